From an optimization exercise on the open Yosys and OpenROAD flow, aimed at small area, a short achievable clock period and few clock cycles; shortcuts taken in it are not production practice. The RTL was checked by simulation tests, not by an equivalence proof against the original design. The runs stand in the order in which they began. Some may have run side by side, so a run need not build on the results above it, and the first need not be the original design. Some runs may be left out. An edit can pass the tests and still lose a function that they never use. Power figures rest on the tool's default switching activity, not on a simulated workload.

==> design/flow/design.v <==
module a(
    input clk,
    input load,
    input[4:0] a_op,
    input[15:0] bus,
    input[15:0] in,
    output[15:0] out,
    output[2:0] flags,
    input reset
);
localparam A_INC = 1;
localparam A_DEC = 2;
localparam A_RTL = 3;
localparam A_RTR = 4;
localparam A_NOT = 5;
localparam A_COM = 6;
localparam A_ADD = 7;
localparam A_ADC = 8;
localparam A_SUB = 9;
localparam A_SBB = 10;
localparam A_MOD = 11;
localparam A_AND = 12;
localparam A_OR = 13;
localparam A_XOR = 14;
localparam A_SET = 15;
localparam A_CLR = 16;
localparam A_BSL = 17;
localparam A_CLW = 18;
localparam A_IN_LOAD = 19;
localparam FLAG_Z = 0;
localparam FLAG_C = 1;
localparam FLAG_S = 2;
reg[15:0] a;
reg[2:0] flags_q;
reg[15:0] a_op_val;
reg c_op_val;
always @(*) begin
    a_op_val = a;
    c_op_val = flags_q[FLAG_C];
    if (reset) begin
        a_op_val = 16'b0;
        c_op_val = 1'b0;
    end else if (!load) begin
        case (a_op)
            A_INC: begin
                {c_op_val, a_op_val} = {1'b0, a} + 17'd1;
            end
            A_DEC: begin
                c_op_val = (a < 16'd1);
                a_op_val = a - 16'd1;
            end
            A_RTL: begin
                c_op_val = a[15];
                a_op_val = a << 1;
            end
            A_RTR: begin
                c_op_val = a[0];
                a_op_val = a >> 1;
            end
            A_NOT: begin
                a_op_val = ~a;
            end
            A_COM: begin
                a_op_val = ~a + 16'd1;
            end
            A_ADD: begin
                {c_op_val, a_op_val} = {1'b0, a} + {1'b0, bus};
            end
            A_ADC: begin
                {c_op_val, a_op_val} = {1'b0, a} + {1'b0, bus} + {16'b0, flags_q[FLAG_C]};
            end
            A_SUB: begin
                c_op_val = (a < bus);
                a_op_val = a - bus;
            end
            A_SBB: begin
                c_op_val = (a < (bus + {15'b0, flags_q[FLAG_C]}));
                a_op_val = a - bus - {15'b0, flags_q[FLAG_C]};
            end
            A_AND: begin
                a_op_val = a & bus;
            end
            A_OR: begin
                a_op_val = a | bus;
            end
            A_XOR: begin
                a_op_val = a ^ bus;
            end
            A_SET: begin
                a_op_val[bus[3:0]] = 1'b1;
            end
            A_CLR: begin
                a_op_val[bus[3:0]] = 1'b0;
            end
            A_BSL: begin
                {c_op_val, a_op_val} = {1'b0, a} << bus[3:0];
            end
            A_CLW: begin
                a_op_val = 16'b0;
            end
            A_IN_LOAD: begin
                a_op_val = in;
            end
            default: begin
            end
        endcase
    end
end
always @(posedge clk) begin
    if (!reset && load) begin
        a <= bus;
    end else begin
        a <= a_op_val;
    end
    flags_q[FLAG_C] <= c_op_val;
    flags_q[FLAG_Z] <= (a_op_val == 16'b0);
    flags_q[FLAG_S] <= a_op_val[15];
end
assign out = a;
assign flags = flags_q;
endmodule
module controller(
    input clk,
    input rst,
    input[15:0] a_out,
    input[15:0] in,
    input[15:0] ir_out,
    input[15:0] ram_out,
    input[2:0] flags,
    output reg[4:0] a_op,
    output[20:0] out,
    output reset,
    output mem_re,
    output halted
);
localparam OP_NOARG = 4'b0000;
localparam OP_LDW   = 4'b0001;
localparam OP_STW   = 4'b0010;
localparam OP_ADD   = 4'b0011;
localparam OP_ADC   = 4'b0100;
localparam OP_SUB   = 4'b0101;
localparam OP_SBB   = 4'b0110;
localparam OP_MOD   = 4'b0111;
localparam OP_AND   = 4'b1000;
localparam OP_OR    = 4'b1001;
localparam OP_XOR   = 4'b1010;
localparam OP_JMP   = 4'b1011;
localparam OP_JPZ   = 4'b1100;
localparam OP_JPC   = 4'b1101;
localparam OP_JPS   = 4'b1110;
localparam OP_CAL   = 4'b1111;
localparam OP_NOST  = 2'b00;
localparam OP_MSW   = 2'b01;
localparam OP_POP   = 2'b10;
localparam OP_RET   = 2'b11;
localparam OP_NOBIT = 3'b000;
localparam OP_BWS   = 3'b001;
localparam OP_BWC   = 3'b010;
localparam OP_BWJ   = 3'b011;
localparam OP_BOS   = 3'b100;
localparam OP_BOC   = 3'b101;
localparam OP_BIJ   = 3'b110;
localparam OP_BSL   = 3'b111;
localparam OP_NOP   = 4'b0000;
localparam OP_INC   = 4'b0001;
localparam OP_DEC   = 4'b0010;
localparam OP_RTL   = 4'b0011;
localparam OP_RTR   = 4'b0100;
localparam OP_NOT   = 4'b0101;
localparam OP_COM   = 4'b0110;
localparam OP_LDP   = 4'b0111;
localparam OP_STP   = 4'b1000;
localparam OP_MWO   = 4'b1001;
localparam OP_MIW   = 4'b1010;
localparam OP_CLW   = 4'b1011;
localparam OP_CLO   = 4'b1100;
localparam OP_IDK   = 4'b1101;  
localparam OP_PSH   = 4'b1110;
localparam OP_RST   = 4'b1111;
localparam SIG_OUT_CLR_ALL  = 20;
localparam SIG_JUMP         = 19;
localparam SIG_MAR_A_LOAD   = 18;
localparam SIG_OUT_MWO      = 17;
localparam SIG_OUT_CLEAR    = 16;
localparam SIG_OUT_SET      = 15;
localparam SIG_MAR_INC      = 14;
localparam SIG_PC_MAR_LOAD  = 13;
localparam SIG_STACK_LOAD   = 12;
localparam SIG_MAR_STACK    = 11;
localparam SIG_SP_ADD       = 10;
localparam SIG_RAM_EN       = 9;
localparam SIG_MAR_LOAD     = 8;
localparam SIG_RAM_LOAD     = 7;
localparam SIG_A_EN         = 6;
localparam SIG_A_LOAD       = 5;
localparam SIG_MAR_EN       = 4;
localparam SIG_PC_LOAD      = 3;
localparam SIG_PC_INC       = 2;
localparam SIG_IR_EN        = 1;
localparam SIG_IR_LOAD      = 0;
localparam A_INC = 1;
localparam A_DEC = 2;
localparam A_RTL = 3;
localparam A_RTR = 4;
localparam A_NOT = 5;
localparam A_COM = 6;
localparam A_ADD = 7;
localparam A_ADC = 8;
localparam A_SUB = 9;
localparam A_SBB = 10;
localparam A_MOD = 11;
localparam A_AND = 12;
localparam A_OR = 13;
localparam A_XOR = 14;
localparam A_SET = 15;
localparam A_CLR = 16;
localparam A_BSL = 17;
localparam A_CLW = 18;
localparam A_IN_LOAD = 19;
localparam FLAG_Z = 0;
localparam FLAG_C = 1;
localparam FLAG_S = 2;
reg stage;
reg halt;
reg[20:0] ctrl_word;
reg stage_rst;
reg reset_op;
reg halt_op;
wire[3:0] ram_type_ram;
wire[1:0] ram_type_stack;
wire[2:0] ram_type_bit;
wire[3:0] ram_type_noarg;
wire[3:0] ir_type_ram;
wire[1:0] ir_type_stack;
wire[3:0] ir_type_noarg;
assign ram_type_ram = ram_out[15:12];
assign ram_type_stack = ram_out[11:10];
assign ram_type_bit = ram_out[6:4];
assign ram_type_noarg = ram_out[3:0];
assign ir_type_ram = ir_out[15:12];
assign ir_type_stack = ir_out[11:10];
assign ir_type_noarg = ir_out[3:0];
always @(posedge clk) begin
    if (rst) begin
        stage <= 0;
        halt <= 0;
    end else if (!halt) begin
        if (halt_op) begin
            halt <= 1;
        end
        if (stage_rst) begin
            stage <= 0;
        end else begin
            stage <= stage + 1;
        end
    end
end
assign halted = halt;
assign reset = rst | reset_op;
assign mem_re = !halt && ((stage == 0) || (ir_type_ram == OP_LDW) ||
    (ir_type_ram == OP_ADD) || (ir_type_ram == OP_ADC) ||
    (ir_type_ram == OP_SUB) || (ir_type_ram == OP_SBB) ||
    (ir_type_ram == OP_AND) || (ir_type_ram == OP_OR) ||
    (ir_type_ram == OP_XOR) ||
    ((ir_type_ram == OP_NOARG) && (ir_type_stack != OP_NOST)) ||
    ((ir_type_ram == OP_NOARG) && (ir_type_stack == OP_NOST) &&
        (ir_type_noarg == OP_LDP)));
always @(*) begin
    ctrl_word = 0;
    a_op = 0;
    stage_rst = 0;
    reset_op = 0;
    halt_op = 0;
    if (halt) begin
        stage_rst = 1;
    end else case (stage)
        0: begin
            ctrl_word[SIG_RAM_EN] = 1;
            ctrl_word[SIG_IR_LOAD] = 1;
            ctrl_word[SIG_PC_INC] = 1;
            ctrl_word[SIG_MAR_INC] = 1;
            case (ram_type_ram)
                OP_JMP: begin
                    ctrl_word[SIG_PC_LOAD] = 1;
                    ctrl_word[SIG_MAR_LOAD] = 1;
                    stage_rst = 1;
                end
                OP_JPZ: begin
                    if (flags[FLAG_Z]) begin
                        ctrl_word[SIG_PC_LOAD] = 1;
                        ctrl_word[SIG_MAR_LOAD] = 1;
                    end
                    stage_rst = 1;
                end
                OP_JPC: begin
                    if (flags[FLAG_C]) begin
                        ctrl_word[SIG_PC_LOAD] = 1;
                        ctrl_word[SIG_MAR_LOAD] = 1;
                    end
                    stage_rst = 1;
                end
                OP_JPS: begin
                    if (flags[FLAG_S]) begin
                        ctrl_word[SIG_PC_LOAD] = 1;
                        ctrl_word[SIG_MAR_LOAD] = 1;
                    end
                    stage_rst = 1;
                end
                OP_CAL: begin
                    ctrl_word[SIG_PC_LOAD] = 1;
                end
                OP_NOARG: begin
                    if (ram_type_stack == OP_NOST) begin
                        case (ram_type_bit)
                            OP_BWS: begin
                                a_op = A_SET;
                                stage_rst = 1;
                            end
                            OP_BWC: begin
                                a_op = A_CLR;  
                                stage_rst = 1;
                            end
                            OP_BWJ: begin
                                if (a_out[ram_type_noarg]) begin
                                    ctrl_word[SIG_JUMP] = 1;
                                end
                                stage_rst = 1;
                            end
                            OP_BOS: begin
                                ctrl_word[SIG_OUT_SET] = 1;
                                stage_rst = 1;
                            end
                            OP_BOC: begin
                                ctrl_word[SIG_OUT_CLEAR] = 1;
                                stage_rst = 1;
                            end
                            OP_BIJ: begin
                                if (in[ram_type_noarg]) begin
                                    ctrl_word[SIG_JUMP] = 1;
                                end
                                stage_rst = 1;
                            end
                            OP_BSL: begin
                                a_op = A_BSL;
                                stage_rst = 1;
                            end
                            default: begin
                                case (ram_type_noarg)
                                    OP_NOP: begin
                                        stage_rst = 1;
                                    end
                                    OP_INC: begin
                                        a_op = A_INC;
                                        stage_rst = 1;
                                    end
                                    OP_DEC: begin
                                        a_op = A_DEC;
                                        stage_rst = 1;
                                    end
                                    OP_RTL: begin
                                        a_op = A_RTL;
                                        stage_rst = 1;
                                    end
                                    OP_RTR: begin
                                        a_op = A_RTR;
                                        stage_rst = 1;
                                    end
                                    OP_NOT: begin
                                        a_op = A_NOT;
                                        stage_rst = 1;
                                    end
                                    OP_COM: begin
                                        a_op = A_COM;
                                        stage_rst = 1;
                                    end
                                    OP_LDP: begin
                                        ctrl_word[SIG_MAR_A_LOAD] = 1;
                                    end
                                    OP_STP: begin
                                        ctrl_word[SIG_MAR_A_LOAD] = 1;
                                    end
                                    OP_MWO: begin
                                        ctrl_word[SIG_OUT_MWO] = 1;
                                        stage_rst = 1;
                                    end
                                    OP_MIW: begin
                                        a_op = A_IN_LOAD;
                                        stage_rst = 1;
                                    end
                                    OP_CLW: begin
                                        a_op = A_CLW;
                                        stage_rst = 1;
                                    end
                                    OP_CLO: begin
                                        ctrl_word[SIG_OUT_CLR_ALL] = 1;
                                        stage_rst = 1;
                                    end
                                    OP_PSH: begin
                                        ctrl_word[SIG_MAR_LOAD] = 1;
                                    end
                                    OP_IDK: begin
                                        halt_op = 1;
                                        ctrl_word = 0;
                                        stage_rst = 1;
                                    end
                                    OP_RST: begin
                                        reset_op = 1;
                                    end
                                endcase
                            end
                        endcase
                    end else begin
                        ctrl_word[SIG_MAR_STACK] = 1;
                    end
                end
                default: begin
                    ctrl_word[SIG_MAR_LOAD] = 1;
                end      
            endcase
        end
        1: begin
            stage_rst = 1;
            ctrl_word[SIG_PC_MAR_LOAD] = 1;
            case (ir_type_ram)
                OP_LDW: begin
                    ctrl_word[SIG_RAM_EN] = 1;
                    ctrl_word[SIG_A_LOAD] = 1;
                end
                OP_STW: begin
                    ctrl_word[SIG_A_EN] = 1;
                    ctrl_word[SIG_RAM_LOAD] = 1;
                end
                OP_ADD: begin
                    a_op = A_ADD;
                    ctrl_word[SIG_RAM_EN] = 1;
                end
                OP_ADC: begin
                    a_op = A_ADC;
                    ctrl_word[SIG_RAM_EN] = 1;
                end
                OP_SUB: begin
                    a_op = A_SUB;
                    ctrl_word[SIG_RAM_EN] = 1;
                end
                OP_SBB: begin
                    a_op = A_SBB;
                    ctrl_word[SIG_RAM_EN] = 1;
                end
                OP_AND: begin
                    a_op = A_AND;
                    ctrl_word[SIG_RAM_EN] = 1;
                end
                OP_OR: begin
                    a_op = A_OR;
                    ctrl_word[SIG_RAM_EN] = 1;
                end
                OP_XOR: begin
                    a_op = A_XOR;
                    ctrl_word[SIG_RAM_EN] = 1;
                end
                OP_CAL: begin
                    ctrl_word[SIG_MAR_EN] = 1;
                    ctrl_word[SIG_STACK_LOAD] = 1;
                    ctrl_word[SIG_PC_MAR_LOAD] = 1;
                end
                OP_NOARG: begin
                    case (ir_type_stack)
                        OP_MSW: begin
                            ctrl_word[SIG_RAM_EN] = 1;
                            ctrl_word[SIG_A_LOAD] = 1;
                        end
                        OP_POP: begin
                            ctrl_word[SIG_RAM_EN] = 1;
                            ctrl_word[SIG_A_LOAD] = 1;
                            ctrl_word[SIG_SP_ADD] = 1;
                        end
                        OP_RET: begin
                            ctrl_word[SIG_RAM_EN] = 1;
                            ctrl_word[SIG_PC_LOAD] = 1;
                            ctrl_word[SIG_MAR_LOAD] = 1;
                            ctrl_word[SIG_SP_ADD] = 1;
                        end
                        OP_NOST: begin
                            case (ir_type_noarg)
                                OP_LDP: begin
                                    ctrl_word[SIG_RAM_EN] = 1;
                                    ctrl_word[SIG_A_LOAD] = 1;
                                end
                                OP_STP: begin
                                    ctrl_word[SIG_A_EN] = 1;
                                    ctrl_word[SIG_RAM_LOAD] = 1;
                                end
                                OP_PSH: begin
                                    ctrl_word[SIG_A_EN] = 1;
                                    ctrl_word[SIG_STACK_LOAD] = 1;
                                end
                            endcase
                        end
                    endcase
                end
            endcase
        end
    endcase
end
assign out = ctrl_word;
endmodule
module ir(
    input clk,
    input load,
    input[15:0] bus,
    output[15:0] out,
    input reset
);
reg[15:0] register;
always @(posedge clk) begin
    if (reset) begin
        register <= 16'b0;
    end else if (load) begin
        register <= bus;
    end
end
assign out = register;
endmodule
module mar(
    input clk,
    input load,
    input mar_inc,
    input jump,
    input pc_mar_load,
    input mar_a_load,
    input mar_stack,
    input[15:0] sp_out,
    input[9:0] ir_arg,
    input[11:0] a_out,
    input[11:0] pc,
    input[11:0] bus,
    output[11:0] out,
    input reset
);
reg[11:0] register;
always @(posedge clk) begin
    if (reset) begin
        register <= 12'b0;
    end else if (mar_stack) begin
        register <= sp_out[11:0] + ir_arg + 1;
    end else if (load) begin
        register <= bus;
    end else if (jump) begin
        register <= register + 2;
    end else if (pc_mar_load) begin
        register <= pc;
    end else if (mar_a_load) begin
        register <= a_out;
    end else if (mar_inc) begin
        register <= register + 1;
    end
end
assign out = register;
endmodule
module pc(
    input clk,
    input load,
    input inc,
    input jump,
    input[11:0] bus,
    output[15:0] out,
    input reset
);
reg[11:0] register;
always @(posedge clk) begin
    if (reset) begin
        register <= 12'b0;
    end else if (load) begin
        register <= bus;
    end else if (jump) begin
        register <= register + 2;
    end else if (inc) begin
        register <= register + 1;
    end
end
assign out = {4'b0000, register};
endmodule
module sp(
    input clk,
    input stack_load,
    input sp_add,
    input[9:0] ram_arg,
    output[15:0] out,
    input ir_reset
);
reg[11:0] register;
always @(posedge clk) begin
    if (ir_reset) begin
        register <= 12'b111111111111;
    end else if (stack_load) begin
        register <= register - 1;
    end else if (sp_add) begin
        register <= register + ram_arg + 1;
    end
end
assign out = {4'b0000, register};
endmodule
module out(
    input clk,
    input out_set,
    input out_clear,
    input out_clr_all,
    input out_mwo,
    input[15:0] a_out,
    input[15:0] bus,
    output[15:0] out,
    input reset
);
reg[15:0] out_reg;
always @(posedge clk) begin
    if (reset) begin
        out_reg <= 16'b0;
    end else if (out_set) begin
        out_reg[bus[3:0]] <= 1'b1;
    end else if (out_clear) begin
        out_reg[bus[3:0]] <= 1'b0;
    end else if (out_mwo) begin
        out_reg <= a_out;
    end else if (out_clr_all) begin
        out_reg <= 16'b0;
    end
end
assign out = out_reg;
endmodule
module meh16(
    input clk,
    input rst,
    input[15:0] in_port,
    output[15:0] out_port,
    output[11:0] mem_addr,
    output[15:0] mem_wdata,
    output mem_we,
    input[15:0] mem_rdata,
    output halted
);
wire[15:0] in;
assign in = in_port;
wire mem_re;
reg[15:0] ram_q;
wire[15:0] ram_out;
assign ram_out = mem_re ? mem_rdata : ram_q;
always @(posedge clk) begin
    if (mem_re) begin
        ram_q <= mem_rdata;
    end
end
reg[15:0] bus;
always @(*) begin
    if (a_en) begin
        bus = a_out;
    end else if (ram_en) begin
        bus = ram_out;
    end else if (mar_en) begin
        bus = {4'b0, mar_out};
    end else if (ir_en) begin
        bus = ir_out;
    end else begin
        bus = 16'b0;
    end
end
assign mem_we = (ram_load | stack_load) & !rst;
assign mem_addr = stack_load ? sp_out[11:0] : mar_out;
assign mem_wdata = bus;
wire ram_en;
wire ram_load;
wire stack_load;
wire mar_stack;
wire mar_load;
wire pc_mar_load;
wire mar_en;
wire mar_inc;
wire mar_a_load;
wire[11:0] mar_out;
mar mar(
    .clk(clk),
    .load(mar_load),
    .pc_mar_load(pc_mar_load),
    .mar_a_load(mar_a_load),
    .mar_inc(mar_inc),
    .mar_stack(mar_stack),
    .jump(jump),
    .ir_arg(ram_out[9:0]),
    .sp_out(sp_out),
    .a_out(a_out[11:0]),
    .pc(pc_out[11:0]),
    .bus(bus[11:0]),
    .out(mar_out),
    .reset(reset)
);
wire reset;
controller controller(
    .clk(clk),
    .rst(rst),
    .ir_out(ir_out),
    .ram_out(ram_out),
    .flags(flags),
    .a_out(a_out),
    .in(in),
    .a_op(a_op),
    .reset(reset),
    .mem_re(mem_re),
    .halted(halted),
    .out({
        out_clr_all,
        jump,
        mar_a_load,
        out_mwo,
        out_clear,
        out_set,
        mar_inc,
        pc_mar_load,
        stack_load,
        mar_stack,
        sp_add,
        ram_en,
        mar_load,
        ram_load,
        a_en,
        a_load,
        mar_en,
        pc_load,
        pc_inc,
        ir_en,
        ir_load
    })
);
wire[4:0] a_op;
wire a_en;
wire a_load;
wire[15:0] a_out;
wire[2:0] flags;
a reg_a(
    .clk(clk),
    .load(a_load),
    .a_op(a_op),
    .bus(bus),
    .in(in),
    .out(a_out),
    .flags(flags),
    .reset(reset)
);
wire ir_en;
wire ir_load;
wire[15:0] ir_out;
ir ir(
    .clk(clk),
    .load(ir_load),
    .bus(bus),
    .out(ir_out),
    .reset(reset)
);
wire jump;
wire pc_load;
wire pc_inc;
wire[15:0] pc_out;
pc pc(
    .clk(clk),
    .load(pc_load),
    .inc(pc_inc),
    .jump(jump),
    .bus(bus[11:0]),
    .out(pc_out),
    .reset(reset)
);
wire sp_add;
wire[15:0] sp_out;
sp sp(
    .clk(clk),
    .stack_load(stack_load),
    .sp_add(sp_add),
    .ram_arg(ram_q[9:0]),
    .out(sp_out),
    .ir_reset(reset)
);
wire out_set;
wire out_clear;
wire out_clr_all;
wire out_mwo;
wire[15:0] out_out;
out out(
    .clk(clk),
    .bus(bus),
    .a_out(a_out),
    .out_set(out_set),
    .out_clear(out_clear),
    .out_clr_all(out_clr_all),
    .out_mwo(out_mwo),
    .out(out_out),
    .reset(reset)
);
assign out_port = out_out;
endmodule
==> design/flow/run.sh <==
#!/bin/bash
# synth_recipe.tcl (not shown) runs the flow's synth.tcl, then flattens the netlist and writes it again
# the make line also repeats each setting of config.mk as NAME=value (left out here)
make -C /OpenROAD-flow-scripts/flow DESIGN_CONFIG=/design/flow/config.mk WORK_HOME=/design/flow/orfs CLKGATE_MAP_FILE= SYNTH_SCRIPT=/design/flow/synth_recipe.tcl finish
==> design/flow/config.mk <==
export PLATFORM = sky130hd
export DESIGN_NAME = meh16
export DESIGN_NICKNAME = meh16
export VERILOG_FILES = /design/flow/design.v
export SDC_FILE = /design/flow/constraint.sdc
export NUM_CORES = 4
export LEC_CHECK = 0
export CAP_MARGIN = 20
export CORE_MARGIN = 2
export CORE_UTILIZATION = 40
export SLEW_MARGIN = 20
==> design/flow/constraint.sdc <==
create_clock -name core_clock -period 8.5 [get_ports {clk}]
set_input_delay 1.7000 -clock core_clock [delete_from_list [all_inputs] [get_ports {clk}]]
set_output_delay 1.7000 -clock core_clock [all_outputs]
set_load 0.01 [all_outputs]
==> out/metrics.sh, run 1 <==
SYNTH_AREA_LEADERS='sky130_fd_sc_hd__dfxtp_1 13%, sky130_fd_sc_hd__ha_1 7.8%, sky130_fd_sc_hd__nor2_1 5.7%, sky130_fd_sc_hd__nand2_1 5.5%, sky130_fd_sc_hd__xnor2_1 4.6%'
CAP_VIOL_MAX_COUNT=0
POST_CTS_HOLD_BUFFER_COUNT=0
CLK_ROOT_BUFFER_CELL='sky130_fd_sc_hd__clkbuf_16'
GRT_MAX_DEGREE=58
DIE_WIDTH_UM=199
TIMING.HOLD.WS_PS=449
DRIVE_ABOVE_1_SHARE=0.0842
GROUTE.USAGE.OVERALL=0.422
SHARE_OF_YOSYS_CELL_AREA_CLAIMED_BY_THE_TOP_AREA_CELL_TYPE=0.130
WORSTSETUPPATHTYPE='in -> reg'
SYNTH_FF_TYPE='sky130_fd_sc_hd__dfxtp_1'
INSERTED_CLOCK_BUFFERS=9
VIA_COUNT_OF_THE_FIRST_GLOBAL_ROUTING_PASS=17693
CTS_TREE='built'
GRT_FIRST_PASS_WIRELENGTH_UM=122000
CLKTRANSATPATHREGS_PS=70
MAPPEDNETLISTAREA_UM2=15200
DETAIL_ROUTE.WL_PER_CELL_UM=31.1
FFS_LATCHES_SYNTH=99
CRITICAL_PATH.ENDPOINT='reg_a.flags_q[0]$_DFF_P_'
POWER_PER_CELL_AREA_nW_PER_UM2=245
FLOW.AREA_GROWTH_FROM_SYNTHESIS_PCT=11.5
TIMING.FINAL.CRIT_PERIOD_PS=7970
POST-ROUTE-DRC-COUNT=0
CLOCK_SKEW_PS=11.2
R2R-END='reg_a.flags_q[0]$_DFF_P_'
COMMONEST_CELLS_AFTER_ROUTING_FILL_AND_TAPS_ASIDE='231 x sky130_fd_sc_hd__nor2_1, 225 x sky130_fd_sc_hd__nand2_1, 138 x sky130_fd_sc_hd__a21oi_1'
SYNTH-WARNING-COUNT=8
MIN-DELAY-PATH-CLASS='reg -> reg'
FMAXACHIEVABLE_GHz=0.126
FLOORPLAN.DIE_AREA_UM2=39700
DATA_ARRIVAL_AT_THE_ENDPOINT_OF_THE_CRITICAL_PATH_PS=8240
CLOCK_SINK_COUNT=99
WORST-SLEW-PIN-TRANSITION_PS=1210
CRITPATHSLOWESTCELL='sky130_fd_sc_hd__o41ai_1'
POST_CTS_RESIZE_COUNT=0
LAYOUT_COMMONEST_CELL='sky130_fd_sc_hd__nor2_1'
ASYNC_RESET_FF_FRAC=0
PLACE_CONGESTION=1.10
ELEMENT_TYPE_AT_THE_CRITICAL_PATH_START='input pin'
SYNTH.LARGEST_AREA_CELL='sky130_fd_sc_hd__dfxtp_1'
POSTCTSSETUPBUFFERS=0
SETUP_REPAIR_AFTER_GLOBAL_ROUTING_MISSED_ITS_MARGIN='false'
RR_WORST_DEPTH=24
FINALHOLDVIOLATIONS=0
OVERFLOW=0
ANTENNA_CELLS=0
FINALSETUPVIOLCOUNT=0
CP-STARTPOINT='mem_rdata[6]'
DR_TOTAL_VIAS=19025
PATH_MAX_FANOUT=10
TIMING.CRITICAL_PATH.TO_TYPE='flop'
STATUS='complete, no violations'
STATIC-LEAKAGE-POWER_nW=6.50
SYNTH-EDFF-COUNT=0
ROUTED_WL_UM=84700
NUMBER_OF_PINS_EXCEEDING_THEIR_MAX_SLEW_LIMIT_IN_THE_FINAL_REPORT=0
PORT_BUFFERS=79
INITIAL_CORE_UTIL=0.405
IO_PINS=80
CLOCKBUFFERDEPTH=2
YOSYSSEQAREASHARE=0.130
NUMBER_OF_DISTINCT_STANDARD_CELLS_REFERENCED_BY_THE_SYNTHESIZED_NETLIST=107
PATH_CELLS='clkdlybuf4s50_1 > nor4_4 > nand4_1 > nor3_1 > o21a_1 > inv_1 > ha_1 > o21ai_0 > nor4b_1 > nor3_1 > a311oi_1 > nand2_1 > xnor2_1 > nor2_1 > nor4_1 > o211ai_1 > o41ai_1 > and4_1 > nand4_1 > nor4_1'
R2R-START='ir.register[14]$_SDFFE_PN0P_'
FF2FF_SETUP_SLACK_PS=1310
CTS_MAX_LEVEL=3
POST_SYNTHESIS_INSTANCE_TOTAL=2187
DR.FIRST_ITER.DRC_COUNT=3089
DETAIL_ROUTE.FIRST_PASS.ITERATIONS=9
FINAL.PERIOD_UTILIZATION=0.937
CLOCK_LATENCY_PS=370
POST_SYNTHESIS_AVERAGE_CELL_AREA_UM2=6.97
POSTROUTEANTENNANETS=0
SETUP_TNS_AFTER_FINAL_LAYOUT_PS=0
CP_DATA_REQUIRED_TIME_PS=8770
DRT-VIAS-PER-INSTANCE=6.99
MAX_SLEW_MARGIN=0.184
FLOORPLAN.CORE_AREA_UM2=37600
DIE_Y_UM=199
HPWL_UM=65500
HIGHEST_CELL_DELAY_ON_THE_WORST_TIMING_PATH_PS=710
SYNTH_FP_NETS=2319
PLACEMENTROWS=71
VDD_DROP_MAX_mV=0.127
GRT_ANTENNA_BEFORE_REPAIR=1
LAYOUT.NETS=2338
-- metal layers --
layer  vias up  global-route usage  part of all wire
met5         -                   0                 0
li1       8248                   -                 -
met3       295               0.121              0.13
met2      1405               0.590              0.40
met4         0               0.286             0.078
met1      9077               0.557              0.40
-- worst max-delay path: cells and delay by family --
family	cells	cell delay, ps
AO/OA/AOI/OAI	5	1700
buffers and inverters	2	760
adder cells (fa/ha/maj)	1	520
XOR/XNOR	1	160
AND/OR/NAND/NOR	11	3390
-- synth_stat cells, types with 9 or more instances --
library cell,n
sky130_fd_sc_hd__nor4_1,23
sky130_fd_sc_hd__buf_1,12
sky130_fd_sc_hd__dfxtp_1,99
sky130_fd_sc_hd__nand2b_1,19
sky130_fd_sc_hd__and3_1,18
sky130_fd_sc_hd__nand2_1,225
sky130_fd_sc_hd__nand4_1,33
sky130_fd_sc_hd__and4_1,10
sky130_fd_sc_hd__mux2_2,17
sky130_fd_sc_hd__a211o_1,12
sky130_fd_sc_hd__xnor2_1,80
sky130_fd_sc_hd__or3_1,28
sky130_fd_sc_hd__inv_1,78
sky130_fd_sc_hd__o22ai_1,13
sky130_fd_sc_hd__a21o_1,41
sky130_fd_sc_hd__o21ai_0,114
sky130_fd_sc_hd__and2_1,13
sky130_fd_sc_hd__o21bai_1,10
sky130_fd_sc_hd__o211ai_1,47
sky130_fd_sc_hd__nor3_1,66
sky130_fd_sc_hd__a21oi_1,139
sky130_fd_sc_hd__clkbuf_1,128
sky130_fd_sc_hd__nor3b_1,10
sky130_fd_sc_hd__a22oi_1,25
sky130_fd_sc_hd__xor2_1,30
sky130_fd_sc_hd__o31ai_1,13
sky130_fd_sc_hd__a32oi_1,9
sky130_fd_sc_hd__nand3_1,80
sky130_fd_sc_hd__nor2_1,232
sky130_fd_sc_hd__ha_1,95
sky130_fd_sc_hd__a221oi_1,33
sky130_fd_sc_hd__mux2i_1,65
sky130_fd_sc_hd__o2111ai_1,14
sky130_fd_sc_hd__a211oi_1,64
sky130_fd_sc_hd__buf_2,16
sky130_fd_sc_hd__o21ai_1,9
sky130_fd_sc_hd__a221o_1,9
sky130_fd_sc_hd__a31oi_1,22
sky130_fd_sc_hd__or2_2,13
sky130_fd_sc_hd__nor2b_1,15
sky130_fd_sc_hd__o21a_1,12
sky130_fd_sc_hd__a222oi_1,11
-- where the power goes --
group          internal (mW)  switching [mW]  total, mW
sequential             0.543           0.164      0.707
combinational           1.03            2.02       3.06
clock                  0.204           0.194      0.398
total                   1.78            2.38       4.16
-- how the worst min path moves through the flow --
stage	from	to	slack [ps]	cells after the start
3_5_place_dp	ram_q[11]$_DFF_P_	ram_q[11]$_DFF_P_	440	2
5_1_grt	ram_q[11]$_DFF_P_	ram_q[11]$_DFF_P_	490	2
4_1_cts	ram_q[11]$_DFF_P_	ram_q[11]$_DFF_P_	450	2
6_report	ram_q[11]$_DFF_P_	ram_q[11]$_DFF_P_	450	2
2_1_floorplan	ram_q[11]$_DFF_P_	ram_q[11]$_DFF_P_	410	2
3_3_place_gp	ram_q[11]$_DFF_P_	ram_q[11]$_DFF_P_	440	2
-- logic make-up after synthesis --
logic type / synth area share
multiplexers: 0.0567
AND/OR/NAND/NOR: 0.272
adder cells (fa/ha/maj): 0.0839
AO/OA/AOI/OAI: 0.330
XOR/XNOR: 0.0632
buffers and inverters: 0.0636
flip-flops: 0.130
-- metrics by stage --
stage	instances	power (mW)	setup WS, ps	util	cell area, um^2
2_1_floorplan	2187	2.54	1460	-	15200
3_3_place_gp	2705	3.58	284	0.445	16700
3_5_place_dp	2705	3.59	330	0.445	16700
4_1_cts	2719	4.00	710	0.452	17000
5_1_grt	2720	4.31	323	0.452	17000
6_report	2720	4.16	535	0.452	17000
-- area by class of cell --
| cell class | count | area [um^2] |
|---|---|---|
| flip-flops and latches | 99 | 1980 |
| clock inverters | 4 | 26.3 |
| multi-input cells | 1841 | 12300 |
| clock buffers | 10 | 239 |
| fillers | 3906 | 20600 |
| repair buffers | 170 | 1470 |
| inverters | 85 | 319 |
| well taps | 511 | 639 |
Testbench counts, summed over its fixed seeds: cycles 86,235.
==> run 2, diff against run 1 <==
==> design/flow/design.v (replaced) <==
module meh16(
    input clk,
    input rst,
    input[15:0] in_port,
    output[15:0] out_port,
    output[11:0] mem_addr,
    output[15:0] mem_wdata,
    output mem_we,
    input[15:0] mem_rdata,
    output halted
);
localparam S_F = 4'd0;   
localparam S_M = 4'd1;   
localparam S_W = 4'd2;   
localparam S_P = 4'd3;   
localparam S_X = 4'd4;   
localparam S_L = 4'd5;   
localparam S_R = 4'd6;   
localparam S_T = 4'd7;   
localparam S_B = 4'd8;   
localparam S_C = 4'd9;   
localparam S_Z = 4'd10;  
localparam E_NONE  = 5'd0;
localparam E_LD    = 5'd1;
localparam E_ADD   = 5'd2;
localparam E_ADC   = 5'd3;
localparam E_SUB   = 5'd4;
localparam E_SBB   = 5'd5;
localparam E_AND   = 5'd6;
localparam E_OR    = 5'd7;
localparam E_XOR   = 5'd8;
localparam E_INC   = 5'd9;
localparam E_DEC   = 5'd10;
localparam E_RTL   = 5'd11;
localparam E_RTR   = 5'd12;
localparam E_NOT   = 5'd13;
localparam E_CLW   = 5'd14;
localparam E_MIW   = 5'd15;
localparam E_BWS   = 5'd16;
localparam E_BWC   = 5'd17;
localparam E_CLRC  = 5'd18;
localparam E_INCNC = 5'd19;
localparam E_MWO   = 5'd20;
localparam E_BOS   = 5'd21;
localparam E_BOC   = 5'd22;
localparam E_CLO   = 5'd23;
reg[11:0] pc;
reg[15:0] d;
reg[15:0] a;
reg c;
reg[15:0] outr;
reg[11:0] sp;
reg halt;
reg[3:0] st;
reg[4:0] eop;
reg lr;          
reg sq;          
reg sel_pc, sel_d, sel_sp, sel_a;
reg we;
reg wsel_pc;
assign mem_addr = ({12{sel_pc}} & pc) | ({12{sel_d}} & d[11:0]) |
                  ({12{sel_sp}} & sp) | ({12{sel_a}} & a[11:0]);
assign mem_wdata = wsel_pc ? {4'b0, pc} : a;
assign mem_we = we;
assign out_port = outr;
assign halted = halt;
wire[15:0] ins = mem_rdata;
wire[3:0] op = ins[15:12];
wire grp0 = (ins[15:10] == 6'b0);
wire[2:0] bg = ins[6:4];
wire[3:0] lo = ins[3:0];
wire[11:0] pc_inc = pc + 12'd1;
wire z_a = (a == 16'b0);
wire e_a = (eop == E_ADD) || (eop == E_ADC) || (eop == E_SUB) ||
           (eop == E_SBB) || (eop == E_AND) || (eop == E_OR) ||
           (eop == E_XOR) || (eop == E_INC) || (eop == E_DEC) ||
           (eop == E_RTL) || (eop == E_RTR) || (eop == E_NOT) ||
           (eop == E_CLW) || (eop == E_MIW) || (eop == E_BWS) ||
           (eop == E_BWC) || (eop == E_INCNC);
wire e_c = (eop == E_ADD) || (eop == E_ADC) || (eop == E_SUB) ||
           (eop == E_SBB) || (eop == E_INC) || (eop == E_DEC);
wire c_f = (eop == E_RTR) ? a[0] : (eop == E_RTL) ? a[15] :
           (eop == E_CLRC) ? 1'b0 : c;
wire lr_cond = d[15] ? ((d[13:12] == 2'b00) ? z_a :
                        (d[13:12] == 2'b01) ? c : a[15])
                     : a[d[3:0]];
wire squash = sq | (lr & lr_cond);
wire[11:0] redirect = (lr & d[15]) ? d[11:0] : pc_inc;
wire go = (st == S_F) && !halt && !squash;
wire take = (op == 4'hB) || ((op == 4'hC) && z_a && !e_a) ||
            ((op == 4'hD) && c_f && !e_c) || ((op == 4'hE) && a[15] && !e_a);
wire late = (((op == 4'hC) || (op == 4'hE)) && e_a) || ((op == 4'hD) && e_c) ||
            (grp0 && (bg == 3'd3));
reg[3:0] st_n;
always @(*) begin
    st_n = S_F;
    case (st)
        S_F: if (go) begin
            if (op != 4'h0) begin
                if (op == 4'hF) st_n = S_W;
                else if (op <= 4'hA) st_n = S_M;
            end else if (ins[11:10] != 2'b00) begin
                st_n = S_X;
            end else begin
                case (bg)
                    3'd6: st_n = S_T;
                    3'd7: if (lo >= 4'd2) st_n = S_B;
                    3'd0: case (lo)
                        4'h6: st_n = S_C;
                        4'h7, 4'h8: st_n = S_P;
                        4'hE: st_n = S_W;
                        4'hF: st_n = S_Z;
                        default: ;
                    endcase
                    default: ;
                endcase
            end
        end
        S_X: st_n = (d[11:10] == 2'b11) ? S_R : S_L;
        S_B: st_n = (d[3:0] == 4'd2) ? S_F : S_B;
        default: st_n = S_F;
    endcase
end
wire we_n = go && ((op == 4'h2) || (op == 4'hF) ||
                   (grp0 && (bg == 3'd0) && ((lo == 4'h8) || (lo == 4'hE))));
reg[4:0] eop_n;
always @(*) begin
    eop_n = E_NONE;
    case (st)
        S_F: if (go && grp0) begin
            case (bg)
                3'd1: eop_n = E_BWS;
                3'd2: eop_n = E_BWC;
                3'd4: eop_n = E_BOS;
                3'd5: eop_n = E_BOC;
                3'd7: eop_n = (lo == 4'd0) ? E_CLRC : E_RTL;
                3'd0: case (lo)
                    4'h1: eop_n = E_INC;
                    4'h2: eop_n = E_DEC;
                    4'h3: eop_n = E_RTL;
                    4'h4: eop_n = E_RTR;
                    4'h5: eop_n = E_NOT;
                    4'h6: eop_n = E_NOT;
                    4'h9: eop_n = E_MWO;
                    4'hA: eop_n = E_MIW;
                    4'hB: eop_n = E_CLW;
                    4'hC: eop_n = E_CLO;
                    default: ;
                endcase
                default: ;
            endcase
        end
        S_M: case (d[15:12])
            4'h1: eop_n = E_LD;
            4'h3: eop_n = E_ADD;
            4'h4: eop_n = E_ADC;
            4'h5: eop_n = E_SUB;
            4'h6: eop_n = E_SBB;
            4'h8: eop_n = E_AND;
            4'h9: eop_n = E_OR;
            4'hA: eop_n = E_XOR;
            default: ;
        endcase
        S_P: if (d[3:0] == 4'h7) eop_n = E_LD;
        S_L: eop_n = E_LD;
        S_B: eop_n = E_RTL;
        S_C: eop_n = E_INCNC;
        default: ;
    endcase
end
wire sp_dec = (st == S_W);
wire[12:0] sp_sum2 = {sp, 1'b1} + {(sp_dec ? 12'hFFF : {2'b00, d[9:0]}), !sp_dec};
wire[11:0] sp_sum = sp_sum2[12:1];
wire[15:0] mask = 16'b1 << d[3:0];
reg[15:0] yv;
reg sub;
reg cin;
always @(*) begin
    yv = 16'b0;
    sub = 1'b0;
    cin = 1'b0;
    case (eop)
        E_ADD: yv = d;
        E_ADC: begin yv = d; cin = c; end
        E_SUB: begin yv = d; sub = 1'b1; cin = 1'b1; end
        E_SBB: begin yv = d; sub = 1'b1; cin = !c; end
        E_INC, E_INCNC: cin = 1'b1;
        E_DEC: sub = 1'b1;
        E_RTL: yv = a;
        default: ;
    endcase
end
wire[17:0] sum2 = {1'b0, a, 1'b1} + {1'b0, yv ^ {16{sub}}, cin};
wire[15:0] sum = sum2[16:1];
wire cout = sum2[17];
reg[15:0] a_e;
reg a_w;
reg c_e;
reg c_w;
always @(*) begin
    a_e = sum;
    a_w = 1'b1;
    c_e = cout;
    c_w = 1'b0;
    case (eop)
        E_LD: a_e = d;
        E_ADD, E_ADC, E_INC, E_RTL: c_w = 1'b1;
        E_SUB, E_DEC: begin c_e = !cout; c_w = 1'b1; end
        E_SBB: begin c_e = !cout && !(c && (&d)); c_w = 1'b1; end
        E_INCNC: ;
        E_AND: a_e = a & d;
        E_OR: a_e = a | d;
        E_XOR: a_e = a ^ d;
        E_RTR: begin a_e = {1'b0, a[15:1]}; c_e = a[0]; c_w = 1'b1; end
        E_NOT: a_e = ~a;
        E_CLW: a_e = 16'b0;
        E_MIW: a_e = in_port;
        E_BWS: a_e = a | mask;
        E_BWC: a_e = a & ~mask;
        E_CLRC: begin a_w = 1'b0; c_e = 1'b0; c_w = 1'b1; end
        default: a_w = 1'b0;
    endcase
end
wire clr = rst || (st == S_Z);
always @(posedge clk) begin
    if (clr) begin
        a <= 16'b0;
        c <= 1'b0;
        outr <= 16'b0;
        sp <= 12'hFFF;
    end else begin
        if (a_w) a <= a_e;
        if (c_w) c <= c_e;
        case (eop)
            E_MWO: outr <= a;
            E_BOS: outr <= outr | mask;
            E_BOC: outr <= outr & ~mask;
            E_CLO: outr <= 16'b0;
            default: ;
        endcase
        if (st == S_W) sp <= sp_sum;
        else if ((st == S_X) && (d[11:10] != 2'b01)) sp <= sp_sum;
    end
end
always @(posedge clk) begin
    if (rst) begin
        pc <= 12'b0;
    end else begin
        case (st)
            S_F: if (!halt) begin
                if (squash) pc <= redirect;
                else if (take) pc <= ins[11:0];
                else pc <= pc_inc;
            end
            S_W: if (d[15]) pc <= d[11:0];
            S_R: pc <= ins[11:0];
            S_Z: pc <= 12'b0;
            default: ;
        endcase
    end
end
always @(posedge clk) begin
    d[15:12] <= mem_rdata[15:12];
    d[11:4] <= (st == S_X) ? sp_sum[11:4] : mem_rdata[11:4];
    d[3:0] <= (st == S_X) ? sp_sum[3:0] : (st == S_B) ? (d[3:0] - 4'd1) : mem_rdata[3:0];
end
always @(posedge clk) begin
    if (rst) begin
        st <= S_F;
        eop <= E_NONE;
        lr <= 1'b0;
        sq <= 1'b0;
        halt <= 1'b0;
        we <= 1'b0;
        wsel_pc <= 1'b0;
        sel_pc <= 1'b1;
        sel_d <= 1'b0;
        sel_sp <= 1'b0;
        sel_a <= 1'b0;
    end else begin
        st <= st_n;
        eop <= eop_n;
        lr <= go && late;
        sq <= (st == S_T) && in_port[d[3:0]];
        if (go && grp0 && (bg == 3'd0) && (lo == 4'hD)) halt <= 1'b1;
        we <= we_n;
        wsel_pc <= go && (op == 4'hF);
        sel_d <= (st_n == S_M) || (st_n == S_L) || (st_n == S_R);
        sel_sp <= (st_n == S_W);
        sel_a <= (st_n == S_P);
        sel_pc <= !((st_n == S_M) || (st_n == S_L) || (st_n == S_R) ||
                    (st_n == S_W) || (st_n == S_P));
    end
end
endmodule
==> out/metrics.sh, run 2 <==
LAYOUT_COMMONEST_CELL='sky130_fd_sc_hd__nand2_1'
SETUP_TNS_AFTER_FINAL_LAYOUT_PS=0  # unchanged
CLOCKBUFFERDEPTH=2  # unchanged
DETAIL_ROUTE.WL_PER_CELL_UM=22.4  # -28%
SYNTH-EDFF-COUNT=0  # unchanged
ANTENNA_CELLS=0  # unchanged
VDD_DROP_MAX_mV=0.0890  # -30%
TIMING.CRITICAL_PATH.TO_TYPE='flop'
DIE_Y_UM=153  # -23%
CLOCK_LATENCY_PS=370  # about the same
CTS_TREE='built'
POST_CTS_HOLD_BUFFER_COUNT=0  # unchanged
SETUP_REPAIR_AFTER_GLOBAL_ROUTING_MISSED_ITS_MARGIN='false'
GRT_ANTENNA_BEFORE_REPAIR=1  # unchanged
YOSYSSEQAREASHARE=0.214  # +0.0842
CTS_MAX_LEVEL=3  # unchanged
PLACE_CONGESTION=0.950  # -14%
CAP_VIOL_MAX_COUNT=0  # unchanged
MAPPEDNETLISTAREA_UM2=8880  # -42%
CRITPATHSLOWESTCELL='sky130_fd_sc_hd__dfxtp_1'
SYNTH.MOST_COMMON_CELL='sky130_fd_sc_hd__nand2_1'
FLOW.AREA_GROWTH_FROM_SYNTHESIS_PCT=13.2
SYNTH-WARNING-COUNT=1  # -7
FLOORPLAN.DIE_AREA_UM2=23400  # -41%
IO_PINS=80  # unchanged
PATH_MAX_FANOUT=20  # +10
POST-ROUTE-DRC-COUNT=0  # unchanged
FINAL.PERIOD_UTILIZATION=0.570  # -0.368
PLACED_CELLS_INCL_TAPS=1491  # -45%
FINALSETUPVIOLCOUNT=0  # unchanged
CLOCK_SKEW_PS=11.4  # +0.180 ps
FINALHOLDVIOLATIONS=0  # unchanged
PLACEMENTROWS=54  # -24%
SYNTH_AREA_LEADERS='sky130_fd_sc_hd__dfxtp_1 21%, sky130_fd_sc_hd__o21ai_0 6.7%, sky130_fd_sc_hd__ha_1 5.9%, sky130_fd_sc_hd__nand2_1 5.4%, sky130_fd_sc_hd__a21oi_1 5.1%'
DATA_ARRIVAL_AT_THE_ENDPOINT_OF_THE_CRITICAL_PATH_PS=5090  # -3150 ps
FILLERS=2214  # -43%
TIMING.FINAL.CRIT_PERIOD_PS=4840  # -3120 ps
ASYNC_RESET_FF_FRAC=0  # unchanged
CLOCK_SINK_COUNT=95  # -4.0%
GRT_FIRST_PASS_WIRELENGTH_UM=52000  # -57%
LAYOUT.NETS=1300  # -44%
RR_WORST_DEPTH=14  # -42%
POSTCTSSETUPBUFFERS=0  # unchanged
SYNTH.LARGEST_AREA_CELL='sky130_fd_sc_hd__dfxtp_1'
VIA_COUNT_OF_THE_FIRST_GLOBAL_ROUTING_PASS=8963  # -49%
HPWL_UM=24400  # -63%
NUMBER_OF_DISTINCT_STANDARD_CELLS_REFERENCED_BY_THE_SYNTHESIZED_NETLIST=70  # -35%
POST_CTS_RESIZE_COUNT=0  # unchanged
FLOORPLAN.CORE_AREA_UM2=21800  # -42%
FFS_LATCHES_SYNTH=95  # -4.0%
INITIAL_CORE_UTIL=0.407  # +0.00132
CP_DATA_REQUIRED_TIME_PS=8750  # -20 ps
DRT-VIAS-PER-INSTANCE=6.45  # -7.7%
POST_SYNTHESIS_INSTANCE_TOTAL=1219  # -44%
SYNTH_FP_NETS=1297  # -44%
ELEMENT_TYPE_AT_THE_CRITICAL_PATH_START='flop'
SYNTH_FF_TYPE='sky130_fd_sc_hd__dfxtp_1'
DRIVE_ABOVE_1_SHARE=0.0628  # -0.0214
PATH_CELLS='nand2b_1 > or3b_2 > a21oi_2 > buf_4 > xnor2_1 > ha_1 > nand2_1 > nor2_1 > nand2_1 > a211oi_1 > o21ai_1 > a2111oi_0 > nor4_1 > or3b_1'
GRT_MAX_DEGREE=28  # -52%
SYNTH_COMMONEST_CELLS='127 x sky130_fd_sc_hd__nand2_1, 118 x sky130_fd_sc_hd__o21ai_0, 110 x sky130_fd_sc_hd__nor2_1'
CLKTRANSATPATHREGS_PS=70  # about the same
DR_TOTAL_VIAS=9727  # -49%
MAX_SLEW_MARGIN=0.188  # +0.00398
WORSTSETUPPATHTYPE='reg -> reg'
SHARE_OF_YOSYS_CELL_AREA_CLAIMED_BY_THE_TOP_AREA_CELL_TYPE=0.214  # +0.0842
OVERFLOW=0  # unchanged
GROUTE.USAGE.OVERALL=0.279  # -0.143
DPL-INSTANCE-AREA_UM2=9760  # -42%
DR.FIRST_ITER.DRC_COUNT=1348  # -56%
STATUS='complete, no violations'
HIGHEST_CELL_DELAY_ON_THE_WORST_TIMING_PATH_PS=660  # -50 ps
MIN-DELAY-PATH-CLASS='reg -> reg'
DIE_WIDTH_UM=153  # -23%
WORST-SLEW-PIN-TRANSITION_PS=1210  # +2.35 ps
FMAXACHIEVABLE_GHz=0.207  # +65%
TIMING.CRITICAL_PATH.MODE_CELL='sky130_fd_sc_hd__nand2_1'
STATIC-LEAKAGE-POWER_nW=3.76  # -42%
DETAIL_ROUTE.FIRST_PASS.ITERATIONS=8  # -1
ROUTED_WL_UM=33700  # -60%
POSTROUTEANTENNANETS=0  # unchanged
TIMING.HOLD.WORST_PATH_DEPTH=2  # unchanged
NUMBER_OF_PINS_EXCEEDING_THEIR_MAX_SLEW_LIMIT_IN_THE_FINAL_REPORT=0  # unchanged
LAYOUT.CELLS.NON_FILLER=1507  # -45%
CLK_ROOT_BUFFER_CELL='sky130_fd_sc_hd__clkbuf_16'
POWER_PER_CELL_AREA_nW_PER_UM2=131  # -47%
POST_SYNTHESIS_AVERAGE_CELL_AREA_UM2=7.28  # +4.5%
INSERTED_CLOCK_BUFFERS=9  # unchanged
FIN_AREA_UM2=10100  # -41%
COMMONEST_CELLS_AFTER_ROUTING_FILL_AND_TAPS_ASIDE='127 x sky130_fd_sc_hd__nand2_1, 118 x sky130_fd_sc_hd__o21ai_0, 108 x sky130_fd_sc_hd__nor2_1'
PORT_BUFFERS=79  # unchanged
==> run 2: changes by cell type after synthesis, sizes merged, moves of 42 or more <==
cell | previous run | this run
mux2i | 65 | 18
nand2 | 226 | 127
xnor2 | 80 | 38
a211oi | 66 | 13
a21oi | 141 | 91
nor2 | 233 | 110
nand3 | 81 | 24
inv | 82 | 26
ha | 95 | 42
==> run 2: worst paths after layout <==
check                        start               endpoint  slack [ps]
max              eop[1]$_SDFF_PP0_     a[14]$_SDFFE_PP0P_        3660
min          outr[15]$_SDFFE_PP0P_  outr[15]$_SDFFE_PP0P_         500
max reg2reg      eop[1]$_SDFF_PP0_     a[14]$_SDFFE_PP0P_        3660
min reg2reg  outr[15]$_SDFFE_PP0P_  outr[15]$_SDFFE_PP0P_         500
==> run 2: critical path, delay by kind of cell, from the launching register on <==
family,cells,cell delay [ps]
and+or+nand+nor,7,1990
AOI/OAI and AO/OA,4,1280
DFF,1,660
adders and majority gates,1,370
buffers and inverters,1,310
xor gates and xnor gates,1,120
==> run 2: where the power goes <==
| part | total [mW] | switching (mW) | leakage [nW] | internal (mW) |
|---|---|---|---|---|
| Combinational | 0.363 | 0.199 | 2.85 | 0.164 |
| Sequential | 0.538 | 0.0698 | 0.778 | 0.469 |
| Clock | 0.411 | 0.201 | 0.136 | 0.210 |
==> run 2: metrics by stage <==
step | total power, mW | worst slack [ps] | hold slack [ps] | utilization
2_1_floorplan | 0.758 | 4250 | 470 | -
3_3_place_gp | 0.898 | 3790 | 480 | 0.447
3_5_place_dp | 0.899 | 3750 | 481 | 0.447
4_1_cts | 1.31 | 3710 | 495 | 0.460
5_1_grt | 1.37 | 3020 | 536 | 0.461
6_report | 1.31 | 3660 | 496 | 0.461
==> run 2: metal layers <==
metal / GRT usage / up-vias / share of wire
li1: - / 4541 / -
met1: 0.391 / 4580 / 0.42
met2: 0.428 / 536 / 0.44
met3: 0.0570 / 68 / 0.11
met4: 0.0957 / 2 / 0.029
met5: 0 / - / 0.00039
==> run 2: area by class of cell <==
type	count	area, um^2	area share
inverters	26	97.6	0.00971
flip-flops and latches	95	1900	0.189
clock buffers	11	243	0.0242
repair buffers	97	926	0.0921
well taps	280	350	0.0349
multi-input cells	993	6490	0.646
clock inverters	5	42.5	0.00423
==> run 2: cells by family (layout without fill, tap and decap cells) <==
family,count (synthesis),after routing,synth area share
compound gates,424,424,0.314
fa+ha+maj,44,44,0.0637
simple gates,426,426,0.229
buf+inv,131,139,0.0561
xor+xnor,52,52,0.0513
mux,47,47,0.0710
flops,95,95,0.214
Testbench counts for the RTL of run 2, summed over its fixed seeds: cycles 87,416.
==> run 3, diff against run 2 <==
==> design/flow/design.v (replaced) <==
module meh16(
    input clk,
    input rst,
    input[15:0] in_port,
    output[15:0] out_port,
    output[11:0] mem_addr,
    output[15:0] mem_wdata,
    output mem_we,
    input[15:0] mem_rdata,
    output halted
);
localparam S_F = 4'd0;   
localparam S_M = 4'd1;   
localparam S_W = 4'd2;   
localparam S_P = 4'd3;   
localparam S_X = 4'd4;   
localparam S_L = 4'd5;   
localparam S_R = 4'd6;   
localparam S_T = 4'd7;   
localparam S_B = 4'd8;   
localparam S_C = 4'd9;   
localparam S_Z = 4'd10;  
localparam E_NONE  = 5'd0;
localparam E_LD    = 5'd1;
localparam E_ADD   = 5'd2;   
localparam E_SUB   = 5'd3;   
localparam E_SBB   = 5'd4;
localparam E_INCNC = 5'd5;   
localparam E_AND   = 5'd6;
localparam E_OR    = 5'd7;
localparam E_XOR   = 5'd8;
localparam E_RTR   = 5'd9;
localparam E_NOT   = 5'd10;
localparam E_CLW   = 5'd11;
localparam E_MIW   = 5'd12;
localparam E_BWS   = 5'd13;
localparam E_BWC   = 5'd14;
localparam E_CLRC  = 5'd15;
localparam E_MWO   = 5'd16;
localparam E_BOS   = 5'd17;
localparam E_BOC   = 5'd18;
localparam E_CLO   = 5'd19;
reg[11:0] pc;
reg[15:0] d;
reg[15:0] a;
reg c;
reg[15:0] outr;
reg[11:0] sp;
reg halt;
reg[3:0] st;
reg[4:0] eop;
reg ad_yd, ad_ya, ad_sub, ad_ck, ad_cc;
reg lr;          
reg sq;          
reg sel_pc, sel_d, sel_sp, sel_a;
reg we;
reg wsel_pc;
assign mem_addr = ({12{sel_pc}} & pc) | ({12{sel_d}} & d[11:0]) |
                  ({12{sel_sp}} & sp) | ({12{sel_a}} & a[11:0]);
assign mem_wdata = wsel_pc ? {4'b0, pc} : a;
assign mem_we = we;
assign out_port = outr;
assign halted = halt;
wire[15:0] ins = mem_rdata;
wire[3:0] op = ins[15:12];
wire grp0 = (ins[15:10] == 6'b0);
wire[2:0] bg = ins[6:4];
wire[3:0] lo = ins[3:0];
wire[11:0] pc_inc = pc + 12'd1;
wire z_a = (a == 16'b0);
wire e_a = (eop == E_ADD) || (eop == E_SUB) || (eop == E_SBB) ||
           (eop == E_INCNC) || (eop == E_AND) || (eop == E_OR) ||
           (eop == E_XOR) || (eop == E_RTR) || (eop == E_NOT) ||
           (eop == E_CLW) || (eop == E_MIW) || (eop == E_BWS) ||
           (eop == E_BWC);
wire e_rtl = (eop == E_ADD) && ad_ya;
wire e_c = ((eop == E_ADD) && !ad_ya) || (eop == E_SUB) || (eop == E_SBB);
wire c_f = (eop == E_RTR) ? a[0] : e_rtl ? a[15] :
           (eop == E_CLRC) ? 1'b0 : c;
wire lr_cond = (d[13:12] == 2'b00) ? z_a : (d[13:12] == 2'b01) ? c : a[15];
wire squash = sq | (lr & lr_cond);
wire[11:0] redirect = lr ? d[11:0] : pc_inc;
wire go = (st == S_F) && !halt && !squash;
wire take = (op == 4'hB) || ((op == 4'hC) && z_a && !e_a) ||
            ((op == 4'hD) && c_f && !e_c) || ((op == 4'hE) && a[15] && !e_a);
wire late = (((op == 4'hC) || (op == 4'hE)) && e_a) || ((op == 4'hD) && e_c);
reg[3:0] st_n;
always @(*) begin
    st_n = S_F;
    case (st)
        S_F: if (go) begin
            if (op != 4'h0) begin
                if (op == 4'hF) st_n = S_W;
                else if (op <= 4'hA) st_n = S_M;
            end else if (ins[11:10] != 2'b00) begin
                st_n = S_X;
            end else begin
                case (bg)
                    3'd3, 3'd6: st_n = S_T;
                    3'd7: if (lo >= 4'd2) st_n = S_B;
                    3'd0: case (lo)
                        4'h6: st_n = S_C;
                        4'h7, 4'h8: st_n = S_P;
                        4'hE: st_n = S_W;
                        4'hF: st_n = S_Z;
                        default: ;
                    endcase
                    default: ;
                endcase
            end
        end
        S_X: st_n = (d[11:10] == 2'b11) ? S_R : S_L;
        S_B: st_n = (d[3:0] == 4'd2) ? S_F : S_B;
        default: st_n = S_F;
    endcase
end
wire we_n = go && ((op == 4'h2) || (op == 4'hF) ||
                   (grp0 && (bg == 3'd0) && ((lo == 4'h8) || (lo == 4'hE))));
reg[4:0] eop_n;
reg yd_n, ya_n, sub_n, ck_n, cc_n;
always @(*) begin
    eop_n = E_NONE;
    yd_n = 1'b0;
    ya_n = 1'b0;
    sub_n = 1'b0;
    ck_n = 1'b0;
    cc_n = 1'b0;
    case (st)
        S_F: if (go && grp0) begin
            case (bg)
                3'd1: eop_n = E_BWS;
                3'd2: eop_n = E_BWC;
                3'd4: eop_n = E_BOS;
                3'd5: eop_n = E_BOC;
                3'd7: if (lo == 4'd0) eop_n = E_CLRC;
                      else begin eop_n = E_ADD; ya_n = 1'b1; end
                3'd0: case (lo)
                    4'h1: begin eop_n = E_ADD; ck_n = 1'b1; end
                    4'h2: begin eop_n = E_SUB; sub_n = 1'b1; end
                    4'h3: begin eop_n = E_ADD; ya_n = 1'b1; end
                    4'h4: eop_n = E_RTR;
                    4'h5: eop_n = E_NOT;
                    4'h6: eop_n = E_NOT;
                    4'h9: eop_n = E_MWO;
                    4'hA: eop_n = E_MIW;
                    4'hB: eop_n = E_CLW;
                    4'hC: eop_n = E_CLO;
                    default: ;
                endcase
                default: ;
            endcase
        end
        S_M: case (d[15:12])
            4'h1: eop_n = E_LD;
            4'h3: begin eop_n = E_ADD; yd_n = 1'b1; end
            4'h4: begin eop_n = E_ADD; yd_n = 1'b1; cc_n = 1'b1; end
            4'h5: begin eop_n = E_SUB; yd_n = 1'b1; sub_n = 1'b1; ck_n = 1'b1; end
            4'h6: begin eop_n = E_SBB; yd_n = 1'b1; sub_n = 1'b1; ck_n = 1'b1; cc_n = 1'b1; end
            4'h8: eop_n = E_AND;
            4'h9: eop_n = E_OR;
            4'hA: eop_n = E_XOR;
            default: ;
        endcase
        S_P: if (!d[3]) eop_n = E_LD;
        S_L: eop_n = E_LD;
        S_B: begin eop_n = E_ADD; ya_n = 1'b1; end
        S_C: begin eop_n = E_INCNC; ck_n = 1'b1; end
        default: ;
    endcase
end
wire sp_dec = (st == S_W);
wire[12:0] sp_sum2 = {sp, 1'b1} + {(sp_dec ? 12'hFFF : {2'b00, d[9:0]}), !sp_dec};
wire[11:0] sp_sum = sp_sum2[12:1];
wire[15:0] mask = 16'b1 << d[3:0];
wire[15:0] ay = ({16{ad_yd}} & d) | ({16{ad_ya}} & a);
wire[15:0] ab = ay ^ {16{ad_sub}};
wire cin = ad_ck ^ (ad_cc & c);
wire[16:0] g0 = {a & ab, cin};
wire[16:0] p0 = {a ^ ab, 1'b0};
wire[16:0] g1, p1, g2, p2, g3, p3, g4, p4, g5, g6, g7;
genvar i;
generate
    for (i = 0; i < 17; i = i + 1) begin : up1
        if (i % 2 == 1) begin : n
            assign g1[i] = g0[i] | (p0[i] & g0[i-1]);
            assign p1[i] = p0[i] & p0[i-1];
        end else begin : t
            assign g1[i] = g0[i];
            assign p1[i] = p0[i];
        end
    end
    for (i = 0; i < 17; i = i + 1) begin : up2
        if (i % 4 == 3) begin : n
            assign g2[i] = g1[i] | (p1[i] & g1[i-2]);
            assign p2[i] = p1[i] & p1[i-2];
        end else begin : t
            assign g2[i] = g1[i];
            assign p2[i] = p1[i];
        end
    end
    for (i = 0; i < 17; i = i + 1) begin : up3
        if (i % 8 == 7) begin : n
            assign g3[i] = g2[i] | (p2[i] & g2[i-4]);
            assign p3[i] = p2[i] & p2[i-4];
        end else begin : t
            assign g3[i] = g2[i];
            assign p3[i] = p2[i];
        end
    end
    for (i = 0; i < 17; i = i + 1) begin : up4
        if (i == 15) begin : n
            assign g4[i] = g3[i] | (p3[i] & g3[i-8]);
            assign p4[i] = p3[i] & p3[i-8];
        end else begin : t
            assign g4[i] = g3[i];
            assign p4[i] = p3[i];
        end
    end
    for (i = 0; i < 17; i = i + 1) begin : dn1
        if (i == 11) begin : n
            assign g5[i] = g4[i] | (p4[i] & g4[7]);
        end else begin : t
            assign g5[i] = g4[i];
        end
    end
    for (i = 0; i < 17; i = i + 1) begin : dn2
        if ((i % 4 == 1) && (i > 4)) begin : n
            assign g6[i] = g5[i] | (p4[i] & g5[i-2]);
        end else begin : t
            assign g6[i] = g5[i];
        end
    end
    for (i = 0; i < 17; i = i + 1) begin : dn3
        if ((i % 2 == 0) && (i > 1)) begin : n
            assign g7[i] = g6[i] | (p0[i] & g6[i-1]);
        end else begin : t
            assign g7[i] = g6[i];
        end
    end
endgenerate
wire[15:0] sum = p0[16:1] ^ g7[15:0];
wire cout = g7[16];
reg[15:0] a_e;
reg c_e;
always @(*) begin
    a_e = a;
    c_e = c;
    case (eop)
        E_LD: a_e = d;
        E_ADD: begin a_e = sum; c_e = cout; end
        E_SUB: begin a_e = sum; c_e = !cout; end
        E_SBB: begin a_e = sum; c_e = !cout && !(c && (&d)); end
        E_INCNC: a_e = sum;
        E_AND: a_e = a & d;
        E_OR: a_e = a | d;
        E_XOR: a_e = a ^ d;
        E_RTR: begin a_e = {1'b0, a[15:1]}; c_e = a[0]; end
        E_NOT: a_e = ~a;
        E_CLW: a_e = 16'b0;
        E_MIW: a_e = in_port;
        E_BWS: a_e = a | mask;
        E_BWC: a_e = a & ~mask;
        E_CLRC: c_e = 1'b0;
        default: ;
    endcase
end
wire clr = rst || (st == S_Z);
always @(posedge clk) begin
    if (clr) begin
        a <= 16'b0;
        c <= 1'b0;
        outr <= 16'b0;
        sp <= 12'hFFF;
    end else begin
        a <= a_e;
        c <= c_e;
        case (eop)
            E_MWO: outr <= a;
            E_BOS: outr <= outr | mask;
            E_BOC: outr <= outr & ~mask;
            E_CLO: outr <= 16'b0;
            default: ;
        endcase
        if (st == S_W) sp <= sp_sum;
        else if ((st == S_X) && (d[11:10] != 2'b01)) sp <= sp_sum;
    end
end
always @(posedge clk) begin
    if (rst) begin
        pc <= 12'b0;
    end else begin
        case (st)
            S_F: if (!halt) begin
                if (squash) pc <= redirect;
                else if (take) pc <= ins[11:0];
                else pc <= pc_inc;
            end
            S_W: if (d[15]) pc <= d[11:0];
            S_R: pc <= ins[11:0];
            S_Z: pc <= 12'b0;
            default: ;
        endcase
    end
end
always @(posedge clk) begin
    d[15:12] <= mem_rdata[15:12];
    d[11:4] <= (st == S_X) ? sp_sum[11:4] : mem_rdata[11:4];
    d[3:0] <= (st == S_X) ? sp_sum[3:0] : (st == S_B) ? (d[3:0] - 4'd1) : mem_rdata[3:0];
end
always @(posedge clk) begin
    if (rst) begin
        st <= S_F;
        eop <= E_NONE;
        ad_yd <= 1'b0;
        ad_ya <= 1'b0;
        ad_sub <= 1'b0;
        ad_ck <= 1'b0;
        ad_cc <= 1'b0;
        lr <= 1'b0;
        sq <= 1'b0;
        halt <= 1'b0;
        we <= 1'b0;
        wsel_pc <= 1'b0;
        sel_pc <= 1'b1;
        sel_d <= 1'b0;
        sel_sp <= 1'b0;
        sel_a <= 1'b0;
    end else begin
        st <= st_n;
        eop <= eop_n;
        ad_yd <= yd_n;
        ad_ya <= ya_n;
        ad_sub <= sub_n;
        ad_ck <= ck_n;
        ad_cc <= cc_n;
        lr <= go && late;
        sq <= (st == S_T) && (|((d[6] ? in_port : a) & mask));
        if (go && grp0 && (bg == 3'd0) && (lo == 4'hD)) halt <= 1'b1;
        we <= we_n;
        wsel_pc <= go && (op == 4'hF);
        sel_d <= (st_n == S_M) || (st_n == S_L) || (st_n == S_R);
        sel_sp <= (st_n == S_W);
        sel_a <= (st_n == S_P);
        sel_pc <= !((st_n == S_M) || (st_n == S_L) || (st_n == S_R) ||
                    (st_n == S_W) || (st_n == S_P));
    end
end
endmodule
--- a/design/flow/config.mk
+++ b/design/flow/config.mk
@@ -5,7 +5,9 @@
 export SDC_FILE = /design/flow/constraint.sdc
 export NUM_CORES = 4
 export LEC_CHECK = 0
+export ABC_AREA = 1
 export CAP_MARGIN = 20
 export CORE_MARGIN = 2
 export CORE_UTILIZATION = 40
+export SETUP_SLACK_MARGIN = 5
 export SLEW_MARGIN = 20
==> out/metrics.sh, run 3 <==
ELEMENT_TYPE_AT_THE_CRITICAL_PATH_START='flop'
CLOCK_LATENCY_PS=380  # about the same
MIN-DELAY-PATH-CLASS='reg -> reg'
HPWL_UM=29100  # +19%
POST_SYNTHESIS_INSTANCE_TOTAL=1432  # +17%
FLOORPLAN.DIE_AREA_UM2=24000  # +2.4%
CLOCK_SKEW_PS=20.6  # +9.20 ps
TIMING.HOLD.WS_PS=480  # -16.6 ps
POST_SYNTHESIS_AVERAGE_CELL_AREA_UM2=6.35  # -13%
SETUP_REPAIR_AFTER_GLOBAL_ROUTING_MISSED_ITS_MARGIN='true'
GROUTE.USAGE.OVERALL=0.330  # +0.0508
NUMBER_OF_PINS_EXCEEDING_THEIR_MAX_SLEW_LIMIT_IN_THE_FINAL_REPORT=0  # unchanged
FINAL.PERIOD_UTILIZATION=0.413  # -0.157
DR_TOTAL_VIAS=11075  # +14%
DATA_ARRIVAL_AT_THE_ENDPOINT_OF_THE_CRITICAL_PATH_PS=1810  # -3280 ps
DPL-INSTANCE-AREA_UM2=10000  # +2.6%
FINALHOLDVIOLATIONS=0  # unchanged
ROUTED_WL_UM=40600  # +20%
PATH_MAX_FANOUT=15  # -25%
CTS_TREE='built'
FF2FF_SETUP_SLACK_PS=5020  # +1360 ps
MAX_SLEW_MARGIN=0.318  # +0.130
VDD_DROP_MAX_mV=0.0925  # +3.9%
SYNTH_FP_NETS=1518  # +17%
SEQUENTIAL_CELL_AREA_UM2=2140  # +12%
PLACE_CONGESTION=0.994  # +4.7%
SETUP_TNS_AFTER_FINAL_LAYOUT_PS=0  # unchanged
FILLERS=2374  # +7.2%
VIA_COUNT_OF_THE_FIRST_GLOBAL_ROUTING_PASS=10252  # +14%
DIE_Y_UM=155  # +1.2%
MAPPEDNETLISTAREA_UM2=9100  # +2.5%
ASYNC_RESET_FF_FRAC=0  # unchanged
FMAXACHIEVABLE_GHz=0.285  # +38%
IO_PINS=80  # unchanged
MULTIINPUTGATEAREA_UM2=6230  # -3.9%
CTS_MAX_LEVEL=3  # unchanged
SYNTH.LARGEST_AREA_CELL='sky130_fd_sc_hd__dfxtp_1'
DRT-VIAS-PER-INSTANCE=6.21  # -3.7%
SYNTH-EDFF-COUNT=0  # unchanged
PLACEMENTROWS=55  # +1.9%
PORT_BUFFERS=79  # unchanged
CAP_VIOL_MAX_COUNT=0  # unchanged
GRT_ANTENNA_BEFORE_REPAIR=0  # -1
OVERFLOW=0  # unchanged
DETAIL_ROUTE.FIRST_PASS.ITERATIONS=6  # -2
TIMING.CRITICAL_PATH.TO_TYPE='primary output'
LAYOUT.NETS=1578  # +21%
FFS_LATCHES_SYNTH=103  # +8.4%
INSERTED_CLOCK_BUFFERS=9  # unchanged
GRT_FIRST_PASS_WIRELENGTH_UM=60600  # +16%
ANTENNA_CELLS=0  # unchanged
SYNTH_COMMONEST_CELLS='289 x sky130_fd_sc_hd__nand2_1, 152 x sky130_fd_sc_hd__inv_1, 127 x sky130_fd_sc_hd__nor2_1'
WORSTSETUPPATHTYPE='reg -> out'
SYNTH-WARNING-COUNT=1  # unchanged
DR.FIRST_ITER.DRC_COUNT=1261  # -6.5%
FIN_AREA_UM2=10900  # +8.0%
PRE_CTS_SLACK_PS=4300  # +548 ps
POWER_PER_CELL_AREA_nW_PER_UM2=131  # +0.55%
GRT_MAX_DEGREE=30  # +7.1%
POST-ROUTE-WORST-SETUP-SLACK_PS=4990  # +1330 ps
FLOW.AREA_GROWTH_FROM_SYNTHESIS_PCT=19.3
FLOORPLAN.CORE_AREA_UM2=22500  # +3.1%
CLKTRANSATPATHREGS_PS=90  # +20 ps
POST-ROUTE-DRC-COUNT=0  # unchanged
FINALSETUPVIOLCOUNT=0  # unchanged
DIE_WIDTH_UM=155  # +1.2%
POSTROUTEANTENNANETS=0  # unchanged
INITIAL_CORE_UTIL=0.404  # -0.00244
SHARE_OF_YOSYS_CELL_AREA_CLAIMED_BY_THE_TOP_AREA_CELL_TYPE=0.227  # +0.0124
NUMBER_OF_DISTINCT_STANDARD_CELLS_REFERENCED_BY_THE_SYNTHESIZED_NETLIST=56  # -20%
TIMING.FINAL.CRIT_PERIOD_PS=3510  # -1330 ps
CLOCK_SINK_COUNT=103  # +8.4%
STATIC-LEAKAGE-POWER_nW=4.76  # +27%
CLOCKBUFFERDEPTH=2  # unchanged
SYNTH_FF_TYPE='sky130_fd_sc_hd__dfxtp_1'
STATUS='complete, no violations'
CP_DATA_REQUIRED_TIME_PS=6800  # -1950 ps
SYNTH.MOST_COMMON_CELL='sky130_fd_sc_hd__nand2_1'
DETAIL_ROUTE.WL_PER_CELL_UM=22.8  # +1.8%
CLK_ROOT_BUFFER_CELL='sky130_fd_sc_hd__clkbuf_16'
LAYOUT_COMMONEST_CELL='sky130_fd_sc_hd__nand2_1'
COMMONEST_CELLS_AFTER_ROUTING_FILL_AND_TAPS_ASIDE='286 x sky130_fd_sc_hd__nand2_1, 131 x sky130_fd_sc_hd__inv_1, 122 x sky130_fd_sc_hd__nor2_1'
SYNTH_AREA_LEADERS='sky130_fd_sc_hd__dfxtp_1 23%, sky130_fd_sc_hd__nand2_1 12%, sky130_fd_sc_hd__o21ai_0 6.9%, sky130_fd_sc_hd__inv_1 6.3%, sky130_fd_sc_hd__a21oi_1 5.8%'
DRIVE_ABOVE_1_SHARE=0.116  # +0.0535
YOSYSSEQAREASHARE=0.227  # +0.0124
WORST-SLEW-PIN-TRANSITION_PS=1020  # -191 ps
run 3: changes by cell type after synthesis, sizes merged, moves of 22 or more:
| cell | delta |
|---|---|
| a222oi | -26 |
| a22oi | -39 |
| clkbuf | -41 |
| inv | +136 |
| nand2 | +166 |
| nand2b | -22 |
| nand3 | +68 |
| nor2 | +26 |
| nor3 | -22 |
| o22ai | +41 |
| xnor2 | -31 |
run 3: layout make-up:
type | count | area share
clock inverter | 7 | 0.00680
timing repair buffer | 116 | 0.101
clock buffer | 9 | 0.0208
tap | 285 | 0.0329
multi-input combinational | 1091 | 0.574
inverter | 171 | 0.0676
sequential | 103 | 0.197
run 3: path summary, 6_finish.rpt:
path	endpoint	startpoint	depth (start not counted)
max	mem_wdata[1]	wsel_pc$_SDFF_PP0_	3
min	ad_yd$_SDFF_PP0_	flop	1
max reg2reg	a[10]$_SDFFE_PP0P_	d[0]$_DFF_P_	14
min reg2reg	ad_yd$_SDFF_PP0_	flop	1
run 3: cell families after synthesis:
group,Yosys count,share of synthesized area
AO/OA/AOI/OAI,411,0.275
buffers and inverters,241,0.105
AND/OR/NAND/NOR,586,0.276
XOR/XNOR,39,0.0375
flip-flops,103,0.227
adder cells (fa/ha/maj),52,0.0798
run 3: worst max-delay path: stages (launching register included):
cell and delay [ps]:
sky130_fd_sc_hd__dfxtp_4 430, sky130_fd_sc_hd__buf_8 200, sky130_fd_sc_hd__o21ai_2 220, sky130_fd_sc_hd__clkdlybuf4s50_1 580
run 3: per-stage QoR:
stage / util / instances / total power [mW]
floorplan: - / 1432 / 0.794
detailed placement: 0.445 / 1736 / 0.955
global route: 0.482 / 1782 / 1.49
finish: 0.482 / 1782 / 1.42
global placement: 0.445 / 1736 / 0.956
CTS: 0.472 / 1767 / 1.40
run 3: metal layers:
layer,wire length [um],share of wire,GRT usage,up-vias
met2,17700,0.44,0.516,702
li1,-,-,-,5091
met4,2330,0.057,0.175,0
met1,16600,0.41,0.430,5147
met5,0,0,0,-
met3,3980,0.098,0.0642,135
run 3: power by group:
group | total, mW | internal [mW] | switching, mW
Sequential | 0.561 | 0.510 | 0.0516
Combinational | 0.421 | 0.150 | 0.271
Clock | 0.442 | 0.209 | 0.233
Total | 1.42 | 0.869 | 0.556
run 3: what timing repair did:
item / 4_1_cts / 5_1_grt
buffers inserted: 14 / 13
hold buffers: 0 / 0
cloned: 1 / 2
endpoints found under the setup margin: 55 / 54
pin swaps: 1 / 4
resized for setup: 107 / 42
Testbench counts for the RTL of run 3, summed over its fixed seeds: cycles 87,480.
==> run 4, diff against run 3 <==
==> design/flow/design.v: back to that of run 2 <==
--- a/design/flow/config.mk
+++ b/design/flow/config.mk
@@ -5,7 +5,6 @@
 export SDC_FILE = /design/flow/constraint.sdc
 export NUM_CORES = 4
 export LEC_CHECK = 0
-export ABC_AREA = 1
 export CAP_MARGIN = 20
 export CORE_MARGIN = 2
 export CORE_UTILIZATION = 40
==> out/metrics.sh, run 4 <==
GROUTE.USAGE.OVERALL=0.294  # -0.0358
CRITICAL_PATH.ENDPOINT='mem_addr[1]'
DIE_Y_UM=153  # -1.2%
SYNTH_COMMONEST_CELLS='127 x sky130_fd_sc_hd__nand2_1, 118 x sky130_fd_sc_hd__o21ai_0, 110 x sky130_fd_sc_hd__nor2_1'
SYNTH-WARNING-COUNT=1  # unchanged
SYNTH.MOST_COMMON_CELL='sky130_fd_sc_hd__nand2_1'
FLOW.AREA_GROWTH_FROM_SYNTHESIS_PCT=19.8
STATUS='complete, no violations'
SYNTH_FP_NETS=1297  # -15%
VDD_DROP_MAX_mV=0.0934  # +0.95%
TIMING.CRITICAL_PATH.TO_TYPE='primary output'
PORT_BUFFERS=79  # unchanged
DR_TOTAL_VIAS=10210  # -7.8%
OVERFLOW=0  # unchanged
CAP_VIOL_MAX_COUNT=0  # unchanged
POWER_REPORT.INTERNAL_TOTAL_mW=0.875  # +0.76%
ELEMENT_TYPE_AT_THE_CRITICAL_PATH_START='flop'
WORSTSETUPPATHTYPE='reg -> out'
SYNTH-EDFF-COUNT=0  # unchanged
DR.FIRST_ITER.DRC_COUNT=1368  # +8.5%
FLOORPLAN.DIE_AREA_UM2=23400  # -2.4%
SETUP_TNS_AFTER_FINAL_LAYOUT_PS=0  # unchanged
FLOORPLAN.CORE_AREA_UM2=21800  # -3.0%
POST_CTS_HOLD_BUFFER_COUNT=0  # unchanged
P_SWITCHING_mW=0.493  # -11%
HIGHEST_CELL_DELAY_ON_THE_WORST_TIMING_PATH_PS=590  # about the same
CP-STARTPOINT='d[1]$_DFF_P_'
PLACE_CONGESTION=0.947  # -4.8%
PRE_CTS_SLACK_PS=3830  # -471 ps
PATH_CELLS='a22oi_1 > nand2_1 > clkdlybuf4s50_1'
CP_DATA_REQUIRED_TIME_PS=6800  # about the same
INITIAL_CORE_UTIL=0.407  # +0.00244
CLOCK_SKEW_PS=14.3  # -6.32 ps
DATA_ARRIVAL_AT_THE_ENDPOINT_OF_THE_CRITICAL_PATH_PS=1780  # -30 ps
TIMING.FINAL.CRIT_PERIOD_PS=3480  # -22.8 ps
CRITPATHSLOWESTCELL='sky130_fd_sc_hd__dfxtp_2'
FMAXACHIEVABLE_GHz=0.287  # +0.65%
POST_SYNTHESIS_AVERAGE_CELL_AREA_UM2=7.28  # +15%
PLACEMENTROWS=54  # -1.8%
VIA_COUNT_OF_THE_FIRST_GLOBAL_ROUTING_PASS=9355  # -8.7%
MAPPEDNETLISTAREA_UM2=8880  # -2.4%
CTS_MAX_LEVEL=3  # unchanged
DETAIL_ROUTE.FIRST_PASS.ITERATIONS=8  # +2
LAYOUT_COMMONEST_CELL='sky130_fd_sc_hd__nand2_1'
CLOCK_POWER_SHARE=0.328  # +0.018
DIE_WIDTH_UM=153  # -1.2%
FF2FF_SETUP_SLACK_PS=5050  # +30 ps
TIMING.HOLD.WORST_PATH_DEPTH=2  # +1
NUMBER_OF_PINS_EXCEEDING_THEIR_MAX_SLEW_LIMIT_IN_THE_FINAL_REPORT=0  # unchanged
FILLERS=2176  # -8.3%
R2R-START='eop[3]$_SDFF_PP0_'
FINALHOLDVIOLATIONS=0  # unchanged
POSTROUTEANTENNANETS=0  # unchanged
CLOCK_LATENCY_PS=380  # about the same
FINAL.PERIOD_UTILIZATION=0.410  # -0.00268
P_SEQ_FRAC=0.399  # +0.005
SYNTH_FF_TYPE='sky130_fd_sc_hd__dfxtp_1'
NUMBER_OF_DISTINCT_STANDARD_CELLS_REFERENCED_BY_THE_SYNTHESIZED_NETLIST=70  # +25%
GRT_FIRST_PASS_WIRELENGTH_UM=54400  # -10%
P_COMB_FRAC=0.273  # -0.023
FINALSETUPVIOLCOUNT=0  # unchanged
WORST-SLEW-PIN-TRANSITION_PS=1180  # +155 ps
LAYOUT.NETS=1340  # -15%
DETAIL_ROUTE.WL_PER_CELL_UM=23.5  # +3.0%
SYNTH.LARGEST_AREA_CELL='sky130_fd_sc_hd__dfxtp_1'
RR_WORST_DEPTH=14  # unchanged
POST-ROUTE-DRC-COUNT=0  # unchanged
SETUP_REPAIR_AFTER_GLOBAL_ROUTING_MISSED_ITS_MARGIN='false'
GRT_ANTENNA_BEFORE_REPAIR=1  # +1
DRT-VIAS-PER-INSTANCE=6.60  # +6.2%
CLOCKBUFFERDEPTH=2  # unchanged
POST_SYNTHESIS_INSTANCE_TOTAL=1219  # -15%
ASYNC_RESET_FF_FRAC=0  # unchanged
POWER_PER_CELL_AREA_nW_PER_UM2=129  # -2.0%
YOSYSSEQAREASHARE=0.214  # -0.0124
GRT_MAX_DEGREE=36  # +20%
DRIVE_ABOVE_1_SHARE=0.148  # +0.0321
FFS_LATCHES_SYNTH=95  # -7.8%
PATH_MAX_FANOUT=16  # +1
ANTENNA_CELLS=0  # unchanged
POST-ROUTE-WORST-SETUP-SLACK_PS=5020  # +22.8 ps
CLOCK_SINK_COUNT=95  # -7.8%
SHARE_OF_YOSYS_CELL_AREA_CLAIMED_BY_THE_TOP_AREA_CELL_TYPE=0.214  # -0.0124
IO_PINS=80  # unchanged
COMMONEST_CELLS_AFTER_ROUTING_FILL_AND_TAPS_ASIDE='123 x sky130_fd_sc_hd__nand2_1, 113 x sky130_fd_sc_hd__o21ai_0, 106 x sky130_fd_sc_hd__nor2_1'
CLKTRANSATPATHREGS_PS=80  # about the same
MIN-DELAY-PATH-CLASS='reg -> reg'
CTS_TREE='built'
SYNTH_AREA_LEADERS='sky130_fd_sc_hd__dfxtp_1 21%, sky130_fd_sc_hd__o21ai_0 6.7%, sky130_fd_sc_hd__ha_1 5.9%, sky130_fd_sc_hd__nand2_1 5.4%, sky130_fd_sc_hd__a21oi_1 5.1%'
CLK_ROOT_BUFFER_CELL='sky130_fd_sc_hd__clkbuf_16'
STATIC-LEAKAGE-POWER_nW=4.05  # -15%
ROUTED_WL_UM=36300  # -11%
HPWL_UM=24500  # -16%
MAX_SLEW_MARGIN=0.212  # -0.106
SW_FRAC_OF_TOTAL=0.360  # -0.0299
INSERTED_CLOCK_BUFFERS=9  # unchanged
R2R-END='a[14]$_SDFFE_PP0P_'
==> run 4: kinds of logic (layout without fill, tap and decap cells) <==
kind of cell	after synthesis	in the layout	share of synthesized area
flip-flops	95	95	0.214
AO/OA/AOI/OAI	424	424	0.314
multiplexers	47	47	0.0710
AND/OR/NAND/NOR	426	427	0.229
buffers and inverters	131	178	0.0561
XOR/XNOR	52	52	0.0513
adder cells (fa/ha/maj)	44	44	0.0637
==> run 4: worst min-delay path by stage <==
stage / start / endpoint
5_1_grt: sp[1]$_SDFFE_PP1P_ / sp[1]$_SDFFE_PP1P_
2_1_floorplan: sp[10]$_SDFFE_PP1P_ / sp[10]$_SDFFE_PP1P_
3_5_place_dp: outr[15]$_SDFFE_PP0P_ / outr[15]$_SDFFE_PP0P_
6_report: outr[1]$_SDFFE_PP0P_ / outr[1]$_SDFFE_PP0P_
4_1_cts: outr[1]$_SDFFE_PP0P_ / outr[1]$_SDFFE_PP0P_
3_3_place_gp: outr[1]$_SDFFE_PP0P_ / outr[1]$_SDFFE_PP0P_
==> run 4: cell type report <==
cell class,count,area [um^2],share of cell area
multi-input combinational,994,6680,0.628
sequential,95,1970,0.185
timing repair buffer,136,1230,0.116
tap,280,350,0.0329
clock buffer,10,229,0.0215
inverter,26,97.6,0.00918
clock inverter,6,73.8,0.00694
==> run 4: routing by layer <==
metal | global-route usage | part of all wire
met1 | 0.376 | 0.39
met2 | 0.477 | 0.46
met3 | 0.0564 | 0.10
met4 | 0.142 | 0.044
met5 | 0 | 0
==> run 4: power groups by stage <==
stage                     sequential, mW  combinational, mW  clock [mW]
after CTS                          0.543              0.353       0.451
after floorplan                    0.494              0.264           0
final                              0.545              0.374       0.449
after global routing               0.546              0.406       0.467
after global placement             0.553              0.346           0
after detailed placement           0.552              0.348           0
==> run 4: worst max-delay path: cells and delay by family (launching register included) <==
kind / cells / cell delay [ps]
AOI/OAI and AO/OA: 1 / 130
buffers and inverters: 1 / 560
DFF: 1 / 590
and+or+nand+nor: 1 / 130
==> run 4: repair_timing <==
action	CTS	global route
gates resized for setup	65	38
cloned	1	0
setup buffers	9	33
pin swaps	7	17
setup endpoints to repair	69	33
==> run 4: through the flow <==
stage / utilization / hold slack, ps / power (mW) / instances / area [um^2]
final: 0.487 / 511 / 1.37 / 1547 / 10600
after detailed placement: 0.448 / 501 / 0.900 / 1488 / 9770
after global routing: 0.487 / 548 / 1.42 / 1547 / 10600
after floorplan: - / 470 / 0.759 / 1219 / 8930
after CTS: 0.471 / 518 / 1.35 / 1514 / 10300
after global placement: 0.448 / 494 / 0.898 / 1488 / 9770
Testbench counts for the RTL of run 4, summed over its fixed seeds: cycles 87,416.
==> run 5, diff against run 4 <==
--- a/design/flow/design.v
+++ b/design/flow/design.v
@@ -124,49 +124,44 @@
 wire we_n = go && ((op == 4'h2) || (op == 4'hF) ||
                    (grp0 && (bg == 3'd0) && ((lo == 4'h8) || (lo == 4'hE))));
 reg[4:0] eop_n;
-always @(*) begin
+reg[4:0] eop_f;      
+reg[4:0] eop_m;      
+always @(*) begin
+    eop_f = E_NONE;
+    if (bg == 3'd1) eop_f = E_BWS;
+    else if (bg == 3'd2) eop_f = E_BWC;
+    else if (bg == 3'd4) eop_f = E_BOS;
+    else if (bg == 3'd5) eop_f = E_BOC;
+    else if (bg == 3'd7) eop_f = (lo == 4'd0) ? E_CLRC : E_RTL;
+    else if (bg == 3'd0) begin
+        if (lo == 4'h1) eop_f = E_INC;
+        else if (lo == 4'h2) eop_f = E_DEC;
+        else if (lo == 4'h3) eop_f = E_RTL;
+        else if (lo == 4'h4) eop_f = E_RTR;
+        else if ((lo == 4'h5) || (lo == 4'h6)) eop_f = E_NOT;
+        else if (lo == 4'h9) eop_f = E_MWO;
+        else if (lo == 4'hA) eop_f = E_MIW;
+        else if (lo == 4'hB) eop_f = E_CLW;
+        else if (lo == 4'hC) eop_f = E_CLO;
+    end
+    eop_m = E_NONE;
+    if (d[15:12] == 4'h1) eop_m = E_LD;
+    else if (d[15:12] == 4'h3) eop_m = E_ADD;
+    else if (d[15:12] == 4'h4) eop_m = E_ADC;
+    else if (d[15:12] == 4'h5) eop_m = E_SUB;
+    else if (d[15:12] == 4'h6) eop_m = E_SBB;
+    else if (d[15:12] == 4'h8) eop_m = E_AND;
+    else if (d[15:12] == 4'h9) eop_m = E_OR;
+    else if (d[15:12] == 4'hA) eop_m = E_XOR;
     eop_n = E_NONE;
-    case (st)
-        S_F: if (go && grp0) begin
-            case (bg)
-                3'd1: eop_n = E_BWS;
-                3'd2: eop_n = E_BWC;
-                3'd4: eop_n = E_BOS;
-                3'd5: eop_n = E_BOC;
-                3'd7: eop_n = (lo == 4'd0) ? E_CLRC : E_RTL;
-                3'd0: case (lo)
-                    4'h1: eop_n = E_INC;
-                    4'h2: eop_n = E_DEC;
-                    4'h3: eop_n = E_RTL;
-                    4'h4: eop_n = E_RTR;
-                    4'h5: eop_n = E_NOT;
-                    4'h6: eop_n = E_NOT;
-                    4'h9: eop_n = E_MWO;
-                    4'hA: eop_n = E_MIW;
-                    4'hB: eop_n = E_CLW;
-                    4'hC: eop_n = E_CLO;
-                    default: ;
-                endcase
-                default: ;
-            endcase
-        end
-        S_M: case (d[15:12])
-            4'h1: eop_n = E_LD;
-            4'h3: eop_n = E_ADD;
-            4'h4: eop_n = E_ADC;
-            4'h5: eop_n = E_SUB;
-            4'h6: eop_n = E_SBB;
-            4'h8: eop_n = E_AND;
-            4'h9: eop_n = E_OR;
-            4'hA: eop_n = E_XOR;
-            default: ;
-        endcase
-        S_P: if (d[3:0] == 4'h7) eop_n = E_LD;
-        S_L: eop_n = E_LD;
-        S_B: eop_n = E_RTL;
-        S_C: eop_n = E_INCNC;
-        default: ;
-    endcase
+    if (st == S_F) begin
+        if (go && grp0) eop_n = eop_f;
+    end else if (st == S_M) eop_n = eop_m;
+    else if (st == S_P) begin
+        if (d[3:0] == 4'h7) eop_n = E_LD;
+    end else if (st == S_L) eop_n = E_LD;
+    else if (st == S_B) eop_n = E_RTL;
+    else if (st == S_C) eop_n = E_INCNC;
 end
 wire sp_dec = (st == S_W);
 wire[12:0] sp_sum2 = {sp, 1'b1} + {(sp_dec ? 12'hFFF : {2'b00, d[9:0]}), !sp_dec};
==> design/flow/flow/run.sh (new file) <==
#!/bin/bash
set -euo pipefail
W=$PWD
sed "s#^source \$::env(SCRIPTS_DIR)/synth.tcl#source $W/flow_synth_body.tcl#" \
    synth_recipe.tcl > flow_synth.tcl
sed "s#^source \$::env(SCRIPTS_DIR)/synth_preamble.tcl\$#&\nset abc_args [list -script $W/flow/area.abc {*}\$lib_args {*}\$lib_dont_use_args -constr \$::env(OBJECTS_DIR)/abc.constr]#" \
    "$FLOW_HOME/scripts/synth.tcl" > flow_synth_body.tcl
grep -q "flow_synth_body.tcl" flow_synth.tcl
grep -q "flow/area.abc" flow_synth_body.tcl
bash standard.sh "SYNTH_SCRIPT=$W/flow_synth.tcl" \
    "BUFFER_PORTS_ARGS=-buffer_cell sky130_fd_sc_hd__buf_2" \
    SETUP_SLACK_MARGIN=5.3 finish > flow_make.log 2>&1
test -s out/final.def
==> design/flow/flow/area.abc (new file) <==
strash
&get -n
&st
&dch
&nf
&put
topo
==> design/flow/standard.sh (new file) <==
#!/bin/bash
# synth_recipe.tcl (not shown) runs the flow's synth.tcl, then flattens the netlist and writes it again
# the make line also repeats each setting of config.mk as NAME=value (left out here)
make -C /OpenROAD-flow-scripts/flow DESIGN_CONFIG=/design/flow/config.mk WORK_HOME=/design/flow/orfs CLKGATE_MAP_FILE= SYNTH_SCRIPT=/design/flow/synth_recipe.tcl "${@:-finish}"
--- a/design/flow/config.mk
+++ b/design/flow/config.mk
@@ -7,6 +7,5 @@
 export LEC_CHECK = 0
 export CAP_MARGIN = 20
 export CORE_MARGIN = 2
-export CORE_UTILIZATION = 40
-export SETUP_SLACK_MARGIN = 5
+export CORE_UTILIZATION = 50
 export SLEW_MARGIN = 20
removed: design/flow/run.sh
==> out/metrics.sh, run 5 <==
INITIAL_CORE_UTIL=0.515  # +0.109
GRT_FIRST_PASS_WIRELENGTH_UM=52600  # -3.4%
VDD_DROP_MAX_mV=0.100  # +7.4%
CP_DATA_REQUIRED_TIME_PS=8770  # +1970 ps
YOSYSSEQAREASHARE=0.221  # +0.00667
CAP_VIOL_MAX_COUNT=0  # unchanged
DR.FIRST_ITER.DRC_COUNT=1298  # -5.1%
SYNTH-WARNING-COUNT=1  # unchanged
STATUS='complete, no violations'
TIMING.HOLD.WS_PS=519  # +8.29 ps
SYNTH-EDFF-COUNT=0  # unchanged
FINAL.PERIOD_UTILIZATION=0.388  # -0.0215
FLOORPLAN.DIE_AREA_UM2=17500  # -25%
PORT_BUFFERS=79  # unchanged
MAX_SLEW_MARGIN=0.238  # +0.0267
OVERFLOW=0  # unchanged
WORSTSETUPPATHTYPE='reg -> reg'
DR_TOTAL_VIAS=10291  # +0.79%
CLOCKBUFFERDEPTH=2  # unchanged
STATIC-LEAKAGE-POWER_nW=3.96  # -2.3%
HPWL_UM=23400  # -4.7%
DATA_ARRIVAL_AT_THE_ENDPOINT_OF_THE_CRITICAL_PATH_PS=3570  # +1790 ps
DIE_Y_UM=132  # -13%
DETAIL_ROUTE.WL_PER_CELL_UM=23.6  # +0.55%
SETUP_TNS_AFTER_FINAL_LAYOUT_PS=0  # unchanged
SYNTH.LARGEST_AREA_CELL='sky130_fd_sc_hd__dfxtp_1'
CLOCK_LATENCY_PS=370  # about the same
FLOORPLAN.CORE_AREA_UM2=16000  # -27%
ASYNC_RESET_FF_FRAC=0  # unchanged
COMMONEST_CELLS_AFTER_ROUTING_FILL_AND_TAPS_ASIDE='163 x sky130_fd_sc_hd__nand2_1, 120 x sky130_fd_sc_hd__a21oi_1, 108 x sky130_fd_sc_hd__nor2_1'
TIMING.CRITICAL_PATH.TO_TYPE='flop'
FMAXACHIEVABLE_GHz=0.303  # +5.5%
CLKTRANSATPATHREGS_PS=80  # about the same
SYNTH_COMMONEST_CELLS='170 x sky130_fd_sc_hd__nand2_1, 131 x sky130_fd_sc_hd__a21oi_1, 114 x sky130_fd_sc_hd__nor2_1'
FLOW.AREA_GROWTH_FROM_SYNTHESIS_PCT=25.5
PATH_MAX_FANOUT=7  # -9
IO_PINS=80  # unchanged
FFS_LATCHES_SYNTH=91  # -4.2%
TIMING.FINAL.CRIT_PERIOD_PS=3300  # -183 ps
GRT_ANTENNA_BEFORE_REPAIR=0  # -1
CLOCK_SINK_COUNT=91  # -4.2%
PLACEMENTROWS=46  # -15%
DETAIL_ROUTE.FIRST_PASS.ITERATIONS=6  # -2
SYNTH_AREA_LEADERS='sky130_fd_sc_hd__dfxtp_1 22%, sky130_fd_sc_hd__a21oi_1 8.0%, sky130_fd_sc_hd__nand2_1 7.7%, sky130_fd_sc_hd__o21ai_0 5.6%, sky130_fd_sc_hd__nor2_1 5.2%'
POSTROUTEANTENNANETS=0  # unchanged
SHARE_OF_YOSYS_CELL_AREA_CLAIMED_BY_THE_TOP_AREA_CELL_TYPE=0.221  # +0.00667
POST_SYNTHESIS_INSTANCE_TOTAL=1128  # -7.5%
ELEMENT_TYPE_AT_THE_CRITICAL_PATH_START='flop'
WORST-SLEW-PIN-TRANSITION_PS=1140  # -39.8 ps
PLACE_CONGESTION=0.966  # +2.0%
GROUTE.USAGE.OVERALL=0.382  # +0.0883
SYNTH_FF_TYPE='sky130_fd_sc_hd__dfxtp_1'
CTS_TREE='built'
ROUTED_WL_UM=35400  # -2.4%
MAPPEDNETLISTAREA_UM2=8250  # -7.1%
CLK_ROOT_BUFFER_CELL='sky130_fd_sc_hd__clkbuf_16'
POST_CTS_HOLD_BUFFER_COUNT=0  # unchanged
ANTENNA_CELLS=0  # unchanged
NUMBER_OF_DISTINCT_STANDARD_CELLS_REFERENCED_BY_THE_SYNTHESIZED_NETLIST=61  # -13%
NUMBER_OF_PINS_EXCEEDING_THEIR_MAX_SLEW_LIMIT_IN_THE_FINAL_REPORT=0  # unchanged
FINALHOLDVIOLATIONS=0  # unchanged
LAYOUT_COMMONEST_CELL='sky130_fd_sc_hd__nand2_1'
CTS_MAX_LEVEL=3  # unchanged
POST_SYNTHESIS_AVERAGE_CELL_AREA_UM2=7.31  # +0.39%
MIN-DELAY-PATH-CLASS='reg -> reg'
INSERTED_CLOCK_BUFFERS=9  # unchanged
PLACED_CELLS_INCL_TAPS=1443  # -3.0%
LAYOUT.CELLS.NON_FILLER=1502  # -2.9%
DRT-VIAS-PER-INSTANCE=6.85  # +3.8%
LAYOUT.NETS=1350  # +0.75%
SETUP_REPAIR_AFTER_GLOBAL_ROUTING_MISSED_ITS_MARGIN='true'
SYNTH.MOST_COMMON_CELL='sky130_fd_sc_hd__nand2_1'
DRIVE_ABOVE_1_SHARE=0.208  # +0.0592
VIA_COUNT_OF_THE_FIRST_GLOBAL_ROUTING_PASS=9150  # -2.2%
POST-ROUTE-DRC-COUNT=0  # unchanged
FILLERS=1508  # -31%
SYNTH_FP_NETS=1197  # -7.7%
DIE_WIDTH_UM=132  # -13%
GRT_MAX_DEGREE=30  # -17%
POWER_PER_CELL_AREA_nW_PER_UM2=130  # +1.3%
CLOCK_SKEW_PS=11.6  # -2.68 ps
FINALSETUPVIOLCOUNT=0  # unchanged
## run 5: changes by cell type after synthesis, sizes merged, moves of 27 or more
| cell | delta |
|---|---|
| nand2 | +43 |
| xor2 | +30 |
| clkbuf | -91 |
| o21ai | -28 |
| a21oi | +40 |
| nor3 | -27 |
## run 5: cell type report
type	instances	area (um^2)	share of cell area
timing repair buffer	140	956	0.0924
clock buffer	9	225	0.0218
tap	216	270	0.0261
sequential	91	1890	0.183
multi-input combinational	1024	6880	0.665
inverter	15	65.1	0.00629
clock inverter	7	65.1	0.00629
## run 5: cells by family after synthesis
logic type,share of synthesized area
AO/OA/AOI/OAI,0.359
AND/OR/NAND/NOR,0.247
flip-flops,0.221
XOR/XNOR,0.0722
adder cells (fa/ha/maj),0.0549
multiplexers,0.0391
buffers and inverters,0.00683
## run 5: power breakdown
part / total, mW / internal, mW / switching, mW
Sequential: 0.523 / 0.449 / 0.0735
Combinational: 0.404 / 0.170 / 0.233
Clock: 0.422 / 0.207 / 0.215
Total: 1.35 / 0.827 / 0.522
## run 5: path summary, 6_finish.rpt
| path | startpoint | to | slack (ps) | cells past startpoint |
|---|---|---|---|---|
| max | eop[2]$_SDFF_PP0_ | c$_SDFFE_PP0P_ | 5200 | 15 |
| min | sp[10]$_SDFFE_PP1P_ | sp[10]$_SDFFE_PP1P_ | 520 | 2 |
| max reg2reg | eop[2]$_SDFF_PP0_ | c$_SDFFE_PP0P_ | 5200 | 15 |
| min reg2reg | sp[10]$_SDFFE_PP1P_ | sp[10]$_SDFFE_PP1P_ | 520 | 2 |
## run 5: timing repair
item	4_1_cts	5_1_grt
cloned	1	2
setup endpoints to repair	81	47
pin swaps	15	40
setup buffers	23	17
gates resized for setup	66	95
## run 5: through the flow
step           cell area [um^2]  power [mW]  utilization  worst slack [ps]
6_report                  10300        1.35        0.647              5200
4_1_cts                    9840        1.30        0.615              5240
5_1_grt                   10300        1.40        0.647              5080
2_1_floorplan              8300       0.732            -              5220
3_3_place_gp               9130       0.873        0.571              4430
3_5_place_dp               9130       0.876        0.571              4390
## run 5: routing by layer
| layer | vias to the layer above | wire length (um) | global-route usage |
|---|---|---|---|
| met4 | 0 | 2000 | 0.194 |
| met3 | 146 | 4010 | 0.0762 |
| met1 | 4779 | 13700 | 0.505 |
| met2 | 667 | 15700 | 0.594 |
| met5 | - | 0 | 0 |
| li1 | 4699 | - | - |
## run 5: critical path, stage by stage, from the launching register on
cell and delay, ps:
sky130_fd_sc_hd__dfxtp_4 400, sky130_fd_sc_hd__or3b_4 430, sky130_fd_sc_hd__o21bai_4 240, sky130_fd_sc_hd__buf_12 150, sky130_fd_sc_hd__a22oi_1 70, sky130_fd_sc_hd__xor2_1 170, sky130_fd_sc_hd__ha_1 360, sky130_fd_sc_hd__nand2_2 90
sky130_fd_sc_hd__o21a_1 200, sky130_fd_sc_hd__o311a_1 300, sky130_fd_sc_hd__o21ai_2 120, sky130_fd_sc_hd__a211oi_2 110, sky130_fd_sc_hd__buf_4 170, sky130_fd_sc_hd__nor3b_4 150, sky130_fd_sc_hd__a211oi_2 150, sky130_fd_sc_hd__a21oi_1 80
Testbench counts for the RTL of run 5, summed over its fixed seeds: cycles 87,416.
==> run 6, diff against run 5 <==
--- a/design/flow/config.mk
+++ b/design/flow/config.mk
@@ -8,4 +8,6 @@
 export CAP_MARGIN = 20
 export CORE_MARGIN = 2
 export CORE_UTILIZATION = 50
+export CTS_BUF_LIST = sky130_fd_sc_hd__clkbuf_8
+export CTS_CLUSTER_SIZE = 30
 export SLEW_MARGIN = 20
==> out/metrics.sh, run 6 <==
STATUS='complete, no violations'
ASYNC_RESET_FF_FRAC=0  # unchanged
DATA_ARRIVAL_AT_THE_ENDPOINT_OF_THE_CRITICAL_PATH_PS=3610  # +40 ps
WORST-SLEW-PIN-TRANSITION_PS=1160  # +17.5 ps
MAX_SLEW_MARGIN=0.227  # -0.0117
CLOCK_SKEW_PS=22.4  # +10.8 ps
DR.FIRST_ITER.DRC_COUNT=1467  # +13%
TIMING.CRITICAL_PATH.MODE_CELL='sky130_fd_sc_hd__buf_4'
FILLERS=1570  # +4.1%
CTS_MAX_LEVEL=3  # unchanged
FINAL.PERIOD_UTILIZATION=0.388  # -0.000573
SYNTH_AREA_LEADERS='sky130_fd_sc_hd__dfxtp_1 22%, sky130_fd_sc_hd__a21oi_1 8.0%, sky130_fd_sc_hd__nand2_1 7.7%, sky130_fd_sc_hd__o21ai_0 5.6%, sky130_fd_sc_hd__nor2_1 5.2%'
SYNTH-EDFF-COUNT=0  # unchanged
LAYOUT.NETS=1356  # +0.44%
DIE_WIDTH_UM=132  # unchanged
MAPPEDNETLISTAREA_UM2=8250  # unchanged
HPWL_UM=23400  # unchanged
HIGHEST_CELL_DELAY_ON_THE_WORST_TIMING_PATH_PS=430  # about the same
POST_CTS_HOLD_BUFFER_COUNT=0  # unchanged
TIMING.CRITICAL_PATH.TO_TYPE='flop'
NUMBER_OF_DISTINCT_STANDARD_CELLS_REFERENCED_BY_THE_SYNTHESIZED_NETLIST=61  # unchanged
FMAXACHIEVABLE_GHz=0.303  # +0.15%
CRITICAL_PATH.ENDPOINT='c$_SDFFE_PP0P_'
DETAIL_ROUTE.FIRST_PASS.ITERATIONS=8  # +2
CLK_ROOT_BUFFER_CELL='sky130_fd_sc_hd__clkbuf_8'
HOLDCRITSTARTPOINT='sp[10]$_SDFFE_PP1P_'
R2R-START='eop[2]$_SDFF_PP0_'
MIN-DELAY-PATH-CLASS='reg -> reg'
PORT_BUFFERS=79  # unchanged
CLOCK_SINK_COUNT=91  # unchanged
CLOCKBUFFERDEPTH=2  # unchanged
SYNTH.LARGEST_AREA_CELL='sky130_fd_sc_hd__dfxtp_1'
GRT_MAX_DEGREE=30  # unchanged
NUMBER_OF_PINS_EXCEEDING_THEIR_MAX_SLEW_LIMIT_IN_THE_FINAL_REPORT=0  # unchanged
DETAIL_ROUTE.WL_PER_CELL_UM=23.2  # -1.6%
WORSTSETUPPATHTYPE='reg -> reg'
DIE_Y_UM=132  # unchanged
DRIVE_ABOVE_1_SHARE=0.195  # -0.0126
ROUTED_WL_UM=35000  # -1.2%
CRITPATHSLOWESTCELL='sky130_fd_sc_hd__or3b_4'
PLACE_CONGESTION=0.966  # unchanged
SYNTH_FP_NETS=1197  # unchanged
POWER_PER_CELL_AREA_nW_PER_UM2=123  # -5.9%
CLKTRANSATPATHREGS_PS=120  # +40 ps
LAYOUT_COMMONEST_CELL='sky130_fd_sc_hd__nand2_1'
PATH_CELLS='or3b_4 > buf_4 > a2bb2oi_4 > xor2_1 > ha_1 > nand2_2 > o21a_1 > o311a_1 > o21ai_2 > a211oi_2 > buf_4 > nor3b_1 > a211oi_1 > a21oi_1'
COMMONEST_CELLS_AFTER_ROUTING_FILL_AND_TAPS_ASIDE='165 x sky130_fd_sc_hd__nand2_1, 129 x sky130_fd_sc_hd__a21oi_1, 108 x sky130_fd_sc_hd__nor2_1'
FLOORPLAN.DIE_AREA_UM2=17500  # unchanged
LAYOUT.CELLS.NON_FILLER=1509  # +0.47%
YOSYSSEQAREASHARE=0.221  # unchanged
CAP_VIOL_MAX_COUNT=0  # unchanged
SHARE_OF_YOSYS_CELL_AREA_CLAIMED_BY_THE_TOP_AREA_CELL_TYPE=0.221  # unchanged
SETUP_TNS_AFTER_FINAL_LAYOUT_PS=0  # unchanged
DR_TOTAL_VIAS=10286  # -0.049%
RR_WORST_DEPTH=14  # -1
CTS_TREE='built'
POST_SYNTHESIS_INSTANCE_TOTAL=1128  # unchanged
VDD_DROP_MAX_mV=0.0846  # -16%
PLACEMENTROWS=46  # unchanged
GROUTE.USAGE.OVERALL=0.384  # +0.00194
SYNTH-WARNING-COUNT=1  # unchanged
GRT_ANTENNA_BEFORE_REPAIR=1  # +1
IO_PINS=80  # unchanged
CP_DATA_REQUIRED_TIME_PS=8810  # +40 ps
VIA_COUNT_OF_THE_FIRST_GLOBAL_ROUTING_PASS=9265  # +1.3%
POSTROUTEANTENNANETS=0  # unchanged
GRT_FIRST_PASS_WIRELENGTH_UM=52700  # +0.24%
SETUP_REPAIR_AFTER_GLOBAL_ROUTING_MISSED_ITS_MARGIN='true'
FLOORPLAN.CORE_AREA_UM2=16000  # unchanged
TIMING.FINAL.CRIT_PERIOD_PS=3300  # -4.87 ps
FINALHOLDVIOLATIONS=0  # unchanged
FINALSETUPVIOLCOUNT=0  # unchanged
SYNTH_FF_TYPE='sky130_fd_sc_hd__dfxtp_1'
CLOCK_LATENCY_PS=410  # +40 ps
PLACED_CELLS_INCL_TAPS=1443  # unchanged
FLOW.AREA_GROWTH_FROM_SYNTHESIS_PCT=21.7
INSERTED_CLOCK_BUFFERS=9  # unchanged
CP.DEPTH=14  # -1
CP-STARTPOINT='eop[2]$_SDFF_PP0_'
FFS_LATCHES_SYNTH=91  # unchanged
FIN_AREA_UM2=10000  # -3.0%
STATIC-LEAKAGE-POWER_nW=3.87  # -2.2%
SYNTH.MOST_COMMON_CELL='sky130_fd_sc_hd__nand2_1'
POST-ROUTE-DRC-COUNT=0  # unchanged
PATH_MAX_FANOUT=10  # +3
DRT-VIAS-PER-INSTANCE=6.82  # -0.51%
INITIAL_CORE_UTIL=0.515  # unchanged
SYNTH_COMMONEST_CELLS='170 x sky130_fd_sc_hd__nand2_1, 131 x sky130_fd_sc_hd__a21oi_1, 114 x sky130_fd_sc_hd__nor2_1'
TIMING.CRITICAL_PATH.BUF_INV=2  # unchanged
ELEMENT_TYPE_AT_THE_CRITICAL_PATH_START='flop'
R2R-END='c$_SDFFE_PP0P_'
OVERFLOW=0  # unchanged
POWER_mW=1.23  # -8.7%
CRIT_FAMILY='compound AO/OA/AOI/OAI gates'
FF2FF_SETUP_SLACK_PS=5200  # about the same
POST_SYNTHESIS_AVERAGE_CELL_AREA_UM2=7.31  # unchanged
DPL-INSTANCE-AREA_UM2=9130  # unchanged
run 6: changes by cell type in the layout (fill, tap and decap cells not counted), sizes merged:
cell	previous run	this run
diode	0	1
clkbuf	11	9
clkinvlp	1	0
o31a	4	3
clkinv	16	17
buf	138	147
run 6: final cells by class:
class,count,area [um^2],area share
diodes,1,2.50,0.000249
clock inverters,7,65.1,0.00648
multi-input cells,1023,6680,0.665
repair buffers,147,942,0.0938
inverters,15,62.6,0.00623
well taps,216,270,0.0269
flip-flops and latches,91,1890,0.189
clock buffers,9,124,0.0123
run 6: worst register-to-register path, stage by stage, from the launching register on:
cell	delay [ps]
sky130_fd_sc_hd__dfxtp_4	420
sky130_fd_sc_hd__or3b_4	430
sky130_fd_sc_hd__buf_4	160
sky130_fd_sc_hd__a2bb2oi_4	200
sky130_fd_sc_hd__xor2_1	220
sky130_fd_sc_hd__ha_1	350
sky130_fd_sc_hd__nand2_2	90
sky130_fd_sc_hd__o21a_1	220
sky130_fd_sc_hd__o311a_1	300
sky130_fd_sc_hd__o21ai_2	120
sky130_fd_sc_hd__a211oi_2	100
sky130_fd_sc_hd__buf_4	160
sky130_fd_sc_hd__nor3b_1	140
sky130_fd_sc_hd__a211oi_1	200
sky130_fd_sc_hd__a21oi_1	90
run 6: kinds of logic after synthesis:
family                     count (synthesis)  synth area share
AOI/OAI and AO/OA                        458             0.359
xor gates and xnor gates                  68            0.0722
adders and majority gates                 35            0.0549
buffers and inverters                     15           0.00683
DFF                                       91             0.221
muxes                                     21            0.0391
and+or+nand+nor                          440             0.247
run 6: routing by layer:
layer / up-vias / track usage / routed length, um
li1: 4699 / - / -
met4: 0 / 0.220 / 1980
met5: - / 0 / 0
met2: 687 / 0.594 / 15500
met3: 150 / 0.0728 / 3990
met1: 4750 / 0.502 / 13600
run 6: timing repair:
item	in CTS	in global routing
setup endpoints to repair	85	52
endpoints found under the hold margin	0	0
gates cloned	1	0
buffers inserted	23	25
pin swaps	18	18
gates resized for setup	77	31
run 6: per-stage QoR:
stage / setup slack, ps / util / hold WS (ps)
global route: 5100 / 0.627 / 558
finish: 5200 / 0.627 / 522
floorplan: 5220 / - / 461
detailed placement: 4390 / 0.571 / 509
global placement: 4430 / 0.571 / 500
CTS: 5210 / 0.608 / 524
run 6: worst min path at each step:
| stage | end | slack (ps) | cells past startpoint |
|---|---|---|---|
| 2_1_floorplan | pc[11]$_SDFFE_PP0P_ | 460 | 2 |
| 3_3_place_gp | pc[11]$_SDFFE_PP0P_ | 500 | 2 |
| 3_5_place_dp | sp[4]$_SDFFE_PP1P_ | 510 | 2 |
| 4_1_cts | sp[10]$_SDFFE_PP1P_ | 520 | 2 |
| 5_1_grt | sp[10]$_SDFFE_PP1P_ | 560 | 2 |
| 6_report | sp[10]$_SDFFE_PP1P_ | 520 | 2 |
run 6: power by group:
part           leakage (nW)  total (mW)  switching, mW  internal (mW)
logic                  3.01       0.394          0.230          0.164
clock network         0.100       0.317          0.202          0.115
registers             0.757       0.520         0.0702          0.449
total                  3.87        1.23          0.503          0.728
==> run 7, diff against run 6 <==
--- a/design/flow/config.mk
+++ b/design/flow/config.mk
@@ -9,5 +9,5 @@
 export CORE_MARGIN = 2
 export CORE_UTILIZATION = 50
 export CTS_BUF_LIST = sky130_fd_sc_hd__clkbuf_8
-export CTS_CLUSTER_SIZE = 30
+export CTS_CLUSTER_SIZE = 20
 export SLEW_MARGIN = 20
==> out/metrics.sh, run 7 <==
STATUS='complete, no violations'
POST-ROUTE-WORST-SETUP-SLACK_PS=5200  # unchanged
STATIC-LEAKAGE-POWER_nW=3.87  # unchanged
PORT_BUFFERS=79  # unchanged
INSERTED_CLOCK_BUFFERS=9  # unchanged
NUMBER_OF_DISTINCT_STANDARD_CELLS_REFERENCED_BY_THE_SYNTHESIZED_NETLIST=61  # unchanged
HOLD_END='sp[10]$_SDFFE_PP1P_'
VDD_DROP_MAX_mV=0.0846  # unchanged
DATA_ARRIVAL_AT_THE_ENDPOINT_OF_THE_CRITICAL_PATH_PS=3610  # about the same
POST_CTS_HOLD_BUFFER_COUNT=0  # unchanged
POST-ROUTE-DRC-COUNT=0  # unchanged
FLOORPLAN.DIE_AREA_UM2=17500  # unchanged
LAYOUT_COMMONEST_CELL='sky130_fd_sc_hd__nand2_1'
DRIVE_ABOVE_1_SHARE=0.195  # unchanged
HPWL_UM=23400  # unchanged
LAYOUT.NETS=1356  # unchanged
LAYOUT.CELLS.NON_FILLER=1509  # unchanged
INITIAL_CORE_UTIL=0.515  # unchanged
SYNTH-WARNING-COUNT=1  # unchanged
FINALSETUPVIOLCOUNT=0  # unchanged
GRT_FIRST_PASS_WIRELENGTH_UM=52700  # unchanged
CTS_TREE='built'
GRT_MAX_DEGREE=30  # unchanged
FINALHOLDVIOLATIONS=0  # unchanged
FINAL.PERIOD_UTILIZATION=0.388  # unchanged
SYNTH_AREA_LEADERS='sky130_fd_sc_hd__dfxtp_1 22%, sky130_fd_sc_hd__a21oi_1 8.0%, sky130_fd_sc_hd__nand2_1 7.7%, sky130_fd_sc_hd__o21ai_0 5.6%, sky130_fd_sc_hd__nor2_1 5.2%'
SYNTH.LARGEST_AREA_CELL='sky130_fd_sc_hd__dfxtp_1'
DRT-VIAS-PER-INSTANCE=6.82  # unchanged
DR.FIRST_ITER.DRC_COUNT=1467  # unchanged
ELEMENT_TYPE_AT_THE_CRITICAL_PATH_START='flop'
R2R-END='c$_SDFFE_PP0P_'
FFS_LATCHES_SYNTH=91  # unchanged
DR_TOTAL_VIAS=10286  # unchanged
GROUTE.USAGE.OVERALL=0.384  # unchanged
DIE_Y_UM=132  # unchanged
CTS_MAX_LEVEL=3  # unchanged
PRE_CTS_SLACK_PS=4390  # unchanged
TIMING.CRITICAL_PATH.TO_TYPE='flop'
ASYNC_RESET_FF_FRAC=0  # unchanged
R2R-START='eop[2]$_SDFF_PP0_'
SYNTH.MOST_COMMON_CELL='sky130_fd_sc_hd__nand2_1'
CLOCKBUFFERDEPTH=2  # unchanged
CLOCK_SINK_COUNT=91  # unchanged
MAX_SLEW_MARGIN=0.227  # unchanged
WORSTSETUPPATHTYPE='reg -> reg'
SYNTH-EDFF-COUNT=0  # unchanged
POST_SYNTHESIS_AVERAGE_CELL_AREA_UM2=7.31  # unchanged
TIMING.HOLD.WORST_PATH_DEPTH=2  # unchanged
SETUP_TNS_AFTER_FINAL_LAYOUT_PS=0  # unchanged
CLKTRANSATPATHREGS_PS=120  # about the same
HOLDCRITSTARTPOINT='sp[10]$_SDFFE_PP1P_'
ROUTED_WL_UM=35000  # unchanged
POST_SYNTHESIS_INSTANCE_TOTAL=1128  # unchanged
FLOW.AREA_GROWTH_FROM_SYNTHESIS_PCT=21.7  # unchanged
PLACEMENTROWS=46  # unchanged
TIMING.FINAL.CRIT_PERIOD_PS=3300  # unchanged
CP_DATA_REQUIRED_TIME_PS=8810  # about the same
CAP_VIOL_MAX_COUNT=0  # unchanged
FILLERS=1570  # unchanged
SYNTH_COMMONEST_CELLS='170 x sky130_fd_sc_hd__nand2_1, 131 x sky130_fd_sc_hd__a21oi_1, 114 x sky130_fd_sc_hd__nor2_1'
PLACE_CONGESTION=0.966  # unchanged
DETAIL_ROUTE.WL_PER_CELL_UM=23.2  # unchanged
FF2FF_SETUP_SLACK_PS=5200  # about the same
DETAIL_ROUTE.FIRST_PASS.ITERATIONS=8  # unchanged
FMAXACHIEVABLE_GHz=0.303  # unchanged
PATH_MAX_FANOUT=10  # unchanged
VIA_COUNT_OF_THE_FIRST_GLOBAL_ROUTING_PASS=9265  # unchanged
POWER_mW=1.23  # unchanged
COMMONEST_CELLS_AFTER_ROUTING_FILL_AND_TAPS_ASIDE='165 x sky130_fd_sc_hd__nand2_1, 129 x sky130_fd_sc_hd__a21oi_1, 108 x sky130_fd_sc_hd__nor2_1'
FLOORPLAN.CORE_AREA_UM2=16000  # unchanged
IO_PINS=80  # unchanged
PLACED_CELLS_INCL_TAPS=1443  # unchanged
SHARE_OF_YOSYS_CELL_AREA_CLAIMED_BY_THE_TOP_AREA_CELL_TYPE=0.221  # unchanged
CLK_ROOT_BUFFER_CELL='sky130_fd_sc_hd__clkbuf_8'
RR_WORST_DEPTH=14  # unchanged
POSTROUTEANTENNANETS=0  # unchanged
MIN-DELAY-PATH-CLASS='reg -> reg'
NUMBER_OF_PINS_EXCEEDING_THEIR_MAX_SLEW_LIMIT_IN_THE_FINAL_REPORT=0  # unchanged
CLOCK_SKEW_PS=22.4  # unchanged
MAPPEDNETLISTAREA_UM2=8250  # unchanged
YOSYSSEQAREASHARE=0.221  # unchanged
WORST-SLEW-PIN-TRANSITION_PS=1160  # unchanged
POWER_PER_CELL_AREA_nW_PER_UM2=123  # unchanged
GRT_ANTENNA_BEFORE_REPAIR=1  # unchanged
SYNTH_FP_NETS=1197  # unchanged
SETUP_REPAIR_AFTER_GLOBAL_ROUTING_MISSED_ITS_MARGIN='true'
SYNTH_FF_TYPE='sky130_fd_sc_hd__dfxtp_1'
OVERFLOW=0  # unchanged
DIE_WIDTH_UM=132  # unchanged
CLOCK_LATENCY_PS=410  # about the same
==> run 7: cell counts after synthesis <==
Identical to the previous run, type by type.
==> run 7: kinds of logic after synthesis <==
logic type	count (synthesis)	synth area share
DFF	91	0.221
and+or+nand+nor	440	0.247
xor gates and xnor gates	68	0.0722
buffers and inverters	15	0.00683
muxes	21	0.0391
AOI/OAI and AO/OA	458	0.359
adders and majority gates	35	0.0549
==> run 7: metal layers <==
layer / GRT usage / up-vias / part of all wire
li1: - / 4699 / -
met1: 0.502 / 4750 / 0.39
met2: 0.594 / 687 / 0.44
met3: 0.0728 / 150 / 0.11
met4: 0.220 / 0 / 0.056
met5: 0 / - / 0
==> run 7: per-stage QoR <==
stage	hold WS, ps	utilization	cell area, um^2
3_5_place_dp	509	0.571	9130
6_report	522	0.627	10000
2_1_floorplan	461	-	8300
4_1_cts	524	0.608	9730
5_1_grt	558	0.627	10000
3_3_place_gp	500	0.571	9130
==> run 7: layout make-up <==
type	count	area [um^2]	area share
inverters	15	62.6	0.00623
clock buffers	9	124	0.0123
multi-input cells	1023	6680	0.665
diodes	1	2.50	0.000249
flip-flops and latches	91	1890	0.189
clock inverters	7	65.1	0.00648
well taps	216	270	0.0269
repair buffers	147	942	0.0938
==> run 7: how the worst max path moves through the flow <==
stage / depth (start not counted) / slack, ps / endpoint / start
finish: 14 / 5200 / c$_SDFFE_PP0P_ / eop[2]$_SDFF_PP0_
global route: 16 / 5100 / c$_SDFFE_PP0P_ / eop[3]$_SDFF_PP0_
CTS: 14 / 5210 / c$_SDFFE_PP0P_ / eop[2]$_SDFF_PP0_
detailed placement: 13 / 4390 / c$_SDFFE_PP0P_ / eop[1]$_SDFF_PP0_
global placement: 13 / 4430 / c$_SDFFE_PP0P_ / eop[1]$_SDFF_PP0_
floorplan: 13 / 5220 / c$_SDFFE_PP0P_ / eop[2]$_SDFF_PP0_
==> run 7: worst max-delay path, stage by stage (launching register included) <==
cell and delay (ps):
sky130_fd_sc_hd__dfxtp_4 420, sky130_fd_sc_hd__or3b_4 430, sky130_fd_sc_hd__buf_4 160, sky130_fd_sc_hd__a2bb2oi_4 200
sky130_fd_sc_hd__xor2_1 210, sky130_fd_sc_hd__ha_1 350, sky130_fd_sc_hd__nand2_2 90, sky130_fd_sc_hd__o21a_1 220
sky130_fd_sc_hd__o311a_1 300, sky130_fd_sc_hd__o21ai_2 120, sky130_fd_sc_hd__a211oi_2 100, sky130_fd_sc_hd__buf_4 160
sky130_fd_sc_hd__nor3b_1 140, sky130_fd_sc_hd__a211oi_1 200, sky130_fd_sc_hd__a21oi_1 90
==> run 7: where the power goes <==
part           total [mW]  leakage [nW]  switching [mW]  internal [mW]
registers           0.520         0.757          0.0702          0.449
clock network       0.317         0.100           0.202          0.115
logic               0.394          3.01           0.230          0.164
total                1.23          3.87           0.503          0.728
==> run 7: repair_timing <==
action,CTS,global route
resized for setup,77,31
setup buffers,23,25
endpoints found under the setup margin,85,52
endpoints found under the hold margin,0,0
gates cloned,1,0
pin swaps,18,18
==> run 8, diff against run 7 <==
--- a/design/flow/flow/run.sh
+++ b/design/flow/flow/run.sh
@@ -9,5 +9,5 @@
 grep -q "flow/area.abc" flow_synth_body.tcl
 bash standard.sh "SYNTH_SCRIPT=$W/flow_synth.tcl" \
     "BUFFER_PORTS_ARGS=-buffer_cell sky130_fd_sc_hd__buf_2" \
-    SETUP_SLACK_MARGIN=5.3 finish > flow_make.log 2>&1
+    SETUP_SLACK_MARGIN=5.45 finish > flow_make.log 2>&1
 test -s out/final.def
--- a/design/flow/config.mk
+++ b/design/flow/config.mk
@@ -9,5 +9,5 @@
 export CORE_MARGIN = 2
 export CORE_UTILIZATION = 50
 export CTS_BUF_LIST = sky130_fd_sc_hd__clkbuf_8
-export CTS_CLUSTER_SIZE = 20
+export CTS_CLUSTER_SIZE = 30
 export SLEW_MARGIN = 20
==> out/metrics.sh, run 8 <==
LAYOUT.CELLS.NON_FILLER=1558  # +3.2%
LAYOUT_COMMONEST_CELL='sky130_fd_sc_hd__nand2_1'
POST_SYNTHESIS_AVERAGE_CELL_AREA_UM2=7.31  # unchanged
DETAIL_ROUTE.WL_PER_CELL_UM=23.9  # +3.0%
POST-ROUTE-DRC-COUNT=0  # unchanged
VDD_DROP_MAX_mV=0.102  # +21%
SYNTH.MOST_COMMON_CELL='sky130_fd_sc_hd__nand2_1'
SYNTH_FF_TYPE='sky130_fd_sc_hd__dfxtp_1'
CTS_TREE='built'
YOSYSSEQAREASHARE=0.221  # unchanged
SYNTH_AREA_LEADERS='sky130_fd_sc_hd__dfxtp_1 22%, sky130_fd_sc_hd__a21oi_1 8.0%, sky130_fd_sc_hd__nand2_1 7.7%, sky130_fd_sc_hd__o21ai_0 5.6%, sky130_fd_sc_hd__nor2_1 5.2%'
FFS_LATCHES_SYNTH=91  # unchanged
PLACED_CELLS_INCL_TAPS=1442  # -0.069%
PLACE_CONGESTION=0.973  # +0.77%
TIMING.CRITICAL_PATH.TO_TYPE='flop'
MAX_SLEW_MARGIN=0.281  # +0.0545
STATIC-LEAKAGE-POWER_nW=4.29  # +11%
RR_WORST_DEPTH=13  # -1
ELEMENT_TYPE_AT_THE_CRITICAL_PATH_START='flop'
FINAL.PERIOD_UTILIZATION=0.397  # +0.00966
MIN-DELAY-PATH-CLASS='reg -> reg'
CLK_ROOT_BUFFER_CELL='sky130_fd_sc_hd__clkbuf_8'
LAYOUT.NETS=1406  # +3.7%
PLACEMENTROWS=46  # unchanged
GRT_FIRST_PASS_WIRELENGTH_UM=53600  # +1.8%
SYNTH.LARGEST_AREA_CELL='sky130_fd_sc_hd__dfxtp_1'
TIMING.CRITICAL_PATH.BUF_INV=0  # -2
CLOCK_LATENCY_PS=400  # about the same
SYNTH-EDFF-COUNT=0  # unchanged
R2R-START='eop[3]$_SDFF_PP0_'
INITIAL_CORE_UTIL=0.515  # unchanged
DRIVE_ABOVE_1_SHARE=0.268  # +0.0725
CAP_VIOL_MAX_COUNT=0  # unchanged
SHARE_OF_YOSYS_CELL_AREA_CLAIMED_BY_THE_TOP_AREA_CELL_TYPE=0.221  # unchanged
CRIT_FAMILY='compound AO/OA/AOI/OAI gates'
WORSTSETUPPATHTYPE='reg -> reg'
PATH_CELLS='or3b_4 > o21bai_4 > a22oi_2 > xor2_1 > ha_1 > a21oi_2 > o21a_1 > o311a_1 > o21ai_4 > a211oi_4 > nor4b_2 > a211oi_1 > a21oi_1'
MAPPEDNETLISTAREA_UM2=8250  # unchanged
GRT_ANTENNA_BEFORE_REPAIR=0  # -1
TIMING.FINAL.CRIT_PERIOD_PS=3380  # +82.1 ps
FLOORPLAN.CORE_AREA_UM2=16000  # unchanged
CLOCK_SINK_COUNT=91  # unchanged
R2R-END='c$_SDFFE_PP0P_'
HIGHEST_CELL_DELAY_ON_THE_WORST_TIMING_PATH_PS=470  # +40 ps
HPWL_UM=23200  # -0.53%
GRT_MAX_DEGREE=30  # unchanged
DR_TOTAL_VIAS=10828  # +5.3%
INSERTED_CLOCK_BUFFERS=9  # unchanged
FLOW.AREA_GROWTH_FROM_SYNTHESIS_PCT=33.2
CLOCKBUFFERDEPTH=2  # unchanged
IO_PINS=80  # unchanged
NUMBER_OF_DISTINCT_STANDARD_CELLS_REFERENCED_BY_THE_SYNTHESIZED_NETLIST=61  # unchanged
DETAIL_ROUTE.FIRST_PASS.ITERATIONS=8  # unchanged
GROUTE.USAGE.OVERALL=0.391  # +0.00697
DIE_Y_UM=132  # unchanged
STATUS='complete, no violations'
SYNTH_FP_NETS=1197  # unchanged
ANTENNA_CELLS=0  # -1
FF2FF_SETUP_SLACK_PS=5120  # -80 ps
SETUP_TNS_AFTER_FINAL_LAYOUT_PS=0  # unchanged
HOLDCRITSTARTPOINT='sp[6]$_SDFFE_PP1P_'
FINALSETUPVIOLCOUNT=0  # unchanged
DIE_WIDTH_UM=132  # unchanged
POSTROUTEANTENNANETS=0  # unchanged
HOLD_END='sp[6]$_SDFFE_PP1P_'
PATH_MAX_FANOUT=6  # -4
DR.FIRST_ITER.DRC_COUNT=1377  # -6.1%
PORT_BUFFERS=79  # unchanged
FMAXACHIEVABLE_GHz=0.296  # -2.4%
DRT-VIAS-PER-INSTANCE=6.95  # +2.0%
ROUTED_WL_UM=37200  # +6.3%
SYNTH_COMMONEST_CELLS='170 x sky130_fd_sc_hd__nand2_1, 131 x sky130_fd_sc_hd__a21oi_1, 114 x sky130_fd_sc_hd__nor2_1'
SETUP_REPAIR_AFTER_GLOBAL_ROUTING_MISSED_ITS_MARGIN='true'
DATA_ARRIVAL_AT_THE_ENDPOINT_OF_THE_CRITICAL_PATH_PS=3660  # +50 ps
COMMONEST_CELLS_AFTER_ROUTING_FILL_AND_TAPS_ASIDE='160 x sky130_fd_sc_hd__nand2_1, 116 x sky130_fd_sc_hd__a21oi_1, 106 x sky130_fd_sc_hd__nor2_1'
CRITPATHSLOWESTCELL='sky130_fd_sc_hd__or3b_4'
ASYNC_RESET_FF_FRAC=0  # unchanged
POWER_mW=1.32  # +7.2%
POST_SYNTHESIS_INSTANCE_TOTAL=1128  # unchanged
VIA_COUNT_OF_THE_FIRST_GLOBAL_ROUTING_PASS=9356  # +0.98%
OVERFLOW=0  # unchanged
FINALHOLDVIOLATIONS=0  # unchanged
CLOCK_SKEW_PS=20.4  # -1.98 ps
SYNTH-WARNING-COUNT=1  # unchanged
FLOORPLAN.DIE_AREA_UM2=17500  # unchanged
CLKTRANSATPATHREGS_PS=100  # -20 ps
CTS_MAX_LEVEL=3  # unchanged
WORST-SLEW-PIN-TRANSITION_PS=1080  # -77.5 ps
POWER_PER_CELL_AREA_nW_PER_UM2=120  # -2.0%
POST_CTS_HOLD_BUFFER_COUNT=0  # unchanged
NUMBER_OF_PINS_EXCEEDING_THEIR_MAX_SLEW_LIMIT_IN_THE_FINAL_REPORT=0  # unchanged
CP_DATA_REQUIRED_TIME_PS=8780  # -30 ps
TIMING.HOLD.WORST_PATH_DEPTH=2  # unchanged
==> run 8: per-stage QoR <==
step / setup WS (ps) / hold slack [ps] / cell area (um^2) / util
global placement: 4570 / 495 / 9170 / 0.573
CTS: 5300 / 513 / 10300 / 0.642
finish: 5120 / 514 / 11000 / 0.686
floorplan: 5290 / 461 / 8340 / -
detailed placement: 4550 / 502 / 9170 / 0.573
global route: 5090 / 527 / 11000 / 0.686
==> run 8: power by group <==
| group | switching (mW) | total [mW] | leakage, nW | internal [mW] |
|---|---|---|---|---|
| logic | 0.269 | 0.472 | 3.42 | 0.203 |
| clock network | 0.178 | 0.340 | 0.109 | 0.162 |
| registers | 0.0580 | 0.508 | 0.761 | 0.450 |
==> run 8: layout make-up <==
cell class,instances,area (um^2)
clock buffer,12,165
clock inverter,4,55.1
fill,1366,5020
inverter,15,65.1
multi-input combinational,1027,7040
sequential,91,1910
tap,216,270
timing repair buffer,193,1480
==> run 8: per-layer routing <==
metal | track usage | routed length [um] | share of wire
met1 | 0.511 | 14000 | 0.38
met2 | 0.616 | 16100 | 0.43
met3 | 0.0793 | 4600 | 0.12
met4 | 0.193 | 2540 | 0.068
met5 | 0 | 0 | 0
==> run 8: cells by family (layout without fill, tap and decap cells) <==
group / count (synthesis) / in the layout / share of synthesized area
fa+ha+maj: 35 / 35 / 0.0549
xor+xnor: 68 / 68 / 0.0722
compound gates: 458 / 462 / 0.359
simple gates: 440 / 441 / 0.247
mux: 21 / 21 / 0.0391
buf+inv: 15 / 224 / 0.00683
flops: 91 / 91 / 0.221
==> run 8: worst max-delay path by stage <==
| stage | from | to | slack, ps | cells past startpoint |
|---|---|---|---|---|
| 4_1_cts | eop[2]$_SDFF_PP0_ | c$_SDFFE_PP0P_ | 5300 | 13 |
| 5_1_grt | eop[2]$_SDFF_PP0_ | c$_SDFFE_PP0P_ | 5090 | 14 |
| 2_1_floorplan | mem_rdata[13] | pc[10]$_SDFFE_PP0P_ | 5290 | 6 |
| 3_5_place_dp | eop[1]$_SDFF_PP0_ | c$_SDFFE_PP0P_ | 4550 | 13 |
| 3_3_place_gp | eop[1]$_SDFF_PP0_ | c$_SDFFE_PP0P_ | 4570 | 13 |
| 6_report | eop[3]$_SDFF_PP0_ | c$_SDFFE_PP0P_ | 5120 | 13 |
==> run 8: worst min-delay path: cells and delay by family, from the launching register on <==
kind	cells	cell delay, ps
AND/OR/NAND/NOR	1	60
flip-flops	1	330
AO/OA/AOI/OAI	1	70
==> run 8: repair_timing <==
action | 4_1_cts | 5_1_grt
setup endpoints to repair | 76 | 66
hold endpoints to repair | 0 | 0
pin swaps | 29 | 62
gates resized for setup | 128 | 100
buffers inserted | 55 | 40
cloned | 3 | 2
==> run 9, diff against run 8 <==
--- a/design/flow/flow/run.sh
+++ b/design/flow/flow/run.sh
@@ -9,5 +9,5 @@
 grep -q "flow/area.abc" flow_synth_body.tcl
 bash standard.sh "SYNTH_SCRIPT=$W/flow_synth.tcl" \
     "BUFFER_PORTS_ARGS=-buffer_cell sky130_fd_sc_hd__buf_2" \
-    SETUP_SLACK_MARGIN=5.45 finish > flow_make.log 2>&1
+    SETUP_SLACK_MARGIN=5.2 finish > flow_make.log 2>&1
 test -s out/final.def
==> out/metrics.sh, run 9 <==
MUXSHAREOFSYNTHAREA=0.0391  # unchanged
VDD_DROP_MAX_mV=0.112  # +9.8%
CP_DATA_REQUIRED_TIME_PS=6800  # -1980 ps
FINAL.PERIOD_UTILIZATION=0.387  # -0.00992
POST_SYNTHESIS_INSTANCE_TOTAL=1128  # unchanged
DR_TOTAL_VIAS=10336  # -4.5%
GRT_MAX_DEGREE=30  # unchanged
POST_CTS_HOLD_BUFFER_COUNT=0  # unchanged
CLKTRANSATPATHREGS_PS=110  # about the same
POST-ROUTE-DRC-COUNT=0  # unchanged
TIMING.FINAL.CRIT_PERIOD_PS=3290  # -84.3 ps
MAPPEDNETLISTAREA_UM2=8250  # unchanged
PLACE_CONGESTION=0.955  # -1.9%
DIE_WIDTH_UM=132  # unchanged
POST_SYNTHESIS_AVERAGE_CELL_AREA_UM2=7.31  # unchanged
OVERFLOW=0  # unchanged
GR-USAGE-MET3=0.0579  # -0.0215
DR.FIRST_ITER.DRC_COUNT=1288  # -6.5%
INITIAL_CORE_UTIL=0.515  # unchanged
POSTROUTEANTENNANETS=0  # unchanged
SETUP_TNS_AFTER_FINAL_LAYOUT_PS=0  # unchanged
NUMBER_OF_DISTINCT_STANDARD_CELLS_REFERENCED_BY_THE_SYNTHESIZED_NETLIST=61  # unchanged
CLOCK_SKEW_PS=7.13  # -13.2 ps
ELEMENT_TYPE_AT_THE_CRITICAL_PATH_START='flop'
WORST-SLEW-PIN-TRANSITION_PS=1140  # +56.9 ps
PLACEMENTROWS=46  # unchanged
FILLERS=1490  # +9.1%
LAYOUT.CELLS.NON_FILLER=1509  # -3.1%
DRIVE_ABOVE_1_SHARE=0.205  # -0.0624
CLOCKBUFFERDEPTH=2  # unchanged
CLOCK_LATENCY_PS=400  # about the same
INSERTED_CLOCK_BUFFERS=9  # unchanged
WORSTSETUPPATHTYPE='reg -> out'
HPWL_UM=23900  # +2.6%
TIMING.HOLD.WORST_PATH_DEPTH=2  # unchanged
DIE_Y_UM=132  # unchanged
YOSYSSEQAREASHARE=0.221  # unchanged
SYNTH-WARNING-COUNT=1  # unchanged
LAYOUT.NETS=1357  # -3.5%
MET2_USAGE=0.588  # -0.0276
FINALHOLDVIOLATIONS=0  # unchanged
PATH_MAX_FANOUT=13  # +7
SYNTH-EDFF-COUNT=0  # unchanged
SYNTH_FF_TYPE='sky130_fd_sc_hd__dfxtp_1'
CLOCK_SINK_COUNT=91  # unchanged
SYNTH-SIMPLE-AREA-SHARE=0.247  # unchanged
DETAIL_ROUTE.FIRST_PASS.ITERATIONS=6  # -2
FLOW.AREA_GROWTH_FROM_SYNTHESIS_PCT=23.6
SYNTH_AREA_LEADERS='sky130_fd_sc_hd__dfxtp_1 22%, sky130_fd_sc_hd__a21oi_1 8.0%, sky130_fd_sc_hd__nand2_1 7.7%, sky130_fd_sc_hd__o21ai_0 5.6%, sky130_fd_sc_hd__nor2_1 5.2%'
SYNTH_TOP_FAMILY_BY_AREA='compound AO/OA/AOI/OAI gates'
STATUS='complete, no violations'
SYNTH_COMPOUND_AREA_FRAC=0.359  # unchanged
FLOORPLAN.CORE_AREA_UM2=16000  # unchanged
LAYOUT_COMMONEST_CELL='sky130_fd_sc_hd__nand2_1'
NUMBER_OF_PINS_EXCEEDING_THEIR_MAX_SLEW_LIMIT_IN_THE_FINAL_REPORT=0  # unchanged
CAP_VIOL_MAX_COUNT=0  # unchanged
ASYNC_RESET_FF_FRAC=0  # unchanged
FMAXACHIEVABLE_GHz=0.304  # +2.6%
SYNTH.MOST_COMMON_CELL='sky130_fd_sc_hd__nand2_1'
FFS_LATCHES_SYNTH=91  # unchanged
YOSYS.AREA_SHARE.XOR_XNOR=0.0722  # unchanged
ROUTED_WL_UM=35000  # -5.9%
PORT_BUFFERS=79  # unchanged
POST_SYNTH_FA_HA_MAJ_AREA_FRACTION=0.0549  # unchanged
MAX_SLEW_MARGIN=0.240  # -0.0407
STATIC-LEAKAGE-POWER_nW=4.01  # -6.6%
IO_PINS=80  # unchanged
GR-USAGE-MET1=0.517  # +0.00558
CTS_MAX_LEVEL=3  # unchanged
FINALSETUPVIOLCOUNT=0  # unchanged
SYNTH_FP_NETS=1197  # unchanged
SHARE_OF_YOSYS_CELL_AREA_CLAIMED_BY_THE_TOP_AREA_CELL_TYPE=0.221  # unchanged
CLK_ROOT_BUFFER_CELL='sky130_fd_sc_hd__clkbuf_8'
VIA_COUNT_OF_THE_FIRST_GLOBAL_ROUTING_PASS=9137  # -2.3%
DETAIL_ROUTE.WL_PER_CELL_UM=23.2  # -2.8%
TOP_USAGE_LAYER='met2'
RR_WORST_DEPTH=15  # +2
GROUTE.USAGE.OVERALL=0.379  # -0.0119
TIMING.CRITICAL_PATH.TO_TYPE='primary output'
COMMONEST_CELLS_AFTER_ROUTING_FILL_AND_TAPS_ASIDE='161 x sky130_fd_sc_hd__nand2_1, 122 x sky130_fd_sc_hd__a21oi_1, 108 x sky130_fd_sc_hd__nor2_1'
FLOORPLAN.DIE_AREA_UM2=17500  # unchanged
PLACED_CELLS_INCL_TAPS=1445  # +0.21%
CTS_TREE='built'
SETUP_REPAIR_AFTER_GLOBAL_ROUTING_MISSED_ITS_MARGIN='true'
GRT_FIRST_PASS_WIRELENGTH_UM=52500  # -2.1%
GRT_ANTENNA_BEFORE_REPAIR=0  # unchanged
MIN-DELAY-PATH-CLASS='reg -> reg'
SYNTH_COMMONEST_CELLS='170 x sky130_fd_sc_hd__nand2_1, 131 x sky130_fd_sc_hd__a21oi_1, 114 x sky130_fd_sc_hd__nor2_1'
POWER_PER_CELL_AREA_nW_PER_UM2=120  # -0.24%
SYNTH.LARGEST_AREA_CELL='sky130_fd_sc_hd__dfxtp_1'
DRT-VIAS-PER-INSTANCE=6.85  # -1.4%
DATA_ARRIVAL_AT_THE_ENDPOINT_OF_THE_CRITICAL_PATH_PS=1590  # -2070 ps
==> run 9: cell count changes in the layout (fill, tap and decap cells not counted), sizes merged <==
cell          delta
buf             -44
clkbuf           -3
a2bb2oi          -2
clkinvlp         +2
bufinv           -1
diode            +1
dlymetal6s2s     +1
nor2             -1
o21bai           -1
o31a             -1
==> run 9: kinds of logic (layout without fill, tap and decap cells) <==
| logic type | Yosys count | count (layout) |
|---|---|---|
| buffers and inverters | 15 | 179 |
| AND/OR/NAND/NOR | 440 | 440 |
| XOR/XNOR | 68 | 68 |
| adder cells (fa/ha/maj) | 35 | 35 |
| flip-flops | 91 | 91 |
| AO/OA/AOI/OAI | 458 | 458 |
| multiplexers | 21 | 21 |
| other | 0 | 1 |
==> run 9: per-layer routing <==
layer / part of all wire / vias up
met5: 0 / -
met2: 0.45 / 667
met4: 0.049 / 0
li1: - / 4689
met3: 0.10 / 138
met1: 0.40 / 4842
==> run 9: final timing paths <==
| kind | from | to | slack, ps |
|---|---|---|---|
| max | a[1]$_SDFFE_PP0P_ | mem_wdata[1] | 5210 |
| min | sp[4]$_SDFFE_PP1P_ | sp[4]$_SDFFE_PP1P_ | 520 |
| max reg2reg | eop[2]$_SDFF_PP0_ | c$_SDFFE_PP0P_ | 5220 |
| min reg2reg | sp[4]$_SDFFE_PP1P_ | sp[4]$_SDFFE_PP1P_ | 520 |
==> run 9: cell type report <==
cell class              instances  area (um^2)  share of cell area
diodes                          1         2.50            0.000246
clock inverters                 5         37.5             0.00368
repair buffers                149         1010              0.0988
well taps                     216          270              0.0265
multi-input cells            1022         6810               0.668
inverters                      15         65.1             0.00638
clock buffers                  10          138              0.0135
flip-flops and latches         91         1860               0.183
==> run 9: worst max-delay path: stages (launching register included) <==
cell and delay (ps):
sky130_fd_sc_hd__dfxtp_1 840, sky130_fd_sc_hd__mux2_1 220, sky130_fd_sc_hd__buf_2 120
==> run 9: per-stage QoR <==
step	hold slack, ps	power, mW	cell area, um^2	utilization	setup slack [ps]
after global placement	503	0.873	9110	0.569	4590
after global routing	552	1.27	10200	0.637	5100
after CTS	520	1.17	9500	0.594	5080
final	519	1.22	10200	0.637	5210
after detailed placement	508	0.875	9120	0.570	4560
after floorplan	461	0.731	8260	-	5110
==> run 9: report_power, final <==
group | switching, mW | internal (mW)
sequential | 0.0769 | 0.449
clock | 0.188 | 0.114
combinational | 0.228 | 0.165
total | 0.493 | 0.728
==> run 9: what timing repair did <==
action	4_1_cts	5_1_grt
gates cloned	0	1
setup endpoints to repair	56	45
resized for setup	31	100
pin swaps	4	42
buffers inserted	11	36
==> run 10, diff against run 9 <==
--- a/design/flow/flow/run.sh
+++ b/design/flow/flow/run.sh
@@ -9,5 +9,5 @@
 grep -q "flow/area.abc" flow_synth_body.tcl
 bash standard.sh "SYNTH_SCRIPT=$W/flow_synth.tcl" \
     "BUFFER_PORTS_ARGS=-buffer_cell sky130_fd_sc_hd__buf_2" \
-    SETUP_SLACK_MARGIN=5.2 finish > flow_make.log 2>&1
+    SETUP_SLACK_MARGIN=5.3 finish > flow_make.log 2>&1
 test -s out/final.def
--- a/design/flow/config.mk
+++ b/design/flow/config.mk
@@ -7,7 +7,7 @@
 export LEC_CHECK = 0
 export CAP_MARGIN = 20
 export CORE_MARGIN = 2
-export CORE_UTILIZATION = 50
+export CORE_UTILIZATION = 45
 export CTS_BUF_LIST = sky130_fd_sc_hd__clkbuf_8
 export CTS_CLUSTER_SIZE = 30
 export SLEW_MARGIN = 20
==> out/metrics.sh, run 10 <==
STATUS='complete, no violations'
CLOCK_SKEW_PS=13.8  # +6.64 ps
CRITPATHSLOWESTCELL='sky130_fd_sc_hd__or3b_4'
ROUTED_WL_UM=38400  # +9.7%
CLKTRANSATPATHREGS_PS=100  # about the same
FINALSETUPVIOLCOUNT=0  # unchanged
MAX_SLEW_MARGIN=0.298  # +0.0572
LAYOUT_COMMONEST_CELL='sky130_fd_sc_hd__nand2_1'
WORSTSETUPPATHTYPE='reg -> reg'
IO_PINS=80  # unchanged
SETUP_REPAIR_AFTER_GLOBAL_ROUTING_MISSED_ITS_MARGIN='true'
DATA_ARRIVAL_AT_THE_ENDPOINT_OF_THE_CRITICAL_PATH_PS=3760  # +2170 ps
FLOW.AREA_GROWTH_FROM_SYNTHESIS_PCT=32.0
VIA_COUNT_OF_THE_FIRST_GLOBAL_ROUTING_PASS=9630  # +5.4%
STATIC-LEAKAGE-POWER_nW=4.24  # +5.8%
SYNTH_FF_TYPE='sky130_fd_sc_hd__dfxtp_1'
SYNTH_COMMONEST_CELLS='170 x sky130_fd_sc_hd__nand2_1, 131 x sky130_fd_sc_hd__a21oi_1, 114 x sky130_fd_sc_hd__nor2_1'
SYNTH.MOST_COMMON_CELL='sky130_fd_sc_hd__nand2_1'
CLK_ROOT_BUFFER_CELL='sky130_fd_sc_hd__clkbuf_8'
TIMING.FINAL.CRIT_PERIOD_PS=3420  # +123 ps
SYNTH-EDFF-COUNT=0  # unchanged
GRT_ANTENNA_BEFORE_REPAIR=0  # unchanged
SYNTH_AREA_LEADERS='sky130_fd_sc_hd__dfxtp_1 22%, sky130_fd_sc_hd__a21oi_1 8.0%, sky130_fd_sc_hd__nand2_1 7.7%, sky130_fd_sc_hd__o21ai_0 5.6%, sky130_fd_sc_hd__nor2_1 5.2%'
FMAXACHIEVABLE_GHz=0.293  # -3.6%
YOSYSSEQAREASHARE=0.221  # unchanged
DR_TOTAL_VIAS=10573  # +2.3%
POWER_PER_CELL_AREA_nW_PER_UM2=125  # +4.2%
CTS_MAX_LEVEL=3  # unchanged
VDD_DROP_MAX_mV=0.0878  # -22%
POST_SYNTHESIS_INSTANCE_TOTAL=1128  # unchanged
POST_SYNTHESIS_AVERAGE_CELL_AREA_UM2=7.31  # unchanged
MUXSHAREOFSYNTHAREA=0.0391  # unchanged
DIE_Y_UM=139  # +5.2%
OVERFLOW=0  # unchanged
SYNTH.LARGEST_AREA_CELL='sky130_fd_sc_hd__dfxtp_1'
TIMING.CRITICAL_PATH.TO_TYPE='flop'
DR.FIRST_ITER.DRC_COUNT=1213  # -5.8%
SYNTH_TOP_FAMILY_BY_AREA='compound AO/OA/AOI/OAI gates'
HIGHEST_CELL_DELAY_ON_THE_WORST_TIMING_PATH_PS=410  # -430 ps
P_COMB_FRAC=0.321  # about the same
CLOCK_SINK_COUNT=91  # unchanged
SW_FRAC_OF_TOTAL=0.368  # -0.0353
NUMBER_OF_DISTINCT_STANDARD_CELLS_REFERENCED_BY_THE_SYNTHESIZED_NETLIST=61  # unchanged
INITIAL_CORE_UTIL=0.459  # -0.0563
DRIVE_ABOVE_1_SHARE=0.247  # +0.0421
SYNTH-WARNING-COUNT=1  # unchanged
P_SEQ_FRAC=0.382  # -0.048
PLACE_CONGESTION=0.955  # about the same
HPWL_UM=24200  # +1.4%
FFS_LATCHES_SYNTH=91  # unchanged
FINAL.PERIOD_UTILIZATION=0.402  # +0.0145
INSERTED_CLOCK_BUFFERS=9  # unchanged
POWER_REPORT.INTERNAL_TOTAL_mW=0.859  # +18%
PATH_CELLS='or3b_4 > nor2_4 > buf_6 > a22oi_2 > xor2_1 > buf_4 > ha_2 > nand2_1 > nor2_2 > buf_4 > nand2_1 > o21ai_4 > a211oi_4 > nor3b_2 > a211oi_2 > a21oi_1'
SYNTH-SIMPLE-AREA-SHARE=0.247  # unchanged
DIE_WIDTH_UM=139  # +5.2%
P_SWITCHING_mW=0.501  # +1.6%
MIN-DELAY-PATH-CLASS='reg -> reg'
COMMONEST_CELLS_AFTER_ROUTING_FILL_AND_TAPS_ASIDE='161 x sky130_fd_sc_hd__nand2_1, 118 x sky130_fd_sc_hd__a21oi_1, 105 x sky130_fd_sc_hd__nor2_1'
PATH_MAX_FANOUT=6  # -7
NUMBER_OF_PINS_EXCEEDING_THEIR_MAX_SLEW_LIMIT_IN_THE_FINAL_REPORT=0  # unchanged
PLACEMENTROWS=49  # +6.5%
ELEMENT_TYPE_AT_THE_CRITICAL_PATH_START='flop'
CLOCK_POWER_SHARE=0.297  # +0.050
CTS_TREE='built'
SETUP_TNS_AFTER_FINAL_LAYOUT_PS=0  # unchanged
FLOORPLAN.DIE_AREA_UM2=19400  # +11%
GRT_MAX_DEGREE=46  # +53%
FLOORPLAN.CORE_AREA_UM2=18000  # +12%
CLOCK_LATENCY_PS=400  # about the same
GRT_FIRST_PASS_WIRELENGTH_UM=55400  # +5.6%
SYNTH_COMPOUND_AREA_FRAC=0.359  # unchanged
CAP_VIOL_MAX_COUNT=0  # unchanged
POST_SYNTH_FA_HA_MAJ_AREA_FRACTION=0.0549  # unchanged
POST-ROUTE-DRC-COUNT=0  # unchanged
POSTROUTEANTENNANETS=0  # unchanged
PORT_BUFFERS=79  # unchanged
YOSYS.AREA_SHARE.XOR_XNOR=0.0722  # unchanged
FIN_AREA_UM2=10900  # +6.8%
DETAIL_ROUTE.WL_PER_CELL_UM=24.8  # +6.7%
POST_CTS_HOLD_BUFFER_COUNT=0  # unchanged
GROUTE.USAGE.OVERALL=0.365  # -0.0145
DETAIL_ROUTE.FIRST_PASS.ITERATIONS=7  # +1
CLOCKBUFFERDEPTH=2  # unchanged
FINALHOLDVIOLATIONS=0  # unchanged
LAYOUT.NETS=1387  # +2.2%
ASYNC_RESET_FF_FRAC=0  # unchanged
MAPPEDNETLISTAREA_UM2=8250  # unchanged
DPL-INSTANCE-AREA_UM2=9150  # +0.38%
DRT-VIAS-PER-INSTANCE=6.81  # -0.54%
FILLERS=1690  # +13%
SHARE_OF_YOSYS_CELL_AREA_CLAIMED_BY_THE_TOP_AREA_CELL_TYPE=0.221  # unchanged
SYNTH_FP_NETS=1197  # unchanged
CP_DATA_REQUIRED_TIME_PS=8840  # +2040 ps
ANTENNA_CELLS=0  # -1
WORST-SLEW-PIN-TRANSITION_PS=1050  # -85.5 ps
run 10: area by class of cell:
| cell class | count | area [um^2] | share of cell area |
|---|---|---|---|
| Clock buffer | 9 | 124 | 0.0114 |
| Clock inverter | 7 | 133 | 0.0122 |
| Inverter | 15 | 61.3 | 0.00563 |
| Multi-Input combinational cell | 1025 | 7010 | 0.644 |
| Sequential cell | 91 | 1900 | 0.174 |
| Tap cell | 229 | 287 | 0.0263 |
| Timing Repair Buffer | 176 | 1380 | 0.127 |
run 10: metal layers:
metal  global-route usage  share of wire
met1                0.473           0.39
met2                0.588           0.45
met3               0.0540          0.096
met4                0.192          0.059
met5                    0              0
run 10: path summary, 6_finish.rpt:
check                                     endpoint  cells after the start  slack (ps)          startpoint
worst min-delay path            pc[1]$_SDFFE_PP0P_                      2         510  pc[1]$_SDFFE_PP0P_
worst max register to register      c$_SDFFE_PP0P_                     16        5080   eop[3]$_SDFF_PP0_
worst min register to register  pc[1]$_SDFFE_PP0P_                      2         510  pc[1]$_SDFFE_PP0P_
worst max-delay path                c$_SDFFE_PP0P_                     16        5080   eop[3]$_SDFF_PP0_
run 10: power by group through the flow:
| stage | Clock, mW | Combinational [mW] | Sequential [mW] |
|---|---|---|---|
| detailed placement | 0 | 0.350 | 0.529 |
| floorplan | 0 | 0.227 | 0.505 |
| CTS | 0.407 | 0.370 | 0.517 |
| global placement | 0 | 0.349 | 0.529 |
| finish | 0.404 | 0.437 | 0.519 |
| global route | 0.426 | 0.469 | 0.520 |
run 10: timing repair:
item | 4_1_cts | 5_1_grt
endpoints found under the hold margin | 0 | 0
pin swaps | 12 | 75
setup endpoints to repair | 83 | 52
buffers inserted | 26 | 48
resized for setup | 76 | 140
cloned | 2 | 3
run 10: logic make-up (layout without fill, tap and decap cells):
logic type | Yosys count | count (layout)
compound gates | 458 | 460
xor+xnor | 68 | 68
fa+ha+maj | 35 | 35
buf+inv | 15 | 207
flops | 91 | 91
mux | 21 | 21
simple gates | 440 | 441
run 10: per-stage QoR:
stage                     power (mW)  instances  hold WS (ps)  setup WS, ps   util
after global routing            1.41       1552           542          5030  0.606
after floorplan                0.732       1128           461          5220      -
after CTS                       1.29       1501           522          5140  0.551
final                           1.36       1552           514          5080  0.606
after global placement         0.878       1457           499          4140  0.510
after detailed placement       0.878       1457           508          4090  0.510
run 10: critical path: cells and delay by family, from the launching register on:
kind | cells | cell delay [ps]
buffers and inverters | 3 | 460
adders and majority gates | 1 | 260
DFF | 1 | 390
xor gates and xnor gates | 1 | 270
AOI/OAI and AO/OA | 5 | 710
and+or+nand+nor | 6 | 1280

## afterwards: timing with drivers on the ports
How much do the figures lean on ideal ports? The routed layouts below were timed once more, with nothing changed but the port constraints. Step 1 (the two cells are an assumption about what drives the block):
set clk [get_ports {clk}]
set_driving_cell -lib_cell sky130_fd_sc_hd__clkbuf_16 $clk
set_driving_cell -lib_cell sky130_fd_sc_hd__buf_2 [delete_from_list [all_inputs] $clk]
Step 2 also shifts input and output timing later by t, the mid clock arrival at the registers, as if the neighbouring blocks saw the same clock. a / b / c = ideal ports / drivers / drivers and shift; a / b = the first two.
run	t (ns)	slack for setup (ns)	pins driven straight from the clock port
run 1	0.404	0.535 / 0.546 / 0.142	1
run 2	0.401	3.659 / 3.659 / 3.659	1
run 3	0.415	4.994 / 4.947 / 4.730	1
run 4	0.417	5.016 / 4.968 / 4.689	1
run 5	0.410	5.199 / 5.199 / 4.843	1
run 6	0.444	5.204 / 5.204 / 4.908	1
run 7	0.444	5.204 / 5.204 / 4.908	1
run 8	0.433	5.122 / 5.122 / 4.914	1
run 9	0.432	5.206 / 5.166 / 4.907	1
run 10	0.440	5.083 / 5.083 / 4.847	1
After both steps every run listed still meets setup and hold. For run 1, which loses most, drivers alone change the setup slack by +0.011 ns; drivers and shift together by -0.393 ns.
